Context: an optimization exercise on an open-source flow, tuned for small area, a short achievable clock period and few clock cycles. The choices shown serve that exercise and are no tape-out recipe. The RTL was checked by simulation tests, not by an equivalence proof against the original design. Runs are listed by start time; runs that overlapped did not see each other's results, and the first one shown may already differ from the original design. The series may have gaps, and a smaller design here may also do less where the tests do not look. No activity file was given, so power comes from the tool's default toggle rates.

==> design.v <==
module alu(
    input  wire logic        clk,
    input  wire logic [31:0] in1_i,
    input  wire logic [31:0] in2_i,
    input  wire logic [2:0]  op_i,
    input                    op_qual_i,  
    output      logic [31:0] out_o
    );
    always_comb begin
        case (op_i)
            3'b000: out_o = op_qual_i ? in1_i - in2_i : in1_i + in2_i;                         
            3'b010: out_o = ($signed(in1_i) < $signed(in2_i)) ? 32'b1 : 32'b0;                 
            3'b011: out_o = (in1_i < in2_i) ? 32'b1 : 32'b0;                                   
            3'b100: out_o = in1_i ^ in2_i;                                                     
            3'b110: out_o = in1_i | in2_i;                                                     
            3'b111: out_o = in1_i & in2_i;                                                     
            3'b001: out_o = in1_i << in2_i[4:0];                                               
            3'b101: out_o = $signed({op_qual_i ? in1_i[31] : 1'b0, in1_i}) >>> in2_i[4:0];     
        endcase
    end
endmodule
module register_file(
    input  wire logic        clk,
    input  wire logic [31:0] in_i,        
    input  wire logic [4:0]  in_sel_i,    
    input  wire logic        in_en_i,     
    input  wire logic [4:0]  out1_sel_i,  
    input  wire logic [4:0]  out2_sel_i,  
    output      logic [31:0] out1_o,
    output      logic [31:0] out2_o
    );
    logic [31:0] regs[31:1];
    always_ff @(posedge clk) begin
        if (in_en_i) begin
            if (in_sel_i != 0)
                regs[in_sel_i] <= in_i;
        end
        out1_o <= (out1_sel_i == 5'd0) ? 32'd0 : regs[out1_sel_i];
        out2_o <= (out2_sel_i == 5'd0) ? 32'd0 : regs[out2_sel_i];
    end
endmodule
module decoder(
    input  wire logic        en_i,
    input  wire logic [31:0] instr_i,
    input  wire logic [31:0] reg_out1_i,
    input  wire logic [31:0] reg_out2_i,
    output      logic [1:0]  next_pc_sel_o,
    output      logic [1:0]  reg_in_source_o,    
    output      logic [4:0]  reg_in_sel_o,
    output      logic        reg_in_en_o,
    output      logic [4:0]  reg_out1_sel_o,
    output      logic [4:0]  reg_out2_sel_o,
    output      logic [2:0]  alu_op_o,
    output      logic        alu_op_qual_o,
    output      logic        d_we_o,
    output      logic        addr_valid_o,
    output      logic [31:0] addr_o,
    output      logic [31:0] imm_o,
    output      logic        alu_in1_sel_o,    
    output      logic        alu_in2_sel_o,    
    output      logic [3:0]  mask_o,
    output      logic        sext_o
    );
    logic [4:0] rd;
    logic [4:0] rs1;
    logic [4:0] rs2;
    logic [31:0] i_imm;
    logic [31:0] s_imm;
    logic [31:0] b_imm;
    logic [31:0] u_imm;
    logic [31:0] j_imm;
    logic [2:0] branch_predicate;
    logic is_branch_taken;
    always_comb begin
        rd   = instr_i[11:7];
        rs1 = instr_i[19:15];
        rs2 = instr_i[24:20];
        i_imm = {{21{instr_i[31]}}, instr_i[30:20]};
        s_imm = {{21{instr_i[31]}}, instr_i[30:25], instr_i[11:7]};
        b_imm = {{20{instr_i[31]}}, instr_i[7], instr_i[30:25], instr_i[11:8], 1'b0};
        u_imm = {instr_i[31:12], {12{1'b0}}};
        j_imm = {{12{instr_i[31]}}, instr_i[19:12], instr_i[20], instr_i[30:21], 1'b0};
    end
    always_comb begin
        next_pc_sel_o   = 2'b00;
        reg_in_source_o = 2'b00;
        reg_in_en_o     = 1'b0;
        alu_op_o        = 3'b000;
        alu_op_qual_o   = 1'b0;
        addr_valid_o    = 1'b0;
        d_we_o          = 1'b0;
        addr_o          = 32'd0;
        imm_o           = 32'd0;
        alu_in1_sel_o   = 1'b0;
        alu_in2_sel_o   = 1'b0;
        is_branch_taken = 1'b0;
        reg_in_sel_o    = 5'b00000;
        reg_out1_sel_o  = 5'b00000;
        reg_out2_sel_o  = 5'b00000;
        mask_o          = 4'b1111;
        sext_o          = 1'b0;
        if (en_i) begin
            case (instr_i[6:0])
                7'b0110111: begin
                    reg_in_sel_o    = rd;
                    reg_out1_sel_o  = 5'b00000;  
                    imm_o           = u_imm;
                    alu_in2_sel_o   = 1'b1;      
                    alu_op_o        = 3'b000;    
                    reg_in_source_o = 2'b00;     
                    reg_in_en_o     = 1'b1;      
                end
                7'b0010111: begin
                    reg_in_sel_o    = rd;
                    imm_o           = u_imm;
                    alu_in1_sel_o   = 1'b1;      
                    alu_in2_sel_o   = 1'b1;      
                    alu_op_o        = 3'b000;    
                    reg_in_source_o = 2'b00;     
                    reg_in_en_o     = 1'b1;      
                end
                7'b1101111: begin
                    reg_in_source_o = 2'b10;  
                    reg_in_sel_o    = rd;
                    reg_in_en_o     = 1'b1;   
                    addr_o          = j_imm;
                    next_pc_sel_o   = 2'b01;  
                end
                7'b1100111: begin
                    reg_in_source_o = 2'b10;  
                    reg_in_sel_o    = rd;
                    reg_in_en_o     = 1'b1;   
                    reg_out1_sel_o  = rs1;
                    addr_o          = reg_out1_i + i_imm;
                    addr_o          = {addr_o[31:1], 1'b0};
                    next_pc_sel_o   = 2'b11;  
                end
                7'b1100011: begin
                    reg_out1_sel_o = rs1;
                    reg_out2_sel_o = rs2;
                    addr_o = b_imm;
                    case (instr_i[14:12])
                        3'b000:
                            if (reg_out1_i == reg_out2_i)
                                is_branch_taken = 1'b1;
                        3'b001:
                            if (reg_out1_i != reg_out2_i)
                                is_branch_taken = 1'b1;
                        3'b100:
                            if ($signed(reg_out1_i) < $signed(reg_out2_i))
                                is_branch_taken = 1'b1;
                        3'b101:
                            if ($signed(reg_out1_i) >= $signed(reg_out2_i))
                                is_branch_taken = 1'b1;
                        3'b110:
                            if (reg_out1_i < reg_out2_i)
                                is_branch_taken = 1'b1;
                        3'b111:
                            if (reg_out1_i >= reg_out2_i)
                                is_branch_taken = 1'b1;
                    endcase
                    if (is_branch_taken)
                        next_pc_sel_o = 2'b01;  
                end
                7'b0000011: begin
                    reg_in_sel_o = rd;                
                    reg_out1_sel_o = rs1;
                    addr_o = reg_out1_i + i_imm;
                    case (instr_i[14:12])
                        3'b000: begin
                            addr_valid_o    = 1'b1;  
                            d_we_o          = 1'b0;  
                            reg_in_source_o = 2'b01;  
                            reg_in_en_o     = 1'b1;  
                            mask_o          = 4'b0001;
                            sext_o          = 1'b1;
                        end
                        3'b001: begin
                            addr_valid_o    = 1'b1;  
                            d_we_o          = 1'b0;  
                            reg_in_source_o = 2'b01;  
                            reg_in_en_o     = 1'b1;  
                            mask_o          = 4'b0011;
                            sext_o          = 1'b1;
                        end
                        3'b010: begin
                            addr_valid_o    = 1'b1;  
                            d_we_o          = 1'b0;  
                            reg_in_source_o = 2'b01;  
                            reg_in_en_o     = 1'b1;  
                        end
                        3'b100: begin
                            addr_valid_o    = 1'b1;  
                            d_we_o          = 1'b0;  
                            reg_in_source_o = 2'b01;  
                            reg_in_en_o     = 1'b1;  
                            mask_o          = 4'b0001;
                        end
                        3'b101: begin
                            addr_valid_o    = 1'b1;  
                            d_we_o          = 1'b0;  
                            reg_in_source_o = 2'b01;  
                            reg_in_en_o     = 1'b1;  
                            mask_o          = 4'b0011;
                        end
                    endcase                
                end
                7'b0100011: begin
                    reg_out1_sel_o = rs1;
                    reg_out2_sel_o = rs2;
                    addr_o = reg_out1_i + s_imm;
                    case (instr_i[14:12])
                        3'b000: begin
                            addr_valid_o    = 1'b1;  
                            d_we_o          = 1'b1;  
                            mask_o          = 4'b0001;
                        end
                        3'b001: begin
                            addr_valid_o    = 1'b1;  
                            d_we_o          = 1'b1;  
                            mask_o          = 4'b0011;
                        end
                        3'b010: begin
                            addr_valid_o    = 1'b1;  
                            d_we_o          = 1'b1;  
                        end
                    endcase
                end
                7'b0010011: begin
                    reg_in_sel_o    = rd;
                    reg_out1_sel_o  = rs1;
                    alu_op_o        = instr_i[14:12];
                    reg_in_source_o = 2'b00;  
                    reg_in_en_o     = 1'b1;  
                    imm_o           = i_imm;
                    alu_in2_sel_o   = 1'b1;  
                    if (instr_i[14:12] == 3'b101) begin
                        alu_op_qual_o   = instr_i[30];
                    end
                end
                7'b0110011: begin
                    reg_in_sel_o    = rd;
                    reg_out1_sel_o  = rs1;
                    reg_out2_sel_o  = rs2;
                    alu_op_o        = instr_i[14:12];
                    alu_op_qual_o   = instr_i[30];
                    reg_in_source_o = 2'b00;  
                    reg_in_en_o     = 1'b1;  
                    alu_in2_sel_o   = 1'b0;  
                end
                7'b0001111: begin
                end
                7'b1110011: begin
                end
            endcase
        end  
    end
endmodule
module processor(
    input wire logic       clk,
    input wire logic       reset_i,
    output      logic        sel_o,
    output      logic [31:0] addr_o,
    output      logic        we_o,
    output      logic [3:0]  wr_mask_o,
    input  wire logic [31:0] data_in_i,
    output      logic [31:0] data_out_o,
    input  wire logic        ack_i
    );
    logic [31:0] d_addr;
    logic [31:0] d_data_out;
    logic        d_we;
    logic        addr_valid;
    logic [31:0] addr;
    logic [31:0] reg_in;
    logic [4:0]  reg_in_sel;
    logic        reg_in_en;
    logic [1:0]  reg_in_source;
    logic [4:0]  reg_out1_sel;
    logic [4:0]  reg_out2_sel;
    logic [31:0] reg_out1;
    logic [31:0] reg_out2;
    logic [31:0] alu_in1;
    logic [31:0] alu_in2;
    logic [2:0]  alu_op;
    logic        alu_op_qual;
    logic [31:0] alu_out;
    logic [31:0] imm;
    logic        alu_in1_sel;
    logic        alu_in2_sel;
    logic [1:0]  next_pc_sel;
    logic [31:0] pc;
    logic [31:0] next_pc;
    logic [31:0] instruction;
    logic [3:0]  mask;
    logic        sext;
    logic [31:0] d_data_out_ext;
    enum {
        FETCH,
        DECODE,
        DECODE2,
        DECODE3,
        WAIT_ACK,
        WRITE,
        WRITE2
    } state;
    register_file register_file(
        .clk(clk),
        .in_i(reg_in),
        .in_sel_i(reg_in_sel),
        .in_en_i(reg_in_en && state == WRITE),
        .out1_sel_i(reg_out1_sel),
        .out2_sel_i(reg_out2_sel),
        .out1_o(reg_out1),
        .out2_o(reg_out2)
    );
    alu alu(
        .clk(clk),
        .in1_i(alu_in1),
        .in2_i(alu_in2),
        .op_i(alu_op),
        .out_o(alu_out),
        .op_qual_i(alu_op_qual)
    );
    decoder decoder(
        .en_i(state == DECODE || state == DECODE2 || state == DECODE3 || state == WAIT_ACK || state == WRITE),
        .instr_i(instruction),
        .reg_out1_i(reg_out1),
        .reg_out2_i(reg_out2),
        .next_pc_sel_o(next_pc_sel),
        .reg_in_source_o(reg_in_source),
        .reg_in_sel_o(reg_in_sel),
        .reg_in_en_o(reg_in_en),
        .reg_out1_sel_o(reg_out1_sel),
        .reg_out2_sel_o(reg_out2_sel),
        .alu_op_o(alu_op),
        .alu_op_qual_o(alu_op_qual),
        .d_we_o(d_we),
        .addr_valid_o(addr_valid),
        .addr_o(addr),
        .imm_o(imm),
        .alu_in1_sel_o(alu_in1_sel),
        .alu_in2_sel_o(alu_in2_sel),
        .mask_o(mask),
        .sext_o(sext)
    );
    always_comb begin
        d_data_out = data_in_i;
    end
    always_comb begin
        next_pc = 32'd0;
        case (next_pc_sel)
            2'b10: begin
                next_pc = reg_out1;
            end
            2'b01: begin
                next_pc = pc + addr;
            end
            2'b11: begin
                next_pc = addr;
            end
            default: begin
                next_pc = pc + 32'd4;
            end
        endcase
    end
    always_comb begin
        d_data_out_ext = d_data_out >> (8 * (d_addr & 2'b11));
        case (mask)
            4'b0001:
                if (sext) begin
                    d_data_out_ext = {{24{d_data_out_ext[7]}}, d_data_out_ext[7:0]};
                end else begin
                    d_data_out_ext = d_data_out_ext & 32'h000000FF;
                end
            4'b0011:
                if (sext) begin
                    d_data_out_ext = {{16{d_data_out_ext[15]}}, d_data_out_ext[15:0]};
                end else begin
                    d_data_out_ext = d_data_out_ext & 32'h0000FFFF;
                end
        endcase
    end
    always_comb begin
        d_addr = (state == DECODE || state == DECODE2 || state == DECODE3 || state == WAIT_ACK || state == WRITE) ? addr : pc;
        reg_in = reg_in_source == 2'b01 ? d_data_out_ext : reg_in_source == 2'b10 ? pc + 4 : alu_out;
        alu_in1 = alu_in1_sel ? pc : reg_out1;
        alu_in2 = alu_in2_sel ? imm : reg_out2;
    end
    always_ff @(posedge clk) begin
        case (state)
            FETCH: begin
                addr_o     <= pc;
                we_o       <= 1'b0;
                sel_o      <= 1'b1;
                if (ack_i) begin
                    sel_o <= 1'b0;
                    instruction <= d_data_out;
                    state <= DECODE;
                end
            end
            DECODE: begin
                state <= DECODE2;
            end
            DECODE2: begin
                addr_o     <= d_addr;
                state <= DECODE3;
            end
            DECODE3: begin
                data_out_o <= reg_out2 << (8 * (d_addr & 2'b11));
                wr_mask_o  <= mask << (d_addr & 2'b11);
                if (addr_valid) begin
                    we_o       <= d_we;
                    sel_o <= 1'b1;
                    state <= WAIT_ACK;
                end else begin
                    state <= WRITE;
                end
            end
            WAIT_ACK: begin
                if (ack_i) begin
                    sel_o <= 1'b0;
                    we_o  <= 1'b0;
                    state <= WRITE;
                end
            end
            WRITE: begin
                pc <= next_pc;
                state <= WRITE2;
            end
            WRITE2: begin
                state <= FETCH;
            end
        endcase
        if (reset_i) begin
            addr_o     <= 32'd0;
            we_o       <= 1'b0;
            wr_mask_o  <= 4'b1111;
            data_out_o <= 32'd0;
            sel_o <= 1'b0;
            state <= FETCH;
            pc    <= 32'd0;
        end
    end
endmodule
==> run.sh <==
#!/bin/bash
# synth_recipe.tcl (not shown) runs the flow's synth.tcl, then flattens the netlist and writes it again
# the make line also repeats each setting of config.mk as NAME=value (left out here)
make -C /OpenROAD-flow-scripts/flow DESIGN_CONFIG=/design/flow/config.mk WORK_HOME=/design/flow/orfs CLKGATE_MAP_FILE= SYNTH_SCRIPT=/design/flow/synth_recipe.tcl finish
==> config.mk <==
export PLATFORM = sky130hd
export DESIGN_NAME = processor
export DESIGN_NICKNAME = processor
export VERILOG_FILES = /design/flow/design.v
export SDC_FILE = /design/flow/constraint.sdc
export NUM_CORES = 4
export LEC_CHECK = 0
export CAP_MARGIN = 20
export CORE_MARGIN = 2
export CORE_UTILIZATION = 40
export SLEW_MARGIN = 20
==> constraint.sdc <==
create_clock -name core_clock -period 10.0 [get_ports {clk}]
set_input_delay 2.0000 -clock core_clock [delete_from_list [all_inputs] [get_ports {clk}]]
set_output_delay 2.0000 -clock core_clock [all_outputs]
set_load 0.01 [all_outputs]
==> impl.org, run 1 <==
** Logic synthesis
- Post-synthesis instance area :: around 0.069 sq mm
- The synthesized design contains 1024 enable-type register cells.
- Average instance area after synthesis :: just under 10 sq um
- Counting flops and latches in the post-synthesis netlist gives roughly 1200.
- Yosys warns :: 4
- After synthesis, flip-flops and latches occupy around 49% of the total area.
- For this run, asynchronously set or reset flops after synthesis account for 0%.
- In the synthesized netlist, the number of instances is slightly above 7000.
- Total nets after synthesis :: roughly 7400
- Synth cell types :: around 110
- In the synthesized netlist the dominant register cell turns out to be sky130_fd_sc_hd__edfxtp_1.

** CTS
- Source-to-sink clock delay at the later pin of the worst-skew pair :: between 0.8 and 0.9 ns
- The number of setup buffers added after CTS is 0.
- The clock tree synthesis step divided the H-tree into 4 levels.
- TritonCTS clock tree :: built
- Hold repair after CTS inserted 0 buffers.
- Clock-pin slew was measured on the worst setup and hold paths at ~0.060 ns.
- TritonCTS created between 100 and 150 clock buffers.
- The tree is rooted in a sky130_fd_sc_hd__clkbuf_16.
- Counting along the longest clock path gives a buffer depth of 3.
- Number of clock sinks seen by CTS :: roughly 1200
- PostCTS Resize Cnt :: 0

** STA
- Tcrit/Tclk final :: approximately four fifths
- The number of hold-slack violations in the final timing report came to 0.
- Measured slew at the worst slew-check pin :: around 1.3 ns
- Final hold analysis gives a worst-case slack of approximately 0.46 ns.
- Clock Skews :: ~0.059 ns
- Final setup vio count :: 0
- RSZ-0062 raised after global routing :: false
- The max-slew violation count was 0.
- Peak Freq :: between 100 and 150 MHz
- Fin Setup TNS :: 0 ns
- The worst pin sits at a relative slew slack of about an eighth.
- Post-layout minimum cycle time :: around 7.9 ns
- Worst-case setup margin in the final layout :: 2.06 ns

** Critical path
- The setup check on the worst reg-to-reg path leaves a slack of 2.06 ns.
- The worst register-to-register path ends at register_file.regs[16][26].
- Element type at the critical path start :: register
- Worst Path Required :: 10.52 ns
- Worst setup endpoint :: register_file.regs[16][26]
- Endpoint type of the worst setup path :: register
- For the worst flop-to-flop path, the logic depth is 24.
- Arrival time of the worst setup path :: approximately 8.5 ns
- The setup path with the least slack is of type register to register.
- Of all nets on the critical path, the largest fanout is 29.
- The most critical setup path has its startpoint at state[1].
- Reg-to-Reg Start :: state[1]

** Power
- Cell internal power was estimated by the tool at around 8.7 mW.
- Across the VDD grid, the largest voltage drop is 0.143 mV.
- Relative contribution of sequential cells to total power :: 47.1%
- Pwr/cell area :: 151 mW/mm^2
- Switching power as a share of total power :: a little over a quarter
- Switching component of the power :: 3.08 mW
- Leakage dissipation :: around 27 nW
- Total power of the final layout :: ~12 mW
- Of the total power, combinational logic draws approximately a tenth.
- The share of total power dissipated in the clock network is a little over two fifths.

** Layout
- Commonest cells after routing, fill and taps aside :: sky130_fd_sc_hd__nand2_1 (1315), sky130_fd_sc_hd__edfxtp_1 (1024), sky130_fd_sc_hd__a21oi_1 (543), sky130_fd_sc_hd__nor2_1 (385), sky130_fd_sc_hd__o21ai_0 (319)
- Most frequent standard cell in the layout excluding fill and tap cells :: sky130_fd_sc_hd__nand2_1
- Post-layout nets :: a little over 7000
- Excluding fillers, the count of instances in the completed layout stands at 9493.
- The post-route netlist has 9.36% of its cells at a drive strength greater than 1.
- Once layout is complete, the utilization of the core stands at between 40% and 50%.
- After routing the design area is 0.0779 sq mm.
- Counting the fill cells in the layout gives ~16000.
- Area growth syn-to-layout :: 12.6%

** Global routing
- Entering global routing, the biggest net connects 170 pins.
- GRT Util Overall :: 37.3%
- Via count of the first global-routing pass :: just over 60000
- The initial antenna violation count came to 19.
- Global-route wire length before repair :: 469 mm
- For this run the aggregate overflow at the end of global routing stands at 0.

** Floorplanning
- Cell row count :: 152
- Number of primary I/O pins :: 105
- Die outline area :: approximately 0.18 sq mm
- The die is approximately 420 um tall.
- For this configuration, the core starts out at a cell density of between 40% and 50%.
- In this run the horizontal extent of the chip is ~420 um.
- Total core area :: approximately 0.17 sq mm

** Drt
- Wires add up to ~340 mm.
- In the final routing, the length of wire on met1 measures 122 mm.
- The first detailed-routing pass ran for 8 iterations.
- Via count :: 66400
- Summed over all nets, wire length on met3 after detailed routing comes to between 40 and 50 mm.
- Number of nets with antenna violations after detailed routing :: 0
- After detailed routing, the number of vias per cell comes to ~7.
- In this run the top signal layer used is met5.
- The detailed router finished its first iteration with approximately 11000 violations.
- DRC violation count after routing :: 0
- Routed length on met2 :: 142 mm
- In the final routed layout, each cell accounts on average for 35.8 um.

** Outcome
- The run finished with no timing, DRC or antenna violations.

** Placed design
- Placement-stage cell area :: between 0.07 and 0.08 sq mm
- At the end of routability-driven placement, the weighted congestion stood at between 1 and 1.5.
- Half-perimeter wire length after placement :: ~210 mm
- # port buffers :: approximately 100
- Setup Slack @ Placement :: approximately 2.0 ns
- Number of cells after detailed placement :: 9220

** Hold path
- Min-delay src :: data_out_o[15]
- Type of the most critical hold path :: register to register

** Flow run
- Max_cap viols :: 0
layer usage:
metal	global-route usage, %	vias to the layer above
met1	46.9	32200
met4	28.7	16
met5	0	-
met3	10.8	1351
li1	-	27300
met2	53.9	5493
how the worst min path moves through the flow:
stage,end,slack [ns],cells after the start
final,data_out_o[15],0.46,2
after global routing,wr_mask_o[3],0.49,1
after CTS,data_out_o[30],0.46,2
after detailed placement,data_out_o[30],0.45,2
after global placement,data_out_o[10],0.45,2
after floorplan,sel_o,0.48,2
worst max-delay path, cell delays in order (launching register included):
cell	delay, ns
sky130_fd_sc_hd__dfxtp_1	1.00
sky130_fd_sc_hd__or2_2	0.31
sky130_fd_sc_hd__o21a_1	0.33
sky130_fd_sc_hd__and2_1	0.35
sky130_fd_sc_hd__nor2b_4	0.26
sky130_fd_sc_hd__mux2i_1	0.29
sky130_fd_sc_hd__buf_4	0.21
sky130_fd_sc_hd__ha_1	0.23
sky130_fd_sc_hd__inv_1	0.08
sky130_fd_sc_hd__fa_1	0.43
sky130_fd_sc_hd__a21o_1	0.17
sky130_fd_sc_hd__a21o_1	0.19
sky130_fd_sc_hd__a21o_1	0.18
sky130_fd_sc_hd__a21oi_1	0.18
sky130_fd_sc_hd__nor2b_1	0.09
sky130_fd_sc_hd__o41a_1	0.40
sky130_fd_sc_hd__a31o_1	0.30
sky130_fd_sc_hd__a41o_1	0.29
sky130_fd_sc_hd__o41a_1	0.41
sky130_fd_sc_hd__a31oi_1	0.28
sky130_fd_sc_hd__a21oi_1	0.13
sky130_fd_sc_hd__xnor2_1	0.16
sky130_fd_sc_hd__a221oi_1	0.93
sky130_fd_sc_hd__a211oi_4	0.18
sky130_fd_sc_hd__buf_6	0.26
logic make-up after synthesis:
| kind of cell | share of synthesized area (%) |
|---|---|
| flip-flops | 49.3 |
| XOR/XNOR | 1.25 |
| multiplexers | 3.43 |
| AND/OR/NAND/NOR | 14.3 |
| buffers and inverters | 4.25 |
| AO/OA/AOI/OAI | 23.8 |
| adder cells (fa/ha/maj) | 3.66 |
power groups by stage:
stage	registers, mW	clock network, mW	logic [mW]
CTS	5.54	5.08	1.11
finish	5.54	5.05	1.17
global route	5.54	5.28	1.21
detailed placement	5.64	0	1.10
floorplan	5.60	0	0.648
global placement	5.64	0	1.10
area by class of cell:
cell class	count	area, sq um	area share, %
repair buffers	321	2790	3.59
flip-flops and latches	1193	34100	43.8
well taps	2310	2890	3.71
multi-input cells	5233	32900	42.3
clock buffers	186	3760	4.83
diodes	17	42.5	0.0546
clock inverters	65	707	0.908
inverters	168	631	0.810
cell usage after synthesis, types with 11 or more instances:
master,instances,area share (%)
sky130_fd_sc_hd__buf_2,26,0.19
sky130_fd_sc_hd__and3_1,43,0.39
sky130_fd_sc_hd__a31oi_1,138,1.2
sky130_fd_sc_hd__a21oi_1,552,4.0
sky130_fd_sc_hd__o21ai_1,13,0.094
sky130_fd_sc_hd__o21ai_0,329,2.4
sky130_fd_sc_hd__dfxtp_1,169,4.9
sky130_fd_sc_hd__o211ai_1,73,0.79
sky130_fd_sc_hd__nor4_1,40,0.36
sky130_fd_sc_hd__o22ai_1,311,2.8
sky130_fd_sc_hd__o21a_1,47,0.51
sky130_fd_sc_hd__nand3b_1,11,0.12
sky130_fd_sc_hd__nor2b_1,22,0.20
sky130_fd_sc_hd__buf_1,73,0.40
sky130_fd_sc_hd__nand3_1,194,1.4
sky130_fd_sc_hd__maj3_1,11,0.16
sky130_fd_sc_hd__or3_1,30,0.27
sky130_fd_sc_hd__o31ai_1,20,0.22
sky130_fd_sc_hd__xnor2_1,73,0.92
sky130_fd_sc_hd__nor2_1,426,2.3
sky130_fd_sc_hd__nand2_1,1332,7.2
sky130_fd_sc_hd__o32ai_1,15,0.19
sky130_fd_sc_hd__a221oi_1,50,0.63
sky130_fd_sc_hd__a311oi_1,223,2.8
sky130_fd_sc_hd__o21bai_1,14,0.15
sky130_fd_sc_hd__inv_1,163,0.88
sky130_fd_sc_hd__edfxtp_1,1024,44
sky130_fd_sc_hd__mux2_2,27,0.44
sky130_fd_sc_hd__clkbuf_1,489,2.7
sky130_fd_sc_hd__a221o_1,12,0.17
sky130_fd_sc_hd__nand2b_1,14,0.13
sky130_fd_sc_hd__mux2i_1,122,1.8
sky130_fd_sc_hd__a21o_1,59,0.64
sky130_fd_sc_hd__o221ai_1,202,2.6
sky130_fd_sc_hd__xor2_1,26,0.33
sky130_fd_sc_hd__a22oi_1,26,0.28
sky130_fd_sc_hd__nand4_1,25,0.23
sky130_fd_sc_hd__nor3_1,90,0.65
sky130_fd_sc_hd__and2_1,24,0.22
sky130_fd_sc_hd__ha_1,181,3.3
sky130_fd_sc_hd__mux4_2,37,1.2
sky130_fd_sc_hd__a22o_1,15,0.19
sky130_fd_sc_hd__or2_2,12,0.11
sky130_fd_sc_hd__o311ai_0,68,0.86
sky130_fd_sc_hd__a211oi_1,159,1.7
state kept, by name, indices dropped and copies added (netlist names):
name and flops:
instruction 32, register_file.out2_o 32, register_file.out1_o 32, data_out_o 32
wr_mask_o 4, pc 32, sel_o 1, state 3
register_file.regs 992, we_o 1, addr_o 32
Testbench counts, summed over its fixed seeds: cycles 346,476.
==> run 2: changes to the inputs <==
==> design.v (replaced) <==
module alu(
    input  wire logic [31:0] in1_i,
    input  wire logic [31:0] in2_i,
    input  wire logic [2:0]  op_i,       
    input  wire logic        sub_i,      
    input  wire logic        arith_i,    
    output      logic [31:0] sum_o,      
    output      logic        eq_o,
    output      logic        lt_o,
    output      logic        ltu_o,
    output      logic [31:0] out_o
    );
    logic [32:0] addsub;
    logic [31:0] x;
    logic [31:0] sr, sl, rin;
    logic [32:0] srx;
    always_comb begin
        addsub = {1'b0, in1_i} + {1'b0, in2_i ^ {32{sub_i}}} + {32'd0, sub_i};
        sum_o  = addsub[31:0];
        x      = in1_i ^ in2_i;
        eq_o   = ~|x;
        ltu_o  = ~addsub[32];
        lt_o   = (in1_i[31] ^ in2_i[31]) ? in1_i[31] : addsub[31];
        for (int i = 0; i < 32; i++) rin[i] = (op_i[2]) ? in1_i[i] : in1_i[31-i];
        srx = $signed({arith_i & op_i[2] & in1_i[31], rin}) >>> in2_i[4:0];
        sr  = srx[31:0];
        for (int i = 0; i < 32; i++) sl[i] = sr[31-i];
        case (op_i)
            3'b000: out_o = sum_o;
            3'b001: out_o = sl;
            3'b010: out_o = {31'd0, lt_o};
            3'b011: out_o = {31'd0, ltu_o};
            3'b100: out_o = x;
            3'b101: out_o = sr;
            3'b110: out_o = in1_i | in2_i;
            default: out_o = in1_i & in2_i;
        endcase
    end
endmodule
module register_file(
    input  wire logic        clk,
    input  wire logic [31:0] in_i,
    input  wire logic [4:0]  in_sel_i,
    input  wire logic        in_en_i,
    input  wire logic [4:0]  out1_sel_i,
    input  wire logic [4:0]  out2_sel_i,
    output      logic [31:0] out1_o,
    output      logic [31:0] out2_o
    );
    logic [31:0] regs[31:1];
    always_ff @(posedge clk) begin
        if (in_en_i && in_sel_i != 5'd0)
            regs[in_sel_i] <= in_i;
    end
    assign out1_o = (out1_sel_i == 5'd0) ? 32'd0 : regs[out1_sel_i];
    assign out2_o = (out2_sel_i == 5'd0) ? 32'd0 : regs[out2_sel_i];
endmodule
module decoder(
    input  wire logic [31:0] instr_i,
    output      logic        is_op_o,        
    output      logic        is_upper_o,     
    output      logic        is_lui_o,
    output      logic        is_jal_o,
    output      logic        is_jalr_o,
    output      logic        is_branch_o,
    output      logic        is_mem_o,       
    output      logic        is_store_o,
    output      logic        use_rs2_o,      
    output      logic        wr_rd_o,        
    output      logic [31:0] imm_o,          
    output      logic [31:0] timm_o          
    );
    logic [4:0] op;
    always_comb begin
        op = instr_i[6:2];
        is_op_o     = ~op[4] &  op[2] & ~op[0];
        is_upper_o  = ~op[4] &  op[2] &  op[0];
        is_lui_o    = ~op[4] &  op[3];
        is_jal_o    =  op[4] &  op[1];
        is_jalr_o   =  op[4] & ~op[1] & op[0];
        is_branch_o =  op[4] & ~op[0];
        is_mem_o    = ~op[4] & ~op[2] & ~op[0];
        is_store_o  =  op[3];           
        use_rs2_o   =  op[3] & (op[2] | (op[4] & ~op[0]));
        wr_rd_o     = (op[4] & op[0]) | (~op[4] & op[2]);
        imm_o = {{21{instr_i[31]}}, instr_i[30:25], (~op[4] & ~op[2] & op[3]) ? instr_i[11:7] : instr_i[24:20]};
        if (~op[4])
            timm_o = {instr_i[31:12], 12'd0};
        else if (op[1])
            timm_o = {{12{instr_i[31]}}, instr_i[19:12], instr_i[20], instr_i[30:21], 1'b0};
        else
            timm_o = {{20{instr_i[31]}}, instr_i[7], instr_i[30:25], instr_i[11:8], 1'b0};
    end
endmodule
module processor(
    input wire logic       clk,
    input wire logic       reset_i,
    output      logic        sel_o,
    output      logic [31:0] addr_o,
    output      logic        we_o,
    output      logic [3:0]  wr_mask_o,
    input  wire logic [31:0] data_in_i,
    output      logic [31:0] data_out_o,
    input  wire logic        ack_i
    );
    typedef enum logic [2:0] {
        FETCH,       
        RD,          
        EX,          
        MEM,         
        LDW          
    } state_t;
    state_t      state;
    logic [31:0] ir;
    logic [31:2] pc;             
    logic [31:0] op_a;
    logic [31:0] op_b;
    logic [4:0]  ld_rd;
    logic [2:0]  ld_f3;
    logic [1:0]  ld_off;
    logic        ldw;            
    logic        is_op, is_upper, is_lui, is_jal, is_jalr, is_branch;
    logic        is_mem, is_store, use_rs2, wr_rd;
    logic [31:0] imm, timm;
    decoder decoder(
        .instr_i(ir),
        .is_op_o(is_op),
        .is_upper_o(is_upper),
        .is_lui_o(is_lui),
        .is_jal_o(is_jal),
        .is_jalr_o(is_jalr),
        .is_branch_o(is_branch),
        .is_mem_o(is_mem),
        .is_store_o(is_store),
        .use_rs2_o(use_rs2),
        .wr_rd_o(wr_rd),
        .imm_o(imm),
        .timm_o(timm)
    );
    logic [2:0]  f3;
    logic [4:0]  rd, rs1, rs2;
    assign f3  = ir[14:12];
    assign rd  = ir[11:7];
    assign rs1 = ir[19:15];
    assign rs2 = ir[24:20];
    logic [31:0] rf_out1, rf_out2;
    logic [31:0] rf_in;
    logic [4:0]  rf_sel;
    logic        rf_en;
    register_file register_file(
        .clk(clk),
        .in_i(rf_in),
        .in_sel_i(rf_sel),
        .in_en_i(rf_en),
        .out1_sel_i(rs1),
        .out2_sel_i(rs2),
        .out1_o(rf_out1),
        .out2_o(rf_out2)
    );
    logic [2:0]  alu_op;
    logic        alu_sub;
    logic [31:0] alu_sum, alu_out;
    logic        alu_eq, alu_lt, alu_ltu;
    assign alu_op  = is_op ? f3 : 3'b000;
    assign alu_sub = (is_op & ((f3 == 3'b000 & ir[30] & ir[5]) | (f3[2:1] == 2'b01))) | is_branch;
    alu alu(
        .in1_i(op_a),
        .in2_i(op_b),
        .op_i(alu_op),
        .sub_i(alu_sub),
        .arith_i(ir[30]),
        .sum_o(alu_sum),
        .eq_o(alu_eq),
        .lt_o(alu_lt),
        .ltu_o(alu_ltu),
        .out_o(alu_out)
    );
    logic [31:0] tsum;           
    logic        cond, taken;
    logic [31:0] wb_x;
    logic [31:0] ld_val;
    logic [31:2] inc_in, inc;
    logic [3:0]  st_mask;
    always_comb begin
        tsum = ({pc, 2'b00} & {32{~(is_upper & is_lui)}}) + timm;
        case (f3[2:1])
            2'b00:   cond = alu_eq;
            2'b10:   cond = alu_lt;
            default: cond = alu_ltu;
        endcase
        taken = (is_branch & (cond ^ f3[0])) | is_jal | is_jalr;
        if (is_jal | is_jalr)
            wb_x = addr_o;               
        else if (is_upper)
            wb_x = tsum;
        else
            wb_x = alu_out;
        case (ld_f3[1:0])
            2'b00: begin
                case (ld_off)
                    2'b00: ld_val[7:0] = op_b[7:0];
                    2'b01: ld_val[7:0] = op_b[15:8];
                    2'b10: ld_val[7:0] = op_b[23:16];
                    default: ld_val[7:0] = op_b[31:24];
                endcase
                ld_val[31:8] = {24{~ld_f3[2] & ld_val[7]}};
            end
            2'b01: begin
                ld_val[15:0] = ld_off[1] ? op_b[31:16] : op_b[15:0];
                ld_val[31:16] = {16{~ld_f3[2] & ld_val[15]}};
            end
            default: ld_val = op_b;
        endcase
        rf_en  = ldw | (state == EX & wr_rd);
        rf_sel = ldw ? ld_rd : rd;
        rf_in  = ldw ? ld_val : wb_x;
        inc_in = (state == MEM) ? pc : addr_o[31:2];
        inc    = inc_in + 30'd1;
        case (f3[1:0])
            2'b00:   st_mask = 4'b0001 << alu_sum[1:0];
            2'b01:   st_mask = alu_sum[1] ? 4'b1100 : 4'b0011;
            default: st_mask = 4'b1111;
        endcase
    end
    always_ff @(posedge clk) begin
        ldw <= 1'b0;
        case (state)
            FETCH: begin
                sel_o <= 1'b1;
                if (sel_o && ack_i) begin
                    ir     <= data_in_i;
                    pc     <= addr_o[31:2];
                    addr_o <= {inc, 2'b00};
                    state  <= RD;
                end
            end
            RD: begin
                op_a <= rf_out1;
                op_b <= use_rs2 ? rf_out2 : imm;
                case (f3[1:0])
                    2'b00:   data_out_o <= {4{rf_out2[7:0]}};
                    2'b01:   data_out_o <= {2{rf_out2[15:0]}};
                    default: data_out_o <= rf_out2;
                endcase
                state <= EX;
            end
            EX: begin
                if (ack_i) begin
                    ir     <= data_in_i;
                    pc     <= addr_o[31:2];
                    ld_rd  <= rd;
                    ld_f3  <= f3;
                    ld_off <= alu_sum[1:0];
                    if (taken) begin
                        addr_o <= is_jalr ? {alu_sum[31:1], 1'b0} : tsum;
                        state  <= FETCH;
                    end else if (is_mem) begin
                        addr_o    <= alu_sum;
                        we_o      <= is_store;
                        wr_mask_o <= st_mask;
                        state     <= MEM;
                    end else begin
                        addr_o <= {inc, 2'b00};
                        state  <= RD;
                    end
                end
            end
            MEM: begin
                if (ack_i) begin
                    we_o   <= 1'b0;
                    op_b   <= data_in_i;
                    ldw    <= ~we_o & (ld_rd != 5'd0);
                    addr_o <= {inc, 2'b00};
                    if (~we_o & (ld_rd != 5'd0) & (ld_rd == rs1 | ld_rd == rs2)) begin
                        sel_o <= 1'b0;
                        state <= LDW;
                    end else begin
                        state <= RD;
                    end
                end
            end
            default: begin   
                sel_o <= 1'b1;
                state <= RD;
            end
        endcase
        if (reset_i) begin
            state  <= FETCH;
            sel_o  <= 1'b0;
            addr_o <= 32'd0;
            we_o   <= 1'b0;
            ldw    <= 1'b0;
        end
    end
endmodule
==> run 2 against run 1 <==
  * Largest power group unchanged
  * Total power rose by 16%
  * Still clean on timing, DRC and antenna
  * Combinational power rose by 130%
  * Clock power down 3%
  * Via count down 31%
  * Synthesized cell count fell by 38%
  * Maximum frequency grew 26%
  * Die area is 5.8% lower
  * Setup slack improved by 1.7 ns
==> impl.org, run 2 <==
** Layout
- The net count of the finished layout is 4687.
- Area growth syn-to-layout :: 13.1%
- The library cell used most frequently in the layout, excluding fill and tap cells, is sky130_fd_sc_hd__edfxtp_1.
- Leaving out fill and tap cells, the most frequent cells in the layout are sky130_fd_sc_hd__edfxtp_1 (1162), sky130_fd_sc_hd__mux4_2 (542), sky130_fd_sc_hd__a21oi_1 (283), sky130_fd_sc_hd__nand2_1 (261), sky130_fd_sc_hd__mux2i_1 (218).
- Cells fill between 40 and 50% of the core in the end.
- Share of layout cells above drive strength 1 :: a little under a quarter
- More flip-flops sit in one register than any other, and that register is register_file.regs.
- Final std cell area, no fill :: 0.0737 sq mm
- The number of antenna diodes in the final layout is 0.
- The register with the most flip-flops in the layout has 992 of them.

** Logic synthesis
- Post-synthesis mux area share :: about a quarter
- After technology mapping, the gate count stands at around 4500.
- For this run, asynchronously set or reset flops after synthesis account for 0%.
- Cell with the most instances after synthesis :: sky130_fd_sc_hd__edfxtp_1
- Share of synthesized cell area in full adder, half adder and majority cells :: 2.48%
- Post-synthesis instance area :: around 0.065 sq mm
- Top cells by area in the synthesized netlist :: sky130_fd_sc_hd__edfxtp_1 (54%), sky130_fd_sc_hd__mux4_2 (19%), sky130_fd_sc_hd__mux2i_1 (3.3%)
- Fraction of synthesized cell area taken by the top area cell type :: 53.6%
- Complex-gate fraction of the synthesized area :: 8.95%
- Seq/Total Area, Yosys :: 54.9%
- During synthesis, Yosys emitted a total of 4 warnings.
- Average instance area after synthesis :: between 10 and 15 sq um
- When the netlist entered floorplanning its net count stood at roughly 4600.
- By area, the combinational part of the netlist is dominated by multiplexers.
- After synthesis the netlist holds a flip-flop and latch count of around 1200.
- Biggest area consumer among synthesized cells :: sky130_fd_sc_hd__edfxtp_1
- After Yosys synthesis, and, or, nand and nor cells account for a little under 6% of the synthesized area.
- Synth cell types :: between 90 and 100
- Most used flip-flop cell after synthesis :: sky130_fd_sc_hd__edfxtp_1
- Number of enable flip-flop cells after synthesis :: ~1200
- The commonest cells after synthesis are sky130_fd_sc_hd__edfxtp_1 (1162), sky130_fd_sc_hd__mux4_2 (542), sky130_fd_sc_hd__a21oi_1 (300), sky130_fd_sc_hd__nand2_1 (262), sky130_fd_sc_hd__nor2_1 (233).
- Of the total synthesized cell area, the portion taken by XOR and XNOR cells is under 10%.

** CTS
- For the worst-skew pair, the clock arrives at the later sink with an insertion delay of 0.79 ns.
- Post-CTS Setup Inserts :: 0
- The clock passes through at most 3 buffers.
- Buffers inserted to repair hold after CTS numbered 0.
- Clock-pin slew was measured on the worst setup and hold paths at about 0.060 ns.
- Once the clock tree was built, the resizer swapped 0 gates to a different size.
- Maximum level of the CTS H-tree :: 4
- CTS root buf :: sky130_fd_sc_hd__clkbuf_16
- TritonCTS built the clock tree.
- TritonCTS Buffers :: 135
- Number of clock sinks seen by CTS :: 1205

** STA
- Once routing completed, OpenROAD measured the worst setup slack at 3.71 ns.
- Summed over all failing endpoints, the final setup total negative slack is 0 ns.
- Setup violations remaining at the end of the flow were counted as 0.
- Clock skew on the completed layout was measured at between 0.03 and 0.04 ns.
- Tcrit/Tclk final :: 62.9%
- Setup repair after global routing left no endpoint under its margin.
- Measured slew at the worst slew-check pin :: roughly 1.3 ns
- For this run, the top clock speed supported by timing is 159 MHz.
- Headroom to the max-slew limit :: 13.7%
- Final max-slew violation count :: 0
- Post-layout minimum cycle time :: 6.29 ns
- Final hold viol count :: 0

** Outcome
- The flow ran to the end and the layout has no timing, DRC or antenna violations.

** Drt
- After detailed routing, the number of remaining DRC violations is 0.
- After detailed routing, the average wire length per cell comes to 35.9 um.
- Using the TritonRoute via totals, the vias-per-cell ratio works out to 6.69.
- Violation count after the first detailed-routing iteration :: between 7000 and 8000
- The first detailed-routing pass ran for 8 iterations.
- Detailed routing inserted a total of 45500 vias.
- In this run the remaining antenna-violating nets after routing total 0.
- Routed wire length :: 244 mm

** Floorplanning
- Cell row count :: about 150
- The die is between 400 and 500 um tall.
- Total core area :: 0.162 sq mm
- In this run the count of I/O pins placed on the die edge is 105.
- The die is around 400 um wide.
- Starting density of the core :: between 40% and 50%
- Die outline area :: around 0.17 sq mm

** Critical path
- Data on the critical path arrives at its endpoint at 6.83 ns.
- STA puts the critical path data required time at between 10 and 15 ns.
- Capturing point of the worst reg2reg path :: register_file.regs[22][29]
- The critical path starts at ir[2].
- Critical setup path kind :: register to register
- Reg-to-Reg Start :: ir[2]
- Worst-path fanout max :: 31
- For flop-to-flop paths, the worst setup slack is between 3 and 4 ns.
- Counting cells, the worst reg-to-reg path comes to 16.
- Element type at the critical path start :: register
- The worst setup path is captured at a register.

** Global routing
- Total grt overflow :: 0
- The initial antenna violation count was 4.
- Global-route wire length before repair :: ~340 mm
- In the global route stage, overall resource usage came out at ~29%.
- Maximum number of pins on one net before global-route repair :: around 120
- The via count of the first global-routing pass is between 40000 and 50000.

** Hold path
- The startpoint identified for the worst hold timing path is ir[11].
- Along the worst hold path, the cell count comes to 0.
- The worst hold path belongs to the class register to register.
- Endpoint with the worst hold slack :: ld_rd[4]

** Placed design
- Placement-stage cell area :: 0.0693 sq mm
- Setup Slack @ Placement :: roughly 3.7 ns
- # port buffers :: roughly 100
- The wire-length estimate of the detail-placed layout is about 150 mm.
- Final weighted congestion in routability-driven placement :: approximately 1.0

** Flow run
- Across the run, the number of max-cap violations was 0.

** Power
- For this design the ratio of total power to cell area is approximately 190 mW/mm^2.
- IR analysis of the VDD net gives a maximum drop of 0.176 mV.
- Total power of the final layout :: about 14 mW
- Leakage dissipation :: roughly 24 nW
## run 2: cell count changes after synthesis, sizes merged, moves of 192 or more
| cell | before | now |
|---|---|---|
| a21oi | 556 | 301 |
| a311oi | 224 | 2 |
| clkbuf | 489 | 215 |
| mux4 | 37 | 542 |
| nand2 | 1334 | 262 |
| nor2 | 428 | 236 |
| o22ai | 311 | 14 |
## run 2: how the worst max path moves through the flow
stage	end	slack, ns	cells after the start
floorplan	register_file.regs[10][29]	3.66	17
global placement	register_file.regs[16][26]	3.91	17
detailed placement	register_file.regs[16][26]	3.70	17
CTS	register_file.regs[19][26]	3.65	17
global route	register_file.regs[19][26]	3.36	17
finish	register_file.regs[22][29]	3.71	16
## run 2: cell families (layout without fill, tap and decap cells)
kind of cell,after synthesis,count (layout)
flip-flops,1205,1205
multiplexers,839,839
buffers and inverters,435,598
AND/OR/NAND/NOR,826,826
adder cells (fa/ha/maj),128,128
AO/OA/AOI/OAI,904,904
XOR/XNOR,129,129
## run 2: per-layer routing
metal | vias up | routed length, um | global-route usage [%]
met4 | 2 | 12500 | 13.0
met1 | 23700 | 95900 | 40.0
met3 | 573 | 27000 | 6.41
met2 | 3039 | 109000 | 43.3
li1 | 18200 | - | -
met5 | - | 13 | 0
## run 2: area by class of cell
type / count / area, sq um
Clock buffer: 172 / 3570
Clock inverter: 70 / 764
Fill cell: 14300 / 88500
Inverter: 110 / 413
Multi-Input combinational cell: 2826 / 28300
Sequential cell: 1205 / 35800
Tap cell: 2175 / 2720
Timing Repair Buffer: 246 / 2170
## run 2: stage by stage
step,hold WS [ns],cells
after floorplan,0.421,4466
after CTS,0.545,6803
after detailed placement,0.530,6561
after global placement,0.533,6559
final,0.547,6804
after global routing,0.576,6804
## run 2: power breakdown
part	switching [mW]	internal, mW	total [mW]	leakage [nW]
Sequential	0.147	5.92	6.07	10.9
Combinational	1.75	0.927	2.67	11.0
Clock	2.14	2.77	4.91	2.09
## run 2: critical path: stages, from the launching register on
cell and delay (ns):
sky130_fd_sc_hd__edfxtp_1 0.65, sky130_fd_sc_hd__nor4b_2 0.51, sky130_fd_sc_hd__o21ai_0 0.16, sky130_fd_sc_hd__nand2_1 0.10, sky130_fd_sc_hd__buf_4 0.47, sky130_fd_sc_hd__xnor2_1 0.13, sky130_fd_sc_hd__ha_1 0.43, sky130_fd_sc_hd__nand4_1 0.17
sky130_fd_sc_hd__nand2b_1 0.23, sky130_fd_sc_hd__or3_1 0.38, sky130_fd_sc_hd__o221ai_1 0.27, sky130_fd_sc_hd__o22ai_1 0.24, sky130_fd_sc_hd__o41ai_1 0.41, sky130_fd_sc_hd__xor2_1 0.48, sky130_fd_sc_hd__a221oi_1 0.19, sky130_fd_sc_hd__o41ai_2 0.75
sky130_fd_sc_hd__buf_4 0.42
Testbench counts for the RTL of run 2, summed over its fixed seeds: cycles 107,153.
==> run 3: changes to the inputs <==
--- a/design.v
+++ b/design.v
@@ -11,15 +11,15 @@
     output      logic [31:0] out_o
     );
-    logic [32:0] addsub;
+    logic [33:0] addsub;
     logic [31:0] x;
     logic [31:0] sr, sl, rin;
     logic [32:0] srx;
     always_comb begin
-        addsub = {1'b0, in1_i} + {1'b0, in2_i ^ {32{sub_i}}} + {32'd0, sub_i};
-        sum_o  = addsub[31:0];
+        addsub = {1'b0, in1_i, 1'b1} + {1'b0, in2_i ^ {32{sub_i}}, sub_i};
+        sum_o  = addsub[32:1];
         x      = in1_i ^ in2_i;
         eq_o   = ~|x;
-        ltu_o  = ~addsub[32];
-        lt_o   = (in1_i[31] ^ in2_i[31]) ? in1_i[31] : addsub[31];
+        ltu_o  = ~addsub[33];
+        lt_o   = (in1_i[31] ^ in2_i[31]) ? in1_i[31] : addsub[32];
         for (int i = 0; i < 32; i++) rin[i] = (op_i[2]) ? in1_i[i] : in1_i[31-i];
         srx = $signed({arith_i & op_i[2] & in1_i[31], rin}) >>> in2_i[4:0];
@@ -43,16 +43,18 @@
     input  wire logic [4:0]  in_sel_i,
     input  wire logic        in_en_i,
-    input  wire logic [4:0]  out1_sel_i,
-    input  wire logic [4:0]  out2_sel_i,
-    output      logic [31:0] out1_o,
-    output      logic [31:0] out2_o
+    input  wire logic [4:0]  out_sel_i,
+    output      logic [31:0] out_o
     );
     logic [31:0] regs[31:1];
     always_ff @(posedge clk) begin
-        if (in_en_i && in_sel_i != 5'd0)
-            regs[in_sel_i] <= in_i;
-    end
-    assign out1_o = (out1_sel_i == 5'd0) ? 32'd0 : regs[out1_sel_i];
-    assign out2_o = (out2_sel_i == 5'd0) ? 32'd0 : regs[out2_sel_i];
+        for (int i = 1; i < 32; i++)
+            if (in_en_i && in_sel_i == i[4:0])
+                regs[i] <= in_i;
+    end
+    always_comb begin
+        out_o = 32'd0;
+        for (int i = 1; i < 32; i++)
+            out_o = out_o | (regs[i] & {32{out_sel_i == i[4:0]}});
+    end
 endmodule
 module decoder(
@@ -104,10 +106,9 @@
     input  wire logic        ack_i
     );
-    typedef enum logic [2:0] {
+    typedef enum logic [1:0] {
         FETCH,       
         RD,          
         EX,          
-        MEM,         
-        LDW          
+        MEM          
     } state_t;
     state_t      state;
@@ -116,8 +117,14 @@
     logic [31:0] op_a;
     logic [31:0] op_b;
+    logic        b_fix;          
+    logic [2:0]  x_op;
+    logic        x_sub;
+    logic        x_arith;
+    logic [31:2] x_tsum;         
     logic [4:0]  ld_rd;
     logic [2:0]  ld_f3;
-    logic [1:0]  ld_off;
-    logic        ldw;            
+    logic        w_en;
+    logic [4:0]  w_rd;
+    logic [31:0] w_val;
     logic        is_op, is_upper, is_lui, is_jal, is_jalr, is_branch;
     logic        is_mem, is_store, use_rs2, wr_rd;
@@ -139,35 +146,30 @@
     );
     logic [2:0]  f3;
-    logic [4:0]  rd, rs1, rs2;
-    assign f3  = ir[14:12];
-    assign rd  = ir[11:7];
-    assign rs1 = ir[19:15];
-    assign rs2 = ir[24:20];
-    logic [31:0] rf_out1, rf_out2;
-    logic [31:0] rf_in;
-    logic [4:0]  rf_sel;
-    logic        rf_en;
+    logic [4:0]  rd, rs1, rs2, in_rs2;
+    assign f3     = ir[14:12];
+    assign rd     = ir[11:7];
+    assign rs1    = ir[19:15];
+    assign rs2    = ir[24:20];
+    assign in_rs2 = data_in_i[24:20];
+    logic [31:0] rf_out;
     register_file register_file(
         .clk(clk),
-        .in_i(rf_in),
-        .in_sel_i(rf_sel),
-        .in_en_i(rf_en),
-        .out1_sel_i(rs1),
-        .out2_sel_i(rs2),
-        .out1_o(rf_out1),
-        .out2_o(rf_out2)
-    );
-    logic [2:0]  alu_op;
-    logic        alu_sub;
+        .in_i(w_val),
+        .in_sel_i(w_rd),
+        .in_en_i(w_en),
+        .out_sel_i(state == RD ? rs1 : in_rs2),
+        .out_o(rf_out)
+    );
+    logic [31:0] src1, src2;
+    assign src1 = (w_en && w_rd == rs1) ? w_val : rf_out;
+    assign src2 = b_fix ? w_val : op_b;
     logic [31:0] alu_sum, alu_out;
     logic        alu_eq, alu_lt, alu_ltu;
-    assign alu_op  = is_op ? f3 : 3'b000;
-    assign alu_sub = (is_op & ((f3 == 3'b000 & ir[30] & ir[5]) | (f3[2:1] == 2'b01))) | is_branch;
     alu alu(
         .in1_i(op_a),
         .in2_i(op_b),
-        .op_i(alu_op),
-        .sub_i(alu_sub),
-        .arith_i(ir[30]),
+        .op_i(x_op),
+        .sub_i(x_sub),
+        .arith_i(x_arith),
         .sum_o(alu_sum),
         .eq_o(alu_eq),
@@ -176,5 +178,5 @@
         .out_o(alu_out)
     );
-    logic [31:0] tsum;           
+    logic [31:0] tsum;
     logic        cond, taken;
     logic [31:0] wb_x;
@@ -193,26 +195,23 @@
             wb_x = addr_o;               
         else if (is_upper)
-            wb_x = tsum;
+            wb_x = {x_tsum, 2'b00};
         else
             wb_x = alu_out;
         case (ld_f3[1:0])
             2'b00: begin
-                case (ld_off)
-                    2'b00: ld_val[7:0] = op_b[7:0];
-                    2'b01: ld_val[7:0] = op_b[15:8];
-                    2'b10: ld_val[7:0] = op_b[23:16];
-                    default: ld_val[7:0] = op_b[31:24];
+                case (addr_o[1:0])
+                    2'b00: ld_val[7:0] = data_in_i[7:0];
+                    2'b01: ld_val[7:0] = data_in_i[15:8];
+                    2'b10: ld_val[7:0] = data_in_i[23:16];
+                    default: ld_val[7:0] = data_in_i[31:24];
                 endcase
                 ld_val[31:8] = {24{~ld_f3[2] & ld_val[7]}};
             end
             2'b01: begin
-                ld_val[15:0] = ld_off[1] ? op_b[31:16] : op_b[15:0];
+                ld_val[15:0] = addr_o[1] ? data_in_i[31:16] : data_in_i[15:0];
                 ld_val[31:16] = {16{~ld_f3[2] & ld_val[15]}};
             end
-            default: ld_val = op_b;
-        endcase
-        rf_en  = ldw | (state == EX & wr_rd);
-        rf_sel = ldw ? ld_rd : rd;
-        rf_in  = ldw ? ld_val : wb_x;
+            default: ld_val = data_in_i;
+        endcase
         inc_in = (state == MEM) ? pc : addr_o[31:2];
         inc    = inc_in + 30'd1;
@@ -224,5 +223,7 @@
     end
     always_ff @(posedge clk) begin
-        ldw <= 1'b0;
+        w_en  <= 1'b0;
+        w_rd  <= rd;
+        w_val <= wb_x;
         case (state)
             FETCH: begin
@@ -231,4 +232,6 @@
                     ir     <= data_in_i;
                     pc     <= addr_o[31:2];
+                    op_b   <= rf_out;
+                    b_fix  <= 1'b0;
                     addr_o <= {inc, 2'b00};
                     state  <= RD;
@@ -236,22 +239,28 @@
             end
             RD: begin
-                op_a <= rf_out1;
-                op_b <= use_rs2 ? rf_out2 : imm;
+                op_a    <= src1;
+                op_b    <= use_rs2 ? src2 : imm;
+                x_op    <= is_op ? f3 : 3'b000;
+                x_sub   <= (is_op & ((f3 == 3'b000 & ir[30] & ir[5]) | (f3[2:1] == 2'b01))) | is_branch;
+                x_arith <= ir[30];
+                x_tsum  <= tsum[31:2];
                 case (f3[1:0])
-                    2'b00:   data_out_o <= {4{rf_out2[7:0]}};
-                    2'b01:   data_out_o <= {2{rf_out2[15:0]}};
-                    default: data_out_o <= rf_out2;
+                    2'b00:   data_out_o <= {4{src2[7:0]}};
+                    2'b01:   data_out_o <= {2{src2[15:0]}};
+                    default: data_out_o <= src2;
                 endcase
                 state <= EX;
             end
             EX: begin
+                w_en <= wr_rd & (rd != 5'd0);
                 if (ack_i) begin
                     ir     <= data_in_i;
                     pc     <= addr_o[31:2];
+                    op_b   <= rf_out;
+                    b_fix  <= wr_rd & (rd != 5'd0) & (rd == in_rs2);
                     ld_rd  <= rd;
                     ld_f3  <= f3;
-                    ld_off <= alu_sum[1:0];
                     if (taken) begin
-                        addr_o <= is_jalr ? {alu_sum[31:1], 1'b0} : tsum;
+                        addr_o <= is_jalr ? {alu_sum[31:1], 1'b0} : {x_tsum, 2'b00};
                         state  <= FETCH;
                     end else if (is_mem) begin
@@ -266,21 +275,14 @@
                 end
             end
-            MEM: begin
+            default: begin   
+                w_rd  <= ld_rd;
+                w_val <= ld_val;
                 if (ack_i) begin
+                    w_en   <= ~we_o & (ld_rd != 5'd0);
+                    b_fix  <= ~we_o & (ld_rd != 5'd0) & (ld_rd == rs2);
                     we_o   <= 1'b0;
-                    op_b   <= data_in_i;
-                    ldw    <= ~we_o & (ld_rd != 5'd0);
                     addr_o <= {inc, 2'b00};
-                    if (~we_o & (ld_rd != 5'd0) & (ld_rd == rs1 | ld_rd == rs2)) begin
-                        sel_o <= 1'b0;
-                        state <= LDW;
-                    end else begin
-                        state <= RD;
-                    end
+                    state  <= RD;
                 end
-            end
-            default: begin   
-                sel_o <= 1'b1;
-                state <= RD;
             end
         endcase
@@ -290,5 +292,5 @@
             addr_o <= 32'd0;
             we_o   <= 1'b0;
-            ldw    <= 1'b0;
+            w_en   <= 1'b0;
         end
     end
==> flow/run.sh (new file) <==
#!/bin/bash
# Standard ORFS layout, with timing repair aimed below the design's clock
# period (the SDC and its clock period are unchanged).
set -euo pipefail
bash standard.sh SETUP_SLACK_MARGIN=6.3 finish > orfs_make.log 2>&1
==> standard.sh (new file) <==
#!/bin/bash
# synth_recipe.tcl (not shown) runs the flow's synth.tcl, then flattens the netlist and writes it again
# the make line also repeats each setting of config.mk as NAME=value (left out here)
make -C /OpenROAD-flow-scripts/flow DESIGN_CONFIG=/design/flow/config.mk WORK_HOME=/design/flow/orfs CLKGATE_MAP_FILE= SYNTH_SCRIPT=/design/flow/synth_recipe.tcl "${@:-finish}"
removed: run.sh
==> run 3 against run 2 <==
  * Clock skew rose by 0.0084 ns
  * Global-route usage increased by 4.9 points
  * Die area shrank 12%
  * Maximum frequency grew 46%
  * Design area up 0.97%
  * Sequential power grew 7.1%
  * Sequential share of layout area increased by 1.8 points
  * Largest cell class unchanged
  * Register-to-register slack improved by 2.0 ns
  * Utilization rose by 6.6 points
  * Critical path depth is 2 higher
  * Critical endpoint is now addr_o[28]
  * Total power up 9.2%
  * Via count fell by 0.24%
  * Critical path type unchanged
==> impl.org, run 3 <==
** CTS
- The H-tree was split into 4 levels.
- After clock tree synthesis, the clock-pin slew on the worst setup and hold paths is around 0.060 ns.
- TritonCTS built the clock tree.
- Number of buffers between clock root and the deepest sink :: 3
- Total of hold buffers inserted after clock tree synthesis :: 0
- The number of clock buffers added by TritonCTS is around 130.
- Source-to-sink clock delay at the later pin of the worst-skew pair :: between 0.8 and 0.9 ns
- The root buffer cell chosen for the clock tree is sky130_fd_sc_hd__clkbuf_16.
- Number of clock sinks seen by CTS :: around 1300

** Power
- Total power for the finished layout comes to approximately 15 mW.
- Pwr/cell area :: ~200 mW/mm^2
- The worst-case IR drop observed on VDD is 0.163 mV.
- In this run the static leakage power is 25.4 nW.

** Hold path
- The path class of the tightest hold or removal check is register to register.
- Endpoint with the worst hold slack :: addr_o[18]
- Cell depth of the worst min-delay path :: 2
- The worst hold path begins at addr_o[18].

** Logic synthesis
- Biggest area consumer among synthesized cells :: sky130_fd_sc_hd__edfxtp_1
- The netlist uses slightly below 90 different library cells.
- Counting every net in the synthesized netlist gives 4516.
- The synthesized design contains approximately 1200 enable-type register cells.
- Yosys warns :: 5
- Summing every instance area after synthesis gives approximately 0.057 sq mm.
- Sequential cells were found to cover between 60% and 70% of the synthesized design area.
- Average instance area after synthesis :: between 10 and 15 sq um
- After synthesis the netlist holds a flip-flop and latch count of approximately 1300.
- Cells after Synth :: 4350
- Fraction of synthesized cell area taken by the top area cell type :: 62.5%
- For this run, the leading register cell type out of synthesis is sky130_fd_sc_hd__edfxtp_1.
- Among all cell types in the netlist, the one instantiated most often is sky130_fd_sc_hd__edfxtp_1.
- Sorting the synthesized cells by how often they occur yields sky130_fd_sc_hd__edfxtp_1 (1196), sky130_fd_sc_hd__a22oi_1 (294), sky130_fd_sc_hd__nor2_1 (279), sky130_fd_sc_hd__nand2_1 (263), sky130_fd_sc_hd__o21ai_0 (232).
- In the synthesized netlist the async set-or-reset flop fraction comes to 0%.
- Top cells by area in the synthesized netlist :: sky130_fd_sc_hd__edfxtp_1 (63%), sky130_fd_sc_hd__a22oi_1 (3.8%), sky130_fd_sc_hd__ha_1 (2.8%)

** Drt
- After detailed routing, the average wire length per cell comes to 37.9 um.
- DRT Pass-1 Iters :: 7
- DRC violation count after routing :: 0
- The detail route stage leaves a number of antenna-violating nets equal to 0.
- Average via count per standard cell :: ~6.7
- Violation count after the first detailed-routing iteration :: approximately 8400
- Via count :: 45400
- For this block, the routed nets add up to 259 mm of wire.

** Floorplanning
- During I/O placement, the number of pins put on the boundary was approximately 110.
- In this run the horizontal extent of the chip is between 300 and 400 um.
- Once the floorplan was initialized, standard cells occupied 40.1% of the core.
- The core region is between 0.1 and 0.15 sq mm.
- The floorplan step defined a die boundary enclosing around 0.15 sq mm.
- Cell row count :: 139
- DIE HEIGHT :: 383 um

** STA
- Final setup vio count :: 0
- For the pin with the worst max-slew slack, the measured transition is approximately 1.4 ns.
- Tcrit/Tclk final :: roughly 43%
- Peak Freq :: 233 MHz
- RSZ-0062 raised after global routing :: true
- Final hold viol count :: 0
- Post-layout minimum cycle time :: 4.30 ns
- Measured against its own limit, the worst slew margin works out to around 7.6%.
- Fin Setup TNS :: 0 ns
- Clock skew on the completed layout was measured at 0.0482 ns.
- The max-slew violation count was 0.

** Outcome
- The run finished with no timing, DRC or antenna violations.

** Global routing
- GRT Util Overall :: between 30% and 40%
- Summed over all layers, the global routing overflow is 0.
- Global-route wire length before repair :: roughly 340 mm
- The via count of the first global-routing pass is 42100.
- Antenna violations before repair :: 10
- Maximum number of pins on one net before global-route repair :: 93

** Layout
- Sequential cell area :: around 0.037 sq mm
- After filler insertion, the fill cell instance count of the layout stands at 11800.
- Fin cells :: 6828
- Compared with the post-synthesis result, the final layout area differs by 29.5%.
- The top cell types in the final layout, fill and taps aside, are sky130_fd_sc_hd__edfxtp_1 (1196), sky130_fd_sc_hd__buf_4 (271), sky130_fd_sc_hd__nand2_1 (251), sky130_fd_sc_hd__a22oi_1 (241), sky130_fd_sc_hd__o21ai_0 (190).
- The library cell used most frequently in the layout, excluding fill and tap cells, is sky130_fd_sc_hd__edfxtp_1.
- Post-layout nets :: about 5000
- Final core occ :: about 52%
- Counting flops per register, the top entry is register_file.regs.
- Number of flip-flops under the largest register name :: approximately 1000
- Footprint of the multi-input gates :: between 0.02 and 0.025 sq mm
- Share of layout cells above drive strength 1 :: 28.6%

** Critical path
- The worst setup path is captured at a register.
- Worst setup slack for register-to-register paths :: between 5 and 6 ns
- Of all nets on the critical path, the largest fanout is 5.
- Capturing point of the worst reg2reg path :: addr_o[28]
- Arrival time of the worst setup path :: about 5.0 ns
- Worst Path Required :: approximately 11 ns
- The startpoint identified for the worst register-to-register timing path is x_sub.
- The worst setup path is launched from a register.
- Critical setup path kind :: register to register
- Worst R2R Path Depth :: 18

** Placed design
- Once placement completed, the tool counted placed cells totaling a little over 6000.
- # port buffers :: between 100 and 150
- Detailed placement finished with a half-perimeter wire length of about 140 mm.
- Final weighted congestion in routability-driven placement :: approximately 1

** Flow run
- Max-cap violations in this run came to 0.
run 3: cell count changes after synthesis, moves of 30 or more:
cell	change
sky130_fd_sc_hd__a21oi_1	-87
sky130_fd_sc_hd__nand4_1	+37
sky130_fd_sc_hd__a22o_1	+69
sky130_fd_sc_hd__o21ai_0	+40
sky130_fd_sc_hd__buf_1	-47
sky130_fd_sc_hd__a222oi_1	+30
sky130_fd_sc_hd__dfxtp_1	+31
sky130_fd_sc_hd__nor2_1	+46
sky130_fd_sc_hd__xor2_1	+35
sky130_fd_sc_hd__a22oi_1	+282
sky130_fd_sc_hd__nand3_1	+68
sky130_fd_sc_hd__edfxtp_1	+34
sky130_fd_sc_hd__mux2i_1	-152
sky130_fd_sc_hd__mux4_2	-510
run 3: kinds of logic (layout without fill, tap and decap cells):
family | Yosys count | in the layout | share of synthesized area [%]
AO/OA/AOI/OAI | 1291 | 1291 | 15.8
XOR/XNOR | 135 | 135 | 2.06
adder cells (fa/ha/maj) | 131 | 131 | 2.87
buffers and inverters | 387 | 955 | 2.59
flip-flops | 1270 | 1270 | 65.1
multiplexers | 161 | 161 | 3.66
other | 0 | 1 | 0
AND/OR/NAND/NOR | 975 | 981 | 7.98
run 3: through the flow:
stage          hold WS [ns]  instance area, sq um  worst slack, ns
3_5_place_dp          0.511                 61700             3.86
3_3_place_gp          0.508                 61700             3.94
2_1_floorplan         0.424                 58200             5.67
6_report              0.490                 74400             5.70
4_1_cts               0.490                 71900             5.72
5_1_grt               0.512                 74400             5.58
run 3: how the worst max path moves through the flow:
stage / cells past startpoint / startpoint / slack [ns] / endpoint
floorplan: 11 / data_in_i[22] / 5.67 / op_a[23]
global placement: 11 / data_in_i[20] / 3.94 / op_a[9]
detailed placement: 11 / data_in_i[20] / 3.86 / op_a[9]
CTS: 18 / ir[6] / 5.72 / x_tsum[31]
global route: 18 / ir[6] / 5.58 / x_tsum[31]
finish: 18 / x_sub / 5.70 / addr_o[28]
run 3: report_power, final:
part | leakage [nW] | switching, mW | internal [mW]
logic | 11.8 | 2.13 | 1.34
registers | 11.6 | 0.320 | 6.18
clock network | 2.05 | 2.24 | 2.71
run 3: repair_timing:
| item | 4_1_cts | 5_1_grt |
|---|---|---|
| resized for setup | 743 | 282 |
| pin swaps | 236 | 257 |
| hold endpoints to repair | 0 | 0 |
| gates cloned | 42 | 11 |
| setup buffers | 209 | 105 |
| endpoints found under the setup margin | 200 | 178 |
run 3: area by class of cell:
cell class                 instances  share of cell area [%]
antenna                            1                 0.00336
clock buffer                     169                    4.77
clock inverter                    67                   0.966
inverter                         127                   0.680
multi-input combinational       2699                    30.5
sequential                      1270                    50.4
tap                             1903                    3.20
timing repair buffer             591                    9.48
timing repair inverter             1                 0.00673
run 3: layer usage:
metal,vias up,wire (um),global-route usage [%]
met2,3661,115000,51.5
met5,-,168,0
met4,16,22200,24.3
met1,22800,90100,42.0
li1,18100,-,-
met3,827,31600,8.11
run 3: worst max-delay path, cell delays in order, from the launching register on:
cell and delay (ns):
sky130_fd_sc_hd__edfxtp_1 0.40, sky130_fd_sc_hd__buf_6 0.16, sky130_fd_sc_hd__buf_12 0.15, sky130_fd_sc_hd__buf_6 0.11
sky130_fd_sc_hd__xor2_1 0.13, sky130_fd_sc_hd__ha_2 0.42, sky130_fd_sc_hd__nor2b_2 0.26, sky130_fd_sc_hd__o31ai_4 0.09
sky130_fd_sc_hd__a211oi_4 0.33, sky130_fd_sc_hd__o21ai_4 0.13, sky130_fd_sc_hd__a21oi_4 0.30, sky130_fd_sc_hd__o211ai_4 0.15
sky130_fd_sc_hd__a221oi_4 0.32, sky130_fd_sc_hd__buf_4 0.16, sky130_fd_sc_hd__buf_6 0.10, sky130_fd_sc_hd__buf_4 0.10
sky130_fd_sc_hd__nand4b_2 0.27, sky130_fd_sc_hd__and3_1 0.29, sky130_fd_sc_hd__o31a_1 0.29
Testbench counts for the RTL of run 3, summed over its fixed seeds: cycles 107,048.
==> run 4: changes to the inputs <==
--- a/design.v
+++ b/design.v
@@ -3,5 +3,5 @@
     input  wire logic [31:0] in2_i,
     input  wire logic [2:0]  op_i,       
-    input  wire logic        sub_i,      
+    input  wire logic        cin_i,      
     input  wire logic        arith_i,    
     output      logic [31:0] sum_o,      
@@ -11,15 +11,15 @@
     output      logic [31:0] out_o
     );
-    logic [33:0] addsub;
+    logic [32:0] addc;
     logic [31:0] x;
     logic [31:0] sr, sl, rin;
     logic [32:0] srx;
     always_comb begin
-        addsub = {1'b0, in1_i, 1'b1} + {1'b0, in2_i ^ {32{sub_i}}, sub_i};
-        sum_o  = addsub[32:1];
-        x      = in1_i ^ in2_i;
-        eq_o   = ~|x;
-        ltu_o  = ~addsub[33];
-        lt_o   = (in1_i[31] ^ in2_i[31]) ? in1_i[31] : addsub[32];
+        addc  = {in1_i, 1'b1} + {in2_i, cin_i};
+        sum_o = addc[32:1];
+        x     = in1_i ^ in2_i;
+        eq_o  = ~|x;
+        ltu_o = in1_i < in2_i;
+        lt_o  = ltu_o ^ in1_i[31] ^ in2_i[31];
         for (int i = 0; i < 32; i++) rin[i] = (op_i[2]) ? in1_i[i] : in1_i[31-i];
         srx = $signed({arith_i & op_i[2] & in1_i[31], rin}) >>> in2_i[4:0];
@@ -164,4 +164,6 @@
     assign src1 = (w_en && w_rd == rs1) ? w_val : rf_out;
     assign src2 = b_fix ? w_val : op_b;
+    logic        is_sub;
+    assign is_sub = is_op & (f3 == 3'b000) & ir[30] & ir[5];
     logic [31:0] alu_sum, alu_out;
     logic        alu_eq, alu_lt, alu_ltu;
@@ -170,5 +172,5 @@
         .in2_i(op_b),
         .op_i(x_op),
-        .sub_i(x_sub),
+        .cin_i(x_sub),
         .arith_i(x_arith),
         .sum_o(alu_sum),
@@ -226,4 +228,8 @@
         w_rd  <= rd;
         w_val <= wb_x;
+        x_op    <= is_op ? f3 : 3'b000;
+        x_sub   <= is_sub;
+        x_arith <= ir[30];
+        x_tsum  <= tsum[31:2];
         case (state)
             FETCH: begin
@@ -240,9 +246,5 @@
             RD: begin
                 op_a    <= src1;
-                op_b    <= use_rs2 ? src2 : imm;
-                x_op    <= is_op ? f3 : 3'b000;
-                x_sub   <= (is_op & ((f3 == 3'b000 & ir[30] & ir[5]) | (f3[2:1] == 2'b01))) | is_branch;
-                x_arith <= ir[30];
-                x_tsum  <= tsum[31:2];
+                op_b    <= use_rs2 ? (is_sub ? ~src2 : src2) : imm;
                 case (f3[1:0])
                     2'b00:   data_out_o <= {4{src2[7:0]}};
==> flow/run.sh (replaced) <==
#!/bin/bash
# Standard ORFS layout, with timing repair aimed below the design's clock
# period (the SDC and its clock period are unchanged) and held to the worst
# endpoint.
set -euo pipefail
bash standard.sh SETUP_SLACK_MARGIN=6.5 TNS_END_PERCENT=0 finish > orfs_make.log 2>&1
==> run 4 against run 3 <==
  * Still clean
  * Synthesized cell count fell by 0.55%
  * Clock skew rose by 0.017 ns
  * Non-clock buffer count decreased by 166
  * Highest routed layer unchanged
==> impl.org, run 4 <==
** Logic synthesis
- Average instance area after synthesis :: around 13 sq um
- Top cells by area in the synthesized netlist :: sky130_fd_sc_hd__edfxtp_1 (60%), sky130_fd_sc_hd__dfxtp_1 (3.8%), sky130_fd_sc_hd__a22oi_1 (3.4%)
- Total nets after synthesis :: roughly 4500
- Synth cell types :: 93
- Yosys instantiated no cell more often than sky130_fd_sc_hd__edfxtp_1.
- Of all flip-flops after synthesis, the portion carrying an async set or reset was 0%.
- Summed over all instances, the cell type with the most area after synthesis is sky130_fd_sc_hd__edfxtp_1.
- During synthesis, Yosys emitted a total of 5 warnings.
- For this run, the register share of the synthesized area comes to 64.1%.
- Number of enable flip-flop cells after synthesis :: 1161
- After synthesis, the most frequently instantiated cells are sky130_fd_sc_hd__edfxtp_1 (1161), sky130_fd_sc_hd__a22oi_1 (258), sky130_fd_sc_hd__nand2_1 (233), sky130_fd_sc_hd__nor2_1 (224), sky130_fd_sc_hd__clkbuf_1 (198).
- Flops & latches, synth :: roughly 1300
- Fraction of synthesized cell area taken by the top area cell type :: 60.4%
- Cells after Synth :: around 4300
- Post-synthesis instance area :: just under 0.06 sq mm
- The most used flip-flop cell after synthesis is sky130_fd_sc_hd__edfxtp_1.

** Placed design
- # port buffers :: between 100 and 150
- Summing all placed instances gives a cell area of between 0.06 and 0.07 sq mm.
- Routability-driven placement finished with a final weighted congestion of around 1.0.
- Prior to clock tree synthesis, the placed netlist has a worst setup slack of 3.84 ns.
- Half-perimeter wire length after placement :: 137 mm
- Number of cells after detailed placement :: slightly above 6000

** STA
- Clock Skews :: approximately 0.066 ns
- Final setup vio count :: 0
- In the final timing run, aggregate negative setup slack is 0 ns.
- Worst-case setup margin in the final layout :: just under 6 ns
- Of the available clock period, the critical path in the final layout requires just over 40%.
- Final hold analysis gives a worst-case slack of 0.490 ns.
- Derived from the worst setup path, the maximum achievable clock frequency is about 250 MHz.
- Counting I/O delays and the setup requirement, the final critical path takes between 4 and 5 ns.
- Setup repair after global routing could not meet its margin everywhere.
- For the pin with the worst max-slew slack, the measured transition is about 1.3 ns.
- Final max-slew violation count :: 0
- Headroom to the max-slew limit :: 12.1%
- Final hold viol count :: 0

** Floorplanning
- Die outline area :: about 0.15 sq mm
- The initial utilization of the core area, before any placement, comes to approximately two fifths.
- Total core area :: between 0.1 and 0.15 sq mm
- Chip Width :: 384 um
- Pin placement for this block handled between 100 and 150 I/O pins.
- The floorplan has 139 rows.
- DIE HEIGHT :: 384 um

** Drt
- The final route contains approximately 44000 vias.
- DRC violation count after routing :: 0
- Dividing the detail-routed via count by the number of cells gives about 6.7.
- Violation count after the first detailed-routing iteration :: approximately 7500
- The first detailed-routing pass ran for 6 iterations.
- WL per Instance :: 37.2 um
- The routed design has between 200 and 250 mm of wire.
- The count of nets left with antenna violations once routing finished came out at 0.

** CTS
- CTS root buf :: sky130_fd_sc_hd__clkbuf_16
- Maximum level of the CTS H-tree :: 4
- The clock net in this run drives a total of 1270 sinks.
- TritonCTS built the clock tree.
- Number of buffers between clock root and the deepest sink :: 3
- Source-to-sink clock delay at the later pin of the worst-skew pair :: between 0.8 and 0.9 ns
- Reg clk slew, reported paths :: 0.06 ns
- TritonCTS Buffers :: between 100 and 150

** Layout
- Antenna Diode Count :: 0
- Relative to the synthesized area, the layout overhead comes to 20.7%.
- Register ranked first by flip-flop count :: register_file.regs
- For this run, the number of standard cells in the final layout without fillers is between 6000 and 7000.
- Post-layout nets :: 4784
- The register with the most flip-flops in the layout has between 900 and 1000 of them.
- Commonest cells after routing, fill and taps aside :: sky130_fd_sc_hd__edfxtp_1 (1161), sky130_fd_sc_hd__a22oi_1 (251), sky130_fd_sc_hd__nand2_1 (226), sky130_fd_sc_hd__buf_4 (225), sky130_fd_sc_hd__nor2_1 (169)
- Leaving out fill and tap cells, the most frequent cell in the layout is sky130_fd_sc_hd__edfxtp_1.
- With fillers left out, the area of the finished cells amounts to roughly 0.07 sq mm.
- Of the cells placed in the final design, the portion with a size suffix greater than 1 is ~20%.
- The filler cells instantiated in the layout total between 10000 and 15000.

** Critical path
- The critical path in this run is classified as input port to register.
- Data arrives at the worst endpoint at about 4.6 ns.
- Element type at the critical path start :: input port
- The slowest stage of the critical path belongs to the cell sky130_fd_sc_hd__a222oi_1.
- Worst-path fanout max :: 4
- At the worst endpoint, the required time is 10.59 ns.
- Worst-path cell chain :: dlygate4sd2_1 -> nor2b_1 -> a21o_1 -> a21oi_1 -> or2_2 -> o31ai_1 -> buf_4 -> a31oi_1 -> buf_6 -> a222oi_1
- STA classifies the critical path endpoint as a register.
- CP peak stage delay :: about 0.88 ns

** Global routing
- Global-route wire length before repair :: about 330 mm
- Global routing used 32.7% of the available tracks.
- Maximum number of pins on one net before global-route repair :: 89
- The via count of the first global-routing pass was slightly above 40000.
- Antenna violations before repair :: 10
- Total grt overflow :: 0

** Power
- Leakage dissipation :: 23.5 nW
- Dividing total power by cell area gives a power density of ~210 mW/mm^2.
- VDD sags by at most approximately 0.15 mV.

** Outcome
- The flow ran to the end and the layout has no timing, DRC or antenna violations.

** Hold path
- Type of the most critical hold path :: register to register

** Flow run
- Max-cap violations in this run came to 0.
==> run 4: cell count changes in the layout (fill, tap and decap cells not counted), moves of 33 or more <==
cell | previous run | this run
sky130_fd_sc_hd__edfxtp_1 | 1196 | 1161
sky130_fd_sc_hd__dfxtp_1 | 21 | 58
sky130_fd_sc_hd__buf_6 | 73 | 24
sky130_fd_sc_hd__o21ai_0 | 190 | 156
sky130_fd_sc_hd__clkdlybuf4s50_1 | 37 | 90
sky130_fd_sc_hd__a22oi_2 | 53 | 7
sky130_fd_sc_hd__dlygate4sd2_1 | 57 | 8
sky130_fd_sc_hd__a221oi_1 | 53 | 119
sky130_fd_sc_hd__buf_12 | 81 | 48
sky130_fd_sc_hd__buf_4 | 271 | 225
==> run 4: area by class of cell <==
class / instances / area [sq um] / area share, %
clock inverters: 72 / 732 / 1.05
flip-flops and latches: 1270 / 37100 / 53.3
multi-input cells: 2658 / 20800 / 29.8
repair buffers: 425 / 4670 / 6.70
inverters: 129 / 519 / 0.745
well taps: 1903 / 2380 / 3.42
clock buffers: 163 / 3500 / 5.02
==> run 4: cell families after synthesis <==
kind of cell / Yosys count / synth area share [%]
flops: 1270 / 64.1
fa+ha+maj: 132 / 2.89
xor+xnor: 134 / 2.03
compound gates: 1279 / 16.2
simple gates: 913 / 7.68
buf+inv: 402 / 2.72
mux: 196 / 4.38
==> run 4: per-stage QoR <==
| stage | utilization (%) | power (mW) |
|---|---|---|
| after floorplan | - | 8.28 |
| after global placement | 43.0 | 9.57 |
| after detailed placement | 43.0 | 9.59 |
| after CTS | 48.4 | 14.7 |
| after global routing | 48.6 | 15.2 |
| final | 48.6 | 14.9 |
==> run 4: final timing paths <==
path	start	end	slack [ns]	depth (start not counted)
worst max-delay path	data_in_i[15]	w_val[19]	5.95	10
worst min-delay path	addr_o[18]	addr_o[18]	0.49	2
worst max register to register	op_b[4]	w_val[19]	5.96	12
worst min register to register	addr_o[18]	addr_o[18]	0.49	2
==> run 4: metal layers <==
layer	global-route usage, %	up-vias	part of all wire [%]
met5	0	-	0.031
met4	21.3	10	7.9
met3	7.14	790	12
met2	49.8	3428	44
met1	42.2	22200	36
li1	-	17800	-
==> run 4: report_power, final <==
part / internal [mW] / switching, mW / total [mW]
sequential: 6.42 / 0.461 / 6.88
combinational: 1.10 / 2.03 / 3.13
clock: 2.68 / 2.20 / 4.88
==> run 4: what timing repair did <==
item | in CTS | in global routing
gates resized for setup | 413 | 30
hold buffers | 0 | 0
gates cloned | 24 | 1
setup buffers | 160 | 13
setup endpoints to repair | 286 | 274
pin swaps | 89 | 20
==> run 4: critical path, delay by kind of cell <==
family / cells / cell delay [ns]
AO/OA/AOI/OAI: 5 / 1.45
buffers and inverters: 3 / 0.69
AND/OR/NAND/NOR: 2 / 0.51
Testbench counts for the RTL of run 4, summed over its fixed seeds: cycles 107,048.
==> run 5: changes to the inputs <==
--- a/design.v
+++ b/design.v
@@ -5,4 +5,5 @@
     input  wire logic        cin_i,      
     input  wire logic        arith_i,    
+    input  wire logic [4:0]  shamt_i,    
     output      logic [31:0] sum_o,      
     output      logic        eq_o,
@@ -23,5 +24,5 @@
         lt_o  = ltu_o ^ in1_i[31] ^ in2_i[31];
         for (int i = 0; i < 32; i++) rin[i] = (op_i[2]) ? in1_i[i] : in1_i[31-i];
-        srx = $signed({arith_i & op_i[2] & in1_i[31], rin}) >>> in2_i[4:0];
+        srx = $signed({arith_i & op_i[2] & in1_i[31], rin}) >>> shamt_i;
         sr  = srx[31:0];
         for (int i = 0; i < 32; i++) sl[i] = sr[31-i];
@@ -117,4 +118,5 @@
     logic [31:0] op_a;
     logic [31:0] op_b;
+    logic [4:0]  shamt;          
     logic        b_fix;          
     logic [2:0]  x_op;
@@ -174,4 +176,5 @@
         .cin_i(x_sub),
         .arith_i(x_arith),
+        .shamt_i(shamt),
         .sum_o(alu_sum),
         .eq_o(alu_eq),
@@ -247,4 +250,5 @@
                 op_a    <= src1;
                 op_b    <= use_rs2 ? (is_sub ? ~src2 : src2) : imm;
+                shamt   <= use_rs2 ? src2[4:0] : imm[4:0];
                 case (f3[1:0])
                     2'b00:   data_out_o <= {4{src2[7:0]}};
==> flow/run.sh (replaced) <==
#!/bin/bash
# Standard ORFS layout (standard.sh) with these changes, all within
# the design's SDC and clock period:
#  - timing repair aimed below the clock period, held to the worst endpoint;
#  - port buffers start as buf_2 (repair may resize them);
#  - clock tree built from clkbuf_4/clkbuf_8, without dummy loads.
set -euo pipefail
bash standard.sh \
  SETUP_SLACK_MARGIN=6.5 \
  TNS_END_PERCENT=0 \
  "BUFFER_PORTS_ARGS=-buffer_cell sky130_fd_sc_hd__buf_2" \
  "CTS_ARGS=-sink_clustering_enable -repair_clock_nets -dont_use_dummy_load -buf_list {sky130_fd_sc_hd__clkbuf_4 sky130_fd_sc_hd__clkbuf_8}" \
  finish > orfs_make.log 2>&1
==> run 5 against run 4 <==
  * First-iteration DRC count shrank 14%
  * Total power decreased by 10%
  * Sequential power about the same
  * Register-to-register slack better by 0.08 ns
  * Largest cell class unchanged
  * Highest routed layer unchanged
==> impl.org, run 5 <==
** Logic synthesis
- After synthesis, the most frequently instantiated cells are sky130_fd_sc_hd__edfxtp_1 (1166), sky130_fd_sc_hd__a22oi_1 (301), sky130_fd_sc_hd__nor2_1 (290), sky130_fd_sc_hd__a21oi_1 (220), sky130_fd_sc_hd__clkbuf_1 (216).
- Number of enable flip-flop cells after synthesis :: between 1000 and 1500
- Among all flip-flop cells after synthesis, the most frequent one is sky130_fd_sc_hd__edfxtp_1.
- Counting every net in the synthesized netlist gives 4512.
- Biggest area consumer among synthesized cells :: sky130_fd_sc_hd__edfxtp_1
- Dividing the synthesized area by the synthesized cell count gives 13.3 sq um.
- In the synthesized netlist the async set-or-reset flop fraction comes to 0%.
- sky130_fd_sc_hd__edfxtp_1 is the most common cell in the netlist.
- After synthesis the cells add up to slightly below 0.06 sq mm.
- Counting flops and latches in the post-synthesis netlist gives 1275.
- After synthesis, the largest area contributor takes up 60.7% of total cell area.
- Seq/Total Area, Yosys :: approximately 64%
- Yosys warns :: 5
- Synth cell types :: 93
- Ranked by total cell area, the synthesized netlist is headed by sky130_fd_sc_hd__edfxtp_1 (61%), sky130_fd_sc_hd__a22oi_1 (3.9%), sky130_fd_sc_hd__dfxtp_1 (3.8%).
- Cells after Synth :: 4345

** Placed design
- Setup Slack @ Placement :: about 4.5 ns
- Port buffering added between 100 and 150 buffers.
- Half-perimeter wire length after placement :: about 130 mm
- Final weighted congestion in routability-driven placement :: roughly 1.0

** Layout
- In the final design database the tool counted 4775 nets.
- Most frequent standard cell in the layout excluding fill and tap cells :: sky130_fd_sc_hd__edfxtp_1
- Counting the fill cells in the layout gives roughly 13000.
- Sequential cell area :: between 0.03 and 0.04 sq mm
- Relative to the synthesized area, the layout overhead comes to 14.7%.
- Number of flip-flops under the largest register name :: about 990
- Share of layout cells above drive strength 1 :: 20.0%
- register_file.regs holds more flip-flops than any other register.
- Commonest cells after routing, fill and taps aside :: sky130_fd_sc_hd__edfxtp_1 (1166), sky130_fd_sc_hd__a22oi_1 (300), sky130_fd_sc_hd__nor2_1 (227), sky130_fd_sc_hd__a21oi_1 (214), sky130_fd_sc_hd__nand2_1 (207)
- Final core occ :: about 46%
- The multi-input combinational cells in the finished layout cover a total of roughly 0.020 sq mm.

** STA
- Worst-case setup margin in the final layout :: approximately 6 ns
- The number of hold-slack violations in the final timing report came to 0.
- Adding up every negative setup slack in the final design gives 0 ns.
- At the pin with the least slew margin, the transition time is 1.12 ns.
- The worst pin sits at a relative slew slack of around 25%.
- Clock Skews :: ~0.12 ns
- Final setup vio count :: 0
- Post-layout minimum cycle time :: a little under 4 ns
- Peak Freq :: roughly 250 MHz
- The max-slew violation count is 0.
- Tcrit/Tclk final :: 39.6%
- RSZ-0062 raised after global routing :: true

** Hold path
- Type of the most critical hold path :: register to register

** Critical path
- Element type at the critical path start :: input port
- STA puts the critical path data required time at 10.65 ns.
- For the worst setup path, the data arrival time is around 4.6 ns.
- Endpoint type of the worst setup path :: register
- Worst path slowest cell :: sky130_fd_sc_hd__or4_4
- Worst-path fanout max :: 32
- The number of buffers and inverters on the critical path is 3.
- The kind of cell with the highest combined delay along the critical path is simple AND/OR/NAND/NOR gates.
- CP peak stage delay :: roughly 0.60 ns
- Critical setup path kind :: input port to register
- The critical path goes through clkbuf_4 -> inv_1 -> o32a_1 -> or2_4 -> nor2_4 -> buf_8 -> a222oi_1 -> nand3_1 -> or4_4 -> mux2_2.

** Floorplanning
- Starting density of the core :: roughly two fifths
- Total core area :: around 0.14 sq mm
- The die is about 380 um tall.
- The die is around 380 um wide.
- Die outline area :: 0.147 sq mm
- Number of primary I/O pins :: 105
- The initialized floorplan defines roughly 140 standard-cell rows.

** CTS
- Number of buffers between clock root and the deepest sink :: 3
- The number of clock buffers added by TritonCTS is 205.
- Reg clk slew, reported paths :: ~0.050 ns
- CTS saw between 1000 and 1500 sinks.
- Clock latency on the worst-skew pair, taken at its later pin, is roughly 0.97 ns.
- CTS root buf :: sky130_fd_sc_hd__clkbuf_8
- In this run the number of H-tree levels came out at 4.
- TritonCTS built the clock tree.

** Power
- VDD sags by at most between 0.1 and 0.15 mV.
- Total power of the final layout :: 13.4 mW
- For this design the static power due to leakage is around 22 nW.
- For this design the ratio of total power to cell area is 202 mW/mm^2.

** Global routing
- Antenna violations before repair :: 9
- Maximum number of pins on one net before global-route repair :: 80
- Total grt overflow :: 0
- The first global-routing pass estimated roughly 310 mm of wire.
- The via count of the first global-routing pass came to 40100.
- Across every metal layer, demand over resource in global routing totals between 30% and 40%.

** Flow run
- Max_cap viols :: 0

** Drt
- The first detailed-routing pass ran for 6 iterations.
- Via count :: approximately 43000
- The final layout contains routed wiring with a total length of ~230 mm.
- Number of nets with antenna violations after detailed routing :: 0
- After detailed routing, the number of remaining DRC violations is 0.
- Violation count after the first detailed-routing iteration :: approximately 6400
- Average via count per standard cell :: between 6 and 7
- In the final routed layout, each cell accounts on average for 35.2 um.

** Outcome
- Result of the run :: finished clean
-- run 5: cell types whose count changed in the layout (fill, tap and decap cells not counted), sizes merged, moves of 30 or more --
cell           previous run  this run
clkbuf                  164       206
o211ai                   69        28
a22oi                   258       302
o21a                     47        17
nor2                    226       290
clkinv                   63         1
clkdlybuf4s50            90         0
a21oi                   170       224
-- run 5: final timing paths --
kind         depth (start not counted)     startpoint          to  slack [ns]
min                                  2     x_tsum[11]  addr_o[11]        0.46
max reg2reg                         12        op_a[0]   w_val[25]        6.04
max                                 10  data_in_i[20]    op_a[22]        6.04
min reg2reg                          2     x_tsum[11]  addr_o[11]        0.46
-- run 5: cell type report --
cell class / count / area share [%]
Sequential cell: 1275 / 56.2
Multi-Input combinational cell: 2653 / 30.7
Timing Repair Buffer: 329 / 4.32
Clock buffer: 205 / 4.26
Tap cell: 1903 / 3.60
Inverter: 144 / 0.819
Antenna cell: 5 / 0.0189
-- run 5: through the flow --
step	cells	hold WS, ns	instance area (sq um)
after floorplan	4345	0.362	57900
after global routing	6511	0.474	66200
after detailed placement	6196	0.457	61000
after CTS	6486	0.463	65600
final	6514	0.463	66200
after global placement	6193	0.452	60900
-- run 5: cells by family after synthesis --
logic type                 count (synthesis)  synth area share, %
DFF                                     1275                 64.5
AOI/OAI and AO/OA                       1243                 15.4
and+or+nand+nor                          925                 7.67
buffers and inverters                    420                 2.89
muxes                                    206                 4.50
xor gates and xnor gates                 144                 2.19
adders and majority gates                132                 2.89
-- run 5: repair_timing --
action                                  CTS  global route
buffers inserted                         77            21
pin swaps                                39            39
hold buffers                              0             0
hold endpoints to repair                  0             0
resized for setup                       180            81
cloned                                    8             1
endpoints found under the setup margin  203           188
-- run 5: power by group --
group	internal [mW]	switching, mW
sequential	6.47	0.428
combinational	0.925	1.89
clock	1.79	1.89
total	9.18	4.21
-- run 5: tightest hold or removal path, cell delays in order (launching register included) --
cell                       delay (ns)
sky130_fd_sc_hd__dfxtp_1         0.31
sky130_fd_sc_hd__nand2_1         0.05
sky130_fd_sc_hd__a211oi_1        0.05
-- run 5: per-layer routing --
| layer | wire, um | part of all wire [%] | track usage [%] | vias to the layer above |
|---|---|---|---|---|
| met5 | 55 | 0.024 | 0 | - |
| met4 | 14300 | 6.2 | 16.3 | 8 |
| met3 | 24500 | 11 | 6.25 | 596 |
| met2 | 104000 | 45 | 47.5 | 2903 |
| met1 | 86500 | 38 | 39.9 | 21600 |
| li1 | - | - | - | 17500 |
Testbench counts for the RTL of run 5, summed over its fixed seeds: cycles 107,048.
==> run 6: changes to the inputs <==
--- a/design.v
+++ b/design.v
@@ -2,6 +2,7 @@
     input  wire logic [31:0] in1_i,
     input  wire logic [31:0] in2_i,
-    input  wire logic [2:0]  op_i,       
+    input  wire logic [7:0]  sel_i,      
     input  wire logic        cin_i,      
+    input  wire logic        right_i,    
     input  wire logic        arith_i,    
     input  wire logic [4:0]  shamt_i,    
@@ -23,18 +24,15 @@
         ltu_o = in1_i < in2_i;
         lt_o  = ltu_o ^ in1_i[31] ^ in2_i[31];
-        for (int i = 0; i < 32; i++) rin[i] = (op_i[2]) ? in1_i[i] : in1_i[31-i];
-        srx = $signed({arith_i & op_i[2] & in1_i[31], rin}) >>> shamt_i;
+        for (int i = 0; i < 32; i++) rin[i] = right_i ? in1_i[i] : in1_i[31-i];
+        srx = $signed({arith_i & in1_i[31], rin}) >>> shamt_i;
         sr  = srx[31:0];
         for (int i = 0; i < 32; i++) sl[i] = sr[31-i];
-        case (op_i)
-            3'b000: out_o = sum_o;
-            3'b001: out_o = sl;
-            3'b010: out_o = {31'd0, lt_o};
-            3'b011: out_o = {31'd0, ltu_o};
-            3'b100: out_o = x;
-            3'b101: out_o = sr;
-            3'b110: out_o = in1_i | in2_i;
-            default: out_o = in1_i & in2_i;
-        endcase
+        out_o = ({32{sel_i[0]}} & sum_o)
+              | ({32{sel_i[1]}} & sl)
+              | {31'd0, (sel_i[2] & lt_o) | (sel_i[3] & ltu_o)}
+              | ({32{sel_i[4]}} & x)
+              | ({32{sel_i[5]}} & sr)
+              | ({32{sel_i[6]}} & (in1_i | in2_i))
+              | ({32{sel_i[7]}} & (in1_i & in2_i));
     end
 endmodule
@@ -120,6 +118,9 @@
     logic [4:0]  shamt;          
     logic        b_fix;          
-    logic [2:0]  x_op;
+    logic [7:0]  x_sel;          
+    logic        x_link;         
+    logic        x_upper;        
     logic        x_sub;
+    logic        x_right;
     logic        x_arith;
     logic [31:2] x_tsum;         
@@ -173,6 +174,7 @@
         .in1_i(op_a),
         .in2_i(op_b),
-        .op_i(x_op),
+        .sel_i(x_sel),
         .cin_i(x_sub),
+        .right_i(x_right),
         .arith_i(x_arith),
         .shamt_i(shamt),
@@ -197,10 +199,7 @@
         endcase
         taken = (is_branch & (cond ^ f3[0])) | is_jal | is_jalr;
-        if (is_jal | is_jalr)
-            wb_x = addr_o;               
-        else if (is_upper)
-            wb_x = {x_tsum, 2'b00};
-        else
-            wb_x = alu_out;
+        wb_x = alu_out
+             | ({32{x_link}} & addr_o)
+             | ({32{x_upper}} & {x_tsum, 2'b00});
         case (ld_f3[1:0])
             2'b00: begin
@@ -231,7 +230,11 @@
         w_rd  <= rd;
         w_val <= wb_x;
-        x_op    <= is_op ? f3 : 3'b000;
+        for (int i = 0; i < 8; i++)
+            x_sel[i] <= is_op & (f3 == i[2:0]);
+        x_link  <= is_jal | is_jalr;
+        x_upper <= is_upper;
         x_sub   <= is_sub;
-        x_arith <= ir[30];
+        x_right <= f3[2];
+        x_arith <= f3[2] & ir[30];
         x_tsum  <= tsum[31:2];
         case (state)
==> run 6 against run 5 <==
  * Still clean
  * Clock-buffer cell count down 4
  * Sequential cell count up 8
  * Register-to-register slack better by 0.18 ns
  * Non-clock buffer count up 62
  * Global-route usage up 0.81 points
  * Cell count down 0.69%
  * Combinational power down 8.9%
  * Total power down 5.1%
  * Sequential share of layout area down 0.16 points
  * Synthesized area down 0.56%
  * Critical path type unchanged
==> impl.org, run 6 <==
** Layout
- The library cell used most frequently in the layout, excluding fill and tap cells, is sky130_fd_sc_hd__edfxtp_1.
- Share of layout cells above drive strength 1 :: about a fifth
- Post-layout nets :: 4746
- In the final layout, the multi-input gates occupy around 0.020 sq mm.
- Relative to the synthesized area, the layout overhead comes to 16.2%.
- Number of flip-flops under the largest register name :: 992
- Commonest cells after routing, fill and taps aside :: sky130_fd_sc_hd__edfxtp_1 (1166), sky130_fd_sc_hd__a22oi_1 (313), sky130_fd_sc_hd__nor2_1 (240), sky130_fd_sc_hd__a21oi_1 (221), sky130_fd_sc_hd__clkbuf_8 (201)
- Sequential cell area :: around 0.037 sq mm
- More flip-flops sit in one register than any other, and that register is register_file.regs.
- Fin cells :: around 6500
- Counting the fill cells in the layout gives between 10000 and 15000.

** CTS
- The root buffer cell chosen for the clock tree is sky130_fd_sc_hd__clkbuf_8.
- CTS built an H-tree with a depth of 4.
- Hold repair after CTS inserted 0 buffers.
- TritonCTS clock tree :: built
- Number of buffers between clock root and the deepest sink :: 3
- TritonCTS Buffers :: between 200 and 250
- For this design, the sink count on the clock tree is approximately 1300.
- Clock-pin slew was measured on the worst setup and hold paths at about 0.060 ns.
- The clock reaches the later pin of the worst-skew pair after about 0.93 ns.

** Placed design
- Buffers placed on the I/O ports in this run total between 100 and 150.
- At the end of routability-driven placement, the weighted congestion stood at a little over 1.
- Including well taps, the total number of placed cells is 6102.
- The wire-length estimate of the detail-placed layout is approximately 130 mm.

** Critical path
- Data on the critical path arrives at its endpoint at 4.41 ns.
- By startpoint and endpoint, the worst setup path is classified as input port to register.
- The worst setup path is captured at a register.
- Worst-path fanout max :: 16
- STA classifies the critical path startpoint as an input port.
- For the worst setup path, the data required time is approximately 11 ns.

** Logic synthesis
- Most used flip-flop cell after synthesis :: sky130_fd_sc_hd__edfxtp_1
- Async SR Flop Fraction :: 0%
- Synth cell types :: 86
- Flops & latches, synth :: 1283
- After synthesis, the mean cell area works out to between 10 and 15 sq um.
- Most numerous cell types in the synthesized netlist :: sky130_fd_sc_hd__edfxtp_1 (1166), sky130_fd_sc_hd__a22oi_1 (315), sky130_fd_sc_hd__nor2_1 (274), sky130_fd_sc_hd__a21oi_1 (230), sky130_fd_sc_hd__nand2_1 (193)
- Fraction of synthesized cell area taken by the top area cell type :: approximately three fifths
- Biggest area consumer among synthesized cells :: sky130_fd_sc_hd__edfxtp_1
- The synthesized design contains about 1200 enable-type register cells.
- Post-synthesis instance area :: about 0.057 sq mm
- In the post-synthesis netlist, the cell with the most instances is sky130_fd_sc_hd__edfxtp_1.
- Top cells by area in the synthesized netlist :: sky130_fd_sc_hd__edfxtp_1 (61%), sky130_fd_sc_hd__a22oi_1 (4.1%), sky130_fd_sc_hd__dfxtp_1 (4.1%)
- Cells after Synth :: around 4300
- Yosys warns :: 5
- Seq/Total Area, Yosys :: roughly 65%
- Total nets after synthesis :: about 4400

** STA
- Subtracting the final worst setup slack from the clock period gives approximately 3.8 ns.
- Headroom to the max-slew limit :: around a fifth
- Final max-slew violation count :: 0
- In the finished design, the share of the clock period the worst path needs comes to roughly two fifths.
- Static timing analysis puts the maximum clock frequency at roughly 260 MHz.
- Setup repair after global routing could not meet its margin everywhere.
- Clock Skews :: about 0.13 ns
- Final hold viol count :: 0
- At the pin with the least slew margin, the transition time is roughly 1.2 ns.
- Setup violations remaining at the end of the flow were counted as 0.
- Fin Setup TNS :: 0 ns

** Global routing
- GRT Util Overall :: 31.2%
- The initial antenna violation count is 13.
- Via count of the first global-routing pass :: ~40000
- Global-route wire length before repair :: 319 mm
- Global routing finished with a remaining overflow of 0.
- Entering global routing, the biggest net connects between 70 and 80 pins.

** Floorplanning
- DIE HEIGHT :: roughly 380 um
- Once the floorplan was initialized, standard cells occupied between 40% and 50% of the core.
- Die outline area :: 0.146 sq mm
- The core region is approximately 0.14 sq mm.
- Cell row count :: approximately 140
- During I/O placement, the number of pins put on the boundary was ~110.
- From left edge to right edge, the die measures 383 um.

** Power
- Max rail drop VDD :: around 0.15 mV
- Sequential cells account for about half of the total power.
- Share of power burned in combinational logic :: roughly a fifth
- After layout, the design draws a total of ~13 mW.
- The internal power of the cells totals a little under 9 mW.
- Leakage dissipation :: between 20 and 25 nW
- Switching power as a share of total power :: 30.2%
- Fraction of power consumed by the clock network :: between 20 and 30%
- Pwr/cell area :: approximately 190 mW/mm^2
- Switching component of the power :: 3.83 mW

** Drt
- Via count :: 42600
- Number of nets with antenna violations after detailed routing :: 0
- After detailed routing, the number of remaining DRC violations is 0.
- For this block, the initial DRC count from the detailed router was 7095.
- WL per Instance :: 36.2 um
- Average via count per standard cell :: ~6.6
- The final layout contains routed wiring with a total length of around 230 mm.
- Before antenna repair, the detailed router went through 9 iterations.

** Outcome
- The flow ran to the end and the layout has no timing, DRC or antenna violations.

** Hold path
- Type of the most critical hold path :: register to register

** Flow run
- Across the run, the number of max-cap violations was 0.
## run 6: cell count changes after synthesis, moves of 21 or more
| cell | before | now |
|---|---|---|
| sky130_fd_sc_hd__o21a_1 | 17 | 65 |
| sky130_fd_sc_hd__clkbuf_1 | 216 | 180 |
| sky130_fd_sc_hd__buf_2 | 27 | 52 |
| sky130_fd_sc_hd__o21ai_1 | 33 | 10 |
| sky130_fd_sc_hd__nor3_1 | 41 | 63 |
| sky130_fd_sc_hd__nand2_1 | 214 | 193 |
## run 6: kinds of logic after synthesis
| logic type | Yosys count | share of synthesized area, % |
|---|---|---|
| AO/OA/AOI/OAI | 1242 | 15.7 |
| adder cells (fa/ha/maj) | 132 | 2.91 |
| flip-flops | 1283 | 65.1 |
| multiplexers | 172 | 3.88 |
| AND/OR/NAND/NOR | 890 | 7.50 |
| buffers and inverters | 410 | 2.94 |
| XOR/XNOR | 127 | 1.94 |
## run 6: per-stage QoR
| step | util, % | hold WS (ns) | area, sq um | setup WS, ns |
|---|---|---|---|---|
| after floorplan | - | 0.424 | 57500 | 5.69 |
| after global placement | 42.7 | 0.506 | 60600 | 4.45 |
| after detailed placement | 42.7 | 0.518 | 60600 | 4.48 |
| after CTS | 46.5 | 0.514 | 66100 | 6.35 |
| after global routing | 47.0 | 0.514 | 66700 | 6.17 |
| final | 47.0 | 0.527 | 66700 | 6.19 |
## run 6: final timing paths
kind | startpoint | to | slack [ns] | depth (start not counted)
max | data_in_i[21] | op_a[1] | 6.19 | 12
min | addr_o[6] | pc[6] | 0.53 | 0
min reg2reg | addr_o[6] | pc[6] | 0.53 | 0
max reg2reg | op_a[0] | w_val[27] | 6.22 | 10
## run 6: cell type report
class | count | share of cell area [%]
diodes | 2 | 0.00751
clock buffers | 201 | 4.15
multi-input cells | 2564 | 29.8
well taps | 1890 | 3.55
inverters | 138 | 0.794
repair buffers | 391 | 5.66
flip-flops and latches | 1283 | 56.1
## run 6: power groups by stage
stage	clock network (mW)	logic (mW)	registers [mW]
floorplan	0	1.28	6.50
global placement	0	2.08	6.65
detailed placement	0	2.09	6.66
CTS	3.63	2.40	6.51
global route	3.84	2.66	6.53
finish	3.61	2.56	6.53
## run 6: critical path: stages
cell	delay, ns
sky130_fd_sc_hd__buf_6	0.13
sky130_fd_sc_hd__nand2_1	0.07
sky130_fd_sc_hd__nor2_1	0.05
sky130_fd_sc_hd__a31oi_4	0.19
sky130_fd_sc_hd__buf_12	0.18
sky130_fd_sc_hd__nor3_2	0.07
sky130_fd_sc_hd__buf_6	0.19
sky130_fd_sc_hd__a22o_4	0.30
sky130_fd_sc_hd__a221oi_2	0.24
sky130_fd_sc_hd__nand3_1	0.12
sky130_fd_sc_hd__or4_4	0.55
sky130_fd_sc_hd__mux2_2	0.28
## run 6: timing repair
action	4_1_cts	5_1_grt
pin swaps	50	28
buffers inserted	116	34
gates cloned	13	1
resized for setup	243	56
setup endpoints to repair	195	177
## run 6: layer usage
| metal | wire length [um] | GRT usage [%] | up-vias |
|---|---|---|---|
| met2 | 107000 | 49.1 | 3191 |
| met5 | 107 | 0 | - |
| met3 | 26700 | 7.25 | 747 |
| met4 | 17700 | 19.7 | 14 |
| li1 | - | - | 17300 |
| met1 | 83300 | 38.9 | 21300 |
Testbench counts for the RTL of run 6, summed over its fixed seeds: cycles 107,048.
==> run 7: changes to the inputs <==
==> flow/run.sh (replaced) <==
#!/bin/bash
# Standard ORFS layout (standard.sh) with these changes, all within
# the design's SDC and clock period:
#  - timing repair aimed below the clock period, held to the worst endpoint;
#  - port buffers start as buf_2 (repair may resize them);
#  - clock tree built from clkbuf_8 in clusters of up to 16 sinks, without
#    dummy loads.
set -euo pipefail
bash standard.sh \
  SETUP_SLACK_MARGIN=6.5 \
  TNS_END_PERCENT=0 \
  "BUFFER_PORTS_ARGS=-buffer_cell sky130_fd_sc_hd__buf_2" \
  "CTS_ARGS=-sink_clustering_enable -repair_clock_nets -dont_use_dummy_load -sink_clustering_size 16 -sink_clustering_max_diameter 50 -buf_list {sky130_fd_sc_hd__clkbuf_8}" \
  finish > orfs_make.log 2>&1
==> run 7 against run 6 <==
  * Still clean
  * Register-to-register slack about the same
  * Cell count is 1.3% lower
  * Non-clock buffer count unchanged
  * Critical path type unchanged
  * Critical endpoint is now op_a[2]
  * Highest routed layer unchanged
==> impl.org, run 7 <==
** Outcome
- The run finished with no timing, DRC or antenna violations.

** Placed design
- Final weighted congestion in routability-driven placement :: just over 1
- Once placement finished, the instance area stood at 0.0606 sq mm.
- # port buffers :: 104
- Half-perimeter wire length after placement :: roughly 130 mm
- Timing analysis after detailed placement gives a worst setup slack of approximately 4.5 ns.

** STA
- Peak Freq :: approximately 260 MHz
- At the pin with the least slew margin, the transition time is 1.25 ns.
- Headroom to the max-slew limit :: 16.2%
- Final setup vio count :: 0
- After layout, the minimum clock period comes to roughly 3.8 ns.
- Setup repair after global routing could not meet its margin everywhere.
- In the post-route analysis, the smallest setup slack over all paths is between 6 and 7 ns.
- Tcrit/Tclk final :: approximately two fifths
- Final hold viol count :: 0
- Fin Setup TNS :: 0 ns
- The clock arrives with between 0.15 and 0.2 ns of skew.
- Final max-slew violation count :: 0

** Logic synthesis
- Counting every net in the synthesized netlist gives around 4400.
- After synthesis, flip-flops and latches occupy 65.1% of the total area.
- In the synthesized netlist, the number of instances is 4256.
- Cell with the most instances after synthesis :: sky130_fd_sc_hd__edfxtp_1
- Biggest area consumer among synthesized cells :: sky130_fd_sc_hd__edfxtp_1
- The synthesized design contains around 1300 register bits.
- Sorting the synthesized cells by area gives the leading types as sky130_fd_sc_hd__edfxtp_1 (61%), sky130_fd_sc_hd__a22oi_1 (4.1%), sky130_fd_sc_hd__dfxtp_1 (4.1%).
- Average instance area after synthesis :: roughly 13 sq um
- Fraction of synthesized cell area taken by the top area cell type :: between 60% and 70%
- Post-synthesis instance area :: about 0.057 sq mm
- Sorting the synthesized cells by how often they occur yields sky130_fd_sc_hd__edfxtp_1 (1166), sky130_fd_sc_hd__a22oi_1 (315), sky130_fd_sc_hd__nor2_1 (274), sky130_fd_sc_hd__a21oi_1 (230), sky130_fd_sc_hd__nand2_1 (193).
- The most used flip-flop cell after synthesis is sky130_fd_sc_hd__edfxtp_1.
- The synthesized design contains 1166 enable-type register cells.
- Yosys warns :: 5
- Synth cell types :: between 80 and 90
- Async SR Flop Fraction :: 0%

** Critical path
- The endpoint identified for the worst register-to-register timing path is w_val[14].
- Measured in cells, the most critical reg-to-reg path has a length of 11.
- The critical path ends at op_a[2].
- Launching element of the worst setup path :: data_in_i[24]
- Critical setup path kind :: input port to register
- At the worst endpoint, the required time is about 11 ns.
- Worst setup slack for register-to-register paths :: just over 6 ns
- Data on the critical path arrives at its endpoint at roughly 4.4 ns.
- The worst setup path is launched from an input port.
- Endpoint type of the worst setup path :: register
- In this run the critical register-to-register path is launched from op_a[0].
- Worst-path fanout max :: 32

** CTS
- Number of clock sinks seen by CTS :: about 1300
- TritonCTS built the clock tree.
- Source-to-sink clock delay at the later pin of the worst-skew pair :: between 0.9 and 1 ns
- Maximum level of the CTS H-tree :: 3
- The cell sitting at the root of the clock tree is a sky130_fd_sc_hd__clkbuf_8.
- TritonCTS Buffers :: around 120
- Number of buffers between clock root and the deepest sink :: 3
- Reg clk slew, reported paths :: about 0.090 ns

** Layout
- In the final design database the tool counted 4663 nets.
- More flip-flops sit in one register than any other, and that register is register_file.regs.
- Share of layout cells above drive strength 1 :: around a fifth
- Leaving out fill and tap cells, the most frequent cell in the layout is sky130_fd_sc_hd__edfxtp_1.
- After routing the design area is between 0.06 and 0.07 sq mm.
- Number of flip-flops under the largest register name :: approximately 990
- Commonest cells after routing, fill and taps aside :: sky130_fd_sc_hd__edfxtp_1 (1166), sky130_fd_sc_hd__a22oi_1 (307), sky130_fd_sc_hd__nor2_1 (239), sky130_fd_sc_hd__a21oi_1 (223), sky130_fd_sc_hd__buf_4 (192)
- Area growth syn-to-layout :: 14.7%

** Global routing
- Entering global routing, the biggest net connects 79 pins.
- The initial antenna violation count was 10.
- The via count of the first global-routing pass was between 30000 and 40000.
- GRT Util Overall :: around 31%
- Global-route wire length before repair :: about 320 mm
- Total grt overflow :: 0

** Floorplanning
- DIE HEIGHT :: 383 um
- The region available for standard cell placement spans ~0.14 sq mm.
- Cell row count :: ~140
- Starting density of the core :: between 40% and 50%
- Chip Width :: between 300 and 400 um
- For this design the top-level I/O count stands at about 110.
- The die covers ~0.15 sq mm.

** Drt
- DRC violation count after routing :: 0
- Routed wire length :: 235 mm
- Violation count after the first detailed-routing iteration :: 6965
- WL per Instance :: around 37 um
- Before antenna repair, the detailed router went through 8 iterations.
- Via count :: approximately 42000
- Average via count per standard cell :: approximately 6.6
- Number of nets with antenna violations after detailed routing :: 0

** Power
- VDD sags by at most about 0.12 mV.
- Dividing total power by cell area gives a power density of between 150 and 200 mW/mm^2.
- Leakage dissipation :: approximately 22 nW

** Hold path
- The worst hold path belongs to the class register to register.

** Flow run
- Across the run, the number of max-cap violations was 0.
==> run 7: cell count changes in the layout (fill, tap and decap cells not counted), sizes merged <==
cell	change
buf	-5
bufbuf	+4
clkbuf	-83
clkinv	+1
clkinvlp	-1
diode	+1
mux2	+1
==> run 7: how the worst min path moves through the flow <==
stage	depth (start not counted)	to	start
CTS	2	addr_o[18]	x_tsum[18]
detailed placement	2	addr_o[18]	x_tsum[18]
global route	0	pc[31]	addr_o[31]
floorplan	0	ld_f3[1]	ir[13]
finish	2	addr_o[18]	x_tsum[18]
global placement	2	addr_o[18]	x_tsum[18]
==> run 7: cell families after synthesis <==
logic type | count (synthesis) | synth area share, %
XOR/XNOR | 127 | 1.94
AO/OA/AOI/OAI | 1242 | 15.7
adder cells (fa/ha/maj) | 132 | 2.91
buffers and inverters | 410 | 2.94
multiplexers | 172 | 3.88
AND/OR/NAND/NOR | 890 | 7.50
flip-flops | 1283 | 65.1
==> run 7: critical path, stage by stage <==
cell                        delay, ns
sky130_fd_sc_hd__buf_4           0.16
sky130_fd_sc_hd__mux2i_4         0.23
sky130_fd_sc_hd__clkbuf_16       0.22
sky130_fd_sc_hd__nor3_2          0.06
sky130_fd_sc_hd__buf_6           0.24
sky130_fd_sc_hd__a22o_1          0.29
sky130_fd_sc_hd__a221oi_1        0.24
sky130_fd_sc_hd__nand3_1         0.14
sky130_fd_sc_hd__or4_4           0.47
sky130_fd_sc_hd__mux2_4          0.28
==> run 7: timing repair <==
action | 4_1_cts | 5_1_grt
resized for setup | 251 | 59
cloned | 19 | 1
hold buffers | 0 | 0
endpoints found under the hold margin | 0 | 0
pin swaps | 48 | 30
buffers inserted | 132 | 13
setup endpoints to repair | 205 | 163
==> run 7: cell type report <==
| cell class | count | area [sq um] |
|---|---|---|
| Antenna cell | 3 | 7.51 |
| Clock buffer | 117 | 1610 |
| Fill cell | 12500 | 76100 |
| Inverter | 138 | 526 |
| Multi-Input combinational cell | 2565 | 19900 |
| Sequential cell | 1283 | 37400 |
| Tap cell | 1890 | 2360 |
| Timing Repair Buffer | 391 | 4000 |
==> run 7: through the flow <==
step                      hold WS [ns]  std cells  power (mW)  utilization [%]
after detailed placement         0.518       6102        8.75             42.7
after CTS                        0.533       6370        11.6             46.0
after global routing             0.543       6385        12.1             46.3
after floorplan                  0.424       4256        7.78                -
final                            0.536       6387        11.8             46.4
after global placement           0.506       6102        8.73             42.7
==> run 7: where the power goes <==
part / switching [mW] / leakage [nW] / internal, mW
logic: 1.64 / 9.52 / 0.908
clock network: 1.69 / 0.841 / 1.03
registers: 0.331 / 11.8 / 6.19
total: 3.66 / 22.2 / 8.13
==> run 7: layer usage <==
metal,wire (um),track usage (%),share of wire (%),vias up
li1,-,-,-,17200
met1,82600,38.2,35,21300
met2,107000,49.2,45,3179
met3,27100,7.69,12,744
met4,18400,20.8,7.8,10
met5,63,0,0.027,-
==> run 8: changes to the inputs <==
==> flow/run.sh (replaced) <==
#!/bin/bash
# Standard ORFS layout (standard.sh) with these changes, all within
# the design's SDC and clock period:
#  - timing repair aimed below the clock period, held to the worst endpoint;
#  - port buffers start as buf_2 (repair may resize them);
#  - clock tree built from clkbuf_4/clkbuf_8, without dummy loads.
set -euo pipefail
bash standard.sh \
  SETUP_SLACK_MARGIN=6.8 \
  TNS_END_PERCENT=0 \
  "BUFFER_PORTS_ARGS=-buffer_cell sky130_fd_sc_hd__buf_2" \
  "CTS_ARGS=-sink_clustering_enable -repair_clock_nets -dont_use_dummy_load -buf_list {sky130_fd_sc_hd__clkbuf_4 sky130_fd_sc_hd__clkbuf_8}" \
  finish > orfs_make.log 2>&1
==> run 8 against run 7 <==
  * Sequential share of layout area shrank 0.74 points
  * Clock-buffer cell count grew 84
  * Sequential power is essentially flat
  * Clock skew shrank 0.049 ns
  * First-iteration DRC count grew 1.9%
  * Via count grew 0.41%
  * Hold slack lost 0.0088 ns
  * Maximum frequency grew 0.65%
  * Total power grew 7.8%
  * Routed wire length shrank 0.19%
==> impl.org, run 8 <==
** Logic synthesis
- Most numerous cell types in the synthesized netlist :: sky130_fd_sc_hd__edfxtp_1 (1166), sky130_fd_sc_hd__a22oi_1 (315), sky130_fd_sc_hd__nor2_1 (274), sky130_fd_sc_hd__a21oi_1 (230), sky130_fd_sc_hd__nand2_1 (193)
- Share of synthesized cell area in full adder, half adder and majority cells :: 2.90%
- Yosys warns :: 5
- After Yosys synthesis, XOR and XNOR cells account for roughly 1.9% of the synthesized area.
- Complex-gate fraction of the synthesized area :: approximately 16%
- Cell with the most instances after synthesis :: sky130_fd_sc_hd__edfxtp_1
- The average instance in the mapped netlist occupies roughly 13 sq um.
- Most used flip-flop cell after synthesis :: sky130_fd_sc_hd__edfxtp_1
- Combinational family with the most area after synthesis :: compound AO/OA/AOI/OAI gates
- Synth cell types :: 86
- Flops & latches, synth :: 1283
- Of the total synthesized cell area, the portion taken by AND, OR, NAND and NOR gates is between 7 and 8%.
- Top cells by area in the synthesized netlist :: sky130_fd_sc_hd__edfxtp_1 (61%), sky130_fd_sc_hd__a22oi_1 (4.1%), sky130_fd_sc_hd__dfxtp_1 (4.1%)
- Synthesis produced a netlist with a net count of roughly 4400.
- After synthesis, the largest area contributor takes up around three fifths of total cell area.
- Counting every instance in the synthesized netlist gives between 4000 and 5000.
- Biggest area consumer among synthesized cells :: sky130_fd_sc_hd__edfxtp_1
- Yosys mapped a number of flops with a built-in enable equal to roughly 1200.
- Post-synthesis instance area :: between 0.05 and 0.06 sq mm
- Post-synthesis mux area share :: under 10%
- Async SR Flop Fraction :: 0%
- For this run, the register share of the synthesized area comes to between 60% and 70%.

** Floorplanning
- The die is ~380 um tall.
- Total core area :: between 0.1 and 0.15 sq mm
- The floorplan step set the die width to ~380 um.
- Once the floorplan was initialized, standard cells occupied approximately two fifths of the core.
- The die covers roughly 0.15 sq mm.
- Number of primary I/O pins :: 105
- Cell row count :: between 100 and 150

** STA
- Tcrit/Tclk final :: 38.1%
- Subtracting the final worst setup slack from the clock period gives about 3.8 ns.
- Final setup vio count :: 0
- Measured slew at the worst slew-check pin :: 1.18 ns
- Based on the critical path, the design can be clocked at up to around 260 MHz.
- In the final timing run, aggregate negative setup slack is 0 ns.
- The number of hold-slack violations in the final timing report was 0.
- Clock Skews :: ~0.13 ns
- Headroom to the max-slew limit :: 20.9%
- Setup repair after global routing could not meet its margin everywhere.
- The max-slew violation count came to 0.

** Global routing
- Routing usage on met2 :: between 40 and 50%
- The global routing stage identified its most utilized layer as met2.
- Total grt overflow :: 0
- The first global-routing pass estimated between 300 and 400 mm of wire.
- The via count of the first global-routing pass is ~40000.
- Global routing consumed, over all layers together, between 30% and 40% of the routing resources.
- Global routing used about two fifths of the available met1 tracks.
- Entering global routing, the biggest net connects just under 80 pins.
- For met3 alone, demand over resource in global routing was 7.25%.
- Antenna violations before repair :: 13

** Critical path
- In this run the worst path has a maximum fanout of 16.
- Arrival time of the worst setup path :: ~4.4 ns
- Endpoint type of the worst setup path :: register
- Worst Path Required :: 10.60 ns
- The worst setup path is launched from an input port.
- Worst R2R Path Depth :: 10
- The critical path in this run is classified as input port to register.

** CTS
- Source-to-sink clock delay at the later pin of the worst-skew pair :: 0.93 ns
- TritonCTS clock tree :: built
- CTS root buf :: sky130_fd_sc_hd__clkbuf_8
- Clock tree synthesis inserted a total of roughly 200 buffers.
- The longest clock path from root to sink contains 3 buffers.
- After clock tree synthesis, the flow added hold-fix buffers numbering 0.
- Counting every sink on the clock net gives 1283.
- The H-tree generated during clock tree synthesis spans 4 levels.
- Reg clk slew, reported paths :: approximately 0.06 ns

** Hold path
- Along the worst hold path, the cell count comes to 0.
- Type of the most critical hold path :: register to register

** Layout
- Register ranked first by flip-flop count :: register_file.regs
- In the layout the commonest cells are sky130_fd_sc_hd__edfxtp_1 (1166), sky130_fd_sc_hd__a22oi_1 (313), sky130_fd_sc_hd__nor2_1 (240), sky130_fd_sc_hd__a21oi_1 (221), sky130_fd_sc_hd__clkbuf_8 (201).
- Fillcell total :: approximately 12000
- At the end of the flow, the number of nets in the layout was 4746.
- Leaving out fill and tap cells, the most frequent cell in the layout is sky130_fd_sc_hd__edfxtp_1.
- Number of flip-flops under the largest register name :: around 990
- The area growth from synthesis to layout is 16.2%.
- Of the cells placed in the final design, the portion with a size suffix greater than 1 is approximately a fifth.
- The finished cells cover 0.0667 sq mm.

** Placed design
- Final weighted congestion in routability-driven placement :: a little over 1
- Half-perimeter wire length after placement :: roughly 130 mm
- # port buffers :: ~100
- After detailed placement, the total cell area comes to slightly above 0.06 sq mm.

** Drt
- For this run, the detailed router's first-pass iteration total came to 9.
- DRC violation count after routing :: 0
- Using the TritonRoute via totals, the vias-per-cell ratio works out to around 6.6.
- The routed design has ~230 mm of wire.
- In this run the remaining antenna-violating nets after routing total 0.
- Via count :: about 43000
- In the final routed layout, each cell accounts on average for 36.2 um.
- In this run, the number of DRC markers left after iteration 0 of detailed routing was approximately 7100.

** Power
- Pwr/cell area :: 191 mW/mm^2
- In this run the static leakage power is between 20 and 25 nW.
- IR analysis of the VDD net gives a maximum drop of about 0.15 mV.
- Total power of the final layout :: around 13 mW

** Flow run
- Max_cap viols :: 0

** Outcome
- Result of the run :: finished clean
run 8: changes by cell type in the layout (fill, tap and decap cells not counted), moves of 6 or more:
cell	previous run	this run
sky130_fd_sc_hd__clkbuf_8	117	201
sky130_fd_sc_hd__a221oi_1	94	100
sky130_fd_sc_hd__buf_4	192	200
sky130_fd_sc_hd__a22oi_1	307	313
sky130_fd_sc_hd__buf_6	16	22
sky130_fd_sc_hd__a22oi_2	8	2
sky130_fd_sc_hd__buf_12	57	46
run 8: worst max-delay path, stage by stage:
cell and delay [ns]:
sky130_fd_sc_hd__buf_6 0.13, sky130_fd_sc_hd__nand2_1 0.07, sky130_fd_sc_hd__nor2_1 0.05, sky130_fd_sc_hd__a31oi_4 0.19
sky130_fd_sc_hd__buf_12 0.18, sky130_fd_sc_hd__nor3_2 0.07, sky130_fd_sc_hd__buf_6 0.19, sky130_fd_sc_hd__a22o_4 0.30
sky130_fd_sc_hd__a221oi_2 0.24, sky130_fd_sc_hd__nand3_1 0.12, sky130_fd_sc_hd__or4_4 0.55, sky130_fd_sc_hd__mux2_2 0.28
run 8: where the power goes:
part,switching [mW],total (mW),internal [mW]
logic,1.64,2.56,0.916
registers,0.332,6.53,6.20
clock network,1.86,3.61,1.76
total,3.83,12.7,8.87
run 8: what timing repair did:
action | in CTS | in global routing
setup endpoints to repair | 222 | 254
resized for setup | 243 | 56
gates cloned | 13 | 1
buffers inserted | 116 | 34
pin swaps | 50 | 28
run 8: area by class of cell:
cell class	instances	area [sq um]	share of cell area (%)
inverter	138	529	0.794
timing repair buffer	391	3770	5.66
antenna	2	5.00	0.00751
tap	1890	2360	3.55
multi-input combinational	2564	19800	29.8
sequential	1283	37400	56.1
clock buffer	201	2770	4.15
run 8: through the flow:
step                util [%]  setup WS (ns)  cells  hold WS (ns)
finish                  47.0           6.19   6469         0.527
global route            47.0           6.17   6468         0.514
CTS                     46.5           6.35   6432         0.514
detailed placement      42.7           4.48   6102         0.518
global placement        42.7           4.45   6102         0.506
floorplan                  -           5.69   4256         0.424
run 8: cell families after synthesis:
group                      Yosys count
AOI/OAI and AO/OA                 1242
xor gates and xnor gates           127
adders and majority gates          132
buffers and inverters              410
DFF                               1283
muxes                              172
and+or+nand+nor                    890
run 8: layer usage:
metal  vias up  share of wire (%)
li1      17300                  -
met1     21300                 36
met2      3191                 45
met3       747                 11
met4        14                7.5
met5         -              0.046
run 8: path summary, 6_finish.rpt:
path                       from        end  slack [ns]
hold / removal        addr_o[6]      pc[6]        0.53
setup / recovery  data_in_i[21]    op_a[1]        6.19
hold reg to reg       addr_o[6]      pc[6]        0.53
setup reg to reg        op_a[0]  w_val[27]        6.22
==> run 9: changes to the inputs <==
==> run.sh (new file) <==
#!/bin/bash
# synth_recipe.tcl (not shown) runs the flow's synth.tcl, then flattens the netlist and writes it again
# the make line also repeats each setting of config.mk as NAME=value (left out here)
make -C /OpenROAD-flow-scripts/flow DESIGN_CONFIG=/design/flow/config.mk WORK_HOME=/design/flow/orfs CLKGATE_MAP_FILE= SYNTH_SCRIPT=/design/flow/synth_recipe.tcl finish
--- a/config.mk
+++ b/config.mk
@@ -9,3 +9,8 @@
 export CORE_MARGIN = 2
 export CORE_UTILIZATION = 40
+export CTS_BUF_LIST = sky130_fd_sc_hd__clkbuf_8
+export CTS_CLUSTER_DIAMETER = 50
+export CTS_CLUSTER_SIZE = 16
+export SETUP_SLACK_MARGIN = 5
 export SLEW_MARGIN = 20
+export TNS_END_PERCENT = 0
removed: flow/run.sh
removed: standard.sh
==> run 9 against run 8 <==
  * Global-route usage fell by 1.1 points
  * Die area did not move
  * Total power fell by 3.5%
  * Clock skew fell by 0.033 ns
  * Clock-buffer cell count fell by 86
  * Highest routed layer unchanged
==> impl.org, run 9 <==
** Logic synthesis
- Biggest area consumer among synthesized cells :: sky130_fd_sc_hd__edfxtp_1
- Top cells by area in the synthesized netlist :: sky130_fd_sc_hd__edfxtp_1 (61%), sky130_fd_sc_hd__a22oi_1 (4.1%), sky130_fd_sc_hd__dfxtp_1 (4.1%)
- Synthesis produced a netlist with a net count of around 4400.
- Yosys warns :: 5
- Post-synthesis instance area :: roughly 0.057 sq mm
- sky130_fd_sc_hd__edfxtp_1 is the most common cell in the netlist.
- In the synthesized netlist, the cells that appear most often are sky130_fd_sc_hd__edfxtp_1 (1166), sky130_fd_sc_hd__a22oi_1 (315), sky130_fd_sc_hd__nor2_1 (274), sky130_fd_sc_hd__a21oi_1 (230), sky130_fd_sc_hd__nand2_1 (193).
- Number of enable flip-flop cells after synthesis :: roughly 1200
- Fraction of synthesized cell area taken by the top area cell type :: 61.0%
- Cells after Synth :: around 4300
- Average instance area after synthesis :: 13.5 sq um
- After synthesis, the netlist uses 86 different library cells.
- Summing the sequential cell areas from Yosys gives 65.1% of the chip area.
- In this run, synthesis produced a sequential element count of between 1000 and 1500.
- Most used flip-flop cell after synthesis :: sky130_fd_sc_hd__edfxtp_1
- Async SR Flop Fraction :: 0%

** CTS
- TritonCTS built the clock tree.
- Buffers inserted to repair hold after CTS numbered 0.
- Clock latency on the worst-skew pair, taken at its later pin, is 0.92 ns.
- Number of clock sinks seen by CTS :: approximately 1300
- Clock-pin slew was measured on the worst setup and hold paths at about 0.090 ns.
- In this run the number of H-tree levels came out at 3.
- TritonCTS Buffers :: between 100 and 150
- CTS root buf :: sky130_fd_sc_hd__clkbuf_8
- Counting along the longest clock path gives a buffer depth of 3.

** Outcome
- Result of the run :: finished clean

** Floorplanning
- Starting density of the core :: 40.4%
- Measured along the x axis, the die boundary spans about 380 um.
- Die outline area :: about 0.15 sq mm
- Number of primary I/O pins :: about 110
- In this run the vertical extent of the chip is between 300 and 400 um.
- In this run the standard cell core region covers about 0.14 sq mm.
- Cell row count :: about 140

** Flow run
- Max_cap viols :: 0

** Critical path
- Arrival time of the worst setup path :: between 5 and 6 ns
- Setup slack on the worst reg-to-reg path comes out at about 4.9 ns.
- The worst setup path is launched from a register.
- The worst setup path is of the register to register kind.
- Worst-path fanout max :: 26
- For the worst setup path, the data required time is around 11 ns.
- The worst setup path is captured at a register.

** Layout
- Post-layout nets :: approximately 4500
- The area growth from synthesis to layout is 10.9%.
- Once layout is complete, the utilization of the core stands at 44.8%.
- Share of layout cells above drive strength 1 :: about an eighth
- The finished layout holds around 6300 standard cells, fillers aside.
- Most frequent standard cell in the layout excluding fill and tap cells :: sky130_fd_sc_hd__edfxtp_1
- Final std cell area, no fill :: 0.0636 sq mm
- The register with the most flip-flops in the layout has between 900 and 1000 of them.
- register_file.regs holds more flip-flops than any other register.
- Commonest cells after routing, fill and taps aside :: sky130_fd_sc_hd__edfxtp_1 (1166), sky130_fd_sc_hd__a22oi_1 (315), sky130_fd_sc_hd__nor2_1 (241), sky130_fd_sc_hd__a21oi_1 (229), sky130_fd_sc_hd__nand2_1 (193)

** Global routing
- The initial antenna violation count came to 12.
- The via count of the first global-routing pass is a little under 40000.
- Global routing consumed, on the met3 layer, about 5.9% of the routing resources.
- Global-route wire length before repair :: between 300 and 400 mm
- Global routing finished with a remaining overflow of 0.
- Global Route met1 Usage :: around two fifths
- Routing usage on met2 :: around half
- Entering global routing, the biggest net connects 85 pins.
- In this run the most used layer during global routing was met2.
- GRT Util Overall :: 30.2%

** STA
- The number of hold-slack violations in the final timing report came to 0.
- Final max-slew violation count :: 0
- Across the routed clock network, the largest skew measured is between 0.09 and 0.1 ns.
- Headroom to the max-slew limit :: roughly 16%
- Timing would allow up to a little under 200 MHz.
- For the pin with the worst max-slew slack, the measured transition is 1.26 ns.
- The final critical path takes up between 50% and 60% of the cycle.
- Post-layout minimum cycle time :: approximately 5.1 ns
- Worst-case setup margin in the final layout :: between 4 and 5 ns
- RSZ-0062 raised after global routing :: true
- Fin Setup TNS :: 0 ns
- Final setup vio count :: 0

** Power
- The analysis attributes to cell leakage a power of about 21 nW.
- Pwr/cell area :: ~190 mW/mm^2
- Across the VDD grid, the largest voltage drop is about 0.12 mV.

** Drt
- WL per Instance :: approximately 36 um
- Violation count after the first detailed-routing iteration :: between 6000 and 7000
- Average via count per standard cell :: about 6.5
- The pre-antenna-repair detailed-routing pass consisted of 8 iterations.
- In the routed design, unresolved DRC markers number 0.
- Number of nets with antenna violations after detailed routing :: 0
- Routed wire length :: about 230 mm
- The routed layout has a little over 40000 vias.

** Hold path
- Type of the most critical hold path :: register to register

** Placed design
- # port buffers :: between 100 and 150
- Half-perimeter wire length after placement :: between 100 and 150 mm
- Placement-stage cell area :: about 0.061 sq mm
- At the end of routability-driven placement, the weighted congestion stood at approximately 0.96.
- Once placement completed, the tool counted placed cells totaling a little over 6000.
- Setup Slack @ Placement :: about 3.8 ns
==> run 9: cells by family after synthesis <==
| logic type | Yosys count | share of synthesized area, % |
|---|---|---|
| adder cells (fa/ha/maj) | 132 | 2.91 |
| AO/OA/AOI/OAI | 1242 | 15.7 |
| flip-flops | 1283 | 65.1 |
| AND/OR/NAND/NOR | 890 | 7.50 |
| buffers and inverters | 410 | 2.94 |
| XOR/XNOR | 127 | 1.94 |
| multiplexers | 172 | 3.88 |
==> run 9: area by class of cell <==
type | instances | area, sq um
fillers | 12800 | 78300
flip-flops and latches | 1283 | 37400
multi-input cells | 2563 | 18800
well taps | 1890 | 2360
repair buffers | 229 | 1980
clock buffers | 115 | 1580
clock inverters | 83 | 993
inverters | 138 | 518
diodes | 2 | 5.00
==> run 9: path summary, 6_finish.rpt <==
| kind | start | to | cells after the start |
|---|---|---|---|
| worst min register to register | x_tsum[18] | addr_o[18] | 2 |
| worst min-delay path | x_tsum[18] | addr_o[18] | 2 |
| worst max-delay path | op_b[29] | addr_o[24] | 10 |
| worst max register to register | op_b[29] | addr_o[24] | 10 |
==> run 9: what timing repair did <==
item	4_1_cts	5_1_grt
endpoints found under the setup margin	13	45
gates resized for setup	1	1
buffers inserted	0	1
==> run 9: layer usage <==
layer	vias up	part of all wire, %	wire [um]
met5	-	0.031	69
met4	10	5.8	13200
met3	564	10	23100
met2	2756	46	105000
met1	20700	37	84600
li1	16900	-	-
==> run 9: stage by stage <==
step / power [mW] / hold slack (ns)
finish: 12.3 / 0.534
global route: 12.6 / 0.552
CTS: 12.2 / 0.535
detailed placement: 8.86 / 0.518
global placement: 8.85 / 0.513
floorplan: 7.77 / 0.424
==> run 9: critical path, stage by stage (launching register included) <==
cell                        delay, ns
sky130_fd_sc_hd__edfxtp_1        0.67
sky130_fd_sc_hd__inv_1           0.13
sky130_fd_sc_hd__ha_1            0.46
sky130_fd_sc_hd__nor4_2          0.78
sky130_fd_sc_hd__and4_1          0.50
sky130_fd_sc_hd__nand3_1         0.27
sky130_fd_sc_hd__a21o_1          0.29
sky130_fd_sc_hd__a2111oi_2       0.40
sky130_fd_sc_hd__or3_1           0.89
sky130_fd_sc_hd__o211ai_1        0.33
sky130_fd_sc_hd__a311oi_2        0.28
==> run 9: power breakdown <==
part           internal [mW]  total, mW  switching, mW
clock network           1.45       3.43           1.99
logic                  0.735       2.25           1.52
registers               6.19       6.57          0.384
==> run 10: changes to the inputs <==
--- a/design.v
+++ b/design.v
@@ -43,4 +43,6 @@
     input  wire logic        in_en_i,
     input  wire logic [4:0]  out_sel_i,
+    input  wire logic        byp_i,
+    input  wire logic [31:0] byp_val_i,
     output      logic [31:0] out_o
     );
@@ -52,7 +54,7 @@
     end
     always_comb begin
-        out_o = 32'd0;
+        out_o = byp_val_i & {32{byp_i}};
         for (int i = 1; i < 32; i++)
-            out_o = out_o | (regs[i] & {32{out_sel_i == i[4:0]}});
+            out_o = out_o | (regs[i] & {32{~byp_i && out_sel_i == i[4:0]}});
     end
 endmodule
@@ -118,4 +120,5 @@
     logic [4:0]  shamt;          
     logic        b_fix;          
+    logic        a_byp;          
     logic [7:0]  x_sel;          
     logic        x_link;         
@@ -162,8 +165,10 @@
         .in_en_i(w_en),
         .out_sel_i(state == RD ? rs1 : in_rs2),
+        .byp_i(a_byp && state == RD),
+        .byp_val_i(w_val),
         .out_o(rf_out)
     );
     logic [31:0] src1, src2;
-    assign src1 = (w_en && w_rd == rs1) ? w_val : rf_out;
+    assign src1 = rf_out;           
     assign src2 = b_fix ? w_val : op_b;
     logic        is_sub;
@@ -246,4 +251,5 @@
                     op_b   <= rf_out;
                     b_fix  <= 1'b0;
+                    a_byp  <= 1'b0;
                     addr_o <= {inc, 2'b00};
                     state  <= RD;
@@ -259,4 +265,5 @@
                     default: data_out_o <= src2;
                 endcase
+                a_byp <= 1'b0;
                 state <= EX;
             end
@@ -268,4 +275,5 @@
                     op_b   <= rf_out;
                     b_fix  <= wr_rd & (rd != 5'd0) & (rd == in_rs2);
+                    a_byp  <= wr_rd & (rd != 5'd0) & (rd == data_in_i[19:15]);
                     ld_rd  <= rd;
                     ld_f3  <= f3;
@@ -290,4 +298,5 @@
                     w_en   <= ~we_o & (ld_rd != 5'd0);
                     b_fix  <= ~we_o & (ld_rd != 5'd0) & (ld_rd == rs2);
+                    a_byp  <= ~we_o & (ld_rd != 5'd0) & (ld_rd == rs1);
                     we_o   <= 1'b0;
                     addr_o <= {inc, 2'b00};
==> flow/run.sh (new file) <==
#!/bin/bash
# Standard ORFS layout (standard.sh) with these changes, all within
# the design's SDC and clock period:
#  - timing repair aimed below the clock period, held to the worst endpoint;
#  - port buffers start as buf_2 (repair may resize them);
#  - clock tree built from clkbuf_8 in clusters of up to 16 sinks, without
#    dummy loads.
set -euo pipefail
bash standard.sh \
  SETUP_SLACK_MARGIN=6.5 \
  TNS_END_PERCENT=0 \
  "BUFFER_PORTS_ARGS=-buffer_cell sky130_fd_sc_hd__buf_2" \
  "CTS_ARGS=-sink_clustering_enable -repair_clock_nets -dont_use_dummy_load -sink_clustering_size 16 -sink_clustering_max_diameter 50 -buf_list {sky130_fd_sc_hd__clkbuf_8}" \
  finish > orfs_make.log 2>&1
==> standard.sh (new file) <==
#!/bin/bash
# synth_recipe.tcl (not shown) runs the flow's synth.tcl, then flattens the netlist and writes it again
# the make line also repeats each setting of config.mk as NAME=value (left out here)
make -C /OpenROAD-flow-scripts/flow DESIGN_CONFIG=/design/flow/config.mk WORK_HOME=/design/flow/orfs CLKGATE_MAP_FILE= SYNTH_SCRIPT=/design/flow/synth_recipe.tcl "${@:-finish}"
--- a/config.mk
+++ b/config.mk
@@ -9,8 +9,3 @@
 export CORE_MARGIN = 2
 export CORE_UTILIZATION = 40
-export CTS_BUF_LIST = sky130_fd_sc_hd__clkbuf_8
-export CTS_CLUSTER_DIAMETER = 50
-export CTS_CLUSTER_SIZE = 16
-export SETUP_SLACK_MARGIN = 5
 export SLEW_MARGIN = 20
-export TNS_END_PERCENT = 0
removed: run.sh
==> run 10 against run 9 <==
  * Clock-buffer cell count grew 15
  * Register-to-register slack gained 1.1 ns
  * Design area grew 1.1%
  * Synthesized area shrank 0.34%
  * Via count grew 1.2%
  * Sequential share of layout area shrank 0.60 points
  * Highest routed layer unchanged
==> impl.org, run 10 <==
** Critical path
- Worst-path fanout max :: 7
- The cell that appears most often on the critical path is sky130_fd_sc_hd__o211ai_1.
- Critical path's top delay family :: compound AO/OA/AOI/OAI gates
- The slowest stage of the critical path is the sky130_fd_sc_hd__edfxtp_1 cell.
- Critical setup path kind :: register to register
- Endpoint type of the worst setup path :: register
- Capturing point of the worst reg2reg path :: w_val[30]
- Worst setup slack for register-to-register paths :: 5.99 ns
- Reg-to-Reg Start :: op_a[3]
- The signal on the critical path passes through inv_1 -> ha_1 -> o211ai_1 -> o211ai_1 -> a41o_1 -> o2111ai_2 -> a311oi_4 -> a31oi_1 -> o21ai_0 -> xor2_2 -> a21oi_1 -> nor2_1.
- In this design, the stage delay of the slowest critical-path cell is around 0.48 ns.
- At the worst endpoint, the required time is approximately 11 ns.
- Arrival time of the worst setup path :: between 4 and 5 ns
- Element type at the critical path start :: register
- Together, buffers and inverters on the worst path number 1.
- Worst R2R Path Depth :: 12

** Drt
- Violation count after the first detailed-routing iteration :: 6662
- DRC violation count after routing :: 0
- Using the TritonRoute via totals, the vias-per-cell ratio works out to approximately 6.5.
- Routed wire length :: 229 mm
- Via count :: about 41000
- WL per Instance :: around 36 um
- In this run the remaining antenna-violating nets after routing total 0.
- Before antenna repair, the detailed router went through 6 iterations.

** Power
- Dividing total power by cell area gives a power density of approximately 190 mW/mm^2.
- Max rail drop VDD :: around 0.14 mV
- Leakage dissipation :: approximately 22 nW
- Power comes to approximately 12 mW.

** Logic synthesis
- Average instance area after synthesis :: between 10 and 15 sq um
- For this run, the number of Yosys warnings is 5.
- Cell with the most instances after synthesis :: sky130_fd_sc_hd__edfxtp_1
- For this run, the register share of the synthesized area comes to between 60% and 70%.
- Synthesis instantiated between 80 and 90 different standard cells from the library.
- Biggest area consumer among synthesized cells :: sky130_fd_sc_hd__edfxtp_1
- Post-synthesis instance area :: 0.0572 sq mm
- In this run, synthesis produced a sequential element count of about 1300.
- For this run, the leading register cell type out of synthesis is sky130_fd_sc_hd__edfxtp_1.
- After synthesis, the largest area contributor takes up between 60% and 70% of total cell area.
- Counting every net in the synthesized netlist gives ~4500.
- In the synthesized netlist, the number of instances is 4308.
- The synthesized design contains ~1200 enable-type register cells.
- Counting flops with an async set or reset pin after synthesis yields a share of 0%.
- Yosys attributes the largest share of cell area to sky130_fd_sc_hd__edfxtp_1 (61%), sky130_fd_sc_hd__a22oi_1 (4.2%), sky130_fd_sc_hd__dfxtp_1 (4.1%).
- The commonest cells after synthesis are sky130_fd_sc_hd__edfxtp_1 (1167), sky130_fd_sc_hd__a22oi_1 (322), sky130_fd_sc_hd__nor2_1 (311), sky130_fd_sc_hd__a21oi_1 (242), sky130_fd_sc_hd__nand2_1 (240).

** Global routing
- The first global-routing pass estimated approximately 310 mm of wire.
- For this run the aggregate overflow at the end of global routing stands at 0.
- The via count of the first global-routing pass came to 38900.
- Entering global routing, the biggest net connects 87 pins.
- Across every metal layer, demand over resource in global routing totals a little under a third.
- Antenna violations before repair :: 8

** STA
- Peak Freq :: between 200 and 250 MHz
- In the final timing run, aggregate negative setup slack is 0 ns.
- The worst path meets setup with 5.99 ns of slack.
- Setup violations remaining at the end of the flow were counted as 0.
- Final hold viol count :: 0
- Tcrit/Tclk final :: 40.1%
- Setup repair after global routing could not meet its margin everywhere.
- Headroom to the max-slew limit :: between 20% and 30%
- Measured slew at the worst slew-check pin :: between 1 and 1.5 ns
- Final-layout worst hold slack :: between 0.5 and 0.6 ns
- The worst path needs ~4 ns of the cycle, external delays included.
- Clock Skews :: 0.157 ns
- Final max-slew violation count :: 0

** CTS
- TritonCTS Buffers :: 130
- Counting every sink on the clock net gives 1284.
- TritonCTS built the clock tree.
- The later pin in the worst-skew pair is clocked with a latency of 0.92 ns.
- Reg clk slew, reported paths :: about 0.09 ns
- Total of hold buffers inserted after clock tree synthesis :: 0
- In this run the deepest clock path goes through 3 buffers.
- CTS root buf :: sky130_fd_sc_hd__clkbuf_8
- Maximum level of the CTS H-tree :: 4

** Hold path
- Cell depth of the worst min-delay path :: 2
- Type of the most critical hold path :: register to register
- The startpoint identified for the worst hold timing path is state[1].
- Endpoint with the worst hold slack :: state[1]

** Placed design
- Setup Slack @ Placement :: ~4.6 ns
- The HPWL after detailed placement is between 100 and 150 mm.
- # port buffers :: roughly 100
- The congestion estimate from routability-driven global placement came to 0.989.
- Summing all placed instances gives a cell area of about 0.061 sq mm.

** Floorplanning
- The core region is 0.142 sq mm.
- DIE HEIGHT :: roughly 380 um
- Starting density of the core :: between 40 and 50%
- Cell row count :: roughly 140
- Pin placement for this block handled approximately 110 I/O pins.
- The die covers 0.146 sq mm.
- The die is between 300 and 400 um wide.

** Layout
- Ranked by flip-flop count, first place goes to register_file.regs.
- The library cells used most frequently in the layout, excluding fill and tap cells, are sky130_fd_sc_hd__edfxtp_1 (1167), sky130_fd_sc_hd__a22oi_1 (322), sky130_fd_sc_hd__nor2_1 (245), sky130_fd_sc_hd__nand2_1 (232), sky130_fd_sc_hd__a21oi_1 (231).
- Number of flip-flops under the largest register name :: slightly below 1000
- Post-layout nets :: 4673
- Most frequent standard cell in the layout excluding fill and tap cells :: sky130_fd_sc_hd__edfxtp_1
- Of the cells placed in the final design, the portion with a size suffix greater than 1 is approximately 17%.
- Area growth syn-to-layout :: 12.5%
- Once layout is done, the placed cells without fillers occupy 0.0643 sq mm.

** Flow run
- Across the run, the number of max-cap violations was 0.

** Outcome
- Result of the run :: finished clean
-- run 10: changes by cell type in the layout (fill, tap and decap cells not counted), moves of 35 or more --
cell,change
sky130_fd_sc_hd__buf_4,+68
sky130_fd_sc_hd__o21a_1,-46
sky130_fd_sc_hd__clkdlybuf4s50_1,-103
sky130_fd_sc_hd__inv_1,-38
sky130_fd_sc_hd__buf_2,+100
sky130_fd_sc_hd__nand2_1,+39
sky130_fd_sc_hd__nand3_1,+55
sky130_fd_sc_hd__mux2_2,-35
-- run 10: routing by layer --
metal	GRT usage [%]	part of all wire (%)
met1	39.7	38
met2	49.6	47
met3	5.46	9.6
met4	15.0	5.7
met5	0	0.015
-- run 10: cell type report --
cell class / instances / area [sq um]
fill: 12700 / 77400
sequential: 1284 / 37400
multi-input combinational: 2619 / 19500
timing repair buffer: 342 / 2750
tap: 1890 / 2360
clock buffer: 130 / 1790
inverter: 129 / 488
antenna: 5 / 12.5
-- run 10: through the flow --
step	instances	util, %
after detailed placement	6158	42.8
after global routing	6396	45.4
after floorplan	4308	-
final	6399	45.4
after global placement	6158	42.8
after CTS	6387	45.3
-- run 10: how the worst max path moves through the flow --
stage / startpoint / to / cells past startpoint
finish: op_a[3] / w_val[30] / 12
global route: op_b[30] / addr_o[27] / 14
CTS: op_a[27] / addr_o[31] / 14
detailed placement: data_in_i[21] / op_b[19] / 11
global placement: data_in_i[21] / op_b[19] / 11
floorplan: data_in_i[21] / op_b[4] / 11
-- run 10: worst min-delay path: stages (launching register included) --
cell	delay, ns
sky130_fd_sc_hd__dfxtp_1	0.36
sky130_fd_sc_hd__nand2b_1	0.09
sky130_fd_sc_hd__a21oi_1	0.05
-- run 10: timing repair --
action                                  4_1_cts  5_1_grt
pin swaps                                    38        4
endpoints found under the setup margin      173      168
buffers inserted                             95        7
gates resized for setup                     217        5
cloned                                        4        0
-- run 10: report_power, final --
| part | internal [mW] | switching, mW |
|---|---|---|
| clock | 1.16 | 1.73 |
| sequential | 6.18 | 0.236 |
| combinational | 0.876 | 1.79 |
-- run 10: kinds of logic (layout without fill, tap and decap cells) --
| logic type | after synthesis | count (layout) | synth area share, % |
|---|---|---|---|
| simple gates | 978 | 978 | 8.07 |
| flops | 1284 | 1284 | 65.4 |
| other cells | 0 | 5 | 0 |
| fa+ha+maj | 132 | 132 | 2.91 |
| compound gates | 1227 | 1227 | 15.4 |
| xor+xnor | 145 | 145 | 2.22 |
| buf+inv | 405 | 601 | 2.78 |
| mux | 137 | 137 | 3.20 |
Testbench counts for the RTL of run 10, summed over its fixed seeds: cycles 107,048.
==> run 11: changes to the inputs <==
--- a/design.v
+++ b/design.v
@@ -43,6 +43,4 @@
     input  wire logic        in_en_i,
     input  wire logic [4:0]  out_sel_i,
-    input  wire logic        byp_i,
-    input  wire logic [31:0] byp_val_i,
     output      logic [31:0] out_o
     );
@@ -54,7 +52,7 @@
     end
     always_comb begin
-        out_o = byp_val_i & {32{byp_i}};
+        out_o = 32'd0;
         for (int i = 1; i < 32; i++)
-            out_o = out_o | (regs[i] & {32{~byp_i && out_sel_i == i[4:0]}});
+            out_o = out_o | (regs[i] & {32{out_sel_i == i[4:0]}});
     end
 endmodule
@@ -120,5 +118,4 @@
     logic [4:0]  shamt;          
     logic        b_fix;          
-    logic        a_byp;          
     logic [7:0]  x_sel;          
     logic        x_link;         
@@ -165,10 +162,8 @@
         .in_en_i(w_en),
         .out_sel_i(state == RD ? rs1 : in_rs2),
-        .byp_i(a_byp && state == RD),
-        .byp_val_i(w_val),
         .out_o(rf_out)
     );
     logic [31:0] src1, src2;
-    assign src1 = rf_out;           
+    assign src1 = (w_en && w_rd == rs1) ? w_val : rf_out;
     assign src2 = b_fix ? w_val : op_b;
     logic        is_sub;
@@ -251,5 +246,4 @@
                     op_b   <= rf_out;
                     b_fix  <= 1'b0;
-                    a_byp  <= 1'b0;
                     addr_o <= {inc, 2'b00};
                     state  <= RD;
@@ -265,5 +259,4 @@
                     default: data_out_o <= src2;
                 endcase
-                a_byp <= 1'b0;
                 state <= EX;
             end
@@ -275,5 +268,4 @@
                     op_b   <= rf_out;
                     b_fix  <= wr_rd & (rd != 5'd0) & (rd == in_rs2);
-                    a_byp  <= wr_rd & (rd != 5'd0) & (rd == data_in_i[19:15]);
                     ld_rd  <= rd;
                     ld_f3  <= f3;
@@ -298,5 +290,4 @@
                     w_en   <= ~we_o & (ld_rd != 5'd0);
                     b_fix  <= ~we_o & (ld_rd != 5'd0) & (ld_rd == rs2);
-                    a_byp  <= ~we_o & (ld_rd != 5'd0) & (ld_rd == rs1);
                     we_o   <= 1'b0;
                     addr_o <= {inc, 2'b00};
--- a/config.mk
+++ b/config.mk
@@ -8,4 +8,4 @@
 export CAP_MARGIN = 20
 export CORE_MARGIN = 2
-export CORE_UTILIZATION = 40
+export CORE_UTILIZATION = 50
 export SLEW_MARGIN = 20
==> run 11 against run 10 <==
  * Clock skew fell by 0.032 ns
  * Design area rose by 0.67%
  * Via count rose by 1.7%
  * Cell count fell by 6.4%
  * Combinational power fell by 4%
  * Utilization rose by 11 points
  * Non-clock buffer count rose by 7
  * First-iteration DRC count rose by 9.3%
  * Critical path depth did not move
  * Routed wire length rose by 2.5%
  * Clock power rose by 1%
  * Critical path type is now input port to register
  * Critical endpoint is now op_a[27]
==> impl.org, run 11 <==
** Logic synthesis
- The biggest area contributor in the post-synthesis netlist is sky130_fd_sc_hd__edfxtp_1.
- Summing every instance area after synthesis gives approximately 0.057 sq mm.
- A synthesized cell averages 13.5 sq um.
- Most used flip-flop cell after synthesis :: sky130_fd_sc_hd__edfxtp_1
- In this run, synthesis produced a sequential element count of 1283.
- Ranked by instance count, the synthesized netlist is headed by sky130_fd_sc_hd__edfxtp_1 (1166), sky130_fd_sc_hd__a22oi_1 (315), sky130_fd_sc_hd__nor2_1 (274), sky130_fd_sc_hd__a21oi_1 (230), sky130_fd_sc_hd__nand2_1 (193).
- Of the post-synthesis cell area, the dominant cell type holds around 61%.
- Number of enable flip-flop cells after synthesis :: approximately 1200
- Seq/Total Area, Yosys :: 65.1%
- Yosys printed 5 warnings.
- Cells after Synth :: 4256
- Async SR Flop Fraction :: 0%
- Among all cell types in the netlist, the one instantiated most often is sky130_fd_sc_hd__edfxtp_1.
- When the netlist entered floorplanning its net count stood at ~4400.
- After synthesis, the cell types taking the most area are sky130_fd_sc_hd__edfxtp_1 (61%), sky130_fd_sc_hd__a22oi_1 (4.1%), sky130_fd_sc_hd__dfxtp_1 (4.1%).
- In this run, distinct cell masters in the synthesized netlist total 86.

** Critical path
- Counting cells, the worst reg-to-reg path comes to 13.
- The worst setup path is of the input port to register kind.
- The worst setup path is captured at a register.
- Capturing point of the worst reg2reg path :: addr_o[25]
- Instance count on the critical path :: 12
- For the worst setup path, the data arrival time is about 4.6 ns.
- On the worst path, the slowest cell contributes a delay of approximately 0.47 ns.
- Worst Path Required :: about 11 ns
- Worst setup slack for register-to-register paths :: around 6.1 ns
- In this run the worst path has a maximum fanout of 32.
- The signal on the critical path passes through buf_4 -> nor3b_2 -> a31oi_4 -> buf_12 -> buf_4 -> nor3_4 -> buf_12 -> a22o_1 -> a221oi_2 -> nand4_1 -> or3_4 -> mux2_4.
- The startpoint identified for the worst register-to-register timing path is op_a[10].
- WP buf/inv :: 4
- Element type at the critical path start :: input port
- Worst path slowest cell :: sky130_fd_sc_hd__or3_4
- Critical path's top delay family :: simple AND/OR/NAND/NOR gates

** Hold path
- Type of the most critical hold path :: register to register
- Min-delay src :: x_sel[2]
- The path with the worst hold slack has its endpoint at w_val[0].
- Cell depth of the worst min-delay path :: 2

** Layout
- Area growth syn-to-layout :: 12.9%
- Most frequent standard cell in the layout excluding fill and tap cells :: sky130_fd_sc_hd__edfxtp_1
- Cells fill a little under three fifths of the core in the end.
- Summing all flip-flop and latch instances after layout gives roughly 0.037 sq mm.
- The finished cells cover 0.0647 sq mm.
- The multi-input combinational cells in the finished layout cover a total of between 0.015 and 0.02 sq mm.
- Fillcell total :: 9245
- The net count of the finished layout is 4635.
- Number of flip-flops under the largest register name :: between 900 and 1000
- Register ranked first by flip-flop count :: register_file.regs
- Share of layout cells above drive strength 1 :: between 10% and 20%
- Commonest cells after routing, fill and taps aside :: sky130_fd_sc_hd__edfxtp_1 (1166), sky130_fd_sc_hd__a22oi_1 (312), sky130_fd_sc_hd__nor2_1 (240), sky130_fd_sc_hd__a21oi_1 (221), sky130_fd_sc_hd__nand2_1 (190)
- The count of cells in the finished layout, fillers not included, comes to 5989.

** Drt
- DRC violation count after routing :: 0
- Across all layers, the routed design uses 42000 vias.
- Dividing the detail-routed wire length by the instance count gives 39.2 um.
- DRT Pass-1 Iters :: 8
- Average via count per standard cell :: 7.02
- Routed wire length :: around 230 mm
- The first routing iteration left between 7000 and 8000 violations.
- Number of nets with antenna violations after detailed routing :: 0

** Floorplanning
- Starting density of the core :: 50.3%
- Total core area :: ~0.11 sq mm
- Chip Width :: approximately 340 um
- DIE HEIGHT :: 343 um
- The floorplan step defined a die boundary enclosing approximately 0.12 sq mm.
- The initialized floorplan defines around 120 standard-cell rows.
- During I/O placement, the number of pins put on the boundary was between 100 and 150.

** Placed design
- Half-perimeter wire length after placement :: 133 mm
- After detailed placement, the design holds a cell count of between 5000 and 6000.
- Final weighted congestion in routability-driven placement :: approximately 1
- Buffers placed on the I/O ports in this run total between 100 and 150.
- Placement-stage cell area :: around 0.060 sq mm

** STA
- RSZ-0062 raised after global routing :: true
- Final hold viol count :: 0
- Tcrit/Tclk final :: 39.3%
- Headroom to the max-slew limit came out at a little under a fifth.
- Post-layout minimum cycle time :: 3.93 ns
- Final max-slew violation count :: 0
- Derived from the worst setup path, the maximum achievable clock frequency is ~250 MHz.
- Final setup vio count :: 0
- Setup total negative slack on the finished layout was measured at 0 ns.
- Measured slew at the worst slew-check pin :: about 1.2 ns
- Clock Skews :: ~0.12 ns

** Global routing
- The global routing stage identified its most utilized layer as met2.
- Total grt overflow :: 0
- Via count of the first global-routing pass :: 38900
- Across every metal layer, demand over resource in global routing totals 39.3%.
- Global-route wire length before repair :: 316 mm
- Entering global routing, the biggest net connects 87 pins.
- For met1 alone, demand over resource in global routing was 50.0%.
- Global routing used approximately 60% of the available met2 tracks.
- Global routing consumed, on the met3 layer, between 7 and 8% of the routing resources.
- The initial antenna violation count was 8.

** CTS
- After clock tree synthesis, the clock-pin slew on the worst setup and hold paths is 0.09 ns.
- TritonCTS clock tree :: built
- Clock latency on the worst-skew pair, taken at its later pin, is ~0.93 ns.
- The tree is rooted in a sky130_fd_sc_hd__clkbuf_8.
- Number of buffers between clock root and the deepest sink :: 3
- Number of clock sinks seen by CTS :: approximately 1300
- In this run the number of H-tree levels came out at 4.
- In this run, CTS created clock tree buffers numbering 132.

** Outcome
- Result of the run :: finished clean

** Flow run
- Max_cap viols :: 0

** Power
- The analysis attributes to cell leakage a power of roughly 22 nW.
- Max rail drop VDD :: 0.148 mV
- In this run the power density over the cells is between 150 and 200 mW/mm^2.
- The design draws 12.0 mW.
## run 11: changes by cell type in the layout (fill, tap and decap cells not counted), sizes merged, moves of 18 or more
cell | previous run | this run
nor3 | 45 | 65
o21a | 20 | 65
nor2 | 311 | 274
a22o | 110 | 83
nand3 | 168 | 113
a32oi | 4 | 22
o211ai | 21 | 46
nand4 | 30 | 54
a211oi | 24 | 46
a221oi | 168 | 132
a222oi | 0 | 33
mux2 | 26 | 61
nand2 | 241 | 193
## run 11: what timing repair did
action | in CTS | in global routing
hold buffers | 0 | 0
resized for setup | 217 | 31
buffers inserted | 89 | 20
setup endpoints to repair | 166 | 168
pin swaps | 46 | 20
cloned | 15 | 3
## run 11: cell families after synthesis
family | share of synthesized area, %
mux | 3.88
flops | 65.1
fa+ha+maj | 2.91
buf+inv | 2.94
simple gates | 7.50
xor+xnor | 1.94
compound gates | 15.7
## run 11: stage by stage
stage / worst slack [ns] / hold slack [ns]
global route: 6.04 / 0.511
global placement: 4.58 / 0.493
floorplan: 5.69 / 0.424
finish: 6.07 / 0.502
detailed placement: 4.54 / 0.491
CTS: 6.22 / 0.505
## run 11: worst register-to-register path, stage by stage, from the launching register on
cell and delay [ns]:
sky130_fd_sc_hd__edfxtp_1 0.59, sky130_fd_sc_hd__inv_1 0.14, sky130_fd_sc_hd__ha_4 0.29, sky130_fd_sc_hd__or4_4 0.54, sky130_fd_sc_hd__nor3_4 0.20, sky130_fd_sc_hd__inv_1 0.09
sky130_fd_sc_hd__o211ai_4 0.33, sky130_fd_sc_hd__o221a_4 0.30, sky130_fd_sc_hd__a21oi_2 0.07, sky130_fd_sc_hd__a211oi_4 0.37, sky130_fd_sc_hd__buf_4 0.20, sky130_fd_sc_hd__bufbuf_16 0.28
sky130_fd_sc_hd__a32oi_1 0.10, sky130_fd_sc_hd__a211oi_1 0.26
## run 11: worst max path at each step
stage / start / end / slack, ns
3_5_place_dp: data_in_i[24] / op_b[22] / 4.54
6_report: data_in_i[20] / op_a[27] / 6.07
5_1_grt: data_in_i[21] / op_a[24] / 6.04
2_1_floorplan: data_in_i[20] / op_a[16] / 5.69
4_1_cts: data_in_i[20] / op_a[29] / 6.22
3_3_place_gp: data_in_i[24] / op_b[22] / 4.58
## run 11: metal layers
metal	routed length [um]	vias up
met4	18500	6
li1	-	17100
met2	107000	3118
met1	82800	21100
met5	39	-
met3	26300	698
## run 11: where the power goes
group          leakage [nW]  switching [mW]  internal [mW]
clock                 0.949            1.74           1.17
combinational          9.14            1.68          0.864
sequential             11.8           0.338           6.19
total                  21.9            3.77           8.23
## run 11: layout make-up
| cell class | count | area share, % |
|---|---|---|
| antenna | 11 | 0.0425 |
| clock buffer | 132 | 2.81 |
| inverter | 138 | 0.810 |
| tap | 1512 | 2.92 |
| timing repair buffer | 349 | 5.38 |
| multi-input combinational | 2564 | 30.3 |
| sequential | 1283 | 57.7 |
Testbench counts for the RTL of run 11, summed over its fixed seeds: cycles 107,048.
==> run 12: changes to the inputs <==
--- a/flow/run.sh
+++ b/flow/run.sh
@@ -2,4 +2,5 @@
 # Standard ORFS layout (standard.sh) with these changes, all within
 # the design's SDC and clock period:
+#  - placement not routability-driven;
 #  - timing repair aimed below the clock period, held to the worst endpoint;
 #  - port buffers start as buf_2 (repair may resize them);
@@ -10,4 +11,5 @@
   SETUP_SLACK_MARGIN=6.5 \
   TNS_END_PERCENT=0 \
+  GPL_ROUTABILITY_DRIVEN=0 \
   "BUFFER_PORTS_ARGS=-buffer_cell sky130_fd_sc_hd__buf_2" \
   "CTS_ARGS=-sink_clustering_enable -repair_clock_nets -dont_use_dummy_load -sink_clustering_size 16 -sink_clustering_max_diameter 50 -buf_list {sky130_fd_sc_hd__clkbuf_8}" \
--- a/config.mk
+++ b/config.mk
@@ -8,4 +8,4 @@
 export CAP_MARGIN = 20
 export CORE_MARGIN = 2
-export CORE_UTILIZATION = 50
+export CORE_UTILIZATION = 40
 export SLEW_MARGIN = 20
==> run 12 against run 11 <==
  * Sequential cell count did not move
  * Setup slack improved by 0.092 ns
  * Highest routed layer unchanged
  * Combinational power fell by 3%
  * Utilization fell by 11 points
  * Routed wire length fell by 2.6%
  * Clock power fell by 6%
  * Cell count rose by 5.9%
  * Global-route usage fell by 8.9 points
  * Hold slack improved by 0.032 ns
  * Still clean on timing, DRC and antenna
  * Clock skew rose by 0.048 ns
==> impl.org, run 12 <==
** Outcome
- The flow ran to the end and the layout has no timing, DRC or antenna violations.

** Global routing
- Global Route met1 Usage :: between 30% and 40%
- Top Usage Layer GRT :: met2
- Global routing used about 6.3% of the available met3 tracks.
- The via count of the first global-routing pass is slightly below 40000.
- Antenna violations before repair :: 10
- Entering global routing, the biggest net connects between 80 and 90 pins.
- Global-route wire length before repair :: 311 mm
- Total grt overflow :: 0
- Routing usage on met2 :: between 40% and 50%
- GRT Util Overall :: a little over 30%

** Flow run
- Max-cap violations in this run came to 0.

** Logic synthesis
- Combinational family with the most area after synthesis :: compound AO/OA/AOI/OAI gates
- Total nets after synthesis :: 4423
- Parity-gate share of the synthesized area counting xor and xnor cells :: between 1.5 and 2%
- Yosys warns :: 5
- In this run, synthesis produced a sequential element count of between 1000 and 1500.
- Number of enable flip-flop cells after synthesis :: approximately 1200
- Most used flip-flop cell after synthesis :: sky130_fd_sc_hd__edfxtp_1
- Post-synthesis mux area share :: around 3.9%
- The largest total area in the synthesized netlist belongs to sky130_fd_sc_hd__edfxtp_1.
- Complex-gate fraction of the synthesized area :: about 16%
- The synthesized netlist devotes under 10% of its cell area to simple gates.
- Summing the sequential cell areas from Yosys gives between 60% and 70% of the chip area.
- Top cells by area in the synthesized netlist :: sky130_fd_sc_hd__edfxtp_1 (61%), sky130_fd_sc_hd__a22oi_1 (4.1%), sky130_fd_sc_hd__dfxtp_1 (4.1%)
- Sorting the synthesized cells by how often they occur yields sky130_fd_sc_hd__edfxtp_1 (1166), sky130_fd_sc_hd__a22oi_1 (315), sky130_fd_sc_hd__nor2_1 (274), sky130_fd_sc_hd__a21oi_1 (230), sky130_fd_sc_hd__nand2_1 (193).
- A synthesized cell averages roughly 13 sq um.
- Cell with the most instances after synthesis :: sky130_fd_sc_hd__edfxtp_1
- After Yosys synthesis, full adders, half adders and majority gates account for 2.90% of the synthesized area.
- The number of different library cells used by synthesis comes to 86.
- Cells after Synth :: roughly 4300
- Summed over its instances, the top area cell type makes up just over 60% of the synthesized netlist area.
- Post-synthesis instance area :: ~0.057 sq mm
- In the synthesized netlist the async set-or-reset flop fraction comes to 0%.

** Critical path
- Arrival time of the worst setup path :: around 4.6 ns
- Element type at the critical path start :: register
- Endpoint type of the worst setup path :: register
- Worst Path Required :: about 11 ns
- Critical setup path kind :: register to register
- Worst-path fanout max :: 13

** CTS
- Number of clock sinks seen by CTS :: 1283
- TritonCTS built the clock tree.
- The clock passes through at most 3 buffers.
- In this run, CTS created clock tree buffers numbering 120.
- For this design, the CTS-stage hold fixing added 0 buffers.
- Clock-pin slew was measured on the worst setup and hold paths at 0.10 ns.
- Source-to-sink clock delay at the later pin of the worst-skew pair :: 0.92 ns
- CTS root buf :: sky130_fd_sc_hd__clkbuf_8
- The clock tree synthesis step divided the H-tree into 3 levels.

** Floorplanning
- The die covers approximately 0.15 sq mm.
- Total core area :: between 0.1 and 0.15 sq mm
- Chip Width :: 383 um
- Starting density of the core :: between 40 and 50%
- The die is 383 um tall.
- Cell row count :: about 140
- Number of primary I/O pins :: approximately 110

** Hold path
- Type of the most critical hold path :: register to register

** STA
- The number of hold-slack violations in the final timing report was 0.
- Post-layout minimum cycle time :: 3.84 ns
- Peak Freq :: roughly 260 MHz
- Tcrit/Tclk final :: 38.4%
- The max-slew violation count came to 0.
- Across the routed clock network, the largest skew measured is 0.173 ns.
- Setup repair after global routing could not meet its margin everywhere.
- For the pin with the worst max-slew slack, the measured transition is approximately 1.4 ns.
- Final setup vio count :: 0
- Fin Setup TNS :: 0 ns
- Headroom to the max-slew limit :: a little under a tenth

** Layout
- The library cells used most frequently in the layout, excluding fill and tap cells, are sky130_fd_sc_hd__edfxtp_1 (1166), sky130_fd_sc_hd__a22oi_1 (311), sky130_fd_sc_hd__nor2_1 (241), sky130_fd_sc_hd__a21oi_1 (223), sky130_fd_sc_hd__nand2_1 (190).
- Number of flip-flops under the largest register name :: between 900 and 1000
- Fillcell total :: 12600
- Footprint of the multi-input gates :: 0.0195 sq mm
- After the last flow step, the layout net total stands at ~4600.
- After the flow finishes, the layout carries non-filler instances totaling about 6300.
- The library cell used most frequently in the layout, excluding fill and tap cells, is sky130_fd_sc_hd__edfxtp_1.
- Share of layout cells above drive strength 1 :: between 15 and 20%
- Register ranked first by flip-flop count :: register_file.regs
- Sequential cell area :: roughly 0.037 sq mm
- Relative to the synthesized area, the layout overhead comes to 12.6%.

** Drt
- Violation count after the first detailed-routing iteration :: 7337
- In the final routed layout, each cell accounts on average for approximately 36 um.
- After detailed routing, the number of remaining DRC violations is 0.
- The routed design has 229 mm of wire.
- DRT Pass-1 Iters :: 6
- The detail route stage leaves a number of antenna-violating nets equal to 0.
- Via count :: ~42000
- Dividing the detail-routed via count by the number of cells gives between 6 and 7.

** Power
- The analysis attributes to cell leakage a power of approximately 22 nW.
- Max rail drop VDD :: 0.108 mV
- Pwr/cell area :: between 150 and 200 mW/mm^2
- Total power of the final layout :: 11.7 mW

** Placed design
- # port buffers :: about 100
- Half-perimeter wire length after placement :: 131 mm
- Number of cells after detailed placement :: around 6000
run 12: worst paths after layout:
kind                                 start          to  slack [ns]  depth (start not counted)
worst min-delay path            x_tsum[18]  addr_o[18]        0.53                          2
worst max-delay path               op_b[4]   addr_o[9]        6.17                         12
worst min register to register  x_tsum[18]  addr_o[18]        0.53                          2
worst max register to register     op_b[4]   addr_o[9]        6.17                         12
run 12: kinds of logic (layout without fill, tap and decap cells):
kind of cell | after synthesis | after routing
compound gates | 1242 | 1242
buf+inv | 410 | 600
simple gates | 890 | 891
fa+ha+maj | 132 | 132
other cells | 0 | 4
mux | 172 | 173
xor+xnor | 127 | 127
flops | 1283 | 1283
run 12: metal layers:
metal	vias to the layer above	share of wire (%)	wire length, um
li1	17100	-	-
met1	21000	36	81300
met2	3090	46	105000
met3	719	11	25400
met4	6	7.3	16700
met5	-	0.018	40
run 12: critical path: stages, from the launching register on:
cell                        delay, ns
sky130_fd_sc_hd__edfxtp_1        0.47
sky130_fd_sc_hd__inv_2           0.11
sky130_fd_sc_hd__ha_1            0.39
sky130_fd_sc_hd__or4_4           0.58
sky130_fd_sc_hd__o211a_1         0.34
sky130_fd_sc_hd__o211ai_4        0.23
sky130_fd_sc_hd__buf_12          0.16
sky130_fd_sc_hd__a21o_2          0.22
sky130_fd_sc_hd__a2111oi_2       0.11
sky130_fd_sc_hd__or3_4           0.40
sky130_fd_sc_hd__buf_4           0.21
sky130_fd_sc_hd__a32oi_1         0.31
sky130_fd_sc_hd__a211oi_2        0.12
run 12: power by group:
part | switching (mW) | internal [mW]
Sequential | 0.313 | 6.19
Combinational | 1.61 | 0.856
Clock | 1.69 | 1.05
Total | 3.62 | 8.10
run 12: timing repair:
action	CTS	global route
gates resized for setup	208	25
setup endpoints to repair	190	167
setup buffers	97	8
pin swaps	41	11
gates cloned	11	1
run 12: layout make-up:
class	instances	area share, %
clock buffers	120	2.56
diodes	4	0.0155
well taps	1890	3.66
flip-flops and latches	1283	57.9
repair buffers	342	4.90
multi-input cells	2565	30.2
inverters	138	0.813
run 12: per-stage QoR:
step | utilization (%) | cell area (sq um) | hold WS, ns | setup slack, ns
after global placement | 42.7 | 60600 | 0.511 | 4.48
after CTS | 45.4 | 64400 | 0.527 | 6.30
after global routing | 45.5 | 64600 | 0.559 | 6.12
after floorplan | - | 57500 | 0.424 | 5.69
final | 45.5 | 64600 | 0.534 | 6.17
after detailed placement | 42.7 | 60600 | 0.513 | 4.45
==> run 13: changes to the inputs <==
--- a/design.v
+++ b/design.v
@@ -43,4 +43,6 @@
     input  wire logic        in_en_i,
     input  wire logic [4:0]  out_sel_i,
+    input  wire logic        byp_i,
+    input  wire logic [31:0] byp_val_i,
     output      logic [31:0] out_o
     );
@@ -52,7 +54,7 @@
     end
     always_comb begin
-        out_o = 32'd0;
+        out_o = byp_val_i & {32{byp_i}};
         for (int i = 1; i < 32; i++)
-            out_o = out_o | (regs[i] & {32{out_sel_i == i[4:0]}});
+            out_o = out_o | (regs[i] & {32{~byp_i && out_sel_i == i[4:0]}});
     end
 endmodule
@@ -118,4 +120,5 @@
     logic [4:0]  shamt;          
     logic        b_fix;          
+    logic        a_byp;          
     logic [7:0]  x_sel;          
     logic        x_link;         
@@ -162,8 +165,10 @@
         .in_en_i(w_en),
         .out_sel_i(state == RD ? rs1 : in_rs2),
+        .byp_i(a_byp && state == RD),
+        .byp_val_i(w_val),
         .out_o(rf_out)
     );
     logic [31:0] src1, src2;
-    assign src1 = (w_en && w_rd == rs1) ? w_val : rf_out;
+    assign src1 = rf_out;           
     assign src2 = b_fix ? w_val : op_b;
     logic        is_sub;
@@ -246,4 +251,5 @@
                     op_b   <= rf_out;
                     b_fix  <= 1'b0;
+                    a_byp  <= 1'b0;
                     addr_o <= {inc, 2'b00};
                     state  <= RD;
@@ -259,4 +265,5 @@
                     default: data_out_o <= src2;
                 endcase
+                a_byp <= 1'b0;
                 state <= EX;
             end
@@ -268,4 +275,5 @@
                     op_b   <= rf_out;
                     b_fix  <= wr_rd & (rd != 5'd0) & (rd == in_rs2);
+                    a_byp  <= wr_rd & (rd != 5'd0) & (rd == data_in_i[19:15]);
                     ld_rd  <= rd;
                     ld_f3  <= f3;
@@ -290,4 +298,5 @@
                     w_en   <= ~we_o & (ld_rd != 5'd0);
                     b_fix  <= ~we_o & (ld_rd != 5'd0) & (ld_rd == rs2);
+                    a_byp  <= ~we_o & (ld_rd != 5'd0) & (ld_rd == rs1);
                     we_o   <= 1'b0;
                     addr_o <= {inc, 2'b00};
==> run 13 against run 12 <==
  * Total power increased by 1.2%
  * Global-route usage decreased by 0.75 points
  * Critical path type unchanged
  * Clock-buffer cell count decreased by 1
  * Sequential cell count increased by 1
  * Largest cell class unchanged
  * Synthesized cell count increased by 1.2%
  * Cell count increased by 0.90%
  * Still clean on timing, DRC and antenna
  * Critical path depth increased by 2
  * Design area decreased by 0.56%
  * Sequential share of layout area increased by 0.34 points
==> impl.org, run 13 <==
** Outcome
- The flow ran to the end and the layout has no timing, DRC or antenna violations.

** Floorplanning
- During I/O placement, the number of pins put on the boundary was 105.
- In this run the standard cell core region covers roughly 0.14 sq mm.
- DIE HEIGHT :: ~380 um
- The floorplan step defined a die boundary enclosing around 0.15 sq mm.
- Cell row count :: 138
- Starting density of the core :: ~40%
- The floorplan step set the die width to 382 um.

** Flow run
- Max_cap viols :: 0

** Layout
- Number of flip-flops under the largest register name :: approximately 990
- register_file.regs holds more flip-flops than any other register.
- Post-layout nets :: roughly 4700
- Commonest cells after routing, fill and taps aside :: sky130_fd_sc_hd__edfxtp_1 (1167), sky130_fd_sc_hd__a22oi_1 (321), sky130_fd_sc_hd__nor2_1 (246), sky130_fd_sc_hd__nand2_1 (233), sky130_fd_sc_hd__a21oi_1 (228)
- Final core occ :: between 40% and 50%
- The post-route netlist has between 15 and 20% of its cells at a drive strength greater than 1.
- Most frequent standard cell in the layout excluding fill and tap cells :: sky130_fd_sc_hd__edfxtp_1
- From synthesis to final layout, the design area changed by 12.4%.

** Placed design
- Timing analysis after detailed placement gives a worst setup slack of 4.65 ns.
- Half-perimeter wire length after placement :: about 130 mm
- # port buffers :: ~100

** Logic synthesis
- Average instance area after synthesis :: ~13 sq um
- After synthesis, the most frequently instantiated cells are sky130_fd_sc_hd__edfxtp_1 (1167), sky130_fd_sc_hd__a22oi_1 (322), sky130_fd_sc_hd__nor2_1 (311), sky130_fd_sc_hd__a21oi_1 (242), sky130_fd_sc_hd__nand2_1 (240).
- Fraction of synthesized cell area taken by the top area cell type :: around 61%
- The number of nets in the synthesized netlist is approximately 4500.
- In the synthesized netlist the async set-or-reset flop fraction comes to 0%.
- The synthesized design contains 1167 enable-type register cells.
- Top cells by area in the synthesized netlist :: sky130_fd_sc_hd__edfxtp_1 (61%), sky130_fd_sc_hd__a22oi_1 (4.2%), sky130_fd_sc_hd__dfxtp_1 (4.1%)
- Flops & latches, synth :: about 1300
- Cells after Synth :: roughly 4300
- Biggest area consumer among synthesized cells :: sky130_fd_sc_hd__edfxtp_1
- The synthesized netlist occupies a cell area of 0.0572 sq mm.
- The Yosys step of the flow raised 5 warnings.
- By instance count, the leading cell after synthesis is sky130_fd_sc_hd__edfxtp_1.
- Counting distinct cell types in the post-synthesis netlist gives slightly above 80.
- Seq/Total Area, Yosys :: 65.4%
- In the synthesized netlist the dominant register cell turns out to be sky130_fd_sc_hd__edfxtp_1.

** Critical path
- The worst setup path is captured at a register.
- Measured in cells, the most critical reg-to-reg path has a length of 14.
- Among all stages on the critical path, the largest delay is contributed by sky130_fd_sc_hd__edfxtp_1.
- Worst-path fanout max :: 15
- Worst Path Required :: ~11 ns
- In this run the worst setup path begins at op_b[29].
- Worst-path cell chain :: inv_2 -> ha_4 -> nor4_4 -> nand4_1 -> buf_6 -> or3_1 -> a21oi_2 -> o31ai_2 -> a21o_1 -> a311o_2 -> buf_12 -> a221o_1 -> a21oi_1 -> nor3_1
- Worst setup slack for register-to-register paths :: about 6.0 ns
- In this run the critical register-to-register path is launched from op_b[29].
- The worst setup path is launched from a register.
- Critical setup path kind :: register to register
- For the worst setup path, the data arrival time is 4.69 ns.
- CP peak stage delay :: 0.47 ns

** Power
- For this design the static power due to leakage is ~22 nW.
- For this design the ratio of total power to cell area is approximately 180 mW/mm^2.
- Total power of the final layout :: roughly 12 mW
- Across the VDD grid, the largest voltage drop is ~0.11 mV.

** CTS
- After clock tree synthesis, the flow added hold-fix buffers numbering 0.
- TritonCTS built the clock tree.
- Source-to-sink clock delay at the later pin of the worst-skew pair :: approximately 0.91 ns
- TritonCTS Buffers :: ~120
- In this run the deepest clock path goes through 3 buffers.
- Clock tree synthesis selected as its root buffer the cell sky130_fd_sc_hd__clkbuf_8.
- Reg clk slew, reported paths :: approximately 0.080 ns
- Maximum level of the CTS H-tree :: 3
- Number of clock sinks seen by CTS :: 1284

** STA
- Setup violations remaining at the end of the flow were counted as 0.
- Post-layout minimum cycle time :: between 4 and 5 ns
- Measured slew at the worst slew-check pin :: around 1.1 ns
- Worst-case setup margin in the final layout :: roughly 6 ns
- Clock Skews :: ~0.17 ns
- Final hold viol count :: 0
- Final max-slew violation count :: 0
- Setup repair after global routing could not meet its margin everywhere.
- Hold timing on the final database bottoms out at a slack of 0.546 ns.
- Peak Freq :: 249 MHz
- Headroom to the max-slew limit came out at a little over a quarter.
- Fin Setup TNS :: 0 ns
- In the finished design, the share of the clock period the worst path needs comes to between 40% and 50%.

** Drt
- The first detailed-routing pass ran for 18 iterations.
- Routed wire length :: about 220 mm
- Once detail routing completed, the nets flagged for antenna violations numbered 0.
- Average via count per standard cell :: 6.53
- After detailed routing, the number of remaining DRC violations is 0.
- Dividing the detail-routed wire length by the instance count gives roughly 35 um.
- Via count :: roughly 42000
- Violation count after the first detailed-routing iteration :: 7103

** Hold path
- Cell depth of the worst min-delay path :: 2
- Type of the most critical hold path :: register to register
- The startpoint identified for the worst hold timing path is sel_o.

** Global routing
- For this run the aggregate overflow at the end of global routing stands at 0.
- For this run, the total global-route usage over all layers was measured as 29.6%.
- Antenna violations before repair :: 7
- Maximum number of pins on one net before global-route repair :: just over 80
- Via count of the first global-routing pass :: 39100
- Global-route wire length before repair :: just over 300 mm
## run 13: cell types whose count changed after synthesis, sizes merged, moves of 27 or more
| cell | change |
|---|---|
| a222oi | -33 |
| nand2 | +48 |
| o21a | -45 |
| nor2 | +37 |
| a22o | +27 |
| mux2 | -35 |
| a221oi | +36 |
| nand3 | +55 |
## run 13: critical path, delay by kind of cell (launching register included)
kind            cells  cell delay [ns]
compound gates      6             1.47
buf+inv             3             0.49
fa+ha+maj           1             0.24
flops               1             0.47
simple gates        4             1.13
## run 13: area by class of cell
type	count	area, sq um
sequential	1284	37400
inverter	129	488
antenna	2	5.00
tap	1890	2360
clock buffer	119	1640
fill	12500	77500
timing repair buffer	354	2790
multi-input combinational	2621	19600
## run 13: timing repair
item / in CTS / in global routing
gates resized for setup: 197 / 36
pin swaps: 39 / 13
hold endpoints to repair: 0 / 0
endpoints found under the setup margin: 185 / 169
setup buffers: 112 / 5
gates cloned: 2 / 0
## run 13: through the flow
| stage | instances | cell area (sq um) |
|---|---|---|
| after floorplan | 4308 | 57500 |
| after global placement | 6159 | 60600 |
| after detailed placement | 6159 | 60600 |
| after CTS | 6392 | 64100 |
| after global routing | 6399 | 64300 |
| final | 6399 | 64300 |
## run 13: worst paths after layout
path                end
max          addr_o[27]
min reg2reg       sel_o
min               sel_o
max reg2reg  addr_o[27]
## run 13: power by group
group	leakage, nW	internal, mW	switching, mW
combinational	9.03	0.900	1.82
sequential	11.7	6.18	0.209
clock	0.856	1.05	1.71
## run 13: routing by layer
metal	track usage, %	wire, um
met1	38.1	81100
met2	46.8	102000
met3	5.69	24100
met4	17.3	15000
met5	0	42
## run 13: kinds of logic (layout without fill, tap and decap cells)
| family | Yosys count | count (layout) | share of synthesized area [%] |
|---|---|---|---|
| mux | 137 | 137 | 3.20 |
| fa+ha+maj | 132 | 132 | 2.91 |
| compound gates | 1227 | 1228 | 15.4 |
| simple gates | 978 | 979 | 8.07 |
| flops | 1284 | 1284 | 65.4 |
| xor+xnor | 145 | 145 | 2.22 |
| buf+inv | 405 | 602 | 2.78 |
| other cells | 0 | 2 | 0 |
Testbench counts for the RTL of run 13, summed over its fixed seeds: cycles 107,048.
==> run 14: changes to the inputs <==
--- a/design.v
+++ b/design.v
@@ -43,6 +43,4 @@
     input  wire logic        in_en_i,
     input  wire logic [4:0]  out_sel_i,
-    input  wire logic        byp_i,
-    input  wire logic [31:0] byp_val_i,
     output      logic [31:0] out_o
     );
@@ -54,7 +52,7 @@
     end
     always_comb begin
-        out_o = byp_val_i & {32{byp_i}};
+        out_o = 32'd0;
         for (int i = 1; i < 32; i++)
-            out_o = out_o | (regs[i] & {32{~byp_i && out_sel_i == i[4:0]}});
+            out_o = out_o | (regs[i] & {32{out_sel_i == i[4:0]}});
     end
 endmodule
@@ -120,5 +118,4 @@
     logic [4:0]  shamt;          
     logic        b_fix;          
-    logic        a_byp;          
     logic [7:0]  x_sel;          
     logic        x_link;         
@@ -165,10 +162,8 @@
         .in_en_i(w_en),
         .out_sel_i(state == RD ? rs1 : in_rs2),
-        .byp_i(a_byp && state == RD),
-        .byp_val_i(w_val),
         .out_o(rf_out)
     );
     logic [31:0] src1, src2;
-    assign src1 = rf_out;           
+    assign src1 = (w_en && w_rd == rs1) ? w_val : rf_out;
     assign src2 = b_fix ? w_val : op_b;
     logic        is_sub;
@@ -251,5 +246,4 @@
                     op_b   <= rf_out;
                     b_fix  <= 1'b0;
-                    a_byp  <= 1'b0;
                     addr_o <= {inc, 2'b00};
                     state  <= RD;
@@ -265,5 +259,4 @@
                     default: data_out_o <= src2;
                 endcase
-                a_byp <= 1'b0;
                 state <= EX;
             end
@@ -275,5 +268,4 @@
                     op_b   <= rf_out;
                     b_fix  <= wr_rd & (rd != 5'd0) & (rd == in_rs2);
-                    a_byp  <= wr_rd & (rd != 5'd0) & (rd == data_in_i[19:15]);
                     ld_rd  <= rd;
                     ld_f3  <= f3;
@@ -298,5 +290,4 @@
                     w_en   <= ~we_o & (ld_rd != 5'd0);
                     b_fix  <= ~we_o & (ld_rd != 5'd0) & (ld_rd == rs2);
-                    a_byp  <= ~we_o & (ld_rd != 5'd0) & (ld_rd == rs1);
                     we_o   <= 1'b0;
                     addr_o <= {inc, 2'b00};
==> flow/run.sh (replaced) <==
#!/bin/bash
# Standard ORFS layout (standard.sh) with these changes, all within
# the design's SDC and clock period:
#  - placement not routability-driven;
#  - timing repair aimed below the clock period, held to the worst endpoint;
#  - port buffers start as buf_2 (repair may resize them);
#  - clock tree built from clkbuf_4/clkbuf_8, without dummy loads.
set -euo pipefail
bash standard.sh \
  SETUP_SLACK_MARGIN=6.5 \
  TNS_END_PERCENT=0 \
  GPL_ROUTABILITY_DRIVEN=0 \
  "BUFFER_PORTS_ARGS=-buffer_cell sky130_fd_sc_hd__buf_2" \
  "CTS_ARGS=-sink_clustering_enable -repair_clock_nets -dont_use_dummy_load -buf_list {sky130_fd_sc_hd__clkbuf_4 sky130_fd_sc_hd__clkbuf_8}" \
  finish > orfs_make.log 2>&1
==> run 14 against run 13 <==
  * Global-route usage rose by 0.71 points
  * Clock-buffer cell count rose by 84
  * Cell count rose by 0.52%
  * Still clean
  * Total power rose by 6.5%
  * Critical path depth fell by 2
==> impl.org, run 14 <==
** Layout
- Area growth syn-to-layout :: 14.9%
- Leaving out fill and tap cells, the most frequent cell in the layout is sky130_fd_sc_hd__edfxtp_1.
- Post-layout nets :: between 4000 and 5000
- Commonest cells after routing, fill and taps aside :: sky130_fd_sc_hd__edfxtp_1 (1166), sky130_fd_sc_hd__a22oi_1 (314), sky130_fd_sc_hd__nor2_1 (239), sky130_fd_sc_hd__a21oi_1 (224), sky130_fd_sc_hd__clkbuf_8 (203)
- More flip-flops sit in one register than any other, and that register is register_file.regs.
- In the final layout, the share of cells above drive strength 1 is 20.0%.
- Final core occ :: roughly 46%
- The register with the most flip-flops in the layout has roughly 990 of them.
- Final std cell area, no fill :: 0.0659 sq mm

** Drt
- After detailed routing, the total wire length is about 230 mm.
- For this block, the initial DRC count from the detailed router was just under 7000.
- The final route contains between 40000 and 50000 vias.
- Average via count per standard cell :: ~6.6
- The first TritonRoute pass finished after 6 iterations.
- In this run the remaining antenna-violating nets after routing total 0.
- In the routed design, unresolved DRC markers number 0.
- WL per Instance :: between 30 and 40 um

** CTS
- Clock-pin slew was measured on the worst setup and hold paths at around 0.060 ns.
- The H-tree was split into 4 levels.
- The clock drives 1283 sinks.
- The longest clock path from root to sink contains 3 buffers.
- Source-to-sink clock delay at the later pin of the worst-skew pair :: 0.96 ns
- TritonCTS created between 200 and 250 clock buffers.
- Total of hold buffers inserted after clock tree synthesis :: 0
- TritonCTS clock tree :: built
- CTS placed an instance of sky130_fd_sc_hd__clkbuf_8 at the clock tree root.

** Global routing
- Entering global routing, the biggest net connects 83 pins.
- Global-route wire length before repair :: approximately 310 mm
- The via count of the first global-routing pass came to about 40000.
- Antenna violations before repair :: 12
- GRT Util Overall :: 30.3%
- After global routing the overflow that remains totals 0.

** Power
- Max rail drop VDD :: 0.153 mV
- Leakage dissipation :: ~22 nW
- Power spread over the standard cell area amounts to approximately 190 mW/mm^2.

** Critical path
- Worst Path Required :: roughly 11 ns
- The setup check on the worst reg-to-reg path leaves a slack of just over 6 ns.
- Critical setup path kind :: register to register
- Launching element of the worst setup path :: op_b[4]
- The worst register-to-register path ends at addr_o[9].
- Instance count on the critical path :: 12
- The number of buffers and inverters on the critical path is 3.
- Element type at the critical path start :: register
- In this run the critical register-to-register path is launched from op_b[4].
- Among all stages on the critical path, the largest delay is contributed by sky130_fd_sc_hd__or4_4.
- Critical path's top delay family :: compound AO/OA/AOI/OAI gates
- Worst R2R Path Depth :: 12
- Arrival time of the worst setup path :: 4.50 ns
- CP peak stage delay :: approximately 0.56 ns
- Worst-path cell chain :: inv_2 -> ha_2 -> or4_4 -> o211a_1 -> o211ai_4 -> buf_12 -> a21o_2 -> a2111oi_2 -> or3_4 -> buf_4 -> a32oi_1 -> a211oi_2
- The worst setup path is captured at a register.
- Of all nets on the critical path, the largest fanout is 13.
- The critical path ends at addr_o[9].

** Logic synthesis
- The number of nets handed over by synthesis was between 4000 and 5000.
- Synth cell types :: 86
- In this run the biggest area consumer among cell types represents about three fifths of the synthesized area.
- Cell with the most instances after synthesis :: sky130_fd_sc_hd__edfxtp_1
- Post-synthesis instance area :: roughly 0.057 sq mm
- Counting flops with an async set or reset pin after synthesis yields a share of 0%.
- Counting flops and latches in the post-synthesis netlist gives approximately 1300.
- Average instance area after synthesis :: 13.5 sq um
- For this run, the register share of the synthesized area comes to between 60% and 70%.
- In the post-synthesis netlist, the biggest area contributors are sky130_fd_sc_hd__edfxtp_1 (61%), sky130_fd_sc_hd__a22oi_1 (4.1%), sky130_fd_sc_hd__dfxtp_1 (4.1%).
- The commonest cells after synthesis are sky130_fd_sc_hd__edfxtp_1 (1166), sky130_fd_sc_hd__a22oi_1 (315), sky130_fd_sc_hd__nor2_1 (274), sky130_fd_sc_hd__a21oi_1 (230), sky130_fd_sc_hd__nand2_1 (193).
- Most used flip-flop cell after synthesis :: sky130_fd_sc_hd__edfxtp_1
- Number of enable flip-flop cells after synthesis :: ~1200
- During synthesis, Yosys emitted a total of 5 warnings.
- The synthesized design spends more area on one cell type than any other, namely sky130_fd_sc_hd__edfxtp_1.
- After technology mapping, the gate count stands at between 4000 and 5000.

** STA
- For the pin with the worst max-slew slack, the measured transition is 1.28 ns.
- Setup violations remaining at the end of the flow were counted as 0.
- Peak Freq :: 261 MHz
- In this run the tightest slew margin relative to its limit is between 10% and 20%.
- The smallest clock period supported by the final layout is computed as between 3 and 4 ns.
- The max-slew violation count is 0.
- Final hold viol count :: 0
- In the final timing run, aggregate negative setup slack is 0 ns.
- The final critical path takes up between 30% and 40% of the cycle.
- Across the routed clock network, the largest skew measured is between 0.1 and 0.15 ns.
- Setup repair after global routing could not meet its margin everywhere.

** Outcome
- Result of the run :: finished clean

** Placed design
- Half-perimeter wire length after placement :: 131 mm
- Placement-stage cell area :: just over 0.06 sq mm
- # port buffers :: 104

** Floorplanning
- The floorplan step defined a die boundary enclosing roughly 0.15 sq mm.
- DIE HEIGHT :: around 380 um
- The floorplan step defined a core boundary enclosing about 0.14 sq mm.
- Starting density of the core :: about 40%
- Number of primary I/O pins :: between 100 and 150
- The die is 383 um wide.
- After floorplanning, the core was divided into about 140 placement rows.

** Hold path
- The worst hold path was traced through 0 stages.
- Type of the most critical hold path :: register to register

** Flow run
- Max_cap viols :: 0
## run 14: final cells by class
type / count / area, sq um
antenna: 3 / 7.51
clock buffer: 203 / 2790
fill: 12500 / 76000
inverter: 138 / 526
multi-input combinational: 2565 / 19600
sequential: 1283 / 37400
tap: 1890 / 2360
timing repair buffer: 350 / 3270
## run 14: routing by layer
layer	share of wire [%]	wire length, um	vias to the layer above	GRT usage [%]
met2	46	105000	3224	48.0
met5	0.017	40	-	0
met4	7.4	17100	6	18.8
li1	-	-	17200	-
met1	36	81500	21000	37.9
met3	11	26100	712	6.83
## run 14: stage by stage
step	setup slack, ns	hold slack, ns	cells	total power, mW
after floorplan	5.69	0.424	4256	7.78
after global placement	4.48	0.511	6101	8.71
after detailed placement	4.45	0.513	6101	8.73
after CTS	6.31	0.525	6408	12.5
after global routing	6.20	0.559	6430	13.0
final	6.16	0.537	6432	12.6
## run 14: timing repair
action	in CTS	in global routing
resized for setup	189	71
cloned	10	4
setup endpoints to repair	199	183
buffers inserted	94	17
pin swaps	32	26
## run 14: worst min-delay path by stage
| stage | from | end | slack [ns] |
|---|---|---|---|
| after global placement | x_tsum[18] | addr_o[18] | 0.51 |
| after CTS | x_tsum[18] | addr_o[18] | 0.52 |
| after detailed placement | x_tsum[18] | addr_o[18] | 0.51 |
| after floorplan | ir[13] | ld_f3[1] | 0.42 |
| after global routing | addr_o[13] | pc[13] | 0.56 |
| final | addr_o[13] | pc[13] | 0.54 |
## run 14: cells by family after synthesis
group                      synth area share, %
and+or+nand+nor                           7.50
AOI/OAI and AO/OA                         15.7
muxes                                     3.88
xor gates and xnor gates                  1.94
adders and majority gates                 2.91
DFF                                       65.1
buffers and inverters                     2.94
## run 14: power by group
| group | internal, mW | leakage (nW) | total, mW | switching [mW] |
|---|---|---|---|---|
| combinational | 0.864 | 9.05 | 2.48 | 1.61 |
| sequential | 6.20 | 11.8 | 6.51 | 0.312 |
| clock | 1.77 | 1.46 | 3.64 | 1.87 |
| total | 8.84 | 22.3 | 12.6 | 3.79 |
Testbench counts for the RTL of run 14, summed over its fixed seeds: cycles 107,048.

separate check: timing with driven ports:
How much do the figures lean on ideal ports? The routed layouts below were timed once more, with nothing changed but the port constraints. Step 1 assumes that a clkbuf_16 drives the clock port and a buf_2 every other input. Step 2 also shifts input and output timing later by t, the mid clock arrival at the registers, as if the neighbouring blocks saw the same clock. Slacks: ideal / step 1 / step 2; pairs: ideal / step 1.
run | shift t [ns] | slack for setup (ns) | latest minus earliest clock arrival (ns)
run 1 | 0.867 | 2.059 / 2.059 / 2.059 | 0.059 / 0.059
run 2 | 0.854 | 3.715 / 3.715 / 3.715 | 0.040 / 0.040
run 3 | 0.865 | 5.700 / 5.700 / 5.004 | 0.052 / 0.052
run 4 | 0.867 | 5.947 / 5.957 / 5.136 | 0.067 / 0.067
run 5 | 0.985 | 6.042 / 6.043 / 5.067 | 0.122 / 0.122
run 6 | 0.949 | 6.190 / 6.222 / 5.277 | 0.139 / 0.139
run 7 | 0.891 | 6.165 / 6.211 / 5.320 | 0.216 / 0.216
run 8 | 0.949 | 6.190 / 6.222 / 5.277 | 0.139 / 0.139
run 9 | 0.952 | 4.864 / 4.864 / 3.997 | 0.101 / 0.101
run 10 | 0.918 | 5.990 / 5.990 / 5.170 | 0.156 / 0.156
run 11 | 0.938 | 6.073 / 6.120 / 5.182 | 0.135 / 0.135
run 12 | 0.906 | 6.165 / 6.165 / 5.293 | 0.200 / 0.200
run 13 | 0.907 | 5.982 / 5.982 / 5.151 | 0.167 / 0.168
run 14 | 0.962 | 6.163 / 6.163 / 5.282 | 0.137 / 0.137
After both steps setup and hold are still met in every run listed. The setup slack of run 5, which loses most, moves by +0.001 ns with the drivers and by -0.975 ns with both steps.
